This design comes from an exercise in tuning for small area on the open sky130 flow, not from production work. RTL that was checked went through simulation tests only; none was proved equivalent to the original. The runs stand in the order in which they began. Some may have run side by side, so a run need not build on the results above it, and the first need not be the original design. Not every run is shown, and edits may drop behaviour that the tests do not exercise. The RTL of runs 2, 3, 7, 8 and 11 to 13 was laid out without a check of its function. The clock input has no modelled driver; a real chip could not lean on it and would need a root buffer or a full tree.

==> design/flow/config.mk <==
export PLATFORM = sky130hd
export DESIGN_NAME = term_project_top
export DESIGN_NICKNAME = term_project_top
export VERILOG_FILES = /design/flow/design.v
export SDC_FILE = /design/flow/constraint.sdc
export NUM_CORES = 4
export LEC_CHECK = 0
export CAP_MARGIN = 20
export CORE_MARGIN = 2
export CORE_UTILIZATION = 40
export SLEW_MARGIN = 20
==> design/flow/constraint.sdc <==
create_clock -name core_clock -period 12.0 [get_ports {CLK}]
set_input_delay 2.4000 -clock core_clock [delete_from_list [all_inputs] [get_ports {CLK}]]
set_output_delay 2.4000 -clock core_clock [all_outputs]
set_load 0.01 [all_outputs]
==> design/flow/design.v <==
module full_adder(
    input a, b, cin,
    output reg s, cout
    );
    reg [2-1:0] _cout;
    reg _s;
    always @ (*) begin
        _s          = a ^ b;
        _cout[0] = a & b;
        s            = _s ^ cin;
        _cout[1] = _s & cin;
        cout       = _cout[0] | _cout[1];
    end
endmodule
module fourbit_adder_subtractor(
    input   [4-1:0] a, b,
    input   M,	 
    output [4-1:0] s,
    output cout, v
    );
    wire [4-1:0] _xb;
    wire [3-1:0] _cout;
    xor (_xb[0], b[0], M);
    xor (_xb[1], b[1], M);
    xor (_xb[2], b[2], M);
    xor (_xb[3], b[3], M);
    full_adder fa0( a[0], _xb[0],        M,    s[0], _cout[0]);
    full_adder fa1( a[1], _xb[1], _cout[0], s[1], _cout[1]);
    full_adder fa2( a[2], _xb[2], _cout[1], s[2], _cout[2]);
    full_adder fa3( a[3], _xb[3], _cout[2], s[3],       cout);
    xor (v, cout, _cout[2]);
endmodule
module fourbit_multiplier(
    input [4-1:0] a, b,
    output [8-1:0] out
    );
    wire [16-1:0] _and_temp;
    wire [8-1:0]   _add_temp;
    wire [3-1:0]   _dump_v;
    and (      out[0],  a[0], b[0]);
    and (_and_temp[1],  a[0], b[1]);
    and (_and_temp[2],  a[0], b[2]);
    and (_and_temp[3],  a[0], b[3]);
    and (_and_temp[4],  a[1], b[0]);
    and (_and_temp[5],  a[1], b[1]);
    and (_and_temp[6],  a[1], b[2]);
    and (_and_temp[7],  a[1], b[3]);
    and ( _and_temp[8], a[2], b[0]);
    and ( _and_temp[9], a[2], b[1]);
    and (_and_temp[10], a[2], b[2]);
    and (_and_temp[11], a[2], b[3]);
    and (_and_temp[12], a[3], b[0]);
    and (_and_temp[13], a[3], b[1]);
    and (_and_temp[14], a[3], b[2]);
    and (_and_temp[15], a[3], b[3]);
    fourbit_adder_subtractor ffa0(
        {1'b0, _and_temp[3:1]}, _and_temp[7:4], 1'b0, 
        {_add_temp[2:0], out[1]}, _add_temp[3], _dump_v[0]);
    fourbit_adder_subtractor ffa1( 
        _add_temp[3:0], _and_temp[11:8], 1'b0, 
        {_add_temp[6:4], out[2]}, _add_temp[7], _dump_v[1]);
    fourbit_adder_subtractor ffa2(
        _add_temp[7:4], _and_temp[15:12], 1'b0, 
        out[6:3], out[7], _dump_v[2]);
endmodule
module adder8_fa(
    input  [7:0] a,
    input  [7:0] b,
    output [7:0] sum,
    output       cout
);
    wire [7:0] c;
    full_adder fa0(a[0], b[0], 1'b0,   sum[0], c[0]);
    full_adder fa1(a[1], b[1], c[0],   sum[1], c[1]);
    full_adder fa2(a[2], b[2], c[1],   sum[2], c[2]);
    full_adder fa3(a[3], b[3], c[2],   sum[3], c[3]);
    full_adder fa4(a[4], b[4], c[3],   sum[4], c[4]);
    full_adder fa5(a[5], b[5], c[4],   sum[5], c[5]);
    full_adder fa6(a[6], b[6], c[5],   sum[6], c[6]);
    full_adder fa7(a[7], b[7], c[6],   sum[7], cout);
endmodule
module adder16_fa(
    input  [15:0] a,
    input  [15:0] b,
    output [15:0] sum,
    output        cout
);
    wire [15:0] c;
    full_adder fa0 (a[0],  b[0],  1'b0,   sum[0],  c[0]);
    full_adder fa1 (a[1],  b[1],  c[0],   sum[1],  c[1]);
    full_adder fa2 (a[2],  b[2],  c[1],   sum[2],  c[2]);
    full_adder fa3 (a[3],  b[3],  c[2],   sum[3],  c[3]);
    full_adder fa4 (a[4],  b[4],  c[3],   sum[4],  c[4]);
    full_adder fa5 (a[5],  b[5],  c[4],   sum[5],  c[5]);
    full_adder fa6 (a[6],  b[6],  c[5],   sum[6],  c[6]);
    full_adder fa7 (a[7],  b[7],  c[6],   sum[7],  c[7]);
    full_adder fa8 (a[8],  b[8],  c[7],   sum[8],  c[8]);
    full_adder fa9 (a[9],  b[9],  c[8],   sum[9],  c[9]);
    full_adder fa10(a[10], b[10], c[9],   sum[10], c[10]);
    full_adder fa11(a[11], b[11], c[10],  sum[11], c[11]);
    full_adder fa12(a[12], b[12], c[11],  sum[12], c[12]);
    full_adder fa13(a[13], b[13], c[12],  sum[13], c[13]);
    full_adder fa14(a[14], b[14], c[13],  sum[14], c[14]);
    full_adder fa15(a[15], b[15], c[14],  sum[15], cout);
endmodule
module mult8x8_struct(
    input  [7:0] a,
    input  [7:0] b,
    output [15:0] p
);
    wire [3:0] al = a[3:0];
    wire [3:0] ah = a[7:4];
    wire [3:0] bl = b[3:0];
    wire [3:0] bh = b[7:4];
    wire [7:0] p0, p1, p2, p3;
    fourbit_multiplier m0(.a(al), .b(bl), .out(p0));
    fourbit_multiplier m1(.a(al), .b(bh), .out(p1));
    fourbit_multiplier m2(.a(ah), .b(bl), .out(p2));
    fourbit_multiplier m3(.a(ah), .b(bh), .out(p3));
    wire [7:0] s1;
    wire       c1;
    adder8_fa add8_0(
        .a   (p1),
        .b   (p2),
        .sum (s1),
        .cout(c1)
    );
    wire [15:0] term0 = {8'd0, p0};
    wire [15:0] term1 = {4'd0, s1, 4'd0};
    wire [15:0] term2 = {p3, 8'd0};
    wire [15:0] temp;
    wire        ctemp, c2;
    adder16_fa add16_0(.a(term0), .b(term1), .sum(temp), .cout(ctemp));
    adder16_fa add16_1(.a(temp),  .b(term2), .sum(p),    .cout(c2));
endmodule
module bcd_to_7seg (
    input  [3:0] bcd,
    output reg [7:0] seg    
);
    always @(*) begin
        case (bcd)
            4'd0: seg = 8'b11111100;  
            4'd1: seg = 8'b01100000;  
            4'd2: seg = 8'b11011010;  
            4'd3: seg = 8'b11110010;  
            4'd4: seg = 8'b01100110;  
            4'd5: seg = 8'b10110110;  
            4'd6: seg = 8'b10111110;  
            4'd7: seg = 8'b11100000;  
            4'd8: seg = 8'b11111110;  
            4'd9: seg = 8'b11110110;  
            default: seg = 8'b00000000;  
        endcase
    end
endmodule
module MEM16x8(
    input        CLK,
    input        WR,
    input  [3:0] ADDR,
    input  [7:0] DATA_IN,
    output reg [7:0] DATA_OUT
);
    reg [7:0] mem [15:0];
    always @(posedge CLK) begin
        if (WR) begin
            mem[ADDR] <= DATA_IN;
        end else begin
            DATA_OUT <= mem[ADDR];
        end
    end
endmodule
module input_unit(
    input       clk,
    input       rst,
    input       enable,
    input       btn_zero,
    input       btn_one,
    input       btn_next,
    output reg [7:0] value,
    output reg       value_ready,
    output [7:0]     cur_value
);
    reg [3:0] bit_cnt;
    reg btn_zero_d, btn_one_d, btn_next_d;
    wire zero_rise = btn_zero & ~btn_zero_d;
    wire one_rise  = btn_one  & ~btn_one_d;
    wire next_rise = btn_next & ~btn_next_d;
    always @(posedge clk or posedge rst) begin
        if (rst) begin
            btn_zero_d <= 1'b0;
            btn_one_d  <= 1'b0;
            btn_next_d <= 1'b0;
        end else begin
            btn_zero_d <= btn_zero;
            btn_one_d  <= btn_one;
            btn_next_d <= btn_next;
        end
    end
    always @(posedge clk or posedge rst) begin
        if (rst) begin
            value       <= 8'd0;
            bit_cnt     <= 4'd0;
            value_ready <= 1'b0;
        end else begin
            value_ready <= 1'b0;
            if (enable) begin
                if (zero_rise && bit_cnt < 4'd8) begin
                    value   <= {value[6:0], 1'b0};
                    bit_cnt <= bit_cnt + 4'd1;
                end
                else if (one_rise && bit_cnt < 4'd8) begin
                    value   <= {value[6:0], 1'b1};
                    bit_cnt <= bit_cnt + 4'd1;
                end
                if (next_rise && bit_cnt == 4'd8) begin
                    value_ready <= 1'b1;
                    bit_cnt     <= 4'd0;
                end
            end else begin
                bit_cnt <= 4'd0;
                value   <= 8'd0;
            end
        end
    end
    assign cur_value=value;
endmodule
module controller(
    input        clk,
    input        rst,
    input  [7:0] input_value,
    input        input_value_ready,
    output reg   input_enable,
    output reg [3:0] ctrl_mem_addr,
    output reg       ctrl_mem_wr,
    output reg       mode_compute,
    output reg       comp_start,
    input            comp_done,
    input      [7:0] comp_result,
    output reg       display_enable,
    output reg [7:0] display_value
);
    localparam S_INPUT_A = 2'd0;
    localparam S_INPUT_B = 2'd1;
    localparam S_COMPUTE = 2'd2;
    localparam S_DISPLAY = 2'd3;
    reg [1:0] state;
    reg [2:0] elem_idx;
    always @(posedge clk or posedge rst) begin
        if (rst) begin
            state          <= S_INPUT_A;
            elem_idx       <= 3'd0;
            input_enable   <= 1'b1;
            ctrl_mem_addr  <= 4'd0;
            ctrl_mem_wr    <= 1'b0;
            mode_compute   <= 1'b0;
            comp_start     <= 1'b0;
            display_enable <= 1'b0;
            display_value  <= 8'd0;
        end else begin
            ctrl_mem_wr    <= 1'b0;
            comp_start     <= 1'b0;
            display_enable <= 1'b0;
            case (state)
                S_INPUT_A: begin
                    input_enable <= 1'b1;
                    mode_compute <= 1'b0;
                    if (input_value_ready) begin
                        ctrl_mem_addr <= {1'b0, elem_idx};
                        ctrl_mem_wr   <= 1'b1;
                        if (elem_idx == 3'd7) begin
                            elem_idx <= 3'd0;
                            state    <= S_INPUT_B;
                        end else begin
                            elem_idx <= elem_idx + 3'd1;
                        end
                    end
                end
                S_INPUT_B: begin
                    input_enable <= 1'b1;
                    mode_compute <= 1'b0;
                    if (input_value_ready) begin
                        ctrl_mem_addr <= 4'd8 + {1'b0, elem_idx};
                        ctrl_mem_wr   <= 1'b1;
                        if (elem_idx == 3'd7) begin
                            elem_idx     <= 3'd0;
                            state        <= S_COMPUTE;
                            mode_compute <= 1'b1;
                            comp_start   <= 1'b1;
                        end else begin
                            elem_idx <= elem_idx + 3'd1;
                        end
                    end
                end
                S_COMPUTE: begin
                    input_enable <= 1'b0;
                    mode_compute <= 1'b1;
                    if (comp_done) begin
                        display_value <= comp_result;
                        state         <= S_DISPLAY;
                        mode_compute  <= 1'b0;
                    end
                end
                S_DISPLAY: begin
                    input_enable   <= 1'b0;
                    mode_compute   <= 1'b0;
                    display_enable <= 1'b1;
                end
            endcase
        end
    end
endmodule
module dot_product_computation(
    input        clk,
    input        rst,
    input        start,
    input  [7:0] mem_data_in,
    output reg [3:0] mem_addr,
    output reg       mem_wr,
    output reg       done,
    output reg [7:0] result
);
    localparam C_IDLE    =4'd0;
    localparam C_LOAD_A  = 4'd1;
    localparam C_WAIT_A1  = 4'd2;
    localparam C_WAIT_A2  = 4'd3;
    localparam C_LOAD_B  = 4'd4;
    localparam C_WAIT_B1  = 4'd5;
    localparam C_WAIT_B2  = 4'd6;
    localparam C_ACCUM   = 4'd7;
    localparam C_DONE    = 4'd8;
    reg [3:0] state;
    reg [2:0] index;
    reg [7:0] a_reg, b_reg;
    reg [15:0] sum;
    wire [15:0] prod;
    mult8x8_struct u_mult(.a(a_reg), .b(b_reg), .p(prod));
    wire [15:0] sum_next;
    wire        cout_sum;
    adder16_fa u_add(.a(sum), .b(prod), .sum(sum_next), .cout(cout_sum));
    always @(posedge clk or posedge rst) begin
        if (rst) begin
            state    <= C_IDLE;
            index    <= 3'd0;
            a_reg    <= 8'd0;
            b_reg    <= 8'd0;
            sum      <= 16'd0;
            mem_addr <= 4'd0;
            mem_wr   <= 1'b0;
            done     <= 1'b0;
            result   <= 8'd0;
        end else begin
            mem_wr <= 1'b0;
            done   <= 1'b0;
            case (state)
                C_IDLE: begin
                    if (start) begin
                        index <= 3'd0;
                        sum   <= 16'd0;
                        state <= C_LOAD_A;
                    end
                end
                C_LOAD_A: begin
                    mem_addr <= {1'b0, index};
                    state    <= C_WAIT_A1;
                end
                C_WAIT_A1: begin
                    state <= C_WAIT_A2;
                end
                C_WAIT_A2: begin
                    a_reg <= mem_data_in;
                    state <= C_LOAD_B;
                end
                C_LOAD_B: begin
                    mem_addr <= 4'd8 + {1'b0, index};
                    state    <= C_WAIT_B1;
                end
                C_WAIT_B1: begin
                    state <= C_WAIT_B2;
                end
                C_WAIT_B2: begin
                    b_reg <= mem_data_in;
                    state <= C_ACCUM;
                end
                C_ACCUM: begin
                    sum <= sum_next;
                    if (index == 3'd7) begin
                        result <= sum_next[7:0];
                        state  <= C_DONE;
                    end else begin
                        index <= index + 3'd1;
                        state <= C_LOAD_A;
                    end
                end
                C_DONE: begin
                    done  <= 1'b1;
                    state <= C_IDLE;
                end
            endcase
        end
    end
endmodule
module display_unit(
    input        clk,
    input        rst,
    input        enable,
    input  [7:0] value,
    output reg [7:0] seg_COM,
    output reg [7:0] seg_DATA
);
    reg [15:0] refresh_cnt;
    always @(posedge clk or posedge rst) begin
        if (rst) refresh_cnt <= 16'd0;
        else     refresh_cnt <= refresh_cnt + 16'd1;
    end
    wire [2:0] digit_sel = refresh_cnt[4:2];
    reg [3:0] hundreds, tens, ones;
    integer v;
    always @(*) begin
        v = value;
        if (v > 255) v = 255;
        hundreds = v / 100;
        tens     = (v % 100) / 10;
        ones     = v % 10;
    end
    wire [7:0] seg_h, seg_t, seg_o;
    bcd_to_7seg u_h(.bcd(hundreds), .seg(seg_h));
    bcd_to_7seg u_t(.bcd(tens),     .seg(seg_t));
    bcd_to_7seg u_o(.bcd(ones),     .seg(seg_o));
    reg [7:0] seg_COM_next, seg_DATA_next;
    always @(*) begin
        if (!enable) begin
            seg_COM_next  = 8'b11111111;
            seg_DATA_next = 8'b00000000;
        end else begin
            case (digit_sel)
                3'd0: begin
                    seg_COM_next  = 8'b11111110;
                    seg_DATA_next = seg_o;
                end
                3'd1: begin
                    seg_COM_next  = 8'b11111101;
                    seg_DATA_next = seg_t;
                end
                3'd2: begin
                    seg_COM_next  = 8'b11111011;
                    seg_DATA_next = seg_h;
                end
                default: begin
                    seg_COM_next  = 8'b11111111;
                    seg_DATA_next = 8'b00000000;
                end
            endcase
        end
    end
    always @(posedge clk or posedge rst) begin
        if (rst) begin
            seg_COM  <= 8'b11111111;
            seg_DATA <= 8'b00000000;
        end else begin
            seg_COM  <= seg_COM_next;
            seg_DATA <= seg_DATA_next;
        end
    end
endmodule
module term_project_top(
    input        CLK,           
    input  [7:0] btn_sw,        
    output [7:0] seg_COM,       
    output [7:0] seg_DATA,       
    output [7:0] led
);
    wire btn_a = btn_sw[0];    
    wire btn_b = btn_sw[1];    
    wire btn_c = btn_sw[2];    
    wire btn_d = btn_sw[3];    
    wire rst = btn_d;
    wire        input_enable;
    wire [7:0]  input_value;
    wire        input_value_ready;
    wire [3:0]  ctrl_mem_addr;
    wire        ctrl_mem_wr;
    wire [3:0]  comp_mem_addr;
    wire        comp_mem_wr;
    wire [3:0]  mem_addr_4;
    wire        mem_wr;
    wire [7:0]  mem_data_in;
    wire [7:0]  mem_data_out;
    wire        comp_start;
    wire        comp_done;
    wire [7:0]  comp_result;
    wire        display_enable;
    wire [7:0]  display_value;
    wire        mode_compute;
    wire [7:0]  cur_input_value;
    input_unit u_input(
        .clk         (CLK),
        .rst         (rst),
        .enable      (input_enable),
        .btn_zero    (btn_a),
        .btn_one     (btn_b),
        .btn_next    (btn_c),
        .value       (input_value),
        .value_ready (input_value_ready),
        .cur_value(cur_input_value)
    );
    assign led = cur_input_value;
    dot_product_computation u_comp(
        .clk        (CLK),
        .rst        (rst),
        .start      (comp_start),
        .mem_data_in(mem_data_out),
        .mem_addr   (comp_mem_addr),
        .mem_wr     (comp_mem_wr),
        .done       (comp_done),
        .result     (comp_result)
    );
    controller u_ctrl(
        .clk              (CLK),
        .rst              (rst),
        .input_value      (input_value),
        .input_value_ready(input_value_ready),
        .input_enable     (input_enable),
        .ctrl_mem_addr    (ctrl_mem_addr),
        .ctrl_mem_wr      (ctrl_mem_wr),
        .mode_compute     (mode_compute),
        .comp_start       (comp_start),
        .comp_done        (comp_done),
        .comp_result      (comp_result),
        .display_enable   (display_enable),
        .display_value    (display_value)
    );
    assign mem_addr_4 = (mode_compute && !ctrl_mem_wr) ? comp_mem_addr : ctrl_mem_addr;
    assign mem_wr = ctrl_mem_wr;
    assign mem_data_in = input_value;
    MEM16x8 u_mem(
        .CLK     (CLK),
        .WR      (mem_wr),
        .ADDR    (mem_addr_4),
        .DATA_IN (mem_data_in),
        .DATA_OUT(mem_data_out)
    );
    display_unit u_disp(
        .clk     (CLK),
        .rst     (rst),
        .enable  (display_enable),
        .value   (display_value),
        .seg_COM (seg_COM),
        .seg_DATA(seg_DATA)
    );
endmodule
==> design/flow/run.sh <==
#!/bin/bash
# synth_recipe.tcl (not shown) runs the flow's synth.tcl, then flattens the netlist and writes it again
# the make line also repeats each setting of config.mk as NAME=value (left out here)
make -C /OpenROAD-flow-scripts/flow DESIGN_CONFIG=/design/flow/config.mk WORK_HOME=/design/flow/orfs CLKGATE_MAP_FILE= SYNTH_SCRIPT=/design/flow/synth_recipe.tcl finish
==> run_results.csv, run 1 <==
group,metric,value,unit
outcome,status,"timing/DRC/antenna clean",
layout,layout.nets,1146,
clock_tree,htreeDepth,1,
yosys,ys_warn_count,7,
critical_path,reg2regPathDepth,26,
worst_hold_path,min-delay-start,"u_disp.refresh_cnt[0]",
drt,wl,25.7,mm
layout,antenna_cells,0,
clock_tree,cts_resized,0,
clock_tree,cts_buffers,25,
yosys,synth_top_area_frac,0.320,
yosys,synth_edf_count,136,
critical_path,crit_start,"u_ctrl.display_value[4]",
layout,drive_above_1_share,0.155,
critical_path,cpLargestDelayFamily,"compound AO/OA/AOI/OAI gates",
critical_path,crit-reg2reg-launch,"u_ctrl.display_value[4]",
floorplanning,io_pins,33,
clock_tree,hold_buffers,0,
yosys,avgSynthCellArea,12.2,um^2
critical_path,critPathBufInv,3,
yosys,synth_largest_area_cell,"edfxtp_1",
clock_tree,clkSlewWorstSetupHoldPaths,0.06,ns
critical_path,reg2reg_to,"u_disp.seg_DATA[3]",
critical_path,crit_type,"reg2reg",
clock_tree,post-cts-setup-buffers,0,
floorplanning,die_area,33400,um^2
layout,largest_register_ff_count,128,
clock_tree,cts_tree,"built",
sta,tns,0,ns
placement,gp_congestion,0.803,
critical_path,max_stage_delay,0.68,ns
yosys,synth-seq-cells,233,
clock_tree,clock_sinks,233,
floorplanning,die_y,183,um
yosys,syn_inst,1044,
floorplanning,rows,65,
sta,worst_pin_slew,0.989,ns
run,max_cap_viol_count,0,
sta,rsz0062_at_grt,"false",
sta,slew_headroom,0.339,
layout,regMostFlops,"u_mem.mem",
global_route,antenna_found_initial,0,
global_route,grt-ovfl-total,0,
worst_hold_path,holdPathEnd,"u_disp.refresh_cnt[0]",
yosys,synth_area_leaders,"edfxtp_1 32%, dfrtp_1 18%, mux4_2 5.6%",
drt,ant_nets,0,
drt,drc,0,
sta,fin_hold_ws,0.448,ns
sta,fmax,131,MHz
drt,drt-pass1-iter-count,6,
yosys,ys_seq_area_frac,0.510,
critical_path,worstSetupPathDepth,26,
floorplanning,dieWidth,183,um
sta,drv_slew,0,
yosys,synth_flop_cell,"edfxtp_1",
critical_path,worstPathArrival,8.05,ns
global_route,grt_max_degree,83,
critical_path,crit_path_frequent_cell,"ha_1",
drt,num_vias,8168,
sta,period_minus_slack,7.65,ns
drt,wire_per_inst,17.3,um
clock_tree,cts.path.max_buffers,3,
drt,first_iter_violations,480,
sta,fin_crit_sh,0.637,
sta,hold_viol_final,0,
sta,setup-violations-final,0,
critical_path,critPathCaptureType,"flip-flop",
layout,syn2layout_area_growth,12.4,%
clock_tree,root_buffer,"clkbuf_16",
placement,io_buffers,22,
placement,dp_hpwl,17.5,mm
yosys,async_flop_share,0.416,
critical_path,worst_setup_path_start_kind,"flip-flop",
global_route,grt_pass1_wl,43.1,mm
floorplanning,coreArea,31500,um^2
critical_path,required,12.40,ns
floorplanning,start_util,0.406,
worst_hold_path,whs_path_depth,1,
yosys,synth_area,12800,um^2
worst_hold_path,worstHoldPathType,"reg2reg",
critical_path,cp_slowest_cell,"dfrtp_1",
sta,clock_skew,0.0259,ns
critical_path,r2r_slack,4.35,ns
clock_tree,clock_latency,0.54,ns
global_route,track_usage,0.160,
critical_path,critPathMaxFanout,16,
global_route,grt_pass1_vias,8098,
drt,vias_per_cell,5.49,
yosys,ys_types,92,
worst max-delay path by stage:
stage	to	slack, ns
6_report	u_disp.seg_DATA[3]	4.35
5_1_grt	u_disp.seg_DATA[3]	3.67
4_1_cts	u_disp.seg_DATA[3]	4.37
3_5_place_dp	u_disp.seg_DATA[3]	4.39
3_3_place_gp	u_disp.seg_DATA[3]	4.41
2_1_floorplan	u_disp.seg_DATA[3]	5.55
cell families after synthesis:
| kind of cell | count (synthesis) | synth area share |
|---|---|---|
| adders and majority gates | 72 | 0.0816 |
| and+or+nand+nor | 286 | 0.111 |
| DFF | 233 | 0.510 |
| AOI/OAI and AO/OA | 216 | 0.122 |
| xor gates and xnor gates | 48 | 0.0347 |
| muxes | 96 | 0.110 |
| buffers and inverters | 91 | 0.0304 |
| other | 2 | 0.000588 |
stage by stage:
stage           util  cells  instance area [um^2]  setup slack (ns)
6_report       0.456   1489                 14400              4.35
5_1_grt        0.456   1489                 14400              3.67
4_1_cts        0.456   1489                 14400              4.37
3_5_place_dp   0.428   1444                 13500              4.39
3_3_place_gp   0.428   1444                 13500              4.41
2_1_floorplan      -   1048                 12800              5.55
layout by cell type (no fill, tap or decap), types with 6 or more instances in the layout:
cell / instances
ha_1: 48
o31ai_1: 9
mux4_2: 32
dfrtp_1: 93
a211oi_1: 19
edfxtp_1: 136
nand2b_1: 11
or2_2: 6
fa_1: 20
nor2b_1: 21
and2_1: 36
a22o_1: 11
nor3_1: 18
a21oi_1: 41
buf_4: 16
mux2_2: 39
o211ai_1: 8
nand3_1: 14
inv_1: 44
xor2_1: 8
clkdlybuf4s50_1: 22
o21ai_1: 6
nand2_1: 86
clkbuf_16: 25
conb_1: 6
a31oi_1: 8
mux2i_1: 22
xnor2_1: 37
o21ai_0: 34
o21a_1: 9
nor2_1: 58
synth_stat cells, types with 6 or more instances:
library cell	number
a21oi_1	41
o21a_1	9
mux2_2	39
nand2_1	86
nand2b_1	11
xor2_1	8
o21ai_1	6
a31oi_1	8
nand3_1	14
a22o_1	11
nor2_1	58
edfxtp_1	136
o21ai_0	34
dfrtp_1	93
nor2b_1	21
buf_2	6
and2_1	36
inv_1	45
a211oi_1	19
clkbuf_1	25
o31ai_1	9
nor3_1	21
ha_1	48
mux2i_1	25
xnor2_1	37
or2_2	6
buf_4	8
o211ai_1	8
mux4_2	32
fa_1	20
final cells by class:
| type | count | area (um^2) |
|---|---|---|
| Multi-Input combinational cell | 724 | 5940 |
| Tap cell | 402 | 503 |
| Timing Repair Buffer | 39 | 352 |
| Sequential cell | 233 | 6520 |
| Clock inverter | 11 | 175 |
| Fill cell | 2846 | 17100 |
| Clock buffer | 34 | 699 |
| Inverter | 46 | 175 |
per-layer routing:
metal  wire, um  up-vias  global-route usage
li1           -     3907                   -
met1      11400     4062               0.218
met2      12900      171               0.277
met3       1010       28              0.0203
met4        357        0              0.0281
met5          0        -                   0
Power of run 1 is not shown: the default activity estimate is doubtful for this run.
==> run 2: changes to the inputs <==
==> design/flow/design.v (replaced) <==
module term_project_top(
    input        CLK,
    input  [7:0] btn_sw,
    output [7:0] seg_COM,
    output [7:0] seg_DATA,
    output [7:0] led
);
    wire rst = btn_sw[3];
    reg  [2:0] bd;           
    reg  [7:0] value;        
    reg  [3:0] cnt;          
    reg        vr;           
    reg  [3:0] idx;          
    reg        done;         
    reg  [4:0] rc;           
    reg  [7:0] acc;          
    reg  [7:0] P;            
    reg  [7:0] S0, S1, S2, S3, S4, S5, S6, S7;
    wire zr = btn_sw[0] & ~bd[0];
    wire orr = btn_sw[1] & ~bd[1];
    wire nr = btn_sw[2] & ~bd[2];
    wire off   = done & idx[0];         
    wire shift = (zr | orr) & ~cnt[3];
    wire bitv  = ~zr;
    wire [7:0] value_n = off ? 8'd0 : shift ? {value[6:0], bitv} : value;
    wire cap  = vr & ~done;             
    wire last = cap & (idx == 4'd15);
    wire [7:0] P_h = shift ? ({P[6:0], 1'b0} + ({8{bitv}} & S7)) : P;
    wire ge10 = (|acc[7:4]) | (acc[3] & (acc[2] | acc[1]));
    wire step = off & ge10;
    wire [7:0] addend = done ? 8'hF6 : P_h;
    wire [7:0] acc_sum = acc + addend;
    wire [3:0] t1 = (P[3:0] == 4'd9) ? 4'd0 : P[3:0] + 4'd1;
    wire [1:0] h1 = (P[3:0] == 4'd9) ? P[5:4] + 2'd1 : P[5:4];
    always @(posedge CLK or posedge rst) begin
        if (rst) begin
            bd    <= 3'd0;
            value <= 8'd0;
            cnt   <= 4'd0;
            vr    <= 1'b0;
            idx   <= 4'd0;
            done  <= 1'b0;
            rc    <= 5'd31;
            acc   <= 8'd0;
        end else begin
            bd    <= btn_sw[2:0];
            value <= value_n;
            rc    <= rc + 5'd1;
            vr    <= ~off & nr & cnt[3];
            if (off || (nr && cnt[3]))
                cnt <= 4'd0;
            else if (shift)
                cnt <= cnt + 4'd1;
            if (cap || (done && !idx[0]))
                idx <= idx + 4'd1;
            if (last)
                done <= 1'b1;
            if ((cap && idx[3]) || step)
                acc <= acc_sum;
        end
    end
    always @(posedge CLK) begin
        if (cap) begin
            S0 <= value_n; S1 <= S0; S2 <= S1; S3 <= S2;
            S4 <= S3; S5 <= S4; S6 <= S5; S7 <= S6;
        end
        if (done) begin
            if (!off)
                P <= 8'd0;
            else if (ge10)
                P <= {2'b00, h1, t1};
        end else if (cap)
            P <= {7'd0, S6[0] & value_n[0]};
        else
            P <= P_h;
    end
    wire       den = off & ~ge10;
    wire [1:0] s   = rc[3:2];
    wire       on  = den & ~rc[4] & ~(rc[3] & rc[2]);
    reg  [3:0] dig;
    always @(*) begin
        case (s)
            2'd0:    dig = acc[3:0];
            2'd1:    dig = P[3:0];
            default: dig = {2'b00, P[5:4]};
        endcase
    end
    reg [6:0] seg;
    always @(*) begin
        case (dig)
            4'd0: seg = 7'b1111110;
            4'd1: seg = 7'b0110000;
            4'd2: seg = 7'b1101101;
            4'd3: seg = 7'b1111001;
            4'd4: seg = 7'b0110011;
            4'd5: seg = 7'b1011011;
            4'd6: seg = 7'b1011111;
            4'd7: seg = 7'b1110000;
            4'd8: seg = 7'b1111111;
            default: seg = 7'b1111011;
        endcase
    end
    assign seg_DATA = {seg & {7{on}}, 1'b0};
    assign seg_COM  = {5'b11111, ~(on & (s == 2'd2)), ~(on & (s == 2'd1)),
                       ~(on & (s == 2'd0))};
    assign led = value;
endmodule
==> run_results.csv, run 2 <==
group,metric,value,unit
outcome,status,"timing/DRC/antenna clean",
placement,placed_area,5090,um^2
yosys,async_flop_share,0.321,
drt,drc,0,
floorplanning,start_util,0.412,
layout,syn2layout_area_growth,13.6,%
placement,gp_congestion,0.803,
floorplanning,die_area,12700,um^2
critical_path,crit_type,"in2reg",
floorplanning,coreArea,11500,um^2
layout,antenna_cells,0,
clock_tree,root_buffer,"clkbuf_16",
yosys,ys_warn_count,1,
clock_tree,clock_sinks,106,
floorplanning,die_y,113,um
sta,period_minus_slack,6.08,ns
global_route,antenna_found_initial,0,
drt,wl_met1,3.55,mm
sta,fmax,164,MHz
sta,fin_crit_sh,0.507,
yosys,synth_area,4740,um^2
critical_path,worstPathArrival,6.35,ns
drt,routed-wl-met3,368,um
sta,rsz0062_at_grt,"false",
global_route,track_usage,0.132,
critical_path,r2r_slack,8.04,ns
sta,worst_pin_slew,0.824,ns
floorplanning,io_pins,33,
floorplanning,dieWidth,113,um
clock_tree,clock_latency,0.35,ns
layout,layout_common_cells,"72 x edfxtp_1, 40 x nand2_1, 29 x a21oi_1, 29 x nor2_1, 29 x dfrtp_1",
sta,tns,0,ns
sta,clock_skew,0.00542,ns
yosys,avgSynthCellArea,12.8,um^2
drt,vias_per_cell,5.12,
sta,fin_hold_ws,0.416,ns
critical_path,critPathBufInv,2,
critical_path,crit_path_frequent_cell,"nor2_1",
global_route,grt_pass1_vias,2727,
drt,wl,7.70,mm
yosys,netlist_top_cells_count,"72 x edfxtp_1, 40 x nand2_1, 30 x a21oi_1, 29 x dfrtp_1, 29 x nor2_1",
placement,dp_hpwl,5.14,mm
worst_hold_path,worstHoldPathType,"reg2reg",
layout,drive_above_1_share,0.0932,
clock_tree,hold_buffers,0,
yosys,synth_largest_area_cell,"edfxtp_1",
drt,ant_nets,0,
sta,hold_viol_final,0,
drt,drt-pass1-iter-count,15,
critical_path,max_stage_delay,0.42,ns
drt,top_layer,"met4",
layout,fillers,1052,
yosys,syn_inst,370,
clock_tree,clkSlewWorstSetupHoldPaths,0.07,ns
global_route,grt_pass1_wl,13.0,mm
drt,wire_per_inst,14.3,um
critical_path,crit_chain,"clkdlybuf4s50_1 > nand2b_1 > and2_1 > ha_1 > inv_1 > fa_1 > nor2b_4 > nor2_1 > nor2_1 > nor2_1 > xnor2_1 > a211o_1 > ha_1 > o21ai_1 > nand2b_1 > and3_1 > a41o_1 > a2111oi_2 > xor2_1",
clock_tree,cts_resized,0,
drt,wl_met2,3.59,mm
yosys,ys_types,51,
sta,setup-violations-final,0,
layout,layout_commonest_cell,"edfxtp_1",
drt,first_iter_violations,134,
yosys,synth_top_area_frac,0.456,
layout,final_util,0.468,
placement,io_buffers,22,
clock_tree,post-cts-setup-buffers,0,
floorplanning,rows,39,
critical_path,required,12.27,ns
layout,fin_area,5380,um^2
critical_path,worst_setup_path_start_kind,"primary input",
critical_path,critPathCaptureType,"flip-flop",
yosys,synth_area_leaders,"edfxtp_1 46%, dfrtp_1 15%, ha_1 6.3%",
critical_path,critPathMaxFanout,13,
critical_path,cpLargestDelayFamily,"simple AND/OR/NAND/NOR gates",
layout,layout.nets,427,
global_route,grt-ovfl-total,0,
sta,slew_headroom,0.451,
global_route,grt_max_degree,67,
clock_tree,cts_buffers,9,
yosys,synth-seq-cells,106,
clock_tree,cts_tree,"built",
yosys,synth_most_common_cell,"edfxtp_1",
drt,num_vias,2766,
clock_tree,htreeDepth,3,
critical_path,cp_slowest_cell,"clkdlybuf4s50_1",
run,max_cap_viol_count,0,
clock_tree,cts.path.max_buffers,2,
yosys,ys_seq_area_frac,0.637,
sta,drv_slew,0,
yosys,synth_edf_count,72,
yosys,synth_flop_cell,"edfxtp_1",
[run 2: cells by family (layout without fill, tap and decap cells)]
logic type | Yosys count | count (layout) | synth area share
adders and majority gates | 26 | 26 | 0.0718
xor gates and xnor gates | 18 | 18 | 0.0333
buffers and inverters | 27 | 50 | 0.0261
AOI/OAI and AO/OA | 74 | 74 | 0.104
muxes | 7 | 7 | 0.0156
and+or+nand+nor | 110 | 110 | 0.111
DFF | 106 | 106 | 0.637
other | 2 | 6 | 0.00158
[run 2: path summary, 6_finish.rpt]
kind | cells past startpoint | from | to
max | 19 | btn_sw[0] | acc[7]
min | 0 | S4[1] | S5[1]
max reg2reg | 18 | bd[0] | acc[7]
min reg2reg | 0 | S4[1] | S5[1]
max in group asynchronous | 3 | btn_sw[3] | rc[4]
min in group asynchronous | 3 | btn_sw[3] | acc[6]
[run 2: metal layers]
metal / global-route usage / up-vias
li1: - / 1367
met1: 0.170 / 1328
met2: 0.208 / 55
met3: 0.0348 / 16
met4: 0.0659 / 0
met5: 0 / -
[run 2: final cells by class]
| cell class | count | area, um^2 | share of cell area |
|---|---|---|---|
| clock buffer | 9 | 225 | 0.0418 |
| timing repair buffer | 25 | 243 | 0.0451 |
| sequential | 106 | 3020 | 0.561 |
| tap | 143 | 179 | 0.0332 |
| clock inverter | 7 | 67.6 | 0.0125 |
| inverter | 9 | 33.8 | 0.00627 |
| multi-input combinational | 241 | 1620 | 0.300 |
[run 2: per-stage QoR]
stage,cells,setup WS (ns)
global route,540,5.61
floorplan,374,6.35
global placement,524,5.58
CTS,540,5.89
detailed placement,524,5.54
finish,540,5.92
Power of run 2 is not shown: the default activity estimate is doubtful for this run.
==> run 3: changes to the inputs <==
--- a/design/flow/design.v
+++ b/design/flow/design.v
@@ -11,23 +11,24 @@
     reg  [3:0] cnt;          
-    reg        vr;           
-    reg  [3:0] idx;          
-    reg        done;         
+    reg  [4:0] idx;          
     reg  [4:0] rc;           
-    reg  [7:0] acc;          
     reg  [7:0] P;            
     reg  [7:0] S0, S1, S2, S3, S4, S5, S6, S7;
-    wire zr = btn_sw[0] & ~bd[0];
+    wire zr  = btn_sw[0] & ~bd[0];
     wire orr = btn_sw[1] & ~bd[1];
-    wire nr = btn_sw[2] & ~bd[2];
-    wire off   = done & idx[0];         
-    wire shift = (zr | orr) & ~cnt[3];
+    wire nr  = btn_sw[2] & ~bd[2];
+    wire done = idx[4];                 
+    wire off  = done & idx[0];          
+    wire acc9 = cnt[3] & cnt[0];        
+    wire full = cnt[3] & ~cnt[0];       
+    wire shift = (zr | orr) & ~full;
     wire bitv  = ~zr;
     wire [7:0] value_n = off ? 8'd0 : shift ? {value[6:0], bitv} : value;
-    wire cap  = vr & ~done;             
-    wire last = cap & (idx == 4'd15);
+    wire cap  = acc9 & ~done;           
+    wire bph  = idx[3];                 
+    wire first = (idx[3:0] == 4'd8);    
     wire [7:0] P_h = shift ? ({P[6:0], 1'b0} + ({8{bitv}} & S7)) : P;
-    wire ge10 = (|acc[7:4]) | (acc[3] & (acc[2] | acc[1]));
+    wire ge10 = (|S0[7:4]) | (S0[3] & (S0[2] | S0[1]));
     wire step = off & ge10;
-    wire [7:0] addend = done ? 8'hF6 : P_h;
-    wire [7:0] acc_sum = acc + addend;
+    wire [7:0] addend  = done ? 8'hF6 : P_h;
+    wire [7:0] acc_sum = (first ? 8'd0 : S0) + addend;
     wire [3:0] t1 = (P[3:0] == 4'd9) ? 4'd0 : P[3:0] + 4'd1;
@@ -39,7 +40,4 @@
             cnt   <= 4'd0;
-            vr    <= 1'b0;
-            idx   <= 4'd0;
-            done  <= 1'b0;
+            idx   <= 5'd0;
             rc    <= 5'd31;
-            acc   <= 8'd0;
         end else begin
@@ -48,13 +46,10 @@
             rc    <= rc + 5'd1;
-            vr    <= ~off & nr & cnt[3];
-            if (off || (nr && cnt[3]))
+            if (off)
                 cnt <= 4'd0;
-            else if (shift)
-                cnt <= cnt + 4'd1;
+            else if (nr && full)
+                cnt <= 4'd9;
+            else
+                cnt <= (cnt & {~acc9, 2'b11, ~acc9}) + {3'd0, shift};
             if (cap || (done && !idx[0]))
-                idx <= idx + 4'd1;
-            if (last)
-                done <= 1'b1;
-            if ((cap && idx[3]) || step)
-                acc <= acc_sum;
+                idx <= idx + 5'd1;
         end
@@ -62,4 +57,7 @@
     always @(posedge CLK) begin
+        if (cap || step) begin
+            S0 <= (bph || done) ? acc_sum : value_n;
+        end
         if (cap) begin
-            S0 <= value_n; S1 <= S0; S2 <= S1; S3 <= S2;
+            S1 <= S0; S2 <= S1; S3 <= S2;
             S4 <= S3; S5 <= S4; S6 <= S5; S7 <= S6;
@@ -82,3 +80,3 @@
         case (s)
-            2'd0:    dig = acc[3:0];
+            2'd0:    dig = S0[3:0];
             2'd1:    dig = P[3:0];
--- a/design/flow/config.mk
+++ b/design/flow/config.mk
@@ -10,2 +10,3 @@
 export CORE_UTILIZATION = 40
+export CTS_BUF_LIST = sky130_fd_sc_hd__clkbuf_8
 export SLEW_MARGIN = 20
==> run_results.csv, run 3 <==
group,metric,value,unit
clock_tree,cts_resized,0,
layout,drive_above_1_share,0.0848,
yosys,syn_inst,376,
critical_path,max_stage_delay,0.51,ns
placement,dp_hpwl,5.55,mm
critical_path,critPathCaptureType,"flip-flop",
layout,syn2layout_area_growth,10.5,%
clock_tree,root_buffer,"clkbuf_8",
critical_path,critPathBufInv,2,
critical_path,reg2reg_to,"S0[7]",
sta,tns,0,ns
worst_hold_path,whs_path_depth,0,
worst_hold_path,holdPathEnd,"S2[4]",
sta,fin_crit_sh,0.471,
critical_path,cp_slowest_cell,"fa_1",
floorplanning,io_pins,33,
yosys,ys_warn_count,1,
yosys,synth_area_leaders,"edfxtp_1 47%, dfrtp_1 11%, ha_1 7.0%",
drt,first_iter_violations,185,
sta,worst_pin_slew,0.948,ns
global_route,antenna_found_initial,0,
critical_path,crit_type,"in2reg",
critical_path,worstPathArrival,5.73,ns
worst_hold_path,min-delay-start,"S1[4]",
yosys,netlist_top_cells_count,"72 x edfxtp_1, 40 x nand2_1, 28 x nor2_1, 26 x a21oi_1, 26 x ha_1",
yosys,synth_edf_count,72,
drt,drc,0,
clock_tree,cts.path.max_buffers,2,
clock_tree,cts_tree,"built",
drt,wire_per_inst,15.1,um
floorplanning,die_area,12500,um^2
sta,hold_viol_final,0,
placement,placed_cells,528,
global_route,track_usage,0.142,
floorplanning,dieWidth,112,um
yosys,async_flop_share,0.258,
placement,gp_congestion,0.817,
floorplanning,start_util,0.407,
yosys,ys_seq_area_frac,0.603,
yosys,synth_most_common_cell,"edfxtp_1",
sta,drv_slew,0,
floorplanning,coreArea,11400,um^2
critical_path,cpLargestDelayFamily,"compound AO/OA/AOI/OAI gates",
yosys,avgSynthCellArea,12.3,um^2
drt,num_vias,2760,
critical_path,crit_path_frequent_cell,"ha_1",
layout,stdcell_count,544,
clock_tree,hold_buffers,0,
sta,setup-violations-final,0,
critical_path,crit_chain,"clkdlybuf4s50_1 > nand2b_1 > and2_1 > ha_1 > inv_1 > fa_1 > nor2_1 > a211o_1 > ha_1 > a21oi_1 > o21ai_0 > o41ai_1 > xor2_1 > o21ai_1",
drt,wl,8.22,mm
layout,antenna_cells,0,
clock_tree,post-cts-setup-buffers,0,
drt,ant_nets,0,
sta,period_minus_slack,5.65,ns
global_route,grt_max_degree,58,
outcome,status,"timing/DRC/antenna clean",
worst_hold_path,worstHoldPathType,"reg2reg",
yosys,synth_top_area_frac,0.467,
critical_path,worstSetupPathDepth,14,
critical_path,worst_setup_path_start_kind,"primary input",
clock_tree,clock_sinks,97,
sta,fin_hold_ws,0.420,ns
critical_path,critPathMaxFanout,9,
clock_tree,cts_buffers,9,
sta,rsz0062_at_grt,"false",
sta,clock_skew,0.00953,ns
placement,io_buffers,22,
clock_tree,clock_latency,0.37,ns
critical_path,reg2regPathDepth,13,
drt,vias_per_cell,5.07,
floorplanning,die_y,112,um
layout,layout.nets,433,
layout,layout_common_cells,"72 x edfxtp_1, 40 x nand2_1, 28 x nor2_1, 26 x a21oi_1, 26 x ha_1",
clock_tree,htreeDepth,3,
yosys,synth_largest_area_cell,"edfxtp_1",
layout,layout_commonest_cell,"edfxtp_1",
critical_path,required,12.09,ns
run,max_cap_viol_count,0,
yosys,synth-seq-cells,97,
global_route,grt_pass1_wl,13.8,mm
global_route,grt-ovfl-total,0,
drt,drt-pass1-iter-count,5,
sta,slew_headroom,0.364,
yosys,synth_area,4630,um^2
clock_tree,clkSlewWorstSetupHoldPaths,0.09,ns
layout,fillers,1052,
global_route,grt_pass1_vias,2712,
yosys,synth_flop_cell,"edfxtp_1",
critical_path,r2r_slack,8.41,ns
yosys,ys_types,57,
critical_path,crit-reg2reg-launch,"bd[0]",
sta,fmax,177,MHz
floorplanning,rows,39,
## run 3: area by class of cell
cell class,count,area (um^2),area share
Clock inverter,7,62.6,0.0122
Clock buffer,9,124,0.0242
Tap cell,143,179,0.0349
Inverter,14,52.6,0.0103
Multi-Input combinational cell,251,1680,0.328
Sequential cell,97,2790,0.546
Timing Repair Buffer,23,228,0.0445
## run 3: cell families (layout without fill, tap and decap cells)
kind of cell	count (synthesis)	after routing	synth area share
adder cells (fa/ha/maj)	28	28	0.0789
AND/OR/NAND/NOR	121	121	0.132
other	2	6	0.00162
multiplexers	6	6	0.0135
AO/OA/AOI/OAI	71	71	0.0972
buffers and inverters	32	53	0.0373
XOR/XNOR	19	19	0.0359
flip-flops	97	97	0.603
## run 3: per-layer routing
metal | track usage | wire length (um) | vias to the layer above
li1 | - | - | 1371
met1 | 0.193 | 4000 | 1322
met2 | 0.213 | 3730 | 55
met3 | 0.0490 | 336 | 12
met4 | 0.0486 | 142 | 0
met5 | 0 | 0 | -
## run 3: worst register-to-register path, stage by stage, from the launching register on
cell	delay [ns]
dfrtp_1	0.40
nand2b_1	0.31
and2_1	0.19
ha_1	0.16
inv_1	0.05
fa_1	0.51
nor2_1	0.06
a211o_1	0.29
ha_1	0.34
a21oi_1	0.22
o21ai_0	0.17
o41ai_1	0.33
xor2_1	0.20
o21ai_1	0.07
## run 3: worst max-delay path by stage
stage	from	end
final	btn_sw[0]	S0[7]
after detailed placement	btn_sw[0]	S0[7]
after CTS	idx[4]	seg_DATA[7]
after global placement	btn_sw[0]	S0[7]
after floorplan	btn_sw[0]	S0[7]
after global routing	idx[4]	seg_DATA[7]
## run 3: per-stage QoR
step	worst slack, ns	instance area [um^2]	util
final	6.35	5120	0.450
after CTS	6.31	5120	0.450
after global routing	6.08	5120	0.450
after global placement	5.95	4930	0.434
after floorplan	6.90	4650	-
after detailed placement	5.98	4930	0.434
Power of run 3 is not shown: the default activity estimate is doubtful for this run.
==> run 4: changes to the inputs <==
--- a/design/flow/design.v
+++ b/design/flow/design.v
@@ -28,3 +28,5 @@
     wire first = (idx[3:0] == 4'd8);    
-    wire [7:0] P_h = shift ? ({P[6:0], 1'b0} + ({8{bitv}} & S7)) : P;
+    wire [7:0] hsum;
+    rca8 u_h(.a({P[6:0], 1'b0}), .b({8{bitv}} & S7), .s(hsum));
+    wire [7:0] P_h = shift ? hsum : P;
     wire ge10 = (|S0[7:4]) | (S0[3] & (S0[2] | S0[1]));
@@ -32,5 +34,15 @@
     wire [7:0] addend  = done ? 8'hF6 : P_h;
-    wire [7:0] acc_sum = (first ? 8'd0 : S0) + addend;
-    wire [3:0] t1 = (P[3:0] == 4'd9) ? 4'd0 : P[3:0] + 4'd1;
-    wire [1:0] h1 = (P[3:0] == 4'd9) ? P[5:4] + 2'd1 : P[5:4];
+    wire [7:0] acc_sum;
+    rca8 u_a(.a(first ? 8'd0 : S0), .b(addend), .s(acc_sum));
+    wire       t9 = P[3] & P[0];
+    wire [3:0] tinc;
+    inc #(4) u_t(.a(P[3:0]), .ci(1'b1), .s(tinc));
+    wire [3:0] t1 = t9 ? 4'd0 : tinc;
+    wire [1:0] h1;
+    inc #(2) u_hh(.a(P[5:4]), .ci(t9), .s(h1));
+    wire [4:0] rc_n, idx_n;
+    wire [3:0] cnt_i;
+    inc #(5) u_rc(.a(rc), .ci(1'b1), .s(rc_n));
+    inc #(5) u_ix(.a(idx), .ci(1'b1), .s(idx_n));
+    inc #(4) u_cn(.a(cnt & {~acc9, 2'b11, ~acc9}), .ci(shift), .s(cnt_i));
     always @(posedge CLK or posedge rst) begin
@@ -45,3 +57,3 @@
             value <= value_n;
-            rc    <= rc + 5'd1;
+            rc    <= rc_n;
             if (off)
@@ -51,5 +63,5 @@
             else
-                cnt <= (cnt & {~acc9, 2'b11, ~acc9}) + {3'd0, shift};
+                cnt <= cnt_i;
             if (cap || (done && !idx[0]))
-                idx <= idx + 5'd1;
+                idx <= idx_n;
         end
@@ -105 +117,31 @@
 endmodule
+module rca8(
+    input  [7:0] a,
+    input  [7:0] b,
+    output [7:0] s
+);
+    wire [8:0] c;
+    assign c[0] = 1'b0;
+    genvar i;
+    generate
+        for (i = 0; i < 8; i = i + 1) begin : g
+            assign s[i]   = a[i] ^ b[i] ^ c[i];
+            assign c[i+1] = (a[i] & b[i]) | (a[i] & c[i]) | (b[i] & c[i]);
+        end
+    endgenerate
+endmodule
+module inc #(parameter W = 4) (
+    input  [W-1:0] a,
+    input          ci,
+    output [W-1:0] s
+);
+    wire [W:0] c;
+    assign c[0] = ci;
+    genvar i;
+    generate
+        for (i = 0; i < W; i = i + 1) begin : g
+            assign s[i]   = a[i] ^ c[i];
+            assign c[i+1] = a[i] & c[i];
+        end
+    endgenerate
+endmodule
==> run_results.csv, run 4 <==
group,metric,value,unit
floorplanning,start_util,0.409,
worst_hold_path,worstHoldPathType,"reg2reg",
global_route,antenna_found_initial,0,
yosys,synth_largest_area_cell,"edfxtp_1",
sta,rsz0062_at_grt,"false",
critical_path,critPathMaxFanout,15,
sta,worst_pin_slew,0.909,ns
drt,wl,7.57,mm
clock_tree,cts_tree,"built",
placement,gp_congestion,0.853,
layout,drive_above_1_share,0.103,
placement,io_buffers,22,
yosys,synth_area,4440,um^2
global_route,grt_pass1_wl,12.1,mm
sta,fin_ws,5.00,ns
clock_tree,htreeDepth,3,
critical_path,worst_setup_path_start_kind,"primary input",
floorplanning,rows,38,
critical_path,max_stage_delay,0.47,ns
yosys,netlist_top_cells_count,"72 x edfxtp_1, 32 x nand2_1, 21 x ha_1, 20 x dfrtp_1",
floorplanning,die_area,12000,um^2
clock_tree,root_buffer,"clkbuf_8",
drt,ant_nets,0,
clock_tree,cts_buffers,9,
floorplanning,io_pins,33,
floorplanning,dieWidth,109,um
yosys,syn_inst,323,
sta,clock_skew,0.00604,ns
drt,drc,0,
layout,syn2layout_area_growth,12.3,%
critical_path,reg2regPathDepth,16,
sta,drv_slew,0,
critical_path,crit_path_frequent_cell,"fa_1",
yosys,synth_flop_cell,"edfxtp_1",
yosys,ys_types,53,
clock_tree,hold_buffers,0,
critical_path,cpLargestDelayFamily,"adder cells",
clock_tree,clkSlewWorstSetupHoldPaths,0.09,ns
run,max_cap_viol_count,0,
global_route,grt_max_degree,54,
yosys,avgSynthCellArea,13.7,um^2
placement,dp_hpwl,5.21,mm
drt,vias_per_cell,4.96,
outcome,status,"timing/DRC/antenna clean",
global_route,grt_pass1_vias,2389,
worst_hold_path,whs_path_depth,0,
sta,setup-violations-final,0,
layout,layout.nets,387,
placement,placed_cells,475,
drt,wl_met1,3.77,mm
sta,period_minus_slack,7.00,ns
critical_path,critPathCaptureType,"flip-flop",
placement,pre_cts_ws,4.60,ns
critical_path,crit_chain,"clkdlybuf4s50_1 > nand2b_1 > a21o_2 > a32oi_1 > nor2_1 > ha_1 > fa_1 > fa_1 > fa_1 > fa_1 > fa_1 > inv_1 > fa_1 > and3b_1 > or2_1 > o211a_1 > a211o_1",
drt,wl_met2,3.38,mm
yosys,async_flop_share,0.258,
critical_path,critPathBufInv,2,
critical_path,required,12.11,ns
drt,wire_per_inst,15.4,um
drt,drt-pass1-iter-count,4,
sta,hold_viol_final,0,
layout,antenna_cells,0,
clock_tree,post-cts-setup-buffers,0,
global_route,track_usage,0.136,
yosys,ys_warn_count,1,
layout,layout_common_cells,"72 x edfxtp_1, 32 x nand2_1, 22 x clkdlybuf4s50_1, 21 x ha_1, 20 x dfrtp_1",
critical_path,cp_slowest_cell,"clkdlybuf4s50_1",
global_route,grt-ovfl-total,0,
drt,top_layer,"met4",
clock_tree,clock_sinks,97,
yosys,synth_most_common_cell,"edfxtp_1",
drt,num_vias,2437,
clock_tree,clock_latency,0.36,ns
clock_tree,cts_resized,0,
yosys,synth-seq-cells,97,
critical_path,worstPathArrival,7.11,ns
layout,stdcell_count,491,
floorplanning,coreArea,10800,um^2
yosys,ys_seq_area_frac,0.630,
sta,tns,0,ns
drt,first_iter_violations,147,
sta,fin_crit_sh,0.583,
yosys,synth_area_leaders,"edfxtp_1 49%, dfrtp_1 11%, ha_1 5.9%",
layout,final_util,0.459,
floorplanning,die_y,109,um
sta,slew_headroom,0.390,
yosys,synth_top_area_frac,0.487,
drt,routed-wl-met3,278,um
layout,layout_commonest_cell,"edfxtp_1",
clock_tree,cts.path.max_buffers,2,
critical_path,worstSetupPathDepth,17,
critical_path,crit_type,"in2reg",
yosys,synth_edf_count,72,
sta,fmax,143,MHz
==> run 4: cell types whose count changed in the layout (fill, tap and decap cells not counted), sizes merged, moves of 3 or more <==
cell and delta:
nor3 -3, nand3 -3, a21oi -9, xnor2 -10, nor2 -10, ha -5, xor2 -6, mux2i +5
nand2 -8, a21o -5, mux2 +7, fa +9, inv -3
==> run 4: final timing paths <==
path / start / end / slack (ns)
hold reg to reg: S1[2] / S2[2] / 0.42
max in group asynchronous: btn_sw[3] / value[3] / 9.15
hold / removal: S1[2] / S2[2] / 0.42
setup reg to reg: bd[0] / S0[7] / 7.09
min in group asynchronous: btn_sw[3] / idx[1] / 2.43
setup / recovery: btn_sw[0] / S0[7] / 5.00
==> run 4: cells by family after synthesis <==
family | Yosys count | synth area share
adders and majority gates | 32 | 0.109
other | 2 | 0.00169
buffers and inverters | 27 | 0.0305
DFF | 97 | 0.630
xor gates and xnor gates | 3 | 0.00592
AOI/OAI and AO/OA | 47 | 0.0674
muxes | 18 | 0.0431
and+or+nand+nor | 97 | 0.113
==> run 4: area by class of cell <==
| cell class | instances | area (um^2) |
|---|---|---|
| Clock buffer | 9 | 124 |
| Clock inverter | 7 | 85.1 |
| Fill cell | 1000 | 5860 |
| Inverter | 12 | 45.0 |
| Multi-Input combinational cell | 203 | 1530 |
| Sequential cell | 97 | 2790 |
| Tap cell | 140 | 175 |
| Timing Repair Buffer | 23 | 228 |
==> run 4: metrics by stage <==
step	hold WS, ns	instance area, um^2
after CTS	0.425	4980
after floorplan	0.400	4450
after detailed placement	0.405	4770
after global routing	0.429	4980
final	0.423	4980
after global placement	0.401	4770
==> run 4: routing by layer <==
| layer | vias to the layer above | GRT usage |
|---|---|---|
| li1 | 1182 | - |
| met1 | 1193 | 0.198 |
| met2 | 52 | 0.198 |
| met3 | 10 | 0.0344 |
| met4 | 0 | 0.0497 |
| met5 | - | 0 |
Power of run 4 is not shown: the default activity estimate is doubtful for this run.
==> run 5: changes to the inputs <==
--- a/design/flow/config.mk
+++ b/design/flow/config.mk
@@ -9,3 +9,3 @@
 export CORE_MARGIN = 2
-export CORE_UTILIZATION = 40
+export CORE_UTILIZATION = 70
 export CTS_BUF_LIST = sky130_fd_sc_hd__clkbuf_8
==> run_results.csv, run 5 <==
group,metric,value,unit
drt,vias_per_cell,6.03,
sta,setup-violations-final,0,
critical_path,worst_setup_path_start_kind,"primary input",
sta,fmax,140,MHz
placement,io_buffers,22,
placement,pre_cts_ws,4.54,ns
layout,antenna_cells,0,
clock_tree,cts_buffers,9,
clock_tree,clock_latency,0.36,ns
sta,slew_headroom,0.373,
layout,layout.nets,387,
floorplanning,io_pins,33,
yosys,synth_largest_area_cell,"edfxtp_1",
drt,wl,7.72,mm
yosys,synth-seq-cells,97,
yosys,synth_area_leaders,"edfxtp_1 49%, dfrtp_1 11%, ha_1 5.9%",
clock_tree,cts_tree,"built",
clock_tree,cts.path.max_buffers,2,
floorplanning,die_y,83.6,um
sta,rsz0062_at_grt,"false",
global_route,antenna_found_initial,0,
yosys,syn_inst,323,
critical_path,crit_path_frequent_cell,"fa_1",
critical_path,cp_slowest_cell,"fa_1",
yosys,synth_flop_cell,"edfxtp_1",
sta,drv_slew,0,
sta,tns,0,ns
critical_path,required,12.23,ns
yosys,avgSynthCellArea,13.7,um^2
critical_path,critPathMaxFanout,11,
sta,fin_crit_sh,0.595,
run,max_cap_viol_count,0,
global_route,grt-ovfl-total,0,
critical_path,crit_chain,"clkdlybuf4s50_1 > nand2b_1 > and2_1 > ha_1 > fa_1 > inv_1 > fa_1 > inv_1 > fa_1 > fa_1 > fa_1 > mux2i_1 > nor2b_1 > fa_1 > a21boi_0 > or2_1 > o41ai_2 > a211o_1",
global_route,track_usage,0.237,
sta,period_minus_slack,7.14,ns
yosys,ys_types,53,
yosys,netlist_top_cells_count,"72 x edfxtp_1, 32 x nand2_1, 21 x ha_1, 20 x dfrtp_1",
yosys,synth_top_area_frac,0.487,
yosys,synth_area,4440,um^2
drt,drt-pass1-iter-count,5,
floorplanning,coreArea,6240,um^2
sta,hold_viol_final,0,
yosys,ys_warn_count,1,
critical_path,cpLargestDelayFamily,"adder cells",
critical_path,crit_type,"in2reg",
sta,worst_pin_slew,0.940,ns
placement,gp_congestion,0.852,
layout,layout_commonest_cell,"edfxtp_1",
yosys,ys_seq_area_frac,0.630,
drt,wl_met2,3.89,mm
critical_path,max_stage_delay,0.52,ns
layout,drive_above_1_share,0.108,
layout,syn2layout_area_growth,10.3,%
global_route,grt_pass1_vias,2505,
drt,ant_nets,0,
clock_tree,htreeDepth,3,
placement,dp_hpwl,5.53,mm
floorplanning,dieWidth,83.6,um
layout,layout_common_cells,"72 x edfxtp_1, 32 x nand2_1, 22 x clkdlybuf4s50_1, 21 x ha_1, 20 x dfrtp_1",
global_route,grt_pass1_wl,12.6,mm
critical_path,worstPathArrival,7.37,ns
layout,fillers,378,
critical_path,critPathBufInv,3,
clock_tree,cts_resized,0,
global_route,grt_max_degree,56,
yosys,synth_most_common_cell,"edfxtp_1",
yosys,synth_edf_count,72,
clock_tree,clock_sinks,97,
drt,top_layer,"met4",
critical_path,critPathCaptureType,"flip-flop",
clock_tree,root_buffer,"clkbuf_8",
yosys,async_flop_share,0.258,
sta,clock_skew,0.0120,ns
clock_tree,post-cts-setup-buffers,0,
clock_tree,clkSlewWorstSetupHoldPaths,0.10,ns
floorplanning,die_area,6990,um^2
drt,first_iter_violations,352,
drt,wire_per_inst,18.0,um
sta,fin_ws,4.86,ns
drt,drc,0,
floorplanning,start_util,0.711,
worst_hold_path,worstHoldPathType,"reg2reg",
floorplanning,rows,29,
clock_tree,hold_buffers,0,
drt,num_vias,2580,
outcome,status,"timing/DRC/antenna clean",
drt,wl_met1,3.15,mm
drt,routed-wl-met3,503,um
[run 5: layout make-up]
class	count	area, um^2	share of cell area
clock buffers	9	124	0.0253
flip-flops and latches	97	2790	0.571
well taps	77	96.3	0.0197
multi-input cells	203	1530	0.313
inverters	12	45.0	0.00920
clock inverters	7	76.3	0.0156
repair buffers	23	228	0.0465
[run 5: cells by family after synthesis]
logic type / Yosys count / synth area share
muxes: 18 / 0.0431
buffers and inverters: 27 / 0.0305
and+or+nand+nor: 97 / 0.113
other: 2 / 0.00169
adders and majority gates: 32 / 0.109
xor gates and xnor gates: 3 / 0.00592
DFF: 97 / 0.630
AOI/OAI and AO/OA: 47 / 0.0674
[run 5: worst reg2reg max path, stage by stage, from the launching register on]
cell      delay (ns)
dfrtp_1         0.38
nand2b_1        0.32
and2_1          0.27
ha_1            0.20
fa_1            0.38
inv_1           0.09
fa_1            0.18
inv_1           0.06
fa_1            0.42
fa_1            0.45
fa_1            0.52
mux2i_1         0.10
nor2b_1         0.18
fa_1            0.45
a21boi_0        0.15
or2_1           0.27
o41ai_2         0.37
a211o_1         0.15
[run 5: final timing paths]
check	from	to	slack, ns	depth (start not counted)
worst max-delay path	btn_sw[0]	S0[7]	4.86	18
worst max register to register	bd[0]	S0[7]	6.96	17
worst min register to register	S5[5]	S6[5]	0.42	0
worst min-delay path	S5[5]	S6[5]	0.42	0
max in group asynchronous	btn_sw[3]	bd[0]	8.87	2
min in group asynchronous	btn_sw[3]	bd[2]	2.55	2
[run 5: per-layer routing]
layer,GRT usage,up-vias
li1,-,1185
met1,0.336,1273
met2,0.364,102
met3,0.0603,20
met4,0.0806,0
met5,0,-
[run 5: per-stage QoR]
step	area, um^2	hold WS, ns	utilization	cells
floorplan	4450	0.400	-	327
global placement	4690	0.401	0.752	412
detailed placement	4690	0.405	0.752	412
CTS	4890	0.429	0.784	428
global route	4890	0.436	0.784	428
finish	4890	0.424	0.784	428
Power of run 5 is not shown: the default activity estimate is doubtful for this run.
==> run 6: changes to the inputs <==
==> design/flow/flow/run.sh (new file) <==
#!/bin/bash
# Layout flow: the standard ORFS flow (standard.sh), with three changes
# that only affect cell area:
#  - Yosys's abc maps the logic with an area-oriented script (flow/abc_area.script)
#    instead of ORFS's delay-oriented one; flip-flops are mapped by dfflibmap before
#    abc exactly as in the standard synthesis, so the registers are unchanged;
#  - the port buffers are sky130_fd_sc_hd__buf_1 (every port still gets one);
#  - clock tree synthesis inserts no dummy loads.
# Each tool's output goes to the ORFS logs under orfs/logs; make's own output
# goes to flow_make.log here.
set -euo pipefail
W=$PWD
F=$W/flow
{
  cat <<TCL
proc abc {args} {
  set i [lsearch \$args -script]
  if {\$i >= 0} { lset args [expr {\$i + 1}] $F/abc_area.script }
  yosys abc {*}\$args
}
TCL
  cat "$W/synth_recipe.tcl"
} > "$W/area_synth.tcl"
bash "$W/standard.sh" \
  SYNTH_SCRIPT="$W/area_synth.tcl" \
  BUFFER_PORTS_ARGS="-buffer_cell sky130_fd_sc_hd__buf_1" \
  CTS_ARGS="-sink_clustering_enable -repair_clock_nets -dont_use_dummy_load -buf_list sky130_fd_sc_hd__clkbuf_8" \
  finish > "$W/flow_make.log" 2>&1
==> design/flow/flow/abc_area.script (new file) <==
strash
dch -f
amap
topo
==> design/flow/standard.sh (new file) <==
#!/bin/bash
# synth_recipe.tcl (not shown) runs the flow's synth.tcl, then flattens the netlist and writes it again
# the make line also repeats each setting of config.mk as NAME=value (left out here)
make -C /OpenROAD-flow-scripts/flow DESIGN_CONFIG=/design/flow/config.mk WORK_HOME=/design/flow/orfs CLKGATE_MAP_FILE= SYNTH_SCRIPT=/design/flow/synth_recipe.tcl "${@:-finish}"
--- a/design/flow/config.mk
+++ b/design/flow/config.mk
@@ -9,3 +9,3 @@
 export CORE_MARGIN = 2
-export CORE_UTILIZATION = 70
+export CORE_UTILIZATION = 40
 export CTS_BUF_LIST = sky130_fd_sc_hd__clkbuf_8
removed: design/flow/run.sh
==> run_results.csv, run 6 <==
group,metric,value,unit
outcome,status,"timing/DRC/antenna clean",
clock_tree,cts.path.max_buffers,2,
clock_tree,cts_resized,0,
drt,ant_nets,0,
global_route,grt_pass1_vias,2391,
critical_path,critPathBufInv,5,
sta,setup-violations-final,0,
worst_hold_path,worstHoldPathType,"reg2reg",
clock_tree,clkSlewWorstSetupHoldPaths,0.09,ns
layout,layout_commonest_cell,"edfxtp_1",
yosys,synth_largest_area_cell,"edfxtp_1",
critical_path,critPathCaptureType,"flip-flop",
floorplanning,start_util,0.412,
yosys,netlist_top_cells_count,"72 x edfxtp_1, 39 x nor2_1, 36 x clkinv_1, 21 x ha_1, 20 x dfrtp_1",
floorplanning,io_pins,33,
run,max_cap_viol_count,0,
yosys,syn_inst,312,
sta,drv_slew,0,
placement,io_buffers,22,
sta,tns,0,ns
sta,clock_skew,0.0276,ns
yosys,avgSynthCellArea,13.6,um^2
yosys,synth_area,4230,um^2
floorplanning,coreArea,10300,um^2
sta,fmax,147,MHz
layout,seqCellArea,2790,um^2
floorplanning,die_y,107,um
yosys,ys_warn_count,1,
yosys,synth_flop_cell,"edfxtp_1",
critical_path,cpLargestDelayFamily,"adder cells",
layout,syn2layout_area_growth,8.67,%
critical_path,worstPathArrival,7.00,ns
clock_tree,htreeDepth,3,
yosys,synth_most_common_cell,"edfxtp_1",
yosys,async_flop_share,0.258,
clock_tree,clock_latency,0.35,ns
yosys,ys_seq_area_frac,0.660,
global_route,grt_max_degree,59,
clock_tree,clock_sinks,97,
layout,layout.nets,386,
drt,drt-pass1-iter-count,4,
clock_tree,root_buffer,"clkbuf_8",
floorplanning,die_area,11400,um^2
critical_path,crit_type,"in2reg",
sta,slew_headroom,0.384,
placement,dp_hpwl,5.17,mm
sta,period_minus_slack,6.80,ns
layout,fin_area,4600,um^2
yosys,ys_types,28,
sta,hold_viol_final,0,
critical_path,required,12.20,ns
layout,stdcell_count,479,
critical_path,worst_setup_path_start_kind,"primary input",
yosys,synth-seq-cells,97,
critical_path,cp_slowest_cell,"clkinv_1",
clock_tree,hold_buffers,0,
global_route,grt_pass1_wl,12.1,mm
global_route,antenna_found_initial,0,
layout,fillers,938,
yosys,synth_area_leaders,"edfxtp_1 51%, dfrtp_1 12%, ha_1 6.2%",
placement,pre_cts_ws,4.85,ns
layout,multi_input_area,1280,um^2
clock_tree,cts_tree,"built",
critical_path,crit_path_frequent_cell,"fa_1",
layout,antenna_cells,0,
placement,placed_cells,470,
global_route,grt-ovfl-total,0,
clock_tree,cts_buffers,9,
clock_tree,post-cts-setup-buffers,0,
drt,wire_per_inst,15.2,um
sta,rsz0062_at_grt,"false",
placement,gp_congestion,0.855,
drt,wl,7.26,mm
drt,first_iter_violations,214,
layout,layout_common_cells,"72 x edfxtp_1, 39 x nor2_1, 36 x clkinv_1, 22 x buf_1, 21 x ha_1",
drt,drc,0,
critical_path,max_stage_delay,0.46,ns
drt,num_vias,2420,
global_route,track_usage,0.138,
critical_path,critPathMaxFanout,17,
yosys,synth_edf_count,72,
sta,fin_crit_sh,0.567,
critical_path,crit_chain,"buf_1 > nor2b_1 > clkinv_1 > nor2_1 > a31oi_1 > buf_4 > clkinv_1 > a32oi_1 > nor2_1 > ha_1 > fa_1 > fa_1 > fa_1 > fa_1 > fa_1 > clkinv_1 > fa_1 > a21oi_1",
sta,fin_ws,5.20,ns
yosys,synth_top_area_frac,0.511,
layout,drive_above_1_share,0.0496,
drt,vias_per_cell,5.05,
floorplanning,dieWidth,107,um
floorplanning,rows,37,
sta,worst_pin_slew,0.919,ns
placement,placed_area,4470,um^2
-- run 6: changes by cell type after synthesis, moves of 10 or more --
cell      delta
and2_1      -16
clkinv_1    +36
nand2_1     -14
o22ai_1     +10
inv_1       -11
nor2_1      +22
-- run 6: path summary, 6_finish.rpt --
path / startpoint / end / slack (ns) / depth (start not counted)
max: btn_sw[0] / S0[6] / 5.20 / 18
min: S5[6] / S6[6] / 0.40 / 0
max reg2reg: cnt[3] / S0[6] / 6.91 / 17
min reg2reg: S5[6] / S6[6] / 0.40 / 0
max in group asynchronous: btn_sw[3] / idx[4] / 9.45 / 2
min in group asynchronous: btn_sw[3] / bd[0] / 2.10 / 2
-- run 6: layout make-up --
type                       instances  area share
clock buffer                       9      0.0269
inverter                          36      0.0294
sequential                        97       0.608
timing repair buffer              24      0.0212
multi-input combinational        177       0.278
tap                              136      0.0370
-- run 6: per-layer routing --
layer,global-route usage,up-vias,share of wire
met5,0,-,0
met4,0.0473,0,0.011
met3,0.0298,8,0.051
met2,0.212,54,0.46
met1,0.196,1186,0.48
li1,-,1172,-
-- run 6: cells by family (layout without fill, tap and decap cells) --
logic type / after synthesis / count (layout) / synth area share
AOI/OAI and AO/OA: 59 / 59 / 0.0976
DFF: 97 / 97 / 0.660
adders and majority gates: 32 / 32 / 0.114
xor gates and xnor gates: 1 / 1 / 0.00207
other: 2 / 6 / 0.00178
buffers and inverters: 42 / 69 / 0.0426
and+or+nand+nor: 79 / 79 / 0.0813
-- run 6: worst register-to-register path: cells and delay by family (launching register included) --
kind                       cells  cell delay [ns]
adders and majority gates      7             2.54
buffers and inverters          5             1.04
AOI/OAI and AO/OA              3             0.72
DFF                            1             0.37
and+or+nand+nor                2             0.28
-- run 6: metrics by stage --
stage / hold WS, ns / utilization
6_report: 0.403 / 0.447
5_1_grt: 0.403 / 0.447
4_1_cts: 0.401 / 0.447
3_5_place_dp: 0.405 / 0.435
3_3_place_gp: 0.401 / 0.435
2_1_floorplan: 0.400 / -
Power of run 6 is not shown: the default activity estimate is doubtful for this run.
==> run 7: changes to the inputs <==
--- a/design/flow/design.v
+++ b/design/flow/design.v
@@ -58,5 +58,3 @@
             rc    <= rc_n;
-            if (off)
-                cnt <= 4'd0;
-            else if (nr && full)
+            if (nr && full)
                 cnt <= 4'd9;
--- a/design/flow/flow/run.sh
+++ b/design/flow/flow/run.sh
@@ -26,3 +26,3 @@
   BUFFER_PORTS_ARGS="-buffer_cell sky130_fd_sc_hd__buf_1" \
-  CTS_ARGS="-sink_clustering_enable -repair_clock_nets -dont_use_dummy_load -buf_list sky130_fd_sc_hd__clkbuf_8" \
+  CTS_ARGS="-sink_clustering_enable -repair_clock_nets -dont_use_dummy_load -buf_list sky130_fd_sc_hd__clkbuf_8 -sink_clustering_size 20 -sink_clustering_max_diameter 200" \
   finish > "$W/flow_make.log" 2>&1
==> run_results.csv, run 7 <==
group,metric,value,unit
placement,gp_congestion,0.858,
yosys,netlist_top_cells_count,"72 x edfxtp_1, 37 x nor2_1, 35 x clkinv_1, 21 x ha_1, 20 x dfrtp_1",
yosys,synth_area,4210,um^2
critical_path,worstPathArrival,6.93,ns
yosys,ys_seq_area_frac,0.663,
floorplanning,io_pins,33,
drt,drt-pass1-iter-count,4,
critical_path,crit_type,"in2reg",
layout,layout_common_cells,"72 x edfxtp_1, 37 x nor2_1, 35 x clkinv_1, 22 x buf_1, 21 x ha_1",
critical_path,crit_chain,"buf_1 > nor2b_1 > clkinv_1 > nor2_1 > a31oi_1 > buf_4 > clkinv_1 > a32oi_1 > nor2_1 > ha_1 > fa_1 > fa_1 > fa_1 > fa_1 > fa_1 > clkinv_1 > fa_1 > a21oi_1",
clock_tree,cts_resized,0,
critical_path,cp_slowest_cell,"clkinv_1",
sta,clock_skew,0.0239,ns
drt,wire_per_inst,15.3,um
critical_path,crit_path_frequent_cell,"fa_1",
drt,drc,0,
outcome,status,"timing/DRC/antenna clean",
layout,fin_area,4580,um^2
worst_hold_path,worstHoldPathType,"reg2reg",
critical_path,critPathCaptureType,"flip-flop",
clock_tree,cts_tree,"built",
sta,setup-violations-final,0,
clock_tree,hold_buffers,0,
critical_path,max_stage_delay,0.46,ns
floorplanning,dieWidth,107,um
global_route,track_usage,0.140,
drt,vias_per_cell,5.05,
placement,io_buffers,22,
yosys,synth_largest_area_cell,"edfxtp_1",
drt,ant_nets,0,
clock_tree,clock_latency,0.36,ns
run,max_cap_viol_count,0,
clock_tree,cts.path.max_buffers,2,
critical_path,required,12.19,ns
yosys,avgSynthCellArea,13.7,um^2
layout,stdcell_count,474,
floorplanning,start_util,0.410,
clock_tree,clkSlewWorstSetupHoldPaths,0.10,ns
yosys,synth_edf_count,72,
critical_path,worst_setup_path_start_kind,"primary input",
sta,fmax,148,MHz
critical_path,r2r_slack,6.93,ns
floorplanning,rows,37,
clock_tree,clock_sinks,97,
yosys,ys_types,25,
placement,placed_area,4460,um^2
yosys,ys_warn_count,1,
global_route,grt_pass1_vias,2332,
placement,placed_cells,465,
yosys,synth_area_leaders,"edfxtp_1 51%, dfrtp_1 12%, ha_1 6.2%",
global_route,grt_max_degree,59,
clock_tree,htreeDepth,3,
sta,period_minus_slack,6.74,ns
drt,num_vias,2394,
layout,syn2layout_area_growth,8.70,%
layout,layout_commonest_cell,"edfxtp_1",
layout,layout.nets,381,
sta,fin_crit_sh,0.562,
yosys,async_flop_share,0.258,
yosys,synth_flop_cell,"edfxtp_1",
global_route,grt-ovfl-total,0,
floorplanning,die_area,11400,um^2
drt,wl,7.25,mm
placement,dp_hpwl,5.12,mm
floorplanning,die_y,107,um
sta,drv_slew,0,
sta,fin_hold_ws,0.407,ns
sta,tns,0,ns
sta,rsz0062_at_grt,"false",
layout,drive_above_1_share,0.0503,
global_route,antenna_found_initial,0,
sta,worst_pin_slew,0.925,ns
yosys,synth_top_area_frac,0.513,
clock_tree,post-cts-setup-buffers,0,
yosys,syn_inst,307,
yosys,synth-seq-cells,97,
sta,hold_viol_final,0,
layout,antenna_cells,0,
sta,slew_headroom,0.379,
clock_tree,cts_buffers,9,
global_route,grt_pass1_wl,12.0,mm
yosys,synth_most_common_cell,"edfxtp_1",
floorplanning,coreArea,10300,um^2
clock_tree,root_buffer,"clkbuf_8",
drt,first_iter_violations,192,
critical_path,critPathMaxFanout,17,
==> run 7: cell families (layout without fill, tap and decap cells) <==
group                    count (synthesis)  in the layout  share of synthesized area
AO/OA/AOI/OAI                           61             61                      0.101
XOR/XNOR                                 1              1                    0.00208
adder cells (fa/ha/maj)                 32             32                      0.115
buffers and inverters                   41             68                     0.0419
flip-flops                              97             97                      0.663
other                                    2              6                    0.00178
AND/OR/NAND/NOR                         73             73                     0.0757
==> run 7: final timing paths <==
kind                                 from  endpoint  cells past startpoint
worst max-delay path            btn_sw[0]     S0[6]                     18
worst max register to register     cnt[3]     S0[6]                     17
min in group asynchronous       btn_sw[3]  value[1]                      2
worst min register to register      S3[6]     S4[6]                      0
worst min-delay path                S3[6]     S4[6]                      0
max in group asynchronous       btn_sw[3]    cnt[2]                      2
==> run 7: critical path: cells and delay by family <==
family | cells | cell delay [ns]
fa+ha+maj | 7 | 2.51
compound gates | 3 | 0.67
buf+inv | 5 | 1.00
simple gates | 3 | 0.33
==> run 7: through the flow <==
step                 util  worst slack (ns)
floorplan               -              4.83
global placement    0.434              4.96
detailed placement  0.434              4.89
CTS                 0.446              5.29
global route        0.446              5.01
finish              0.446              5.26
==> run 7: final cells by class <==
cell class                      instances  area (um^2)
Fill cell                             934         5700
Sequential cell                        97         2790
Clock buffer                            9          124
Multi-Input combinational cell        173         1260
Inverter                               35          131
Timing Repair Buffer                   24         97.6
Tap cell                              136          170
==> run 7: layer usage <==
| metal | routed length (um) | vias up | track usage |
|---|---|---|---|
| li1 | - | 1157 | - |
| met1 | 3480 | 1176 | 0.200 |
| met2 | 3320 | 55 | 0.208 |
| met3 | 379 | 6 | 0.0432 |
| met4 | 74 | 0 | 0.0390 |
| met5 | 0 | - | 0 |
Power of run 7 is not shown: the default activity estimate is doubtful for this run.
==> run 8: changes to the inputs <==
--- a/design/flow/flow/run.sh
+++ b/design/flow/flow/run.sh
@@ -26,3 +26,3 @@
   BUFFER_PORTS_ARGS="-buffer_cell sky130_fd_sc_hd__buf_1" \
-  CTS_ARGS="-sink_clustering_enable -repair_clock_nets -dont_use_dummy_load -buf_list sky130_fd_sc_hd__clkbuf_8 -sink_clustering_size 20 -sink_clustering_max_diameter 200" \
+  CTS_ARGS="-sink_clustering_enable -repair_clock_nets -dont_use_dummy_load -buf_list sky130_fd_sc_hd__clkbuf_8 -sink_clustering_size 30 -sink_clustering_max_diameter 200" \
   finish > "$W/flow_make.log" 2>&1
==> run_results.csv, run 8 <==
group,metric,value,unit
outcome,status,"timing/DRC/antenna clean",
drt,wire_per_inst,15.3,um
yosys,synth_largest_area_cell,"edfxtp_1",
worst_hold_path,min-delay-start,"S3[6]",
clock_tree,cts_buffers,9,
global_route,grt-ovfl-total,0,
critical_path,max_stage_delay,0.46,ns
drt,first_iter_violations,192,
critical_path,crit_path_frequent_cell,"fa_1",
placement,placed_area,4460,um^2
worst_hold_path,worstHoldPathType,"reg2reg",
clock_tree,cts_resized,0,
critical_path,crit_start,"btn_sw[0]",
sta,fin_crit_sh,0.562,
global_route,track_usage,0.140,
layout,syn2layout_area_growth,8.70,%
yosys,async_flop_share,0.258,
sta,hold_viol_final,0,
clock_tree,clock_sinks,97,
global_route,grt_pass1_vias,2332,
sta,tns,0,ns
clock_tree,htreeDepth,3,
sta,fmax,148,MHz
sta,clock_skew,0.0239,ns
yosys,synth_top_area_frac,0.513,
critical_path,crit_chain,"buf_1 > nor2b_1 > clkinv_1 > nor2_1 > a31oi_1 > buf_4 > clkinv_1 > a32oi_1 > nor2_1 > ha_1 > fa_1 > fa_1 > fa_1 > fa_1 > fa_1 > clkinv_1 > fa_1 > a21oi_1",
critical_path,crit_type,"in2reg",
layout,fin_area,4580,um^2
yosys,netlist_top_cells_count,"72 x edfxtp_1, 37 x nor2_1, 35 x clkinv_1, 21 x ha_1, 20 x dfrtp_1",
critical_path,critPathCaptureType,"flip-flop",
drt,vias_per_cell,5.05,
drt,wl,7.25,mm
floorplanning,start_util,0.410,
layout,layout_common_cells,"72 x edfxtp_1, 37 x nor2_1, 35 x clkinv_1, 22 x buf_1, 21 x ha_1",
layout,drive_above_1_share,0.0503,
critical_path,worstPathArrival,6.93,ns
drt,num_vias,2394,
floorplanning,rows,37,
clock_tree,clkSlewWorstSetupHoldPaths,0.10,ns
floorplanning,dieWidth,107,um
layout,antenna_cells,0,
yosys,synth_area_leaders,"edfxtp_1 51%, dfrtp_1 12%, ha_1 6.2%",
clock_tree,hold_buffers,0,
yosys,synth_most_common_cell,"edfxtp_1",
critical_path,r2r_slack,6.93,ns
critical_path,cp_slowest_cell,"clkinv_1",
sta,slew_headroom,0.379,
placement,gp_congestion,0.858,
clock_tree,cts_tree,"built",
sta,rsz0062_at_grt,"false",
clock_tree,clock_latency,0.36,ns
placement,dp_hpwl,5.12,mm
clock_tree,post-cts-setup-buffers,0,
run,max_cap_viol_count,0,
global_route,grt_max_degree,59,
drt,ant_nets,0,
yosys,avgSynthCellArea,13.7,um^2
sta,period_minus_slack,6.74,ns
clock_tree,cts.path.max_buffers,2,
yosys,synth_flop_cell,"edfxtp_1",
critical_path,required,12.19,ns
yosys,ys_seq_area_frac,0.663,
sta,setup-violations-final,0,
yosys,ys_types,25,
critical_path,worst_setup_path_start_kind,"primary input",
yosys,synth-seq-cells,97,
global_route,grt_pass1_wl,12.0,mm
floorplanning,die_area,11400,um^2
drt,drc,0,
layout,layout_commonest_cell,"edfxtp_1",
critical_path,crit-reg2reg-launch,"cnt[3]",
yosys,syn_inst,307,
yosys,ys_warn_count,1,
floorplanning,io_pins,33,
sta,drv_slew,0,
yosys,synth_edf_count,72,
global_route,antenna_found_initial,0,
yosys,synth_area,4210,um^2
sta,worst_pin_slew,0.925,ns
placement,io_buffers,22,
drt,drt-pass1-iter-count,4,
floorplanning,coreArea,10300,um^2
floorplanning,die_y,107,um
clock_tree,root_buffer,"clkbuf_8",
layout,layout.nets,381,
critical_path,critPathMaxFanout,17,
run 8: cell counts in the layout (fill, tap and decap cells not counted):
No cell type changed its count.
run 8: cell families after synthesis:
logic type / synth area share
adder cells (fa/ha/maj): 0.115
AO/OA/AOI/OAI: 0.101
flip-flops: 0.663
other: 0.00178
XOR/XNOR: 0.00208
AND/OR/NAND/NOR: 0.0757
buffers and inverters: 0.0419
run 8: routing by layer:
layer / track usage / vias to the layer above / part of all wire
met3: 0.0432 / 6 / 0.052
li1: - / 1157 / -
met2: 0.208 / 55 / 0.46
met4: 0.0390 / 0 / 0.010
met1: 0.200 / 1176 / 0.48
met5: 0 / - / 0
run 8: area by class of cell:
| type | count | area, um^2 |
|---|---|---|
| fillers | 934 | 5700 |
| flip-flops and latches | 97 | 2790 |
| multi-input cells | 173 | 1260 |
| well taps | 136 | 170 |
| inverters | 35 | 131 |
| clock buffers | 9 | 124 |
| repair buffers | 24 | 97.6 |
run 8: worst max-delay path, delay by kind of cell:
family,cells,cell delay [ns]
and+or+nand+nor,3,0.33
adders and majority gates,7,2.51
buffers and inverters,5,1.00
AOI/OAI and AO/OA,3,0.67
run 8: worst paths after layout:
kind                            end  cells after the start
max reg2reg                   S0[6]                     17
max in group asynchronous    cnt[2]                      2
min                           S4[6]                      0
min reg2reg                   S4[6]                      0
min in group asynchronous  value[1]                      2
max                           S0[6]                     18
run 8: stage by stage:
stage          cells  hold slack, ns  utilization  setup slack (ns)
4_1_cts          474           0.411        0.446              5.29
2_1_floorplan    311           0.400            -              4.83
6_report         474           0.407        0.446              5.26
3_3_place_gp     465           0.400        0.434              4.96
5_1_grt          474           0.415        0.446              5.01
3_5_place_dp     465           0.405        0.434              4.89
Power of run 8 is not shown: the default activity estimate is doubtful for this run.
==> run 9: changes to the inputs <==
--- a/design/flow/design.v
+++ b/design/flow/design.v
@@ -29,3 +29,4 @@
     wire [7:0] hsum;
-    rca8 u_h(.a({P[6:0], 1'b0}), .b({8{bitv}} & S7), .s(hsum));
+    wire [7:0] mul = bph ? S7 : 8'd1;
+    rca8 u_h(.a({P[6:0], 1'b0}), .b({8{bitv}} & mul), .s(hsum));
     wire [7:0] P_h = shift ? hsum : P;
@@ -35,3 +36,3 @@
     wire [7:0] acc_sum;
-    rca8 u_a(.a(first ? 8'd0 : S0), .b(addend), .s(acc_sum));
+    rca8 u_a(.a((bph && !first) || done ? S0 : 8'd0), .b(addend), .s(acc_sum));
     wire       t9 = P[3] & P[0];
@@ -68,3 +69,3 @@
         if (cap || step) begin
-            S0 <= (bph || done) ? acc_sum : value_n;
+            S0 <= acc_sum;
         end
@@ -79,3 +80,3 @@
                 P <= {2'b00, h1, t1};
-        end else if (cap)
+        end else if (cap && (bph || idx[2:0] == 3'd7))
             P <= {7'd0, S6[0] & value_n[0]};
--- a/design/flow/flow/run.sh
+++ b/design/flow/flow/run.sh
@@ -26,3 +26,3 @@
   BUFFER_PORTS_ARGS="-buffer_cell sky130_fd_sc_hd__buf_1" \
-  CTS_ARGS="-sink_clustering_enable -repair_clock_nets -dont_use_dummy_load -buf_list sky130_fd_sc_hd__clkbuf_8 -sink_clustering_size 30 -sink_clustering_max_diameter 200" \
+  CTS_ARGS="-sink_clustering_enable -repair_clock_nets -dont_use_dummy_load -buf_list sky130_fd_sc_hd__clkbuf_8" \
   finish > "$W/flow_make.log" 2>&1
==> run_results.csv, run 9 <==
group,metric,value,unit
clock_tree,htreeDepth,3,
critical_path,max_stage_delay,0.66,ns
global_route,grt_pass1_wl,11.3,mm
yosys,netlist_top_cells_count,"72 x edfxtp_1, 46 x clkinv_1, 38 x nor2_1, 22 x ha_1, 20 x dfrtp_1",
critical_path,crit_path_end,"seg_DATA[3]",
floorplanning,die_area,11400,um^2
clock_tree,clock_latency,0.36,ns
yosys,synth_area,4210,um^2
global_route,antenna_found_initial,0,
global_route,track_usage,0.135,
drt,routed-wl-met3,447,um
sta,fmax,160,MHz
outcome,status,"timing/DRC/antenna clean",
critical_path,cp_slowest_cell,"dfrtp_1",
clock_tree,clock_sinks,97,
layout,fin_area,4570,um^2
yosys,synth_top_area_frac,0.514,
sta,hold_viol_final,0,
drt,first_iter_violations,140,
clock_tree,cts_buffers,9,
drt,wl_met2,3.24,mm
critical_path,critPathMaxFanout,57,
placement,placed_cells,474,
layout,layout_commonest_cell,"edfxtp_1",
placement,dp_hpwl,4.95,mm
drt,wire_per_inst,14.7,um
yosys,synth_flop_cell,"edfxtp_1",
yosys,synth_largest_area_cell,"edfxtp_1",
clock_tree,root_buffer,"clkbuf_8",
critical_path,r2r_slack,7.56,ns
critical_path,crit_chain,"nor3_2 > buf_4 > clkinv_1 > o21ai_0 > nor2_1 > nand2_1 > nor2_1 > o21ai_0 > a211oi_1 > buf_1",
floorplanning,coreArea,10300,um^2
yosys,ys_warn_count,1,
layout,stdcell_count,483,
floorplanning,start_util,0.409,
floorplanning,io_pins,33,
drt,ant_nets,0,
clock_tree,hold_buffers,0,
drt,drc,0,
global_route,grt_pass1_vias,2322,
yosys,ys_seq_area_frac,0.664,
yosys,async_flop_share,0.258,
critical_path,crit_type,"reg2out",
floorplanning,rows,37,
yosys,synth_most_common_cell,"edfxtp_1",
critical_path,crit_start,"idx[4]",
layout,syn2layout_area_growth,8.72,%
critical_path,critPathCaptureType,"output pin",
critical_path,worst_setup_path_start_kind,"flip-flop",
sta,setup-violations-final,0,
global_route,grt_max_degree,58,
clock_tree,clkSlewWorstSetupHoldPaths,0.09,ns
clock_tree,cts_resized,0,
yosys,avgSynthCellArea,13.3,um^2
critical_path,worstPathArrival,3.85,ns
yosys,synth_edf_count,72,
critical_path,required,9.60,ns
layout,layout.nets,391,
critical_path,critPathBufInv,3,
sta,clock_skew,0.0179,ns
sta,tns,0,ns
sta,worst_pin_slew,0.878,ns
critical_path,reg2reg_to,"S0[7]",
clock_tree,post-cts-setup-buffers,0,
clock_tree,cts.path.max_buffers,2,
global_route,grt-ovfl-total,0,
floorplanning,die_y,107,um
yosys,ys_types,29,
critical_path,worstSetupPathDepth,10,
floorplanning,dieWidth,107,um
sta,fin_hold_ws,0.404,ns
layout,drive_above_1_share,0.0490,
yosys,syn_inst,316,
drt,vias_per_cell,5.00,
clock_tree,cts_tree,"built",
sta,drv_slew,0,
layout,layout_common_cells,"72 x edfxtp_1, 46 x clkinv_1, 38 x nor2_1, 22 x ha_1, 22 x buf_1",
drt,wl,7.08,mm
worst_hold_path,worstHoldPathType,"reg2reg",
run,max_cap_viol_count,0,
critical_path,crit-reg2reg-launch,"bd[0]",
placement,gp_congestion,0.882,
placement,placed_area,4450,um^2
sta,slew_headroom,0.411,
layout,antenna_cells,0,
sta,rsz0062_at_grt,"false",
drt,drt-pass1-iter-count,4,
placement,io_buffers,22,
yosys,synth-seq-cells,97,
yosys,synth_area_leaders,"edfxtp_1 51%, dfrtp_1 12%, ha_1 6.5%",
drt,wl_met1,3.22,mm
sta,fin_crit_sh,0.521,
drt,top_layer,"met4",
critical_path,cpLargestDelayFamily,"simple AND/OR/NAND/NOR gates",
critical_path,reg2regPathDepth,17,
drt,num_vias,2413,
sta,period_minus_slack,6.25,ns
## run 9: cell types whose count changed after synthesis, moves of 4 or more
| cell | previous run | this run |
|---|---|---|
| o22a_1 | 9 | 1 |
| a21oi_1 | 11 | 15 |
| o21ai_0 | 12 | 18 |
| clkinv_1 | 35 | 46 |
| o32ai_1 | 0 | 6 |
| and3_1 | 0 | 5 |
| o221a_1 | 7 | 0 |
| nand2_1 | 15 | 11 |
| nor2b_1 | 14 | 7 |
## run 9: how the worst min path moves through the flow
stage	slack [ns]	depth (start not counted)	startpoint	endpoint
floorplan	0.40	0	S1[0]	S2[0]
global placement	0.40	0	S3[2]	S4[2]
detailed placement	0.40	0	S3[7]	S4[7]
CTS	0.41	0	S2[4]	S3[4]
global route	0.41	0	S4[0]	S5[0]
finish	0.40	0	S2[4]	S3[4]
## run 9: cell type report
| class | instances | area, um^2 |
|---|---|---|
| repair buffers | 24 | 97.6 |
| well taps | 136 | 170 |
| multi-input cells | 171 | 1210 |
| clock buffers | 9 | 124 |
| inverters | 46 | 173 |
| fillers | 961 | 5700 |
| flip-flops and latches | 97 | 2790 |
## run 9: kinds of logic (layout without fill, tap and decap cells)
group           count (synthesis)  after routing  share of synthesized area
flops                          97             97                      0.664
simple gates                   69             69                     0.0717
compound gates                 61             61                     0.0886
buf+inv                        52             79                     0.0518
fa+ha+maj                      33             33                      0.118
other cells                     2              6                    0.00179
xor+xnor                        2              2                    0.00416
## run 9: worst register-to-register path, stage by stage (launching register included)
cell      delay, ns
dfrtp_1        0.37
nand2b_1       0.25
and3_1         0.27
ha_1           0.21
fa_1           0.39
clkinv_1       0.07
fa_1           0.17
clkinv_1       0.08
fa_1           0.42
fa_1           0.44
fa_1           0.49
o22ai_1        0.11
nor2b_1        0.18
fa_1           0.44
nor2_1         0.12
a21oi_1        0.06
nor2_1         0.10
a21oi_1        0.04
## run 9: metal layers
metal | global-route usage | up-vias
li1 | - | 1162
met1 | 0.177 | 1160
met2 | 0.205 | 78
met3 | 0.0325 | 13
met4 | 0.0770 | 0
met5 | 0 | -
## run 9: stage by stage
stage          worst slack [ns]   util
4_1_cts                    5.73  0.445
6_report                   5.75  0.445
2_1_floorplan              3.20      -
3_5_place_dp               5.50  0.433
3_3_place_gp               5.52  0.433
5_1_grt                    5.32  0.445
Power of run 9 is not shown: the default activity estimate is doubtful for this run.
==> run 10: changes to the inputs <==
--- a/design/flow/design.v
+++ b/design/flow/design.v
@@ -30,5 +30,5 @@
     wire [7:0] mul = bph ? S7 : 8'd1;
-    rca8 u_h(.a({P[6:0], 1'b0}), .b({8{bitv}} & mul), .s(hsum));
+    rca8 u_h(.a({P[6:0], 1'b0}), .b({8{bitv}} & mul), .s(hsum), .co());
     wire [7:0] P_h = shift ? hsum : P;
-    wire ge10 = (|S0[7:4]) | (S0[3] & (S0[2] | S0[1]));
+    wire ge10;
     wire step = off & ge10;
@@ -36,3 +36,3 @@
     wire [7:0] acc_sum;
-    rca8 u_a(.a((bph && !first) || done ? S0 : 8'd0), .b(addend), .s(acc_sum));
+    rca8 u_a(.a((bph && !first) || done ? S0 : 8'd0), .b(addend), .s(acc_sum), .co(ge10));
     wire       t9 = P[3] & P[0];
@@ -119,5 +119,7 @@
     input  [7:0] b,
-    output [7:0] s
+    output [7:0] s,
+    output       co
 );
     wire [8:0] c;
+    assign co = c[8];
     assign c[0] = 1'b0;
==> run_results.csv, run 10 <==
group,metric,value,unit
drt,wl,7.14,mm
yosys,ys_types,27,
critical_path,critPathCaptureType,"output pin",
critical_path,crit_type,"in2out",
floorplanning,die_area,11300,um^2
sta,period_minus_slack,10.65,ns
clock_tree,clock_sinks,97,
yosys,synth_edf_count,72,
yosys,synth_most_common_cell,"edfxtp_1",
yosys,netlist_top_cells_count,"72 x edfxtp_1, 46 x clkinv_1, 32 x nor2_1, 22 x ha_1, 20 x dfrtp_1",
drt,vias_per_cell,5.03,
critical_path,max_stage_delay,0.55,ns
global_route,track_usage,0.136,
layout,layout.nets,386,
sta,slew_headroom,0.339,
yosys,synth_area,4180,um^2
clock_tree,clock_latency,0.36,ns
layout,antenna_cells,0,
layout,syn2layout_area_growth,8.95,%
global_route,grt_pass1_wl,11.7,mm
clock_tree,cts_resized,0,
critical_path,cp_slowest_cell,"a211oi_1",
placement,io_buffers,22,
outcome,status,"timing/DRC/antenna clean",
sta,rsz0062_at_grt,"false",
clock_tree,htreeDepth,3,
layout,layout_commonest_cell,"edfxtp_1",
sta,setup-violations-final,0,
placement,gp_congestion,0.846,
sta,fmax,93.9,MHz
sta,worst_pin_slew,0.982,ns
yosys,syn_inst,309,
clock_tree,root_buffer,"clkbuf_8",
clock_tree,cts_buffers,9,
yosys,synth_flop_cell,"edfxtp_1",
drt,drt-pass1-iter-count,4,
drt,first_iter_violations,146,
yosys,synth_largest_area_cell,"edfxtp_1",
sta,hold_viol_final,0,
yosys,ys_warn_count,1,
floorplanning,coreArea,10200,um^2
global_route,grt_max_degree,57,
critical_path,cpLargestDelayFamily,"adder cells",
sta,tns,0,ns
yosys,ys_seq_area_frac,0.669,
yosys,async_flop_share,0.258,
sta,clock_skew,0.0264,ns
drt,ant_nets,0,
clock_tree,hold_buffers,0,
critical_path,crit_path_frequent_cell,"fa_1",
yosys,synth-seq-cells,97,
clock_tree,post-cts-setup-buffers,0,
yosys,avgSynthCellArea,13.5,um^2
critical_path,crit_chain,"buf_1 > nand2b_1 > nor2_1 > a31oi_1 > buf_4 > nor2_1 > a21oi_1 > nor2_1 > ha_1 > fa_1 > fa_1 > fa_1 > fa_1 > fa_1 > clkinv_1 > fa_1 > clkinv_1 > fa_1 > clkinv_1 > nand2_1 > a211oi_1 > clkinv_1 > a31oi_1 > buf_1",
drt,num_vias,2399,
floorplanning,die_y,106,um
critical_path,required,9.60,ns
global_route,grt_pass1_vias,2362,
global_route,grt-ovfl-total,0,
worst_hold_path,worstHoldPathType,"reg2reg",
critical_path,critPathMaxFanout,20,
clock_tree,cts.path.max_buffers,2,
clock_tree,cts_tree,"built",
clock_tree,clkSlewWorstSetupHoldPaths,0.09,ns
drt,drc,0,
critical_path,worstPathArrival,8.25,ns
drt,wire_per_inst,15.0,um
yosys,synth_top_area_frac,0.517,
layout,layout_common_cells,"72 x edfxtp_1, 46 x clkinv_1, 32 x nor2_1, 22 x ha_1, 22 x buf_1",
floorplanning,io_pins,33,
placement,dp_hpwl,4.97,mm
sta,drv_slew,0,
floorplanning,dieWidth,106,um
sta,fin_crit_sh,0.887,
run,max_cap_viol_count,0,
yosys,synth_area_leaders,"edfxtp_1 52%, dfrtp_1 12%, ha_1 6.6%",
critical_path,worst_setup_path_start_kind,"primary input",
layout,drive_above_1_share,0.0528,
floorplanning,rows,37,
floorplanning,start_util,0.408,
critical_path,critPathBufInv,7,
global_route,antenna_found_initial,0,
==> run 10: cell count changes after synthesis, sizes merged <==
cell	delta
a22oi	-2
a21oi	-2
o32ai	-1
fa	+1
nand3	-1
a32o	-1
nor2b	+1
o21ai	-4
o22a	-1
nor2	-6
nand2	+5
a221oi	+1
o22ai	+3
==> run 10: layout make-up <==
cell class,count,area [um^2]
repair buffers,25,105
fillers,925,5680
clock buffers,9,124
inverters,46,173
flip-flops and latches,97,2790
multi-input cells,164,1190
well taps,136,170
==> run 10: final timing paths <==
path | start | endpoint | slack (ns) | cells past startpoint
worst max-delay path | btn_sw[0] | seg_DATA[5] | 1.35 | 24
worst min-delay path | S4[3] | S5[3] | 0.41 | 0
max in group asynchronous | btn_sw[3] | cnt[2] | 9.46 | 2
worst min register to register | S4[3] | S5[3] | 0.41 | 0
worst max register to register | cnt[3] | P[3] | 6.71 | 20
min in group asynchronous | btn_sw[3] | value[3] | 2.09 | 2
==> run 10: worst reg2reg max path: stages, from the launching register on <==
cell,delay (ns)
dfrtp_1,0.36
clkinv_1,0.11
nor2_1,0.19
clkinv_1,0.13
a31oi_1,0.27
buf_4,0.30
nor2_1,0.08
a21oi_1,0.22
nor2_1,0.07
ha_1,0.21
fa_1,0.39
fa_1,0.40
fa_1,0.41
fa_1,0.41
fa_1,0.38
clkinv_1,0.07
fa_1,0.16
clkinv_1,0.07
fa_1,0.36
clkinv_1,0.07
nand2_1,0.26
==> run 10: cells by family (layout without fill, tap and decap cells) <==
family,count (synthesis),count (layout),synth area share
adder cells (fa/ha/maj),34,34,0.123
AND/OR/NAND/NOR,68,68,0.0716
XOR/XNOR,2,2,0.00419
flip-flops,97,97,0.669
other,2,6,0.00180
AO/OA/AOI/OAI,54,54,0.0784
buffers and inverters,52,80,0.0521
==> run 10: per-stage QoR <==
step	setup WS [ns]	utilization	cells	hold WS, ns	area (um^2)
6_report	1.35	0.445	477	0.414	4550
5_1_grt	0.843	0.445	477	0.429	4550
2_1_floorplan	1.61	-	313	0.400	4190
3_3_place_gp	1.51	0.433	468	0.402	4430
4_1_cts	1.36	0.445	477	0.422	4550
3_5_place_dp	1.43	0.433	468	0.405	4430
==> run 10: layer usage <==
layer | global-route usage | wire, um | vias to the layer above
met5 | 0 | 0 | -
met4 | 0.0310 | 54 | 0
met3 | 0.0405 | 420 | 6
li1 | - | - | 1128
met1 | 0.186 | 3280 | 1195
met2 | 0.216 | 3380 | 70
Power of run 10 is not shown: the default activity estimate is doubtful for this run.
==> run 11: changes to the inputs <==
--- a/design/flow/design.v
+++ b/design/flow/design.v
@@ -37,5 +37,5 @@
     rca8 u_a(.a((bph && !first) || done ? S0 : 8'd0), .b(addend), .s(acc_sum), .co(ge10));
-    wire       t9 = P[3] & P[0];
+    wire       t9 = P[3] & P[0] & ge10;
     wire [3:0] tinc;
-    inc #(4) u_t(.a(P[3:0]), .ci(1'b1), .s(tinc));
+    inc #(4) u_t(.a(P[3:0]), .ci(ge10), .s(tinc));
     wire [3:0] t1 = t9 ? 4'd0 : tinc;
@@ -46,3 +46,3 @@
     inc #(5) u_rc(.a(rc), .ci(1'b1), .s(rc_n));
-    inc #(5) u_ix(.a(idx), .ci(1'b1), .s(idx_n));
+    inc #(5) u_ix(.a(idx), .ci(cap | (done & ~idx[0])), .s(idx_n));
     inc #(4) u_cn(.a(cnt & {~acc9, 2'b11, ~acc9}), .ci(shift), .s(cnt_i));
@@ -63,4 +63,3 @@
                 cnt <= cnt_i;
-            if (cap || (done && !idx[0]))
-                idx <= idx_n;
+            idx   <= idx_n;
         end
@@ -78,3 +77,3 @@
                 P <= 8'd0;
-            else if (ge10)
+            else
                 P <= {2'b00, h1, t1};
==> run_results.csv, run 11 <==
group,metric,value,unit
layout,layout_commonest_cell,"edfxtp_1",
yosys,ys_seq_area_frac,0.667,
placement,placed_area,4310,um^2
layout,final_util,0.452,
critical_path,reg2reg_to,"P[2]",
sta,drv_slew,0,
critical_path,crit-reg2reg-launch,"cnt[3]",
drt,vias_per_cell,4.88,
sta,period_minus_slack,10.33,ns
yosys,async_flop_share,0.258,
sta,tns,0,ns
yosys,synth_area_leaders,"edfxtp_1 47%, dfrtp_1 12%, ha_1 6.8%",
floorplanning,io_pins,33,
yosys,synthAdderAreaFrac,0.127,
clock_tree,post-cts-setup-buffers,0,
yosys,netlist_top_cells_count,"64 x edfxtp_1, 38 x clkinv_1, 28 x nor2_1, 22 x ha_1, 20 x dfrtp_1",
clock_tree,htreeDepth,3,
worst_hold_path,worstHoldPathType,"reg2reg",
yosys,ys_warn_count,1,
floorplanning,start_util,0.414,
critical_path,worst_setup_path_start_kind,"primary input",
clock_tree,cts_buffers,9,
layout,antenna_cells,0,
run,max_cap_viol_count,0,
yosys,synth-seq-cells,97,
clock_tree,clkSlewWorstSetupHoldPaths,0.08,ns
critical_path,r2r_slack,5.72,ns
critical_path,reg2regPathDepth,21,
layout,fillers,948,
layout,drive_above_1_share,0.0579,
worst_hold_path,min-delay-start,"S4[4]",
yosys,avgSynthCellArea,13.7,um^2
global_route,grt_pass1_wl,11.5,mm
yosys,synth_largest_area_cell,"edfxtp_1",
yosys,syn_inst,296,
clock_tree,root_buffer,"clkbuf_8",
global_route,grt_max_degree,59,
yosys,synth_top_area_frac,0.473,
outcome,status,"timing/DRC/antenna clean",
floorplanning,dieWidth,105,um
sta,slew_headroom,0.410,
critical_path,critPathCaptureType,"output pin",
clock_tree,cts.path.max_buffers,2,
global_route,track_usage,0.136,
clock_tree,hold_buffers,0,
drt,wl,6.74,mm
drt,num_vias,2250,
clock_tree,cts_tree,"built",
drt,drt-pass1-iter-count,4,
yosys,synth-compound-area-share,0.0742,
layout,multi_input_area,1190,um^2
critical_path,required,9.60,ns
drt,wire_per_inst,14.6,um
floorplanning,rows,36,
layout,fin_area,4440,um^2
global_route,antenna_found_initial,0,
clock_tree,cts_resized,0,
layout,syn2layout_area_growth,9.26,%
critical_path,critPathMaxFanout,14,
yosys,synth_flop_cell,"edfxtp_1",
global_route,grt-ovfl-total,0,
yosys,ys_types,29,
floorplanning,die_y,105,um
clock_tree,clock_sinks,97,
sta,hold_viol_final,0,
sta,fin_crit_sh,0.860,
placement,gp_congestion,0.807,
drt,drc,0,
placement,dp_hpwl,4.65,mm
layout,layout_common_cells,"64 x edfxtp_1, 38 x clkinv_1, 28 x nor2_1, 22 x ha_1, 22 x buf_1",
clock_tree,clock_latency,0.36,ns
sta,setup-violations-final,0,
drt,first_iter_violations,120,
critical_path,worstPathArrival,7.93,ns
placement,placed_cells,452,
global_route,grt_pass1_vias,2264,
layout,seqCellArea,2710,um^2
yosys,synth_most_common_cell,"edfxtp_1",
sta,clock_skew,0.0236,ns
sta,fmax,96.8,MHz
yosys,synthSimpleGateAreaFrac,0.0794,
critical_path,crit_type,"in2out",
yosys,synth_top_family_by_area,"adder cells",
worst_hold_path,holdPathEnd,"S5[4]",
floorplanning,die_area,11000,um^2
sta,rsz0062_at_grt,"false",
yosys,synth_mux_area_frac,0,
placement,io_buffers,22,
yosys,synth_area,4070,um^2
yosys,synth_edf_count,64,
yosys,yosys.area_share.xor_xnor,0.00431,
layout,layout.nets,373,
drt,ant_nets,0,
sta,worst_pin_slew,0.885,ns
layout,stdcell_count,461,
floorplanning,coreArea,9820,um^2
worst_hold_path,whs_path_depth,0,
run 11: how the worst max path moves through the flow:
stage / slack, ns / startpoint / depth (start not counted) / end
floorplan: 2.19 / btn_sw[0] / 16 / seg_DATA[3]
global placement: 1.35 / btn_sw[0] / 18 / seg_DATA[5]
detailed placement: 1.24 / btn_sw[0] / 18 / seg_DATA[5]
CTS: 1.20 / btn_sw[0] / 18 / seg_DATA[5]
global route: 1.21 / btn_sw[0] / 18 / seg_DATA[5]
finish: 1.67 / btn_sw[0] / 18 / seg_DATA[5]
run 11: critical path: stages:
cell      delay (ns)
buf_1           0.09
nand2b_1        0.30
nor2_1          0.13
a31oi_2         0.59
clkinv_1        0.44
o22ai_1         0.29
nand2_1         0.11
fa_1            0.43
fa_1            0.46
fa_1            0.50
fa_1            0.49
fa_1            0.43
clkinv_1        0.07
fa_1            0.21
fa_1            0.26
nand3_1         0.27
a31oi_1         0.27
buf_1           0.17
run 11: area by class of cell:
| class | instances | share of cell area |
|---|---|---|
| sequential | 97 | 0.611 |
| inverter | 38 | 0.0321 |
| multi-input combinational | 159 | 0.268 |
| tap | 133 | 0.0375 |
| timing repair buffer | 25 | 0.0237 |
| clock buffer | 9 | 0.0279 |
run 11: per-layer routing:
metal	track usage	routed length, um
met5	0	0
met3	0.0362	351
met4	0.0543	112
met2	0.200	2970
met1	0.191	3300
run 11: through the flow:
step	hold slack, ns	setup WS [ns]
final	0.420	1.67
after global routing	0.424	1.21
after CTS	0.421	1.20
after detailed placement	0.405	1.24
after global placement	0.401	1.35
after floorplan	0.400	2.19
run 11: kinds of logic after synthesis:
kind of cell | Yosys count
buffers and inverters | 44
and+or+nand+nor | 69
DFF | 97
xor gates and xnor gates | 2
AOI/OAI and AO/OA | 48
other | 2
adders and majority gates | 34
Power of run 11 is not shown: the default activity estimate is doubtful for this run.
==> run 12: changes to the inputs <==
--- a/design/flow/config.mk
+++ b/design/flow/config.mk
@@ -7,3 +7,3 @@
 export LEC_CHECK = 0
-export CAP_MARGIN = 20
+export CAP_MARGIN = 0
 export CORE_MARGIN = 2
@@ -11,2 +11,2 @@
 export CTS_BUF_LIST = sky130_fd_sc_hd__clkbuf_8
-export SLEW_MARGIN = 20
+export SLEW_MARGIN = 0
==> run_results.csv, run 12 <==
group,metric,value,unit
clock_tree,clock_sinks,97,
critical_path,critPathCaptureType,"output pin",
yosys,synth_area_leaders,"edfxtp_1 47%, dfrtp_1 12%, ha_1 6.8%",
yosys,synth_most_common_cell,"edfxtp_1",
worst_hold_path,whs_path_depth,0,
global_route,antenna_found_initial,0,
clock_tree,cts_resized,0,
layout,layout_common_cells,"64 x edfxtp_1, 38 x clkinv_1, 28 x nor2_1, 22 x ha_1, 22 x buf_1",
critical_path,worst_setup_path_start_kind,"primary input",
sta,tns,0,ns
clock_tree,cts.path.max_buffers,2,
clock_tree,cts_buffers,9,
sta,drv_slew,0,
floorplanning,start_util,0.414,
clock_tree,cts_tree,"built",
sta,hold_viol_final,0,
yosys,synth_largest_area_cell,"edfxtp_1",
critical_path,crit_type,"in2out",
layout,layout_commonest_cell,"edfxtp_1",
yosys,ys_warn_count,1,
run,max_cap_viol_count,0,
yosys,ys_types,29,
drt,vias_per_cell,4.89,
sta,clock_skew,0.0238,ns
worst_hold_path,min-delay-start,"S4[4]",
critical_path,reg2reg_to,"P[2]",
layout,drive_above_1_share,0.0549,
placement,dp_hpwl,4.65,mm
clock_tree,hold_buffers,0,
yosys,synth_flop_cell,"edfxtp_1",
sta,slew_headroom,0.175,
global_route,grt-busiest-layer,"met2",
global_route,grt_use_met3,0.0362,
yosys,avgSynthCellArea,13.7,um^2
yosys,netlist_top_cells_count,"64 x edfxtp_1, 38 x clkinv_1, 28 x nor2_1, 22 x ha_1, 20 x dfrtp_1",
global_route,grt_pass1_wl,11.5,mm
sta,period_minus_slack,10.79,ns
clock_tree,clkSlewWorstSetupHoldPaths,0.08,ns
yosys,async_flop_share,0.258,
worst_hold_path,worstHoldPathType,"reg2reg",
layout,syn2layout_area_growth,9.11,%
yosys,ys_seq_area_frac,0.667,
clock_tree,root_buffer,"clkbuf_8",
floorplanning,dieWidth,105,um
critical_path,worstPathArrival,8.39,ns
drt,first_iter_violations,105,
global_route,grt_max_degree,59,
drt,ant_nets,0,
critical_path,required,9.60,ns
floorplanning,rows,36,
critical_path,r2r_slack,5.27,ns
yosys,syn_inst,296,
critical_path,reg2regPathDepth,21,
global_route,groute.layer.met2.usage,0.200,
sta,fin_crit_sh,0.899,
clock_tree,htreeDepth,3,
floorplanning,coreArea,9820,um^2
outcome,status,"timing/DRC/antenna clean",
global_route,track_usage,0.136,
drt,wl,6.73,mm
critical_path,critPathMaxFanout,14,
drt,wire_per_inst,14.6,um
yosys,synth_top_area_frac,0.473,
sta,setup-violations-final,0,
sta,worst_pin_slew,1.23,ns
yosys,synth_area,4070,um^2
worst_hold_path,holdPathEnd,"S5[4]",
global_route,grt_pass1_vias,2264,
global_route,grt-ovfl-total,0,
yosys,synth_edf_count,64,
floorplanning,die_area,11000,um^2
placement,io_buffers,22,
yosys,synth-seq-cells,97,
layout,antenna_cells,0,
clock_tree,clock_latency,0.36,ns
drt,drc,0,
sta,fmax,92.7,MHz
drt,drt-pass1-iter-count,4,
drt,num_vias,2255,
global_route,use_met1,0.191,
floorplanning,io_pins,33,
placement,gp_congestion,0.807,
critical_path,crit-reg2reg-launch,"cnt[3]",
floorplanning,die_y,105,um
clock_tree,post-cts-setup-buffers,0,
critical_path,crit_start,"btn_sw[0]",
layout,layout.nets,373,
sta,rsz0062_at_grt,"false",
-- run 12: cell counts after synthesis --
No cell type changed its count.
-- run 12: final cells by class --
| cell class | count | area [um^2] |
|---|---|---|
| tap | 133 | 166 |
| inverter | 38 | 143 |
| multi-input combinational | 159 | 1180 |
| sequential | 97 | 2710 |
| fill | 948 | 5380 |
| clock buffer | 9 | 124 |
| timing repair buffer | 25 | 105 |
-- run 12: logic make-up (layout without fill, tap and decap cells) --
family	Yosys count	in the layout	synth area share
compound gates	48	48	0.0742
xor+xnor	2	2	0.00431
fa+ha+maj	34	34	0.127
buf+inv	44	72	0.0462
flops	97	97	0.667
other cells	2	6	0.00185
simple gates	69	69	0.0794
-- run 12: how the worst max path moves through the flow --
| stage | end | slack, ns | depth (start not counted) |
|---|---|---|---|
| after CTS | seg_DATA[5] | 1.20 | 18 |
| after global routing | seg_DATA[5] | 0.69 | 18 |
| final | seg_DATA[5] | 1.21 | 18 |
| after global placement | seg_DATA[5] | 1.35 | 18 |
| after detailed placement | seg_DATA[5] | 1.24 | 18 |
| after floorplan | seg_DATA[3] | 2.19 | 16 |
-- run 12: through the flow --
| step | area, um^2 | setup WS, ns | hold WS [ns] | std cells | util |
|---|---|---|---|---|---|
| global placement | 4310 | 1.35 | 0.401 | 452 | 0.439 |
| floorplan | 4080 | 2.19 | 0.400 | 300 | - |
| finish | 4440 | 1.21 | 0.420 | 461 | 0.452 |
| CTS | 4440 | 1.20 | 0.421 | 461 | 0.452 |
| detailed placement | 4310 | 1.24 | 0.405 | 452 | 0.439 |
| global route | 4440 | 0.695 | 0.424 | 461 | 0.452 |
-- run 12: routing by layer --
metal  wire length [um]  part of all wire
met3                261             0.039
met4                112             0.017
met1               3390              0.50
met5                  0                 0
met2               2960              0.44
-- run 12: critical path, stage by stage --
cell      delay (ns)
buf_1           0.09
nand2b_1        0.30
nor2_1          0.12
a31oi_1         0.91
clkinv_1        0.57
o22ai_1         0.33
nand2_1         0.12
fa_1            0.43
fa_1            0.46
fa_1            0.50
fa_1            0.49
fa_1            0.43
clkinv_1        0.07
fa_1            0.21
fa_1            0.25
nand3_1         0.27
a31oi_1         0.27
buf_1           0.17
Power of run 12 is not shown: the default activity estimate is doubtful for this run.
==> run 13: changes to the inputs <==
--- a/design/flow/flow/run.sh
+++ b/design/flow/flow/run.sh
@@ -4,4 +4,5 @@
 #  - Yosys's abc maps the logic with an area-oriented script (flow/abc_area.script)
-#    instead of ORFS's delay-oriented one; flip-flops are mapped by dfflibmap before
-#    abc exactly as in the standard synthesis, so the registers are unchanged;
+#    instead of ORFS's delay-oriented one, and full/half adders are left to abc
+#    (no ADDER_MAP_FILE step); flip-flops are mapped by dfflibmap before abc
+#    exactly as in the standard synthesis, so the registers are unchanged;
 #  - the port buffers are sky130_fd_sc_hd__buf_1 (every port still gets one);
@@ -25,2 +26,3 @@
   SYNTH_SCRIPT="$W/area_synth.tcl" \
+  ADDER_MAP_FILE= \
   BUFFER_PORTS_ARGS="-buffer_cell sky130_fd_sc_hd__buf_1" \
==> design/flow/flow/abc_area.script (replaced) <==
strash
resub -K 8
rewrite
refactor
balance
resub -K 10 -N 2
rewrite -z
refactor -z
resub -K 12 -N 2
balance
dch -f
amap
topo
--- a/design/flow/config.mk
+++ b/design/flow/config.mk
@@ -7,3 +7,3 @@
 export LEC_CHECK = 0
-export CAP_MARGIN = 0
+export CAP_MARGIN = 20
 export CORE_MARGIN = 2
@@ -11,2 +11,2 @@
 export CTS_BUF_LIST = sky130_fd_sc_hd__clkbuf_8
-export SLEW_MARGIN = 0
+export SLEW_MARGIN = 20
==> run_results.csv, run 13 <==
group,metric,value,unit
clock_tree,clock_latency,0.38,ns
sta,rsz0062_at_grt,"false",
sta,drv_slew,0,
clock_tree,clkSlewWorstSetupHoldPaths,0.10,ns
critical_path,worstPathArrival,6.96,ns
yosys,synth_area,3960,um^2
floorplanning,dieWidth,103,um
layout,drive_above_1_share,0.0475,
drt,wl,6.99,mm
critical_path,crit-reg2reg-launch,"bd[0]",
yosys,synth_edf_count,64,
critical_path,critPathCaptureType,"output pin",
placement,io_buffers,22,
placement,placed_area,4210,um^2
clock_tree,cts_tree,"built",
global_route,grt_pass1_vias,2438,
critical_path,cpLargestDelayFamily,"compound AO/OA/AOI/OAI gates",
global_route,grt_pass1_wl,11.6,mm
critical_path,r2r_slack,7.18,ns
yosys,avgSynthCellArea,11.4,um^2
clock_tree,post-cts-setup-buffers,0,
worst_hold_path,worstHoldPathType,"reg2reg",
sta,fmax,107,MHz
yosys,async_flop_share,0.258,
floorplanning,start_util,0.409,
sta,worst_pin_slew,0.845,ns
drt,first_iter_violations,135,
layout,layout.nets,390,
clock_tree,hold_buffers,0,
clock_tree,cts_buffers,9,
floorplanning,rows,36,
critical_path,reg2reg_to,"P[2]",
layout,fin_area,4330,um^2
yosys,netlist_top_cells_count,"64 x edfxtp_1, 54 x nor2_1, 36 x clkinv_1, 36 x nand2_1, 34 x o21ai_0",
drt,wire_per_inst,13.7,um
drt,drc,0,
sta,period_minus_slack,9.36,ns
yosys,synth_most_common_cell,"edfxtp_1",
critical_path,critPathMaxFanout,19,
placement,dp_hpwl,4.84,mm
layout,fillers,919,
yosys,syn_inst,347,
sta,setup-violations-final,0,
floorplanning,die_area,10700,um^2
critical_path,worst_setup_path_start_kind,"primary input",
critical_path,crit_type,"in2out",
worst_hold_path,whs_path_depth,0,
worst_hold_path,min-delay-start,"S1[5]",
critical_path,crit_path_frequent_cell,"nand2_1",
sta,tns,0,ns
drt,ant_nets,0,
yosys,ys_seq_area_frac,0.686,
sta,slew_headroom,0.433,
clock_tree,cts.path.max_buffers,2,
layout,antenna_cells,0,
critical_path,required,9.60,ns
placement,gp_congestion,0.812,
yosys,ys_types,31,
outcome,status,"timing/DRC/antenna clean",
placement,placed_cells,503,
yosys,synth_top_area_frac,0.486,
drt,vias_per_cell,5.01,
floorplanning,coreArea,9680,um^2
layout,syn2layout_area_growth,9.42,%
critical_path,critPathBufInv,4,
critical_path,max_stage_delay,0.82,ns
yosys,synth_largest_area_cell,"edfxtp_1",
global_route,grt-ovfl-total,0,
critical_path,cp_slowest_cell,"o311ai_0",
run,max_cap_viol_count,0,
worst_hold_path,holdPathEnd,"S2[5]",
clock_tree,clock_sinks,97,
clock_tree,cts_resized,0,
clock_tree,htreeDepth,3,
global_route,track_usage,0.146,
floorplanning,io_pins,33,
layout,stdcell_count,512,
floorplanning,die_y,103,um
yosys,ys_warn_count,1,
sta,clock_skew,0.0333,ns
sta,fin_crit_sh,0.780,
layout,layout_commonest_cell,"edfxtp_1",
critical_path,reg2regPathDepth,26,
yosys,synth-seq-cells,97,
layout,layout_common_cells,"64 x edfxtp_1, 53 x nor2_1, 36 x clkinv_1, 36 x nand2_1, 34 x o21ai_0",
drt,num_vias,2565,
drt,drt-pass1-iter-count,4,
global_route,grt_max_degree,60,
sta,hold_viol_final,0,
yosys,synth_area_leaders,"edfxtp_1 49%, dfrtp_1 13%, nor2_1 5.1%",
global_route,antenna_found_initial,0,
clock_tree,root_buffer,"clkbuf_8",
yosys,synth_flop_cell,"edfxtp_1",
## run 13: cell types whose count changed in the layout (fill, tap and decap cells not counted), moves of 8 or more
cell     change
nor2_1      +25
nand2_1     +23
ha_1        -22
o21ai_0     +22
fa_1        -12
o21a_1       +8
## run 13: routing by layer
metal  routed length [um]  share of wire  global-route usage
met5                    0              0                   0
met1                 3550           0.51               0.210
met2                 3090           0.44               0.211
met4                  130          0.019              0.0769
met3                  219          0.031              0.0269
## run 13: worst reg2reg max path, stage by stage, from the launching register on
cell and delay [ns]:
dfrtp_1 0.37, nor2b_1 0.23, a21oi_1 0.09, nor2_1 0.10, buf_4 0.24, clkinv_1 0.40, o311ai_0 0.82, nor2_1 0.20
o21ai_0 0.33, nand2_1 0.11, o21ai_0 0.12, nand2_1 0.11, o21ai_0 0.12, nand2_1 0.11, nand2_1 0.09, nand2_1 0.07
nand2_1 0.08, nand2_1 0.06, nand2_1 0.08, nand2_1 0.06, nand2_1 0.17, nor2_1 0.08, clkinv_1 0.09, nor2_1 0.07
nor2_1 0.14, clkinv_1 0.12, o32ai_1 0.26
## run 13: area by class of cell
type                            count  area (um^2)  area share
Clock buffer                        9          124      0.0286
Timing Repair Buffer               25          105      0.0243
Inverter                           36          135      0.0312
Multi-Input combinational cell    212         1090       0.251
Tap cell                          133          166      0.0384
Sequential cell                    97         2710       0.627
## run 13: kinds of logic after synthesis
| kind of cell | after synthesis | synth area share |
|---|---|---|
| flip-flops | 97 | 0.686 |
| buffers and inverters | 42 | 0.0455 |
| AND/OR/NAND/NOR | 117 | 0.124 |
| other | 2 | 0.00190 |
| AO/OA/AOI/OAI | 89 | 0.143 |
## run 13: how the worst max path moves through the flow
stage | endpoint | cells after the start | slack [ns] | from
2_1_floorplan | seg_DATA[3] | 22 | 3.34 | btn_sw[0]
3_3_place_gp | seg_DATA[3] | 25 | 2.85 | btn_sw[0]
3_5_place_dp | seg_DATA[5] | 26 | 2.73 | btn_sw[0]
4_1_cts | seg_DATA[3] | 25 | 2.69 | btn_sw[0]
5_1_grt | seg_DATA[5] | 26 | 2.06 | btn_sw[0]
6_report | seg_DATA[3] | 25 | 2.64 | btn_sw[0]
## run 13: stage by stage
step	setup WS, ns	util	hold WS (ns)
final	2.64	0.447	0.411
after global placement	2.85	0.434	0.400
after global routing	2.06	0.447	0.416
after detailed placement	2.73	0.434	0.405
after CTS	2.69	0.447	0.410
after floorplan	3.34	-	0.400
Power of run 13 is not shown: the default activity estimate is doubtful for this run.
==> run 14: changes to the inputs <==
--- a/design/flow/design.v
+++ b/design/flow/design.v
@@ -12,3 +12,4 @@
     reg  [4:0] idx;          
-    reg  [4:0] rc;           
+    reg  [4:0] rcq;          
+    wire [4:0] rc = ~rcq;    
     reg  [7:0] P;            
@@ -54,3 +55,3 @@
             idx   <= 5'd0;
-            rc    <= 5'd31;
+            rcq   <= 5'd0;
         end else begin
@@ -58,3 +59,3 @@
             value <= value_n;
-            rc    <= rc_n;
+            rcq   <= ~rc_n;
             if (nr && full)
==> run_results.csv, run 14 <==
group,metric,value,unit
critical_path,crit_type,"in2out",
floorplanning,die_area,10700,um^2
sta,fin_crit_sh,0.744,
clock_tree,hold_buffers,0,
drt,drc,0,
global_route,grt-ovfl-total,0,
clock_tree,cts_tree,"built",
yosys,synth-seq-cells,97,
drt,drt-pass1-iter-count,5,
global_route,antenna_found_initial,0,
placement,io_buffers,22,
clock_tree,clock_latency,0.36,ns
critical_path,critPathCaptureType,"output pin",
layout,fillers,934,
global_route,track_usage,0.147,
clock_tree,cts.path.max_buffers,2,
yosys,netlist_top_cells_count,"64 x edfxtp_1, 44 x nor2_1, 39 x nand2_1, 32 x o21ai_0, 27 x clkinv_1",
placement,gp_congestion,0.844,
yosys,synth_flop_cell,"edfxtp_1",
yosys,syn_inst,338,
yosys,ys_types,32,
clock_tree,root_buffer,"clkbuf_8",
global_route,grt_use_met3,0.0410,
yosys,ys_seq_area_frac,0.685,
clock_tree,cts_resized,0,
sta,tns,0,ns
placement,dp_hpwl,4.93,mm
global_route,grt_pass1_wl,11.7,mm
layout,antenna_cells,0,
critical_path,critPathMaxFanout,10,
global_route,groute.layer.met2.usage,0.225,
clock_tree,htreeDepth,3,
global_route,grt_max_degree,60,
yosys,avgSynthCellArea,11.7,um^2
global_route,use_met1,0.202,
layout,layout.nets,381,
yosys,synth_most_common_cell,"edfxtp_1",
yosys,synth_largest_area_cell,"edfxtp_1",
layout,syn2layout_area_growth,9.43,%
worst_hold_path,worstHoldPathType,"reg2reg",
clock_tree,clkSlewWorstSetupHoldPaths,0.09,ns
sta,clock_skew,0.0298,ns
global_route,grt_pass1_vias,2429,
yosys,ys_warn_count,1,
sta,slew_headroom,0.398,
sta,worst_pin_slew,0.880,ns
floorplanning,start_util,0.408,
sta,period_minus_slack,8.92,ns
yosys,synth_top_area_frac,0.486,
yosys,synth_area_leaders,"edfxtp_1 49%, dfrtp_1 16%, nor2_1 4.2%",
drt,vias_per_cell,5.08,
sta,drv_slew,0,
floorplanning,io_pins,33,
floorplanning,rows,36,
layout,layout_common_cells,"64 x edfxtp_1, 43 x nor2_1, 39 x nand2_1, 32 x o21ai_0, 27 x clkinv_1",
floorplanning,coreArea,9680,um^2
yosys,synth_edf_count,64,
clock_tree,post-cts-setup-buffers,0,
drt,wire_per_inst,14.3,um
yosys,async_flop_share,0.258,
critical_path,worstPathArrival,6.52,ns
run,max_cap_viol_count,0,
global_route,grt-busiest-layer,"met2",
sta,hold_viol_final,0,
yosys,synth_area,3950,um^2
floorplanning,dieWidth,103,um
sta,setup-violations-final,0,
floorplanning,die_y,103,um
drt,num_vias,2555,
clock_tree,clock_sinks,97,
sta,fmax,112,MHz
layout,layout_commonest_cell,"edfxtp_1",
outcome,status,"timing/DRC/antenna clean",
clock_tree,cts_buffers,9,
critical_path,required,9.60,ns
layout,drive_above_1_share,0.0351,
drt,ant_nets,0,
drt,wl,7.19,mm
critical_path,worst_setup_path_start_kind,"primary input",
drt,first_iter_violations,149,
sta,rsz0062_at_grt,"false",
## run 14: cell types whose count changed after synthesis, moves of 2 or more
cell | previous run | this run
or3_1 | 0 | 3
clkinv_1 | 36 | 27
a31oi_1 | 2 | 4
o21ai_0 | 34 | 32
or2_0 | 1 | 3
o21a_1 | 8 | 12
nand2_1 | 36 | 39
a21oi_1 | 16 | 10
nor2_1 | 54 | 44
dfrtp_1 | 20 | 25
a221oi_1 | 2 | 0
a21o_1 | 1 | 3
dfstp_2 | 5 | 0
## run 14: path summary, 6_finish.rpt
check / startpoint / endpoint / slack [ns] / depth (start not counted)
min in group asynchronous: btn_sw[3] / rcq[0] / 2.10 / 2
worst min-delay path: S6[1] / S7[1] / 0.42 / 0
worst max-delay path: btn_sw[0] / seg_COM[2] / 3.08 / 26
max in group asynchronous: btn_sw[3] / value[7] / 9.47 / 2
worst min register to register: S6[1] / S7[1] / 0.42 / 0
worst max register to register: bd[0] / S0[4] / 7.26 / 22
## run 14: cell type report
class	instances	area (um^2)	area share
tap	133	166	0.0385
sequential	97	2710	0.626
timing repair buffer	25	105	0.0243
clock buffer	9	124	0.0286
multi-input combinational	212	1120	0.259
inverter	27	101	0.0234
## run 14: worst max-delay path, cell delays in order
cell       delay [ns]
buf_1            0.09
nor2b_1          0.30
clkinv_1         0.33
nand3_1          0.22
o21ai_0          0.11
nor2_1           0.15
a21oi_1          0.07
and2_0           0.15
nor2_1           0.11
nand2_1          0.08
o21a_1           0.13
nand2_1          0.08
o21ai_0          0.11
nand2_1          0.10
o21ai_0          0.11
nor2b_1          0.14
o21ai_0          0.12
o21ai_0          0.13
nor2b_1          0.16
nand2_1          0.11
o21a_1           0.13
nand2_1          0.06
nand2_1          0.17
o2111ai_1        0.36
or3_1            0.47
buf_1            0.13
## run 14: logic make-up after synthesis
logic type / Yosys count / synth area share
other: 2 / 0.00190
buffers and inverters: 33 / 0.0370
flip-flops: 97 / 0.685
AO/OA/AOI/OAI: 90 / 0.149
AND/OR/NAND/NOR: 116 / 0.127
## run 14: per-stage QoR
step | hold WS [ns] | cell area [um^2] | std cells | utilization | setup WS, ns
floorplan | 0.400 | 3970 | 342 | - | 3.51
global placement | 0.402 | 4200 | 494 | 0.434 | 3.19
detailed placement | 0.405 | 4200 | 494 | 0.434 | 3.12
CTS | 0.421 | 4330 | 503 | 0.447 | 3.10
global route | 0.432 | 4330 | 503 | 0.447 | 2.55
finish | 0.417 | 4330 | 503 | 0.447 | 3.08
## run 14: per-layer routing
metal  part of all wire  up-vias
li1                   -     1284
met1               0.49     1223
met2               0.46       43
met3              0.038        5
met4              0.011        0
met5                  0        -
Power of run 14 is not shown: the default activity estimate is doubtful for this run.
==> run 15: changes to the inputs <==
--- a/design/flow/flow/run.sh
+++ b/design/flow/flow/run.sh
@@ -8,3 +8,4 @@
 #  - the port buffers are sky130_fd_sc_hd__buf_1 (every port still gets one);
-#  - clock tree synthesis inserts no dummy loads.
+#  - clock tree synthesis inserts no dummy loads, and flow/clk_merge.tcl then
+#    regroups its 8 leaf buffers into 6 (see that file).
 # Each tool's output goes to the ORFS logs under orfs/logs; make's own output
@@ -28,2 +29,3 @@
   BUFFER_PORTS_ARGS="-buffer_cell sky130_fd_sc_hd__buf_1" \
+  POST_CTS_TCL="$F/clk_merge.tcl" \
   CTS_ARGS="-sink_clustering_enable -repair_clock_nets -dont_use_dummy_load -buf_list sky130_fd_sc_hd__clkbuf_8" \
==> design/flow/flow/clk_merge.tcl (new file) <==
# Runs after clock tree synthesis (POST_CTS_TCL). TritonCTS stops splitting the
# H-tree at 15 sinks, which gives this design 8 leaf buffers; this regroups the
# same flip-flops into 6 balanced, compact clusters (k-means on the flip-flop
# positions), each driven by one clkbuf_8 placed at its cluster's centroid, and
# drives the 6 leaves from a clkbuf_4 root. The tree keeps one root buffer and
# one leaf level, so every flip-flop still sees the same number of buffers.
proc clk_merge {} {
  set db [ord::get_db]
  set block [ord::get_db_block]
  set nleaf 6
  set root [$block findInst clkbuf_0_CLK]
  set rootnet [[$root findITerm X] getNet]
  set leaves {}
  foreach it [$rootnet getITerms] {
    set inst [$it getInst]
    if {[$inst getName] ne [$root getName]} { lappend leaves $inst }
  }
  # collect all sink iterms
  set sinks {}
  foreach l $leaves {
    foreach it [[[$l findITerm X] getNet] getITerms] {
      if {[$it getInst] ne $l} { lappend sinks $it }
    }
  }
  set n [llength $sinks]
  # coordinates
  set xs {}; set ys {}
  foreach it $sinks { set loc [[$it getInst] getLocation]; lappend xs [lindex $loc 0]; lappend ys [lindex $loc 1] }
  # k-means with balanced capacity: init centers from existing leaf positions (first nleaf by spread)
  set cx {}; set cy {}
  set order [lsort -integer -indices $xs]
  for {set k 0} {$k < $nleaf} {incr k} {
    set i [lindex $order [expr {int(($k + 0.5) * $n / $nleaf)}]]
    lappend cx [lindex $xs $i]; lappend cy [lindex $ys $i]
  }
  set cap [expr {int(ceil(double($n) / $nleaf))}]
  for {set iter 0} {$iter < 30} {incr iter} {
    # balanced assignment: greedy by distance with capacity
    set pairs {}
    for {set i 0} {$i < $n} {incr i} {
      for {set k 0} {$k < $nleaf} {incr k} {
        set d [expr {abs([lindex $xs $i]-[lindex $cx $k]) + abs([lindex $ys $i]-[lindex $cy $k])}]
        lappend pairs [list $d $i $k]
      }
    }
    set pairs [lsort -real -index 0 $pairs]
    set asg [lrepeat $n -1]; set cnt [lrepeat $nleaf 0]
    foreach p $pairs {
      lassign $p d i k
      if {[lindex $asg $i] >= 0} continue
      if {[lindex $cnt $k] >= $cap} continue
      lset asg $i $k; lset cnt $k [expr {[lindex $cnt $k]+1}]
    }
    set sx [lrepeat $nleaf 0.0]; set sy [lrepeat $nleaf 0.0]
    for {set i 0} {$i < $n} {incr i} {
      set k [lindex $asg $i]
      lset sx $k [expr {[lindex $sx $k]+[lindex $xs $i]}]
      lset sy $k [expr {[lindex $sy $k]+[lindex $ys $i]}]
    }
    for {set k 0} {$k < $nleaf} {incr k} {
      lset cx $k [expr {int([lindex $sx $k]/max(1,[lindex $cnt $k]))}]
      lset cy $k [expr {int([lindex $sy $k]/max(1,[lindex $cnt $k]))}]
    }
  }
  # keep the first nleaf leaf buffers, delete the rest
  set leafmaster [$db findMaster sky130_fd_sc_hd__clkbuf_8]
  set keep [lrange $leaves 0 [expr {$nleaf-1}]]
  foreach l [lrange $leaves $nleaf end] {
    set net [[$l findITerm X] getNet]
    foreach it [$net getITerms] { if {[$it getInst] ne $l} { $it disconnect } }
    [$l findITerm A] disconnect
    [$l findITerm X] disconnect
    odb::dbInst_destroy $l
    odb::dbNet_destroy $net
  }
  foreach it $sinks { catch { $it disconnect } }
  for {set i 0} {$i < $n} {incr i} {
    set l [lindex $keep [lindex $asg $i]]
    [lindex $sinks $i] connect [[$l findITerm X] getNet]
  }
  for {set k 0} {$k < $nleaf} {incr k} {
    set l [lindex $keep $k]
    $l swapMaster $leafmaster
    $l setLocation [lindex $cx $k] [lindex $cy $k]
    puts "CLKMERGE leaf [$l getName] sinks [lindex $cnt $k]"
  }
  $root swapMaster [$db findMaster sky130_fd_sc_hd__clkbuf_4]
}
clk_merge
detailed_placement
check_placement -verbose
estimate_parasitics -placement
==> run_results.csv, run 15 <==
group,metric,value,unit
drt,drt-pass1-iter-count,4,
critical_path,crit_type,"in2out",
yosys,synth_top_family_by_area,"compound AO/OA/AOI/OAI gates",
drt,vias_per_cell,5.08,
global_route,grt_pass1_wl,11.7,mm
layout,layout.nets,379,
sta,tns,0,ns
worst_hold_path,whs_path_depth,0,
floorplanning,coreArea,9680,um^2
sta,clock_skew,0.0168,ns
floorplanning,io_pins,33,
critical_path,reg2reg_to,"S0[1]",
placement,dp_hpwl,4.93,mm
worst_hold_path,min-delay-start,"S5[1]",
sta,period_minus_slack,8.91,ns
outcome,status,"timing/DRC/antenna clean",
clock_tree,clkSlewWorstSetupHoldPaths,0.10,ns
critical_path,reg2regPathDepth,22,
floorplanning,die_area,10700,um^2
sta,drv_slew,0,
global_route,grt_max_degree,60,
drt,first_iter_violations,169,
critical_path,critPathCaptureType,"output pin",
floorplanning,dieWidth,103,um
sta,worst_pin_slew,0.879,ns
sta,slew_headroom,0.399,
yosys,synth-seq-cells,97,
yosys,netlist_top_cells_count,"64 x edfxtp_1, 44 x nor2_1, 39 x nand2_1, 32 x o21ai_0, 27 x clkinv_1",
critical_path,crit-reg2reg-launch,"bd[0]",
yosys,ys_types,32,
global_route,grt_pass1_vias,2411,
yosys,async_flop_share,0.258,
floorplanning,start_util,0.408,
yosys,synth_mux_area_frac,0,
yosys,synthAdderAreaFrac,0,
drt,num_vias,2547,
yosys,synth_area,3950,um^2
floorplanning,die_y,103,um
sta,rsz0062_at_grt,"false",
yosys,synth_flop_cell,"edfxtp_1",
yosys,synthSimpleGateAreaFrac,0.127,
critical_path,max_stage_delay,0.47,ns
drt,ant_nets,0,
floorplanning,rows,36,
global_route,track_usage,0.148,
worst_hold_path,worstHoldPathType,"reg2reg",
yosys,yosys.area_share.xor_xnor,0,
drt,wl,7.19,mm
worst_hold_path,holdPathEnd,"S6[1]",
yosys,avgSynthCellArea,11.7,um^2
critical_path,worstPathArrival,6.51,ns
layout,layout_commonest_cell,"edfxtp_1",
layout,layout_common_cells,"64 x edfxtp_1, 43 x nor2_1, 39 x nand2_1, 32 x o21ai_0, 27 x clkinv_1",
global_route,antenna_found_initial,0,
sta,setup-violations-final,0,
critical_path,cp_slowest_cell,"or3_1",
sta,fin_crit_sh,0.743,
yosys,ys_seq_area_frac,0.685,
placement,io_buffers,22,
yosys,synth_largest_area_cell,"edfxtp_1",
yosys,synth-compound-area-share,0.149,
clock_tree,clock_sinks,97,
layout,syn2layout_area_growth,8.58,%
yosys,syn_inst,338,
critical_path,r2r_slack,7.26,ns
yosys,synth_edf_count,64,
critical_path,critPathMaxFanout,10,
yosys,ys_warn_count,1,
layout,antenna_cells,0,
critical_path,required,9.60,ns
sta,fmax,112,MHz
critical_path,crit_path_frequent_cell,"nand2_1",
drt,drc,0,
sta,hold_viol_final,0,
drt,wire_per_inst,14.3,um
global_route,grt-ovfl-total,0,
yosys,synth_top_area_frac,0.486,
placement,gp_congestion,0.844,
critical_path,worst_setup_path_start_kind,"primary input",
layout,drive_above_1_share,0.0299,
yosys,synth_area_leaders,"edfxtp_1 49%, dfrtp_1 16%, nor2_1 4.2%",
run,max_cap_viol_count,0,
clock_tree,clock_latency,0.43,ns
yosys,synth_most_common_cell,"edfxtp_1",
-- run 15: changes by cell type in the layout (fill, tap and decap cells not counted) --
cell,delta
clkbuf_4,+1
clkbuf_8,-3
-- run 15: cell type report --
type,count,area [um^2]
well taps,133,166
repair buffers,25,105
clock buffers,7,90.1
fillers,931,5390
flip-flops and latches,97,2710
multi-input cells,212,1120
inverters,27,101
-- run 15: cells by family (layout without fill, tap and decap cells) --
| family | count (synthesis) | after routing |
|---|---|---|
| AOI/OAI and AO/OA | 90 | 90 |
| DFF | 97 | 97 |
| other | 2 | 6 |
| and+or+nand+nor | 116 | 116 |
| buffers and inverters | 33 | 59 |
-- run 15: worst max-delay path by stage --
stage	from	end	slack (ns)	cells past startpoint
6_report	btn_sw[0]	seg_COM[2]	3.09	26
3_3_place_gp	btn_sw[0]	seg_COM[1]	3.19	26
2_1_floorplan	btn_sw[0]	seg_COM[0]	3.51	24
5_1_grt	btn_sw[0]	seg_COM[1]	2.55	27
3_5_place_dp	btn_sw[0]	seg_COM[2]	3.12	26
-- run 15: metrics by stage --
stage                     instance area [um^2]   util  std cells  worst slack (ns)  hold WS (ns)
after floorplan                           3970      -        342              3.51         0.400
after global placement                    4200  0.434        494              3.19         0.402
after detailed placement                  4200  0.434        494              3.12         0.405
after global routing                      4290  0.443        501              2.55         0.432
final                                     4290  0.443        501              3.09         0.428
-- run 15: critical path, delay by kind of cell --
kind / cells / cell delay, ns
buffers and inverters: 3 / 0.55
AND/OR/NAND/NOR: 14 / 2.27
AO/OA/AOI/OAI: 9 / 1.26
-- run 15: routing by layer --
| layer | part of all wire | vias to the layer above | global-route usage |
|---|---|---|---|
| met1 | 0.49 | 1220 | 0.199 |
| met4 | 0.012 | 0 | 0.0455 |
| li1 | - | 1281 | - |
| met5 | 0 | - | 0 |
| met2 | 0.45 | 39 | 0.227 |
| met3 | 0.046 | 7 | 0.0531 |
Power of run 15 is not shown: the default activity estimate is doubtful for this run.
==> run 16: changes to the inputs <==
--- a/design/flow/flow/run.sh
+++ b/design/flow/flow/run.sh
@@ -8,2 +8,3 @@
 #  - the port buffers are sky130_fd_sc_hd__buf_1 (every port still gets one);
+#  - the constant outputs share one tie cell per value (SKIP_REPAIR_TIE_FANOUT);
 #  - clock tree synthesis inserts no dummy loads, and flow/clk_merge.tcl then
@@ -29,2 +30,3 @@
   BUFFER_PORTS_ARGS="-buffer_cell sky130_fd_sc_hd__buf_1" \
+  SKIP_REPAIR_TIE_FANOUT=1 \
   POST_CTS_TCL="$F/clk_merge.tcl" \
==> run_results.csv, run 16 <==
group,metric,value,unit
outcome,status,"timing/DRC/antenna clean",
layout,layout.nets,375,
yosys,netlist_top_cells_count,"64 x edfxtp_1, 44 x nor2_1, 39 x nand2_1, 32 x o21ai_0, 27 x clkinv_1",
placement,io_buffers,22,
layout,layout_common_cells,"64 x edfxtp_1, 43 x nor2_1, 39 x nand2_1, 32 x o21ai_0, 27 x clkinv_1",
global_route,track_usage,0.143,
floorplanning,die_y,103,um
global_route,antenna_found_initial,0,
yosys,async_flop_share,0.258,
layout,drive_above_1_share,0.0302,
yosys,synth_top_area_frac,0.486,
drt,ant_nets,0,
sta,slew_headroom,0.391,
yosys,synth_most_common_cell,"edfxtp_1",
critical_path,crit-reg2reg-launch,"bd[0]",
yosys,synth_mux_area_frac,0,
yosys,synth-seq-cells,97,
sta,setup-violations-final,0,
yosys,synth_flop_cell,"edfxtp_1",
critical_path,critPathMaxFanout,10,
drt,vias_per_cell,5.05,
critical_path,required,9.60,ns
yosys,synth_largest_area_cell,"edfxtp_1",
sta,tns,0,ns
critical_path,crit_type,"in2out",
yosys,synthSimpleGateAreaFrac,0.127,
yosys,synthAdderAreaFrac,0,
drt,wire_per_inst,14.0,um
placement,dp_hpwl,4.69,mm
worst_hold_path,whs_path_depth,0,
yosys,synth_edf_count,64,
worst_hold_path,holdPathEnd,"S4[4]",
sta,fin_crit_sh,0.748,
yosys,ys_warn_count,1,
layout,fillers,902,
sta,hold_viol_final,0,
yosys,synth_area,3950,um^2
yosys,avgSynthCellArea,11.7,um^2
critical_path,reg2reg_to,"S0[7]",
sta,worst_pin_slew,0.908,ns
layout,fin_area,4280,um^2
drt,wl,6.96,mm
yosys,ys_types,32,
sta,rsz0062_at_grt,"false",
floorplanning,io_pins,33,
critical_path,worst_setup_path_start_kind,"primary input",
global_route,grt_pass1_vias,2324,
drt,drc,0,
yosys,synth_area_leaders,"edfxtp_1 49%, dfrtp_1 16%, nor2_1 4.2%",
placement,gp_congestion,0.818,
run,max_cap_viol_count,0,
clock_tree,clock_sinks,97,
drt,first_iter_violations,193,
drt,num_vias,2511,
critical_path,r2r_slack,7.35,ns
yosys,synth_top_family_by_area,"compound AO/OA/AOI/OAI gates",
critical_path,critPathCaptureType,"output pin",
global_route,grt-ovfl-total,0,
critical_path,reg2regPathDepth,22,
layout,antenna_cells,0,
clock_tree,clkSlewWorstSetupHoldPaths,0.09,ns
floorplanning,rows,36,
floorplanning,coreArea,9680,um^2
floorplanning,dieWidth,103,um
placement,pre_cts_ws,3.12,ns
global_route,grt_max_degree,60,
layout,syn2layout_area_growth,8.20,%
floorplanning,start_util,0.408,
floorplanning,die_area,10700,um^2
drt,drt-pass1-iter-count,4,
sta,fin_ws,3.03,ns
global_route,grt_pass1_wl,11.4,mm
placement,placed_cells,490,
yosys,yosys.area_share.xor_xnor,0,
layout,layout_commonest_cell,"edfxtp_1",
yosys,synth-compound-area-share,0.149,
worst_hold_path,min-delay-start,"S3[4]",
worst_hold_path,worstHoldPathType,"reg2reg",
sta,clock_skew,0.0103,ns
clock_tree,clock_latency,0.43,ns
layout,stdcell_count,497,
sta,fmax,111,MHz
yosys,ys_seq_area_frac,0.685,
placement,placed_area,4190,um^2
sta,period_minus_slack,8.97,ns
sta,drv_slew,0,
critical_path,worstPathArrival,6.57,ns
yosys,syn_inst,338,
[run 16: cell counts after synthesis]
No cell type changed its count.
[run 16: cell families after synthesis]
group / after synthesis
flip-flops: 97
buffers and inverters: 33
other: 2
AND/OR/NAND/NOR: 116
AO/OA/AOI/OAI: 90
[run 16: worst max path at each step]
stage / cells past startpoint / from / slack (ns) / endpoint
global route: 27 / btn_sw[0] / 2.44 / seg_COM[1]
floorplan: 24 / btn_sw[0] / 3.51 / seg_COM[0]
global placement: 26 / btn_sw[0] / 3.20 / seg_COM[1]
finish: 27 / btn_sw[0] / 3.03 / seg_COM[1]
detailed placement: 27 / btn_sw[0] / 3.12 / seg_COM[1]
[run 16: area by class of cell]
class                      count  area (um^2)  share of cell area
inverter                      27          101              0.0237
clock buffer                   7         90.1              0.0211
multi-input combinational    208         1110               0.259
tap                          133          166              0.0389
sequential                    97         2710               0.633
timing repair buffer          25          105              0.0246
[run 16: through the flow]
stage	hold slack, ns	utilization
3_5_place_dp	0.405	0.432
2_1_floorplan	0.400	-
5_1_grt	0.435	0.442
3_3_place_gp	0.401	0.432
6_report	0.426	0.442
[run 16: worst max-delay path: stages]
cell	delay, ns
buf_1	0.09
nor2b_1	0.31
clkinv_1	0.33
nand3_1	0.21
nand2_1	0.06
o21ai_0	0.09
nor2_1	0.08
a21oi_1	0.16
and2_0	0.17
nor2_1	0.05
nand2_1	0.07
o21a_1	0.14
nand2_1	0.07
o21ai_0	0.12
nand2_1	0.11
o21ai_0	0.11
nor2b_1	0.07
o21ai_0	0.15
o21ai_0	0.13
nor2b_1	0.16
nand2_1	0.10
o21a_1	0.14
nand2_1	0.06
nand2_1	0.18
o2111ai_1	0.37
or3_1	0.47
buf_1	0.14
[run 16: metal layers]
| metal | track usage | wire, um | vias up |
|---|---|---|---|
| li1 | - | - | 1276 |
| met1 | 0.204 | 3560 | 1181 |
| met2 | 0.208 | 2950 | 47 |
| met3 | 0.0484 | 357 | 7 |
| met4 | 0.0425 | 95 | 0 |
| met5 | 0 | 0 | - |
Power of run 16 is not shown: the default activity estimate is doubtful for this run.
==> run 17: changes to the inputs <==
--- a/design/flow/design.v
+++ b/design/flow/design.v
@@ -80,3 +80,3 @@
                 P <= {2'b00, h1, t1};
-        end else if (cap && (bph || idx[2:0] == 3'd7))
+        end else if (cap && idx_n[3])
             P <= {7'd0, S6[0] & value_n[0]};
==> run_results.csv, run 17 <==
group,metric,value,unit
outcome,status,"timing/DRC/antenna clean",
drt,ant_nets,0,
critical_path,cp_slowest_cell,"a2111oi_0",
drt,wl,6.92,mm
yosys,synth_flop_cell,"edfxtp_1",
sta,setup-violations-final,0,
drt,drt-pass1-iter-count,4,
placement,gp_congestion,0.777,
global_route,track_usage,0.146,
yosys,async_flop_share,0.258,
floorplanning,start_util,0.407,
critical_path,crit_type,"in2out",
global_route,grt-ovfl-total,0,
floorplanning,io_pins,33,
drt,drc,0,
layout,fin_area,4280,um^2
drt,num_vias,2531,
layout,layout_commonest_cell,"edfxtp_1",
global_route,use_met1,0.214,
floorplanning,rows,36,
yosys,ys_seq_area_frac,0.687,
yosys,synth-seq-cells,97,
placement,placed_area,4190,um^2
global_route,grt_pass1_wl,11.7,mm
drt,first_iter_violations,161,
critical_path,max_stage_delay,0.39,ns
floorplanning,die_y,103,um
yosys,synth_most_common_cell,"edfxtp_1",
yosys,synth_area,3940,um^2
yosys,ys_types,28,
drt,vias_per_cell,5.09,
critical_path,critPathCaptureType,"output pin",
sta,rsz0062_at_grt,"false",
clock_tree,clock_latency,0.44,ns
drt,wire_per_inst,13.9,um
yosys,synth_area_leaders,"edfxtp_1 49%, dfrtp_1 16%, nor2_1 4.2%",
sta,fmax,114,MHz
yosys,synth_edf_count,64,
yosys,syn_inst,337,
global_route,groute.layer.met2.usage,0.214,
run,max_cap_viol_count,0,
placement,dp_hpwl,4.74,mm
sta,worst_pin_slew,0.876,ns
yosys,synth_largest_area_cell,"edfxtp_1",
critical_path,worstPathArrival,6.39,ns
clock_tree,clkSlewWorstSetupHoldPaths,0.12,ns
layout,fillers,922,
global_route,grt_pass1_vias,2332,
layout,layout.nets,375,
floorplanning,die_area,10700,um^2
clock_tree,clock_sinks,97,
yosys,synth_top_area_frac,0.487,
critical_path,crit_path_frequent_cell,"nand2_1",
sta,period_minus_slack,8.79,ns
critical_path,critPathMaxFanout,8,
sta,fin_crit_sh,0.732,
global_route,grt_max_degree,59,
critical_path,reg2regPathDepth,27,
worst_hold_path,worstHoldPathType,"reg2reg",
layout,layout_common_cells,"64 x edfxtp_1, 43 x nor2_1, 39 x nand2_1, 30 x o21ai_0, 27 x clkinv_1",
floorplanning,dieWidth,103,um
layout,drive_above_1_share,0.0330,
yosys,netlist_top_cells_count,"64 x edfxtp_1, 44 x nor2_1, 39 x nand2_1, 30 x o21ai_0, 27 x clkinv_1",
layout,antenna_cells,0,
placement,io_buffers,22,
sta,fin_hold_ws,0.402,ns
global_route,antenna_found_initial,0,
worst_hold_path,whs_path_depth,0,
critical_path,worst_setup_path_start_kind,"primary input",
global_route,grt_use_met3,0.0289,
yosys,avgSynthCellArea,11.7,um^2
sta,slew_headroom,0.412,
yosys,ys_warn_count,1,
sta,tns,0,ns
sta,drv_slew,0,
critical_path,required,9.60,ns
sta,hold_viol_final,0,
global_route,grt-busiest-layer,"met2",
layout,syn2layout_area_growth,8.41,%
sta,clock_skew,0.0281,ns
floorplanning,coreArea,9680,um^2
## run 17: logic make-up after synthesis
family | count (synthesis) | share of synthesized area
buf+inv | 33 | 0.0371
compound gates | 90 | 0.150
simple gates | 115 | 0.124
other cells | 2 | 0.00190
flops | 97 | 0.687
## run 17: final cells by class
type / count / area [um^2] / area share
Timing Repair Buffer: 26 / 113 / 0.0263
Clock buffer: 7 / 90.1 / 0.0211
Sequential cell: 97 / 2710 / 0.633
Inverter: 27 / 101 / 0.0237
Multi-Input combinational cell: 207 / 1100 / 0.257
Tap cell: 133 / 166 / 0.0389
## run 17: worst paths after layout
| path | from | end | slack [ns] |
|---|---|---|---|
| worst max-delay path | btn_sw[0] | seg_DATA[3] | 3.21 |
| worst min-delay path | S3[7] | S4[7] | 0.40 |
| worst max register to register | bd[0] | P[5] | 7.62 |
| worst min register to register | S3[7] | S4[7] | 0.40 |
| max in group asynchronous | btn_sw[3] | rcq[2] | 9.57 |
| min in group asynchronous | btn_sw[3] | bd[0] | 1.99 |
## run 17: through the flow
stage / worst slack [ns] / util / instances
after floorplan: 3.35 / - / 337
after detailed placement: 3.25 / 0.432 / 490
after global placement: 3.31 / 0.432 / 490
final: 3.21 / 0.441 / 497
after global routing: 2.64 / 0.441 / 497
## run 17: worst max-delay path: cells and delay by family
kind / cells / cell delay (ns)
AND/OR/NAND/NOR: 13 / 1.76
AO/OA/AOI/OAI: 10 / 1.68
buffers and inverters: 3 / 0.55
## run 17: per-layer routing
metal  wire length, um  share of wire
met3               267          0.039
met5                 0              0
met4               157          0.023
met1              3510           0.51
met2              2990           0.43
Power of run 17 is not shown: the default activity estimate is doubtful for this run.
==> run 18: changes to the inputs <==
--- a/design/flow/flow/run.sh
+++ b/design/flow/flow/run.sh
@@ -1,3 +1,3 @@
 #!/bin/bash
-# Layout flow: the standard ORFS flow (standard.sh), with three changes
+# Layout flow: the standard ORFS flow (standard.sh), with these changes
 # that only affect cell area:
@@ -10,3 +10,3 @@
 #  - clock tree synthesis inserts no dummy loads, and flow/clk_merge.tcl then
-#    regroups its 8 leaf buffers into 6 (see that file).
+#    regroups its 8 leaf buffers into 6 compact clusters (see that file).
 # Each tool's output goes to the ORFS logs under orfs/logs; make's own output
==> design/flow/flow/clk_merge.tcl (replaced) <==
# Runs after clock tree synthesis (POST_CTS_TCL). TritonCTS stops splitting the
# H-tree at 15 sinks, which gives this design 8 leaf buffers. This regroups the
# same flip-flops into 6 compact clusters (split in two halves by x, then each
# half in three by y), each driven by one clkbuf_8 at its cluster's centroid,
# driven in turn by a clkbuf_4 root. A leaf whose estimated clock slew is over
# 112 ps is made a clkbuf_16. Every flip-flop still sees one root and one leaf
# buffer.
proc clk_sink_split {items key parts} {
  # items: list of {iterm x y}; split into parts groups of near-equal size by key (1=x, 2=y)
  set s [lsort -integer -index $key $items]
  set n [llength $s]
  set out {}
  for {set k 0} {$k < $parts} {incr k} {
    set a [expr {($k * $n) / $parts}]
    set b [expr {(($k + 1) * $n) / $parts - 1}]
    lappend out [lrange $s $a $b]
  }
  return $out
}
proc clk_merge {} {
  set db [ord::get_db]
  set block [ord::get_db_block]
  set root [$block findInst clkbuf_0_CLK]
  set rootnet [[$root findITerm X] getNet]
  set leaves {}
  foreach it [$rootnet getITerms] {
    set inst [$it getInst]
    if {[$inst getName] ne [$root getName]} { lappend leaves $inst }
  }
  set items {}
  foreach l $leaves {
    foreach it [[[$l findITerm X] getNet] getITerms] {
      if {[$it getInst] ne $l} {
        set loc [[$it getInst] getLocation]
        lappend items [list $it [lindex $loc 0] [lindex $loc 1]]
      }
    }
  }
  set groups {}
  foreach half [clk_sink_split $items 1 2] {
    foreach g [clk_sink_split $half 2 3] { lappend groups $g }
  }
  set nleaf [llength $groups]
  set keep [lrange $leaves 0 [expr {$nleaf - 1}]]
  foreach l [lrange $leaves $nleaf end] {
    set net [[$l findITerm X] getNet]
    foreach it [$net getITerms] { if {[$it getInst] ne $l} { $it disconnect } }
    [$l findITerm A] disconnect
    [$l findITerm X] disconnect
    odb::dbInst_destroy $l
    odb::dbNet_destroy $net
  }
  foreach item $items { catch { [lindex $item 0] disconnect } }
  set m8 [$db findMaster sky130_fd_sc_hd__clkbuf_8]
  for {set k 0} {$k < $nleaf} {incr k} {
    set l [lindex $keep $k]
    set net [[$l findITerm X] getNet]
    set sx 0; set sy 0
    foreach item [lindex $groups $k] {
      [lindex $item 0] connect $net
      incr sx [lindex $item 1]; incr sy [lindex $item 2]
    }
    set c [llength [lindex $groups $k]]
    $l swapMaster $m8
    $l setLocation [expr {$sx / $c}] [expr {$sy / $c}]
    puts "CLKMERGE leaf [$l getName] sinks $c"
  }
  $root swapMaster [$db findMaster sky130_fd_sc_hd__clkbuf_4]
  return $keep
}
proc clk_leaf_slew {l} {
  set w 0
  foreach it [[[$l findITerm X] getNet] getITerms] {
    if {[$it getInst] eq $l} continue
    set pin [get_pins [[$it getInst] getName]/[[$it getMTerm] getName]]
    set s [get_property $pin slew_max]
    if {$s > $w} { set w $s }
  }
  return $w
}
set clk_leaves [clk_merge]
detailed_placement
estimate_parasitics -placement
set m16 [[ord::get_db] findMaster sky130_fd_sc_hd__clkbuf_16]
set clk_up 0
foreach l $clk_leaves {
  set s [clk_leaf_slew $l]
  puts "CLKMERGE leaf [$l getName] estimated slew $s"
  if {$s > 0.112} { $l swapMaster $m16; set clk_up 1; puts "CLKMERGE leaf [$l getName] -> clkbuf_16" }
}
if {$clk_up} { detailed_placement; estimate_parasitics -placement }
check_placement -verbose
==> run_results.csv, run 18 <==
group,metric,value,unit
outcome,status,"timing/DRC/antenna clean",
sta,tns,0,ns
yosys,synth_area,3940,um^2
floorplanning,dieWidth,103,um
worst_hold_path,worstHoldPathType,"reg2reg",
clock_tree,clkSlewWorstSetupHoldPaths,0.10,ns
drt,ant_nets,0,
sta,fmax,114,MHz
worst_hold_path,whs_path_depth,0,
sta,fin_crit_sh,0.731,
critical_path,critPathMaxFanout,8,
global_route,grt_pass1_vias,2310,
drt,wire_per_inst,13.8,um
sta,rsz0062_at_grt,"false",
critical_path,worstPathArrival,6.37,ns
sta,setup-violations-final,0,
yosys,synth_most_common_cell,"edfxtp_1",
global_route,grt-ovfl-total,0,
floorplanning,die_y,103,um
layout,seqCellArea,2710,um^2
global_route,grt_max_degree,59,
layout,drive_above_1_share,0.0330,
clock_tree,clock_latency,0.43,ns
clock_tree,clock_sinks,97,
yosys,ys_warn_count,1,
layout,multi_input_area,1100,um^2
placement,gp_congestion,0.777,
drt,drc,0,
placement,io_buffers,22,
yosys,synth_flop_cell,"edfxtp_1",
sta,hold_viol_final,0,
sta,slew_headroom,0.405,
drt,num_vias,2487,
yosys,synth_largest_area_cell,"edfxtp_1",
sta,drv_slew,0,
placement,dp_hpwl,4.74,mm
yosys,synth_edf_count,64,
global_route,track_usage,0.147,
global_route,antenna_found_initial,0,
critical_path,crit_type,"in2out",
drt,wl,6.87,mm
critical_path,critPathCaptureType,"output pin",
floorplanning,io_pins,33,
layout,syn2layout_area_growth,8.41,%
yosys,synth_top_area_frac,0.487,
yosys,ys_types,28,
floorplanning,coreArea,9680,um^2
drt,drt-pass1-iter-count,4,
yosys,synth-seq-cells,97,
floorplanning,start_util,0.407,
run,max_cap_viol_count,0,
floorplanning,rows,36,
critical_path,reg2regPathDepth,27,
critical_path,worst_setup_path_start_kind,"primary input",
floorplanning,die_area,10700,um^2
yosys,ys_seq_area_frac,0.687,
drt,vias_per_cell,5.00,
layout,antenna_cells,0,
yosys,avgSynthCellArea,11.7,um^2
yosys,netlist_top_cells_count,"64 x edfxtp_1, 44 x nor2_1, 39 x nand2_1, 30 x o21ai_0, 27 x clkinv_1",
yosys,syn_inst,337,
sta,clock_skew,0.00923,ns
yosys,async_flop_share,0.258,
layout,layout_commonest_cell,"edfxtp_1",
critical_path,required,9.60,ns
layout,fillers,923,
global_route,grt_pass1_wl,11.7,mm
sta,worst_pin_slew,0.887,ns
layout,layout.nets,375,
layout,layout_common_cells,"64 x edfxtp_1, 43 x nor2_1, 39 x nand2_1, 30 x o21ai_0, 27 x clkinv_1",
sta,period_minus_slack,8.77,ns
drt,first_iter_violations,147,
yosys,synth_area_leaders,"edfxtp_1 49%, dfrtp_1 16%, nor2_1 4.2%",
==> run 18: cell counts after synthesis <==
No cell type changed its count.
==> run 18: cell type report <==
| type | instances | share of cell area |
|---|---|---|
| inverter | 27 | 0.0237 |
| timing repair buffer | 26 | 0.0263 |
| multi-input combinational | 207 | 0.257 |
| clock buffer | 7 | 0.0211 |
| tap | 133 | 0.0389 |
| sequential | 97 | 0.633 |
==> run 18: cells by family after synthesis <==
kind of cell    synth area share
simple gates               0.124
buf+inv                   0.0371
compound gates             0.150
flops                      0.687
other cells              0.00190
==> run 18: per-layer routing <==
metal	part of all wire	global-route usage	up-vias	wire, um
li1	-	-	1269	-
met1	0.52	0.216	1176	3550
met2	0.43	0.213	33	2960
met3	0.031	0.0323	9	215
met4	0.021	0.0607	0	143
met5	0	0	-	0
==> run 18: critical path, cell delays in order <==
cell and delay (ns):
buf_1 0.08, nor2b_1 0.26, clkinv_1 0.27, nand3_1 0.18, o21ai_0 0.11, nor2_1 0.14, a21oi_1 0.07, and2_0 0.16
nor2_1 0.12, nand2_1 0.08, o21a_1 0.12, nand2_1 0.07, o21ai_0 0.11, nand2_1 0.10, o21ai_0 0.11, nor2b_1 0.15
o21ai_0 0.18, o21ai_0 0.15, nor2b_1 0.16, nand2_1 0.10, o21a_1 0.13, nand2_1 0.06, nand2_1 0.16, o2111ai_1 0.32
a2111oi_0 0.40, buf_1 0.20
==> run 18: path summary, 6_finish.rpt <==
check	start	to	slack [ns]
setup / recovery	btn_sw[0]	seg_DATA[3]	3.23
hold / removal	S4[4]	S5[4]	0.42
setup reg to reg	bd[0]	P[5]	7.69
hold reg to reg	S4[4]	S5[4]	0.42
max in group asynchronous	btn_sw[3]	value[6]	9.58
min in group asynchronous	btn_sw[3]	rcq[2]	2.00
==> run 18: through the flow <==
stage	util	area (um^2)	setup slack [ns]	hold slack, ns	std cells
finish	0.441	4280	3.23	0.425	497
floorplan	-	3940	3.35	0.400	337
global route	0.441	4280	2.64	0.435	497
global placement	0.432	4190	3.31	0.401	490
detailed placement	0.432	4190	3.25	0.405	490
Power of run 18 is not shown: the default activity estimate is doubtful for this run.
==> run 19: changes to the inputs <==
--- a/design/flow/config.mk
+++ b/design/flow/config.mk
@@ -9,3 +9,3 @@
 export CORE_MARGIN = 2
-export CORE_UTILIZATION = 40
+export CORE_UTILIZATION = 60
 export CTS_BUF_LIST = sky130_fd_sc_hd__clkbuf_8
==> run_results.csv, run 19 <==
group,metric,value,unit
yosys,syn_inst,337,
yosys,synth_flop_cell,"edfxtp_1",
critical_path,max_stage_delay,0.37,ns
yosys,synth_area,3940,um^2
global_route,grt_pass1_vias,2355,
worst_hold_path,min-delay-start,"S5[3]",
floorplanning,die_y,85.1,um
critical_path,critPathCaptureType,"output pin",
critical_path,critPathBufInv,3,
yosys,netlist_top_cells_count,"64 x edfxtp_1, 44 x nor2_1, 39 x nand2_1, 30 x o21ai_0, 27 x clkinv_1",
layout,layout_common_cells,"64 x edfxtp_1, 43 x nor2_1, 39 x nand2_1, 30 x o21ai_0, 27 x clkinv_1",
layout,syn2layout_area_growth,6.63,%
critical_path,worst_setup_path_start_kind,"primary input",
drt,wl,6.66,mm
sta,rsz0062_at_grt,"false",
drt,num_vias,2504,
yosys,synth_edf_count,64,
sta,fin_hold_ws,0.421,ns
drt,wire_per_inst,15.1,um
floorplanning,io_pins,33,
critical_path,critPathMaxFanout,8,
clock_tree,clkSlewWorstSetupHoldPaths,0.09,ns
clock_tree,clock_latency,0.43,ns
placement,dp_hpwl,4.57,mm
layout,layout_commonest_cell,"edfxtp_1",
drt,drt-pass1-iter-count,4,
clock_tree,clock_sinks,97,
yosys,synth_largest_area_cell,"edfxtp_1",
placement,io_buffers,22,
critical_path,crit-reg2reg-launch,"bd[0]",
sta,tns,0,ns
drt,ant_nets,0,
global_route,grt_max_degree,59,
drt,drc,0,
outcome,status,"timing/DRC/antenna clean",
global_route,track_usage,0.199,
floorplanning,start_util,0.621,
layout,layout.nets,375,
critical_path,crit_start,"btn_sw[0]",
critical_path,required,9.60,ns
yosys,synth_top_area_frac,0.487,
critical_path,cp_slowest_cell,"a2111oi_0",
floorplanning,coreArea,6350,um^2
critical_path,worstPathArrival,6.36,ns
critical_path,crit_path_frequent_cell,"nand2_1",
sta,drv_slew,0,
global_route,grt_pass1_wl,11.0,mm
placement,gp_congestion,0.808,
yosys,synth_area_leaders,"edfxtp_1 49%, dfrtp_1 16%, nor2_1 4.2%",
yosys,async_flop_share,0.258,
worst_hold_path,worstHoldPathType,"reg2reg",
critical_path,crit_type,"in2out",
sta,setup-violations-final,0,
floorplanning,rows,29,
global_route,grt-ovfl-total,0,
sta,period_minus_slack,8.76,ns
layout,drive_above_1_share,0.0330,
sta,clock_skew,0.0130,ns
critical_path,cpLargestDelayFamily,"simple AND/OR/NAND/NOR gates",
global_route,antenna_found_initial,0,
yosys,ys_warn_count,1,
layout,antenna_cells,0,
sta,hold_viol_final,0,
yosys,synth-seq-cells,97,
yosys,ys_types,28,
sta,worst_pin_slew,0.871,ns
yosys,avgSynthCellArea,11.7,um^2
floorplanning,die_area,7240,um^2
sta,fmax,114,MHz
sta,slew_headroom,0.415,
drt,first_iter_violations,127,
yosys,synth_most_common_cell,"edfxtp_1",
run,max_cap_viol_count,0,
sta,fin_crit_sh,0.730,
drt,vias_per_cell,5.68,
floorplanning,dieWidth,85.1,um
yosys,ys_seq_area_frac,0.687,
==> run 19: final cells by class <==
cell class	instances	area (um^2)
Sequential cell	97	2710
Fill cell	502	2140
Multi-Input combinational cell	207	1100
Timing Repair Buffer	26	113
Inverter	27	101
Tap cell	77	96.3
Clock buffer	7	90.1
==> run 19: path summary, 6_finish.rpt <==
| path | to | slack, ns | depth (start not counted) |
|---|---|---|---|
| worst max-delay path | seg_DATA[3] | 3.24 | 26 |
| worst min register to register | S6[3] | 0.42 | 0 |
| worst max register to register | P[5] | 7.69 | 27 |
| worst min-delay path | S6[3] | 0.42 | 0 |
| min in group asynchronous | bd[1] | 2.00 | 2 |
| max in group asynchronous | value[6] | 9.58 | 2 |
==> run 19: logic make-up (layout without fill, tap and decap cells) <==
group / Yosys count / count (layout) / share of synthesized area
AOI/OAI and AO/OA: 90 / 90 / 0.150
buffers and inverters: 33 / 60 / 0.0371
DFF: 97 / 97 / 0.687
other: 2 / 2 / 0.00190
and+or+nand+nor: 115 / 115 / 0.124
==> run 19: layer usage <==
| layer | global-route usage | vias up | part of all wire |
|---|---|---|---|
| met5 | 0 | - | 0 |
| met4 | 0.0909 | 0 | 0.011 |
| met3 | 0.0379 | 8 | 0.054 |
| met2 | 0.306 | 62 | 0.45 |
| met1 | 0.279 | 1163 | 0.49 |
| li1 | - | 1271 | - |
==> run 19: stage by stage <==
step / setup WS, ns / util / cells / area (um^2)
after floorplan: 3.35 / - / 337 / 3940
after global placement: 3.32 / 0.648 / 434 / 4120
after detailed placement: 3.27 / 0.648 / 434 / 4120
after global routing: 2.49 / 0.662 / 441 / 4210
final: 3.24 / 0.662 / 441 / 4210
Power of run 19 is not shown: the default activity estimate is doubtful for this run.
==> run 20: changes to the inputs <==
--- a/design/flow/config.mk
+++ b/design/flow/config.mk
@@ -7,6 +7,7 @@
 export LEC_CHECK = 0
-export CAP_MARGIN = 20
+export CAP_MARGIN = 0
 export CORE_MARGIN = 2
-export CORE_UTILIZATION = 60
+export CORE_UTILIZATION = 40
 export CTS_BUF_LIST = sky130_fd_sc_hd__clkbuf_8
-export SLEW_MARGIN = 20
+export GPL_TIMING_DRIVEN = 0
+export SLEW_MARGIN = 0
==> run_results.csv, run 20 <==
group,metric,value,unit
drt,first_iter_violations,169,
sta,fin_ws,1.99,ns
layout,syn2layout_area_growth,9.30,%
yosys,avgSynthCellArea,11.7,um^2
drt,num_vias,2501,
layout,antenna_cells,0,
clock_tree,clock_sinks,97,
global_route,grt_pass1_vias,2252,
critical_path,crit-reg2reg-launch,"bd[0]",
floorplanning,start_util,0.407,
outcome,status,"timing/DRC/antenna clean",
global_route,grt_max_degree,34,
yosys,async_flop_share,0.258,
placement,pre_cts_ws,2.04,ns
placement,dp_hpwl,4.75,mm
sta,period_minus_slack,10.01,ns
floorplanning,die_area,10700,um^2
yosys,synth_top_area_frac,0.487,
placement,gp_congestion,0.748,
sta,clock_skew,0.0120,ns
global_route,grt_pass1_wl,11.3,mm
floorplanning,io_pins,33,
worst_hold_path,holdPathEnd,"S6[1]",
drt,drc,0,
yosys,synth_area_leaders,"edfxtp_1 49%, dfrtp_1 16%, nor2_1 4.2%",
floorplanning,dieWidth,103,um
critical_path,reg2reg_to,"S0[0]",
critical_path,crit_start,"btn_sw[0]",
worst_hold_path,whs_path_depth,0,
layout,multi_input_area,1100,um^2
yosys,synth_largest_area_cell,"edfxtp_1",
critical_path,required,9.60,ns
critical_path,reg2regPathDepth,21,
yosys,synth_most_common_cell,"edfxtp_1",
sta,drv_slew,0,
clock_tree,clkSlewWorstSetupHoldPaths,0.10,ns
layout,layout.nets,378,
critical_path,critPathMaxFanout,19,
floorplanning,die_y,103,um
yosys,ys_warn_count,1,
sta,setup-violations-final,0,
floorplanning,rows,36,
placement,io_buffers,22,
drt,drt-pass1-iter-count,4,
sta,worst_pin_slew,1.20,ns
global_route,track_usage,0.143,
yosys,synth_edf_count,64,
critical_path,critPathBufInv,4,
layout,fillers,904,
sta,hold_viol_final,0,
critical_path,cpLargestDelayFamily,"simple AND/OR/NAND/NOR gates",
yosys,synth_area,3940,um^2
layout,layout_common_cells,"64 x edfxtp_1, 43 x nor2_1, 39 x nand2_1, 30 x o21ai_0, 27 x clkinv_1",
floorplanning,coreArea,9680,um^2
yosys,ys_seq_area_frac,0.687,
yosys,netlist_top_cells_count,"64 x edfxtp_1, 44 x nor2_1, 39 x nand2_1, 30 x o21ai_0, 27 x clkinv_1",
global_route,antenna_found_initial,0,
worst_hold_path,worstHoldPathType,"reg2reg",
sta,fmax,99.9,MHz
critical_path,cp_slowest_cell,"a2111oi_0",
sta,tns,0,ns
run,max_cap_viol_count,0,
critical_path,r2r_slack,6.00,ns
critical_path,crit_type,"in2out",
sta,fin_crit_sh,0.834,
drt,wl,6.85,mm
yosys,synth-seq-cells,97,
global_route,grt-ovfl-total,0,
drt,vias_per_cell,5.00,
critical_path,max_stage_delay,1.03,ns
drt,ant_nets,0,
clock_tree,clock_latency,0.43,ns
yosys,ys_types,28,
critical_path,worstPathArrival,7.61,ns
critical_path,crit_path_frequent_cell,"nand2_1",
yosys,syn_inst,337,
worst_hold_path,min-delay-start,"S5[1]",
layout,drive_above_1_share,0.0409,
yosys,synth_flop_cell,"edfxtp_1",
sta,rsz0062_at_grt,"false",
critical_path,worst_setup_path_start_kind,"primary input",
drt,wire_per_inst,13.7,um
critical_path,critPathCaptureType,"output pin",
sta,slew_headroom,0.198,
layout,layout_commonest_cell,"edfxtp_1",
layout,seqCellArea,2710,um^2
==> run 20: cell type report <==
class / count / area share
Sequential cell: 97 / 0.628
Multi-Input combinational cell: 207 / 0.255
Timing Repair Buffer: 23 / 0.0238
Inverter: 27 / 0.0235
Buffer: 6 / 0.0104
Tap cell: 133 / 0.0386
Clock buffer: 7 / 0.0209
==> run 20: kinds of logic after synthesis <==
family / count (synthesis) / share of synthesized area
and+or+nand+nor: 115 / 0.124
DFF: 97 / 0.687
AOI/OAI and AO/OA: 90 / 0.150
buffers and inverters: 33 / 0.0371
other: 2 / 0.00190
==> run 20: metrics by stage <==
stage / util / cell area (um^2) / hold WS, ns / instances
after floorplan: - / 3940 / 0.400 / 337
after global placement: 0.433 / 4190 / 0.401 / 492
after detailed placement: 0.436 / 4220 / 0.405 / 493
after global routing: 0.445 / 4310 / 0.433 / 500
final: 0.445 / 4310 / 0.417 / 500
==> run 20: worst max path at each step <==
stage                  endpoint  depth (start not counted)
floorplan           seg_DATA[3]                         24
global placement     seg_COM[2]                         25
detailed placement   seg_COM[2]                         25
global route         seg_COM[2]                         25
finish               seg_COM[2]                         25
==> run 20: metal layers <==
| metal | GRT usage | vias to the layer above | part of all wire |
|---|---|---|---|
| li1 | - | 1283 | - |
| met1 | 0.206 | 1165 | 0.51 |
| met2 | 0.200 | 45 | 0.43 |
| met3 | 0.0450 | 8 | 0.043 |
| met4 | 0.0557 | 0 | 0.018 |
| met5 | 0 | - | 0 |
Power of run 20 is not shown: the default activity estimate is doubtful for this run.
==> run 21: changes to the inputs <==
--- a/design/flow/config.mk
+++ b/design/flow/config.mk
@@ -7,3 +7,3 @@
 export LEC_CHECK = 0
-export CAP_MARGIN = 0
+export CAP_MARGIN = 20
 export CORE_MARGIN = 2
@@ -12,2 +12,2 @@
 export GPL_TIMING_DRIVEN = 0
-export SLEW_MARGIN = 0
+export SLEW_MARGIN = 20
==> run_results.csv, run 21 <==
group,metric,value,unit
outcome,status,"timing/DRC/antenna clean",
sta,fin_crit_sh,0.792,
layout,antenna_cells,0,
placement,dp_hpwl,4.78,mm
yosys,synth-compound-area-share,0.150,
yosys,synthAdderAreaFrac,0,
worst_hold_path,worstHoldPathType,"reg2reg",
yosys,synthSimpleGateAreaFrac,0.124,
critical_path,cpLargestDelayFamily,"simple AND/OR/NAND/NOR gates",
critical_path,crit_type,"in2out",
drt,first_iter_violations,114,
critical_path,max_stage_delay,1.01,ns
global_route,grt_pass1_wl,11.1,mm
placement,gp_congestion,0.748,
clock_tree,clock_sinks,97,
drt,wire_per_inst,13.7,um
yosys,synth_area_leaders,"edfxtp_1 49%, dfrtp_1 16%, nor2_1 4.2%",
clock_tree,clkSlewWorstSetupHoldPaths,0.09,ns
yosys,yosys.area_share.xor_xnor,0,
yosys,async_flop_share,0.258,
floorplanning,rows,36,
yosys,syn_inst,337,
yosys,synth_area,3940,um^2
yosys,netlist_top_cells_count,"64 x edfxtp_1, 44 x nor2_1, 39 x nand2_1, 30 x o21ai_0, 27 x clkinv_1",
yosys,avgSynthCellArea,11.7,um^2
run,max_cap_viol_count,0,
critical_path,worstPathArrival,7.10,ns
worst_hold_path,whs_path_depth,0,
global_route,grt-ovfl-total,0,
floorplanning,dieWidth,103,um
critical_path,reg2reg_to,"S0[0]",
yosys,synth_largest_area_cell,"edfxtp_1",
critical_path,crit_path_frequent_cell,"nand2_1",
sta,setup-violations-final,0,
sta,hold_viol_final,0,
yosys,synth_top_family_by_area,"compound AO/OA/AOI/OAI gates",
critical_path,critPathMaxFanout,19,
sta,worst_pin_slew,0.973,ns
yosys,ys_types,28,
sta,rsz0062_at_grt,"false",
drt,drc,0,
yosys,synth_edf_count,64,
placement,io_buffers,22,
layout,final_util,0.447,
worst_hold_path,holdPathEnd,"S6[1]",
critical_path,worst_setup_path_start_kind,"primary input",
layout,syn2layout_area_growth,9.87,%
drt,ant_nets,0,
layout,layout_commonest_cell,"edfxtp_1",
floorplanning,start_util,0.407,
yosys,ys_warn_count,1,
global_route,antenna_found_initial,0,
sta,drv_slew,0,
critical_path,cp_slowest_cell,"a2111oi_0",
sta,clock_skew,0.0150,ns
yosys,ys_seq_area_frac,0.687,
sta,tns,0,ns
drt,num_vias,2520,
yosys,synth_flop_cell,"edfxtp_1",
layout,drive_above_1_share,0.0462,
floorplanning,coreArea,9680,um^2
sta,fin_hold_ws,0.419,ns
drt,wl,6.88,mm
floorplanning,io_pins,33,
critical_path,crit-reg2reg-launch,"bd[0]",
yosys,synth_most_common_cell,"edfxtp_1",
critical_path,r2r_slack,6.77,ns
clock_tree,clock_latency,0.44,ns
critical_path,reg2regPathDepth,21,
global_route,track_usage,0.141,
critical_path,critPathCaptureType,"output pin",
drt,vias_per_cell,5.03,
yosys,synth_mux_area_frac,0,
layout,layout.nets,379,
critical_path,required,9.60,ns
worst_hold_path,min-delay-start,"S5[1]",
global_route,grt_pass1_vias,2251,
critical_path,critPathBufInv,4,
floorplanning,die_area,10700,um^2
sta,fmax,105,MHz
drt,drt-pass1-iter-count,4,
layout,layout_common_cells,"64 x edfxtp_1, 42 x nor2_1, 39 x nand2_1, 29 x o21ai_0, 27 x clkinv_1",
yosys,synth_top_area_frac,0.487,
sta,period_minus_slack,9.50,ns
global_route,grt_max_degree,28,
sta,slew_headroom,0.335,
yosys,synth-seq-cells,97,
floorplanning,die_y,103,um
==> run 21: cell counts after synthesis <==
Identical to the previous run, type by type.
==> run 21: worst max path at each step <==
stage,from,end,slack (ns),cells past startpoint
detailed placement,btn_sw[0],seg_COM[1],2.49,25
global route,btn_sw[0],seg_COM[1],1.85,25
floorplan,btn_sw[0],seg_DATA[3],3.35,24
finish,btn_sw[0],seg_COM[1],2.50,25
global placement,btn_sw[0],seg_COM[2],2.05,25
==> run 21: worst register-to-register path: cells and delay by family, from the launching register on <==
family / cells / cell delay (ns)
AND/OR/NAND/NOR: 17 / 2.14
flip-flops: 1 / 0.38
AO/OA/AOI/OAI: 3 / 1.77
buffers and inverters: 1 / 0.58
==> run 21: final cells by class <==
class,instances,area (um^2)
timing repair buffer,24,123
tap,133,166
sequential,97,2710
buffer,6,45.0
fill,922,5350
clock buffer,7,90.1
multi-input combinational,207,1100
inverter,27,101
==> run 21: routing by layer <==
layer / share of wire / track usage
met1: 0.51 / 0.201
met2: 0.43 / 0.202
met3: 0.041 / 0.0444
met4: 0.017 / 0.0536
met5: 0 / 0
==> run 21: through the flow <==
step / instances / setup slack (ns) / instance area (um^2)
after detailed placement: 494 / 2.49 / 4240
after global placement: 492 / 2.05 / 4190
final: 501 / 2.50 / 4330
after global routing: 501 / 1.85 / 4330
after floorplan: 337 / 3.35 / 3940
==> run 21: cells by family after synthesis <==
group | count (synthesis)
DFF | 97
AOI/OAI and AO/OA | 90
and+or+nand+nor | 115
other | 2
buffers and inverters | 33
Power of run 21 is not shown: the default activity estimate is doubtful for this run.
==> run 22: changes to the inputs <==
--- a/design/flow/config.mk
+++ b/design/flow/config.mk
@@ -9,5 +9,4 @@
 export CORE_MARGIN = 2
-export CORE_UTILIZATION = 40
+export CORE_UTILIZATION = 75
 export CTS_BUF_LIST = sky130_fd_sc_hd__clkbuf_8
-export GPL_TIMING_DRIVEN = 0
 export SLEW_MARGIN = 20
==> run_results.csv, run 22 <==
group,metric,value,unit
worst_hold_path,whs_path_depth,0,
critical_path,crit_path_frequent_cell,"nand2_1",
critical_path,crit-reg2reg-launch,"bd[0]",
sta,setup-violations-final,0,
drt,ant_nets,0,
yosys,synth_largest_area_cell,"edfxtp_1",
critical_path,cp_slowest_cell,"a2111oi_0",
drt,num_vias,2644,
layout,syn2layout_area_growth,6.03,%
sta,drv_slew,0,
drt,wire_per_inst,16.6,um
layout,layout_common_cells,"64 x edfxtp_1, 43 x nor2_1, 39 x nand2_1, 29 x o21ai_0, 27 x clkinv_1",
floorplanning,dieWidth,76.5,um
drt,wl,7.17,mm
clock_tree,clock_latency,0.41,ns
sta,slew_headroom,0.379,
critical_path,crit_type,"in2out",
floorplanning,start_util,0.777,
critical_path,required,9.60,ns
drt,vias_per_cell,6.12,
layout,layout_commonest_cell,"edfxtp_1",
sta,fin_hold_ws,0.426,ns
worst_hold_path,worstHoldPathType,"reg2reg",
yosys,synth_area_leaders,"edfxtp_1 49%, dfrtp_1 16%, nor2_1 4.2%",
global_route,track_usage,0.260,
sta,hold_viol_final,0,
layout,layout.nets,373,
placement,io_buffers,22,
run,max_cap_viol_count,0,
drt,drc,0,
outcome,status,"timing/DRC/antenna clean",
yosys,async_flop_share,0.258,
sta,fin_ws,2.75,ns
worst_hold_path,holdPathEnd,"S4[2]",
yosys,netlist_top_cells_count,"64 x edfxtp_1, 44 x nor2_1, 39 x nand2_1, 30 x o21ai_0, 27 x clkinv_1",
global_route,antenna_found_initial,0,
floorplanning,coreArea,5070,um^2
placement,gp_congestion,0.826,
yosys,syn_inst,337,
yosys,synth_area,3940,um^2
drt,drt-pass1-iter-count,5,
global_route,grt_max_degree,40,
floorplanning,die_area,5850,um^2
global_route,grt_pass1_wl,11.6,mm
yosys,synth_flop_cell,"edfxtp_1",
clock_tree,clkSlewWorstSetupHoldPaths,0.09,ns
drt,first_iter_violations,240,
sta,fin_crit_sh,0.771,
yosys,synth_most_common_cell,"edfxtp_1",
worst_hold_path,min-delay-start,"S3[2]",
critical_path,max_stage_delay,0.38,ns
layout,antenna_cells,0,
critical_path,reg2reg_to,"P[5]",
sta,fmax,108,MHz
sta,worst_pin_slew,0.908,ns
yosys,ys_warn_count,1,
global_route,grt_pass1_vias,2564,
sta,rsz0062_at_grt,"false",
critical_path,critPathCaptureType,"output pin",
yosys,synth_edf_count,64,
floorplanning,io_pins,33,
floorplanning,rows,26,
yosys,ys_seq_area_frac,0.687,
floorplanning,die_y,76.5,um
critical_path,worst_setup_path_start_kind,"primary input",
critical_path,worstPathArrival,6.85,ns
layout,fillers,321,
placement,pre_cts_ws,3.04,ns
placement,dp_hpwl,4.99,mm
global_route,grt-ovfl-total,0,
yosys,synth-seq-cells,97,
critical_path,critPathMaxFanout,8,
critical_path,reg2regPathDepth,27,
clock_tree,clock_sinks,97,
sta,tns,0,ns
critical_path,r2r_slack,7.18,ns
yosys,synth_top_area_frac,0.487,
yosys,ys_types,28,
sta,clock_skew,0.00986,ns
layout,drive_above_1_share,0.0276,
yosys,avgSynthCellArea,11.7,um^2
sta,period_minus_slack,9.25,ns
-- run 22: final cells by class --
| type | count | area (um^2) | area share |
|---|---|---|---|
| inverters | 27 | 101 | 0.0242 |
| multi-input cells | 207 | 1100 | 0.262 |
| flip-flops and latches | 97 | 2710 | 0.648 |
| well taps | 70 | 87.6 | 0.0209 |
| repair buffers | 24 | 97.6 | 0.0233 |
| clock buffers | 7 | 90.1 | 0.0215 |
-- run 22: worst max path at each step --
stage               startpoint  slack, ns  depth (start not counted)     endpoint
finish               btn_sw[0]       2.75                         26  seg_DATA[3]
global route         btn_sw[0]       2.33                         26  seg_DATA[3]
detailed placement   btn_sw[0]       3.04                         26  seg_DATA[3]
global placement     btn_sw[0]       3.35                         26  seg_DATA[3]
floorplan            btn_sw[0]       3.35                         24  seg_DATA[3]
-- run 22: stage by stage --
stage	instance area, um^2	instances	util
finish	4180	432	0.824
global route	4180	432	0.824
detailed placement	4090	425	0.806
global placement	4090	425	0.806
floorplan	3940	337	-
-- run 22: metal layers --
metal,share of wire,up-vias,track usage
met5,0,-,0
met4,0.024,0,0.125
met3,0.052,19,0.0415
met2,0.49,110,0.427
met1,0.43,1244,0.346
li1,-,1271,-
-- run 22: worst max-delay path, delay by kind of cell --
kind                   cells  cell delay [ns]
AOI/OAI and AO/OA         10             1.92
and+or+nand+nor           13             1.95
buffers and inverters      3             0.56
-- run 22: logic make-up after synthesis --
| group | after synthesis | synth area share |
|---|---|---|
| flip-flops | 97 | 0.687 |
| buffers and inverters | 33 | 0.0371 |
| other | 2 | 0.00190 |
| AND/OR/NAND/NOR | 115 | 0.124 |
| AO/OA/AOI/OAI | 90 | 0.150 |
Power of run 22 is not shown: the default activity estimate is doubtful for this run.
==> run 23: changes to the inputs <==
--- a/design/flow/config.mk
+++ b/design/flow/config.mk
@@ -9,3 +9,3 @@
 export CORE_MARGIN = 2
-export CORE_UTILIZATION = 75
+export CORE_UTILIZATION = 85
 export CTS_BUF_LIST = sky130_fd_sc_hd__clkbuf_8
==> run_results.csv, run 23 <==
group,metric,value,unit
yosys,synth_largest_area_cell,"edfxtp_1",
yosys,synth_flop_cell,"edfxtp_1",
yosys,ys_warn_count,1,
global_route,grt_pass1_wl,17.2,mm
sta,tns,0,ns
global_route,grt_pass1_vias,3183,
layout,fillers,118,
worst_hold_path,holdPathEnd,"S6[5]",
yosys,netlist_top_cells_count,"64 x edfxtp_1, 44 x nor2_1, 39 x nand2_1, 30 x o21ai_0, 27 x clkinv_1",
layout,layout_commonest_cell,"edfxtp_1",
layout,layout.nets,373,
drt,drc,0,
sta,slew_headroom,0.158,
sta,clock_skew,0.00805,ns
sta,drv_slew,0,
placement,dp_hpwl,5.85,mm
yosys,syn_inst,337,
yosys,synth_edf_count,64,
clock_tree,clock_sinks,97,
sta,worst_pin_slew,1.23,ns
floorplanning,dieWidth,72.1,um
yosys,synth_area_leaders,"edfxtp_1 49%, dfrtp_1 16%, nor2_1 4.2%",
worst_hold_path,min-delay-start,"S5[5]",
yosys,ys_seq_area_frac,0.687,
clock_tree,clock_latency,0.43,ns
floorplanning,die_y,72.1,um
critical_path,r2r_slack,6.01,ns
yosys,synth_most_common_cell,"edfxtp_1",
critical_path,worstPathArrival,7.93,ns
clock_tree,clkSlewWorstSetupHoldPaths,0.10,ns
yosys,synth_top_area_frac,0.487,
global_route,grt_max_degree,60,
critical_path,crit_type,"in2out",
placement,gp_congestion,0.883,
layout,antenna_cells,0,
yosys,avgSynthCellArea,11.7,um^2
sta,fmax,96.8,MHz
drt,drt-pass1-iter-count,12,
drt,wl,11.2,mm
critical_path,reg2regPathDepth,27,
drt,vias_per_cell,8.00,
floorplanning,die_area,5200,um^2
run,max_cap_viol_count,0,
worst_hold_path,worstHoldPathType,"reg2reg",
global_route,grt-busiest-layer,"met2",
sta,rsz0062_at_grt,"false",
placement,io_buffers,22,
floorplanning,rows,24,
critical_path,worst_setup_path_start_kind,"primary input",
critical_path,crit-reg2reg-launch,"bd[0]",
drt,wire_per_inst,27.1,um
sta,setup-violations-final,0,
floorplanning,coreArea,4410,um^2
critical_path,reg2reg_to,"P[5]",
yosys,ys_types,28,
worst_hold_path,whs_path_depth,0,
sta,period_minus_slack,10.33,ns
global_route,track_usage,0.462,
drt,num_vias,3313,
layout,drive_above_1_share,0.0276,
outcome,status,"timing/DRC/antenna clean",
sta,fin_crit_sh,0.861,
global_route,groute.layer.met2.usage,0.700,
yosys,synth-seq-cells,97,
critical_path,critPathCaptureType,"output pin",
global_route,antenna_found_initial,0,
global_route,grt_use_met3,0.143,
layout,layout_common_cells,"64 x edfxtp_1, 43 x nor2_1, 39 x nand2_1, 29 x o21ai_0, 27 x clkinv_1",
sta,hold_viol_final,0,
global_route,use_met1,0.576,
global_route,grt-ovfl-total,0,
yosys,synth_area,3940,um^2
critical_path,required,9.60,ns
drt,ant_nets,0,
drt,first_iter_violations,802,
floorplanning,io_pins,33,
floorplanning,start_util,0.893,
critical_path,critPathMaxFanout,8,
yosys,async_flop_share,0.258,
layout,syn2layout_area_growth,5.46,%
[run 23: cell counts after synthesis]
Identical to the previous run, type by type.
[run 23: how the worst max path moves through the flow]
| stage | startpoint | to | slack [ns] | depth (start not counted) |
|---|---|---|---|---|
| 2_1_floorplan | btn_sw[0] | seg_DATA[3] | 3.35 | 24 |
| 3_3_place_gp | btn_sw[0] | seg_COM[2] | 3.22 | 26 |
| 3_5_place_dp | btn_sw[0] | seg_DATA[3] | 2.65 | 27 |
| 5_1_grt | btn_sw[0] | seg_DATA[3] | 1.60 | 27 |
| 6_report | btn_sw[0] | seg_DATA[3] | 1.67 | 27 |
[run 23: layer usage]
layer,wire (um),up-vias,share of wire
met2,5080,432,0.45
met5,0,-,0
li1,-,1261,-
met3,1660,149,0.15
met1,3370,1471,0.30
met4,1100,0,0.098
[run 23: through the flow]
| step | worst slack, ns | std cells | hold slack, ns | cell area [um^2] | utilization |
|---|---|---|---|---|---|
| 2_1_floorplan | 3.35 | 337 | 0.400 | 3940 | - |
| 3_3_place_gp | 3.22 | 407 | 0.400 | 4070 | 0.922 |
| 3_5_place_dp | 2.65 | 407 | 0.405 | 4070 | 0.922 |
| 5_1_grt | 1.60 | 414 | 0.433 | 4160 | 0.942 |
| 6_report | 1.67 | 414 | 0.426 | 4160 | 0.942 |
[run 23: logic make-up (layout without fill, tap and decap cells)]
logic type | count (synthesis) | count (layout) | synth area share
other | 2 | 2 | 0.00190
DFF | 97 | 97 | 0.687
and+or+nand+nor | 115 | 115 | 0.124
AOI/OAI and AO/OA | 90 | 90 | 0.150
buffers and inverters | 33 | 58 | 0.0371
[run 23: area by class of cell]
| cell class | instances | area, um^2 | area share |
|---|---|---|---|
| clock buffers | 7 | 90.1 | 0.0217 |
| inverters | 27 | 101 | 0.0244 |
| multi-input cells | 207 | 1100 | 0.264 |
| flip-flops and latches | 97 | 2710 | 0.651 |
| well taps | 52 | 65.1 | 0.0156 |
| repair buffers | 24 | 97.6 | 0.0235 |
[run 23: critical path: stages]
cell and delay [ns]:
buf_1 0.09, nor2b_1 0.32, clkinv_1 0.34, nand3_1 0.28
nand2_1 0.12, o21ai_0 0.17, nor2_1 0.12, a21oi_1 0.19
and2_0 0.26, nor2_1 0.10, nand2_1 0.12, o21a_1 0.18
nand2_1 0.12, o21ai_0 0.22, nand2_1 0.17, o21ai_0 0.14
nor2b_1 0.08, o21ai_0 0.21, o21ai_0 0.16, nor2b_1 0.18
nand2_1 0.15, o21a_1 0.19, nand2_1 0.09, nand2_1 0.20
o2111ai_1 0.40, a2111oi_0 0.66, buf_1 0.25
Power of run 23 is not shown: the default activity estimate is doubtful for this run.
==> run 24: changes to the inputs <==
==> design/flow/flow/abc_area.script (replaced) <==
strash
ifraig
resub -K 8 -N 2
rewrite -z
refactor -z
resub -K 10 -N 2
balance
dch -f
amap
topo
--- a/design/flow/config.mk
+++ b/design/flow/config.mk
@@ -9,3 +9,3 @@
 export CORE_MARGIN = 2
-export CORE_UTILIZATION = 85
+export CORE_UTILIZATION = 75
 export CTS_BUF_LIST = sky130_fd_sc_hd__clkbuf_8
==> run_results.csv, run 24 <==
group,metric,value,unit
outcome,status,"timing/DRC/antenna clean",
sta,fmax,105,MHz
layout,syn2layout_area_growth,6.03,%
yosys,synth_largest_area_cell,"edfxtp_1",
sta,slew_headroom,0.404,
placement,io_buffers,22,
sta,worst_pin_slew,0.891,ns
critical_path,worst_setup_path_start_kind,"primary input",
layout,antenna_cells,0,
floorplanning,start_util,0.777,
drt,ant_nets,0,
yosys,ys_warn_count,1,
placement,placed_area,4090,um^2
floorplanning,coreArea,5070,um^2
yosys,synth-seq-cells,97,
layout,layout.nets,389,
sta,rsz0062_at_grt,"false",
worst_hold_path,min-delay-start,"S2[4]",
placement,gp_congestion,0.854,
layout,fin_area,4180,um^2
layout,drive_above_1_share,0.0265,
sta,fin_crit_sh,0.794,
drt,routed-wl-met3,430,um
floorplanning,die_y,76.5,um
layout,layout_commonest_cell,"edfxtp_1",
critical_path,critPathMaxFanout,10,
yosys,avgSynthCellArea,11.2,um^2
yosys,synth_area,3940,um^2
worst_hold_path,holdPathEnd,"S3[4]",
drt,wl_met2,3.42,mm
floorplanning,io_pins,33,
critical_path,crit_path_frequent_cell,"a21oi_1",
floorplanning,dieWidth,76.5,um
yosys,synth_area_leaders,"edfxtp_1 49%, dfrtp_1 16%, nor2_1 5.0%",
drt,wire_per_inst,15.7,um
global_route,grt_pass1_vias,2597,
sta,setup-violations-final,0,
critical_path,cp_slowest_cell,"or3_1",
sta,drv_slew,0,
critical_path,crit_start,"btn_sw[0]",
yosys,ys_seq_area_frac,0.687,
sta,tns,0,ns
floorplanning,die_area,5850,um^2
global_route,antenna_found_initial,0,
drt,top_layer,"met4",
floorplanning,rows,26,
yosys,syn_inst,353,
placement,placed_cells,441,
critical_path,reg2regPathDepth,28,
yosys,synth_top_area_frac,0.487,
clock_tree,clkSlewWorstSetupHoldPaths,0.09,ns
yosys,ys_types,28,
global_route,track_usage,0.259,
critical_path,critPathCaptureType,"output pin",
critical_path,crit-reg2reg-launch,"bd[0]",
drt,drc,0,
drt,vias_per_cell,5.99,
sta,hold_viol_final,0,
clock_tree,clock_sinks,97,
critical_path,worstPathArrival,7.13,ns
yosys,synth_most_common_cell,"edfxtp_1",
placement,dp_hpwl,4.95,mm
worst_hold_path,whs_path_depth,0,
critical_path,reg2reg_to,"P[4]",
drt,num_vias,2685,
global_route,grt_pass1_wl,11.7,mm
yosys,async_flop_share,0.258,
layout,stdcell_count,448,
yosys,netlist_top_cells_count,"64 x edfxtp_1, 53 x nor2_1, 39 x clkinv_1, 38 x nand2_1, 32 x o21ai_0",
worst_hold_path,worstHoldPathType,"reg2reg",
clock_tree,clock_latency,0.43,ns
run,max_cap_viol_count,0,
drt,first_iter_violations,278,
global_route,grt-ovfl-total,0,
global_route,grt_max_degree,60,
drt,wl,7.02,mm
drt,drt-pass1-iter-count,5,
critical_path,crit_type,"in2out",
layout,layout_common_cells,"64 x edfxtp_1, 52 x nor2_1, 39 x clkinv_1, 38 x nand2_1, 31 x o21ai_0",
sta,clock_skew,0.0138,ns
sta,period_minus_slack,9.53,ns
yosys,synth_edf_count,64,
critical_path,max_stage_delay,0.47,ns
critical_path,required,9.60,ns
critical_path,r2r_slack,6.95,ns
drt,wl_met1,3.03,mm
yosys,synth_flop_cell,"edfxtp_1",
-- run 24: changes by cell type after synthesis, moves of 3 or more --
cell | before | now
clkinv_1 | 27 | 39
nor2_1 | 44 | 53
o21a_1 | 14 | 6
o221a_1 | 7 | 0
a21oi_1 | 14 | 20
o22ai_1 | 8 | 13
nand3_1 | 9 | 6
nor2b_1 | 8 | 5
or3_1 | 0 | 3
-- run 24: stage by stage --
| step | util | hold WS, ns | worst slack, ns |
|---|---|---|---|
| final | 0.824 | 0.417 | 2.47 |
| after global routing | 0.824 | 0.430 | 1.97 |
| after detailed placement | 0.806 | 0.405 | 2.56 |
| after global placement | 0.806 | 0.401 | 2.96 |
| after floorplan | - | 0.400 | 3.68 |
-- run 24: layout make-up --
cell class	count	area, um^2
Clock buffer	7	90.1
Fill cell	299	895
Timing Repair Buffer	24	97.6
Sequential cell	97	2710
Inverter	39	146
Multi-Input combinational cell	211	1050
Tap cell	70	87.6
-- run 24: worst max path at each step --
stage	end	slack (ns)	cells past startpoint
after detailed placement	seg_COM[0]	2.56	25
after floorplan	seg_COM[0]	3.68	23
final	seg_COM[0]	2.47	25
after global routing	seg_COM[2]	1.97	26
after global placement	seg_COM[0]	2.96	26
-- run 24: metal layers --
layer	GRT usage	vias to the layer above
met5	0	-
met2	0.414	112
met3	0.0509	18
met1	0.358	1269
met4	0.102	0
li1	-	1286
-- run 24: logic make-up after synthesis --
family,after synthesis,share of synthesized area
compound gates,88,0.133
buf+inv,45,0.0486
flops,97,0.687
other cells,2,0.00190
simple gates,121,0.130
-- run 24: worst max-delay path: cells and delay by family --
family	cells	cell delay (ns)
buf+inv	3	0.56
compound gates	10	1.76
simple gates	12	2.42
Power of run 24 is not shown: the default activity estimate is doubtful for this run.
==> run 25: changes to the inputs <==
==> design/flow/flow/abc_area.script (replaced) <==
strash
resub -K 8
rewrite
refactor
balance
resub -K 10 -N 2
dch -f
amap
topo
==> run_results.csv, run 25 <==
group,metric,value,unit
yosys,ys_warn_count,1,
critical_path,required,9.60,ns
global_route,grt_pass1_wl,12.2,mm
global_route,grt-ovfl-total,0,
floorplanning,io_pins,33,
sta,hold_viol_final,0,
yosys,synth_flop_cell,"edfxtp_1",
critical_path,worstPathArrival,6.45,ns
drt,num_vias,2706,
sta,worst_pin_slew,0.874,ns
layout,fillers,312,
sta,tns,0,ns
yosys,synth_top_area_frac,0.487,
floorplanning,dieWidth,76.5,um
floorplanning,rows,26,
yosys,synth_edf_count,64,
yosys,ys_seq_area_frac,0.687,
layout,seqCellArea,2710,um^2
floorplanning,coreArea,5070,um^2
global_route,antenna_found_initial,0,
yosys,synth_largest_area_cell,"edfxtp_1",
drt,wl,7.37,mm
global_route,track_usage,0.270,
sta,setup-violations-final,0,
clock_tree,clkSlewWorstSetupHoldPaths,0.10,ns
yosys,synth_most_common_cell,"edfxtp_1",
critical_path,worst_setup_path_start_kind,"primary input",
layout,drive_above_1_share,0.0293,
placement,io_buffers,22,
global_route,grt_max_degree,59,
drt,first_iter_violations,316,
outcome,status,"timing/DRC/antenna clean",
floorplanning,start_util,0.777,
sta,clock_skew,0.00974,ns
drt,drt-pass1-iter-count,5,
floorplanning,die_y,76.5,um
drt,drc,0,
floorplanning,die_area,5850,um^2
placement,gp_congestion,0.825,
drt,vias_per_cell,6.07,
layout,multi_input_area,1080,um^2
layout,layout.nets,387,
layout,layout_commonest_cell,"edfxtp_1",
clock_tree,clock_latency,0.41,ns
yosys,synth-seq-cells,97,
yosys,synth_area_leaders,"edfxtp_1 49%, dfrtp_1 16%, nand2_1 4.6%",
global_route,grt_pass1_vias,2652,
yosys,synth_area,3940,um^2
sta,drv_slew,0,
layout,antenna_cells,0,
yosys,netlist_top_cells_count,"64 x edfxtp_1, 48 x nand2_1, 47 x nor2_1, 32 x clkinv_1, 32 x o21ai_0",
sta,fin_crit_sh,0.738,
sta,rsz0062_at_grt,"false",
sta,fmax,113,MHz
critical_path,critPathCaptureType,"output pin",
critical_path,critPathMaxFanout,11,
yosys,syn_inst,350,
drt,ant_nets,0,
clock_tree,clock_sinks,97,
yosys,avgSynthCellArea,11.3,um^2
sta,period_minus_slack,8.85,ns
sta,slew_headroom,0.414,
layout,layout_common_cells,"64 x edfxtp_1, 48 x nand2_1, 46 x nor2_1, 32 x clkinv_1, 31 x o21ai_0",
critical_path,crit_type,"in2out",
yosys,async_flop_share,0.258,
placement,dp_hpwl,5.10,mm
layout,syn2layout_area_growth,6.22,%
drt,wire_per_inst,16.5,um
yosys,ys_types,28,
worst_hold_path,worstHoldPathType,"reg2reg",
run,max_cap_viol_count,0,
[run 25: cell count changes after synthesis, sizes merged, moves of 3 or more]
cell	previous run	this run
and2	4	0
clkinv	39	32
a22oi	0	4
or3	3	0
nand2	38	48
nor2	53	47
a21oi	20	16
[run 25: path summary, 6_finish.rpt]
path	from	endpoint	slack, ns	depth (start not counted)
setup / recovery	btn_sw[0]	seg_COM[0]	3.15	26
hold / removal	S2[3]	S3[3]	0.43	0
setup reg to reg	bd[0]	P[5]	7.38	27
hold reg to reg	S2[3]	S3[3]	0.43	0
max in group asynchronous	btn_sw[3]	value[0]	9.57	2
min in group asynchronous	btn_sw[3]	rcq[0]	2.03	2
[run 25: cell type report]
cell class,instances,area share
repair buffers,25,0.0251
multi-input cells,215,0.257
flip-flops and latches,97,0.646
inverters,32,0.0287
clock buffers,7,0.0215
well taps,70,0.0209
[run 25: cells by family after synthesis]
family | after synthesis | synth area share
DFF | 97 | 0.687
other | 2 | 0.00190
buffers and inverters | 38 | 0.0419
AOI/OAI and AO/OA | 90 | 0.139
and+or+nand+nor | 123 | 0.130
[run 25: per-stage QoR]
| stage | setup WS [ns] | hold WS (ns) | cells | area [um^2] | utilization |
|---|---|---|---|---|---|
| finish | 3.15 | 0.427 | 446 | 4190 | 0.825 |
| global route | 2.77 | 0.434 | 446 | 4190 | 0.825 |
| detailed placement | 3.22 | 0.405 | 439 | 4100 | 0.808 |
| global placement | 3.47 | 0.400 | 439 | 4100 | 0.808 |
| floorplan | 3.20 | 0.400 | 350 | 3940 | - |
[run 25: worst max-delay path: stages]
cell       delay [ns]
buf_1            0.09
nor2b_1          0.24
clkinv_1         0.34
nand3_1          0.24
nand2_1          0.06
o21ai_0          0.10
nor2_1           0.08
a21oi_1          0.23
a21oi_1          0.13
nand2_1          0.09
o21ai_0          0.14
nor2_1           0.13
nor2_1           0.07
o311a_1          0.28
a21oi_1          0.22
nor2b_1          0.22
nand2_1          0.10
o21a_1           0.13
nand2_1          0.07
nand2_1          0.07
nand2_1          0.09
nand2_1          0.13
o2111ai_1        0.28
clkinv_1         0.22
nand3_1          0.14
buf_1            0.16
[run 25: routing by layer]
metal,track usage,vias to the layer above,wire (um)
li1,-,1301,-
met1,0.365,1286,3180
met2,0.438,103,3560
met3,0.0675,16,482
met4,0.0909,0,148
met5,0,-,0
Power of run 25 is not shown: the default activity estimate is doubtful for this run.
==> run 26: changes to the inputs <==
==> design/flow/flow/abc_area.script (replaced) <==
strash
&get -n
&fraig -x
&put
scorr
dc2
strash
dch -f
amap
topo
==> run_results.csv, run 26 <==
group,metric,value,unit
yosys,async_flop_share,0.258,
floorplanning,rows,26,
yosys,synth_edf_count,64,
critical_path,cp_slowest_cell,"o2111ai_1",
critical_path,crit_path_frequent_cell,"nor2_1",
critical_path,critPathMaxFanout,18,
layout,antenna_cells,0,
sta,slew_headroom,0.377,
floorplanning,die_area,5910,um^2
floorplanning,coreArea,5110,um^2
placement,dp_hpwl,5.20,mm
floorplanning,io_pins,33,
floorplanning,start_util,0.779,
clock_tree,clock_latency,0.42,ns
layout,drive_above_1_share,0.0311,
sta,drv_slew,0,
yosys,ys_seq_area_frac,0.680,
sta,fmax,105,MHz
placement,gp_congestion,0.901,
critical_path,max_stage_delay,0.49,ns
yosys,netlist_top_cells_count,"69 x nor2_1, 64 x edfxtp_1, 36 x nand2_1, 32 x clkinv_1, 25 x dfrtp_1",
yosys,ys_types,28,
global_route,grt_pass1_wl,13.2,mm
layout,layout_commonest_cell,"nor2_1",
drt,num_vias,2890,
yosys,avgSynthCellArea,11.1,um^2
layout,layout_common_cells,"68 x nor2_1, 64 x edfxtp_1, 36 x nand2_1, 32 x clkinv_1, 25 x dfrtp_1",
critical_path,reg2regPathDepth,26,
sta,hold_viol_final,0,
drt,drc,0,
yosys,synth_area,3980,um^2
yosys,synth_most_common_cell,"nor2_1",
drt,drt-pass1-iter-count,5,
worst_hold_path,worstHoldPathType,"reg2reg",
sta,tns,0,ns
yosys,synth_flop_cell,"edfxtp_1",
global_route,grt_max_degree,59,
sta,clock_skew,0.0165,ns
yosys,syn_inst,359,
sta,setup-violations-final,0,
layout,syn2layout_area_growth,6.35,%
floorplanning,dieWidth,76.8,um
global_route,grt_pass1_vias,2817,
sta,rsz0062_at_grt,"false",
run,max_cap_viol_count,0,
layout,layout.nets,397,
drt,ant_nets,0,
yosys,synth_largest_area_cell,"edfxtp_1",
global_route,grt-ovfl-total,0,
global_route,antenna_found_initial,0,
yosys,synth_top_area_frac,0.483,
critical_path,crit_type,"in2out",
global_route,track_usage,0.297,
yosys,synth_area_leaders,"edfxtp_1 48%, dfrtp_1 16%, nor2_1 6.5%",
critical_path,worst_setup_path_start_kind,"primary input",
critical_path,crit_chain,"buf_1 > nor2b_1 > a21oi_1 > nor2_1 > buf_4 > clkinv_1 > o221ai_1 > clkinv_1 > nand2_1 > nand2_1 > o21ai_0 > o21ai_0 > nor2_1 > nor2_1 > nor2_1 > nor2_1 > nor2_1 > nor2_1 > nor2_1 > nor2_1 > o22ai_1 > o2111ai_1 > or3_1 > buf_1",
clock_tree,clock_sinks,97,
yosys,synth-seq-cells,97,
sta,worst_pin_slew,0.929,ns
worst_hold_path,whs_path_depth,0,
drt,wire_per_inst,18.0,um
drt,vias_per_cell,6.34,
yosys,ys_warn_count,1,
clock_tree,clkSlewWorstSetupHoldPaths,0.09,ns
outcome,status,"timing/DRC/antenna clean",
placement,io_buffers,22,
sta,fin_crit_sh,0.797,
critical_path,required,9.60,ns
critical_path,critPathCaptureType,"output pin",
drt,wl,8.21,mm
floorplanning,die_y,76.8,um
sta,period_minus_slack,9.57,ns
critical_path,worstPathArrival,7.17,ns
drt,first_iter_violations,398,
run 26: cell types whose count changed after synthesis, sizes merged, moves of 3 or more:
| cell | delta |
|---|---|
| a21oi | +4 |
| a22oi | -4 |
| and2 | +5 |
| nand2 | -12 |
| nor2 | +22 |
| nor3 | -4 |
| o21ai | -10 |
| o22ai | +4 |
| or3 | +3 |
| xnor2 | +3 |
run 26: layer usage:
layer / global-route usage / share of wire / vias to the layer above
met5: 0 / 0 / -
met4: 0.185 / 0.057 / 0
met3: 0.0553 / 0.080 / 59
met2: 0.484 / 0.48 / 187
met1: 0.370 / 0.39 / 1321
li1: - / - / 1323
run 26: cell families after synthesis:
kind of cell | count (synthesis) | synth area share
flops | 97 | 0.680
buf+inv | 38 | 0.0415
xor+xnor | 3 | 0.00660
other cells | 2 | 0.00189
simple gates | 137 | 0.146
compound gates | 82 | 0.124
run 26: worst max-delay path, delay by kind of cell:
family | cells | cell delay (ns)
AOI/OAI and AO/OA | 6 | 1.88
and+or+nand+nor | 13 | 1.77
buffers and inverters | 5 | 1.06
run 26: stage by stage:
stage          utilization  hold WS, ns  cells  instance area [um^2]  setup slack (ns)
3_5_place_dp         0.811        0.405    449                  4140              2.72
6_report             0.829        0.423    456                  4230              2.43
2_1_floorplan            -        0.400    359                  3980              3.47
5_1_grt              0.829        0.431    456                  4230              2.08
3_3_place_gp         0.811        0.400    449                  4140              3.05
run 26: worst paths after layout:
| kind | start | endpoint | slack, ns |
|---|---|---|---|
| max | btn_sw[0] | seg_COM[1] | 2.43 |
| min in group asynchronous | btn_sw[3] | rcq[4] | 2.02 |
| min reg2reg | S5[4] | S6[4] | 0.42 |
| max reg2reg | cnt[3] | P[5] | 7.06 |
| min | S5[4] | S6[4] | 0.42 |
| max in group asynchronous | btn_sw[3] | bd[1] | 9.54 |
run 26: area by class of cell:
type / instances / area (um^2)
sequential: 97 / 2710
multi-input combinational: 224 / 1110
fill: 287 / 875
inverter: 32 / 120
timing repair buffer: 26 / 113
clock buffer: 7 / 90.1
tap: 70 / 87.6
Power of run 26 is not shown: the default activity estimate is doubtful for this run.
==> run 27: changes to the inputs <==
==> design/flow/flow/abc_area.script (replaced) <==
strash
resub -K 8
rewrite
refactor
balance
resub -K 10 -N 2
rewrite -z
refactor -z
resub -K 12 -N 2
balance
dch -f
amap
topo
--- a/design/flow/config.mk
+++ b/design/flow/config.mk
@@ -7,3 +7,3 @@
 export LEC_CHECK = 0
-export CAP_MARGIN = 20
+export CAP_MARGIN = 0
 export CORE_MARGIN = 2
@@ -11,2 +11,2 @@
 export CTS_BUF_LIST = sky130_fd_sc_hd__clkbuf_8
-export SLEW_MARGIN = 20
+export SLEW_MARGIN = 0
==> run_results.csv, run 27 <==
group,metric,value,unit
floorplanning,coreArea,5070,um^2
critical_path,r2r_slack,6.93,ns
yosys,synth-seq-cells,97,
floorplanning,die_y,76.5,um
floorplanning,die_area,5850,um^2
layout,antenna_cells,0,
critical_path,critPathCaptureType,"output pin",
layout,layout_commonest_cell,"edfxtp_1",
global_route,grt_max_degree,40,
global_route,grt_use_met3,0.0415,
yosys,synth_most_common_cell,"edfxtp_1",
drt,ant_nets,0,
global_route,antenna_found_initial,0,
drt,first_iter_violations,240,
yosys,yosys.area_share.xor_xnor,0,
clock_tree,clkSlewWorstSetupHoldPaths,0.09,ns
floorplanning,io_pins,33,
sta,slew_headroom,0.171,
placement,io_buffers,22,
layout,syn2layout_area_growth,6.03,%
yosys,syn_inst,337,
yosys,ys_warn_count,1,
yosys,synth_top_area_frac,0.487,
worst_hold_path,worstHoldPathType,"reg2reg",
drt,drt-pass1-iter-count,5,
critical_path,required,9.60,ns
yosys,synth-compound-area-share,0.150,
layout,fillers,321,
layout,drive_above_1_share,0.0276,
drt,vias_per_cell,6.11,
yosys,synth_flop_cell,"edfxtp_1",
global_route,grt-ovfl-total,0,
yosys,synthSimpleGateAreaFrac,0.124,
global_route,track_usage,0.260,
floorplanning,start_util,0.777,
critical_path,critPathMaxFanout,8,
layout,final_util,0.824,
critical_path,max_stage_delay,0.38,ns
global_route,grt_pass1_wl,11.6,mm
critical_path,crit_path_frequent_cell,"nand2_1",
floorplanning,rows,26,
layout,layout_common_cells,"64 x edfxtp_1, 43 x nor2_1, 39 x nand2_1, 30 x o21ai_0, 27 x clkinv_1",
critical_path,worstPathArrival,6.83,ns
drt,wire_per_inst,16.6,um
sta,worst_pin_slew,1.23,ns
placement,dp_hpwl,4.99,mm
sta,fin_ws,2.77,ns
drt,wl,7.15,mm
yosys,ys_types,28,
sta,fmax,108,MHz
clock_tree,clock_latency,0.41,ns
critical_path,reg2regPathDepth,22,
yosys,synth_mux_area_frac,0,
sta,rsz0062_at_grt,"false",
yosys,synthAdderAreaFrac,0,
sta,drv_slew,0,
yosys,synth_area,3940,um^2
placement,pre_cts_ws,3.05,ns
yosys,synth_area_leaders,"edfxtp_1 49%, dfrtp_1 16%, nor2_1 4.2%",
sta,fin_crit_sh,0.769,
global_route,use_met1,0.346,
critical_path,crit_type,"in2out",
yosys,async_flop_share,0.258,
floorplanning,dieWidth,76.5,um
drt,drc,0,
outcome,status,"timing/DRC/antenna clean",
critical_path,worst_setup_path_start_kind,"primary input",
sta,hold_viol_final,0,
sta,period_minus_slack,9.23,ns
yosys,synth_largest_area_cell,"edfxtp_1",
yosys,avgSynthCellArea,11.7,um^2
clock_tree,clock_sinks,97,
yosys,netlist_top_cells_count,"64 x edfxtp_1, 44 x nor2_1, 39 x nand2_1, 30 x o21ai_0, 27 x clkinv_1",
global_route,grt-busiest-layer,"met2",
global_route,groute.layer.met2.usage,0.427,
worst_hold_path,whs_path_depth,0,
yosys,synth_edf_count,64,
layout,layout.nets,373,
yosys,synth_top_family_by_area,"compound AO/OA/AOI/OAI gates",
sta,setup-violations-final,0,
yosys,ys_seq_area_frac,0.687,
drt,num_vias,2641,
sta,clock_skew,0.00892,ns
global_route,grt_pass1_vias,2564,
sta,tns,0,ns
placement,gp_congestion,0.826,
critical_path,cp_slowest_cell,"a2111oi_0",
run,max_cap_viol_count,0,
==> run 27: worst max-delay path: cells and delay by family <==
family	cells	cell delay (ns)
buffers and inverters	3	0.56
AOI/OAI and AO/OA	10	1.92
and+or+nand+nor	13	1.94
==> run 27: per-stage QoR <==
stage / hold slack (ns) / cell area (um^2) / instances
5_1_grt: 0.432 / 4180 / 432
6_report: 0.426 / 4180 / 432
3_5_place_dp: 0.405 / 4090 / 425
3_3_place_gp: 0.401 / 4090 / 425
2_1_floorplan: 0.400 / 3940 / 337
==> run 27: area by class of cell <==
class,instances,area (um^2),share of cell area
well taps,70,87.6,0.0209
inverters,27,101,0.0242
multi-input cells,207,1100,0.262
flip-flops and latches,97,2710,0.648
clock buffers,7,90.1,0.0215
repair buffers,24,97.6,0.0233
==> run 27: logic make-up (layout without fill, tap and decap cells) <==
group | count (synthesis) | count (layout)
AOI/OAI and AO/OA | 90 | 90
buffers and inverters | 33 | 58
DFF | 97 | 97
other | 2 | 2
and+or+nand+nor | 115 | 115
==> run 27: routing by layer <==
layer	up-vias	share of wire
met1	1234	0.43
met2	117	0.49
met5	-	0
met4	0	0.024
li1	1271	-
met3	19	0.056
==> run 27: path summary, 6_finish.rpt <==
kind,from,to
max in group asynchronous,btn_sw[3],value[7]
min reg2reg,S3[2],S4[2]
min in group asynchronous,btn_sw[3],rcq[3]
min,S3[2],S4[2]
max reg2reg,bd[0],S0[5]
max,btn_sw[0],seg_DATA[3]
Power of run 27 is not shown: the default activity estimate is doubtful for this run.

separate check: timing with driven ports:
The flow's constraints put no driver on any port. The routed layouts listed below were extracted and timed again, unchanged, in two steps. Step 1 assumes that a clkbuf_16 drives the clock port and a buf_2 every other input. Step 2 adds t to the input delays and takes it off the output delays; t is the mean of the earliest and latest rising clock arrival at the registers after step 1. Input paths then give back, and output paths get back, about the clock's delay inside the block. Three values: no drivers, after step 1, after step 2; two values: the first two.
run	t (ns)	slack for setup (ns)	worst slew at a driven data input, ns
run 1	0.574	4.354 / 4.354 / 4.354	0.04
run 2	0.382	5.916 / 5.933 / 5.551	0.03
run 3	0.395	6.354 / 6.340 / 5.971	0.03
run 4	0.383	4.998 / 5.004 / 4.621	0.03
run 5	0.387	4.862 / 4.871 / 4.484	0.03
run 6	0.370	5.197 / 5.202 / 4.831	0.03
run 7	0.377	5.261 / 5.265 / 4.888	0.03
run 8	0.377	5.261 / 5.265 / 4.888	0.03
run 9	0.383	5.747 / 5.716 / 5.451	0.03
run 10	0.372	1.354 / 1.321 / 1.321	0.04
run 11	0.380	1.674 / 1.647 / 1.647	0.03
run 12	0.380	1.209 / 1.182 / 1.182	0.03
run 13	0.391	2.636 / 2.614 / 2.614	0.03
run 14	0.378	3.075 / 3.051 / 3.051	0.03
run 15	0.453	3.087 / 3.064 / 3.064	0.03
run 16	0.453	3.026 / 3.004 / 3.004	0.03
run 17	0.456	3.210 / 3.184 / 3.184	0.03
run 18	0.456	3.227 / 3.200 / 3.200	0.03
run 19	0.448	3.242 / 3.218 / 3.218	0.03
run 20	0.450	1.995 / 1.970 / 1.970	0.03
run 21	0.456	2.497 / 2.471 / 2.471	0.03
run 22	0.433	2.745 / 2.721 / 2.721	0.03
run 23	0.458	1.667 / 1.642 / 1.642	0.04
run 24	0.448	2.470 / 2.443 / 2.443	0.03
run 25	0.430	3.145 / 3.122 / 3.122	0.03
run 26	0.445	2.432 / 2.405 / 2.405	0.03
run 27	0.433	2.775 / 2.750 / 2.750	0.03
After both steps every run listed still meets setup and hold. For run 3, which loses most, drivers alone change the setup slack by -0.014 ns; drivers and shift together by -0.383 ns.
